Source: an optimization exercise on an open RTL-to-GDS flow (aim: small area). Production flows keep margins and buffers that such runs may drop. In this exercise RTL edits were held to simulation tests only and were not proved equivalent to the original. Runs are listed by start time; runs that overlapped did not see each other's results, and the first one shown may already differ from the original design. Not every run is shown, and edits may drop behaviour that the tests do not exercise. No activity file was given, so power comes from the tool's default toggle rates.

--- constraint.sdc ---
create_clock -name core_clock -period 15.0 [get_ports {clk}]
set_input_delay 3.0000 -clock core_clock [delete_from_list [all_inputs] [get_ports {clk}]]
set_output_delay 3.0000 -clock core_clock [all_outputs]
set_load 0.01 [all_outputs]
--- config.mk ---
export PLATFORM = sky130hd
export DESIGN_NAME = klotski
export DESIGN_NICKNAME = klotski
export VERILOG_FILES = /design/flow/design.v
export SDC_FILE = /design/flow/constraint.sdc
export NUM_CORES = 4
export LEC_CHECK = 0
export ABC_AREA = 1
export CAP_MARGIN = 20
export CORE_MARGIN = 2
export CORE_UTILIZATION = 40
export SLEW_MARGIN = 20
--- design.v ---
`timescale 1ns / 1ps
module MUX2T1_5( input S,         
					input [4:0]D0,
					input [4:0]D1,
					output reg [4:0]Dout
    );
	 always @ * begin
		case(S)
			1'd0: Dout <= D0;
			1'd1: Dout <= D1;
			default: ;
		endcase
	end
endmodule
module init_rom(
    input  [2:0] mode,
    input  [4:0] a,
    output reg [4:0] d
);
    always @(*) begin
        d = 5'd0;
        case (mode)
        3'd0: case (a)
            5'd0: d = 5'd7;
            5'd1: d = 5'd1;
            5'd2: d = 5'd2;
            5'd3: d = 5'd9;
            5'd4: d = 5'd8;
            5'd5: d = 5'd3;
            5'd6: d = 5'd4;
            5'd7: d = 5'd10;
            5'd8: d = 5'd11;
            5'd9: d = 5'd5;
            5'd10: d = 5'd6;
            5'd11: d = 5'd13;
            5'd12: d = 5'd12;
            5'd13: d = 5'd15;
            5'd14: d = 5'd15;
            5'd15: d = 5'd14;
            5'd16: d = 5'd15;
            5'd17: d = 5'd0;
            5'd18: d = 5'd0;
            5'd19: d = 5'd15;
            default: d = 5'd0;
        endcase
        3'd1: case (a)
            5'd0: d = 5'd7;
            5'd1: d = 5'd1;
            5'd2: d = 5'd2;
            5'd3: d = 5'd9;
            5'd4: d = 5'd8;
            5'd5: d = 5'd3;
            5'd6: d = 5'd4;
            5'd7: d = 5'd10;
            5'd8: d = 5'd15;
            5'd9: d = 5'd5;
            5'd10: d = 5'd6;
            5'd11: d = 5'd15;
            5'd12: d = 5'd11;
            5'd13: d = 5'd15;
            5'd14: d = 5'd15;
            5'd15: d = 5'd13;
            5'd16: d = 5'd12;
            5'd17: d = 5'd0;
            5'd18: d = 5'd0;
            5'd19: d = 5'd14;
            default: d = 5'd0;
        endcase
        3'd2: case (a)
            5'd0: d = 5'd7;
            5'd1: d = 5'd1;
            5'd2: d = 5'd2;
            5'd3: d = 5'd9;
            5'd4: d = 5'd8;
            5'd5: d = 5'd3;
            5'd6: d = 5'd4;
            5'd7: d = 5'd10;
            5'd8: d = 5'd15;
            5'd9: d = 5'd15;
            5'd10: d = 5'd15;
            5'd11: d = 5'd15;
            5'd12: d = 5'd11;
            5'd13: d = 5'd5;
            5'd14: d = 5'd6;
            5'd15: d = 5'd13;
            5'd16: d = 5'd12;
            5'd17: d = 5'd0;
            5'd18: d = 5'd0;
            5'd19: d = 5'd14;
            default: d = 5'd0;
        endcase
        3'd3: case (a)
            5'd0: d = 5'd15;
            5'd1: d = 5'd1;
            5'd2: d = 5'd2;
            5'd3: d = 5'd15;
            5'd4: d = 5'd7;
            5'd5: d = 5'd3;
            5'd6: d = 5'd4;
            5'd7: d = 5'd9;
            5'd8: d = 5'd8;
            5'd9: d = 5'd5;
            5'd10: d = 5'd6;
            5'd11: d = 5'd10;
            5'd12: d = 5'd11;
            5'd13: d = 5'd15;
            5'd14: d = 5'd15;
            5'd15: d = 5'd13;
            5'd16: d = 5'd12;
            5'd17: d = 5'd0;
            5'd18: d = 5'd0;
            5'd19: d = 5'd14;
            default: d = 5'd0;
        endcase
        3'd4: case (a)
            5'd0: d = 5'd1;
            5'd1: d = 5'd2;
            5'd2: d = 5'd7;
            5'd3: d = 5'd9;
            5'd4: d = 5'd3;
            5'd5: d = 5'd4;
            5'd6: d = 5'd8;
            5'd7: d = 5'd10;
            5'd8: d = 5'd5;
            5'd9: d = 5'd6;
            5'd10: d = 5'd15;
            5'd11: d = 5'd15;
            5'd12: d = 5'd11;
            5'd13: d = 5'd13;
            5'd14: d = 5'd15;
            5'd15: d = 5'd15;
            5'd16: d = 5'd12;
            5'd17: d = 5'd14;
            5'd18: d = 5'd0;
            5'd19: d = 5'd0;
            default: d = 5'd0;
        endcase
        3'd5: case (a)
            5'd0: d = 5'd7;
            5'd1: d = 5'd1;
            5'd2: d = 5'd2;
            5'd3: d = 5'd9;
            5'd4: d = 5'd8;
            5'd5: d = 5'd3;
            5'd6: d = 5'd4;
            5'd7: d = 5'd10;
            5'd8: d = 5'd0;
            5'd9: d = 5'd11;
            5'd10: d = 5'd13;
            5'd11: d = 5'd0;
            5'd12: d = 5'd15;
            5'd13: d = 5'd12;
            5'd14: d = 5'd14;
            5'd15: d = 5'd15;
            5'd16: d = 5'd15;
            5'd17: d = 5'd5;
            5'd18: d = 5'd6;
            5'd19: d = 5'd15;
            default: d = 5'd0;
        endcase
        default: d = 5'd0;
        endcase
    end
endmodule
module board_ram(
    input            clk,
    input            clr,
    input            we,
    input      [4:0] a,
    input      [4:0] d,
    output     [4:0] spo
);
    reg [4:0] mem [0:31];
    integer i;
    always @(posedge clk) begin
        if (clr) begin
            for (i = 0; i < 32; i = i + 1) mem[i] <= 5'd0;
        end else if (we) begin
            mem[a] <= d;
        end
    end
    assign spo = mem[a];
endmodule
`timescale 1ns / 1ps
module control(	
						input clk,
						input [9:0]col,	 
						input [8:0]row,	 
						output reg [11:0]Dout,  
						output reg DisplayMux,	 
                  input test,			 
                  input [4:0]testnum,	 
						input [4:0]testnum2,	 
						output wire [15:0]DisplaySerial,	 
						output wire [31:0]testSerial1,	 
						output wire [4:0]testSerial2,		 
						input [4:0]RAMData,	 
						output wire [4:0]RAMaddr,  
						output reg [4:0]SyncAddr,  
						output reg RAMaddrEN,		 
						output reg [4:0]RAMwrite,  
						output reg RAMMux,			 
						output reg RAMMux2,			 
						input  [4:0]locout,	 
						output reg [4:0]RAMaddr2,  
						output reg [4:0]locin,  
						output reg RAMaddrEN2,  
						output reg RAMMux3,	 
						input rst,
						input [2:0]mode,
						input [11:0]Din,		 
						output wire [4:0]ROMmux,	 
						output reg [2:0]ROMmux2,	 
						output wire [12:0]ROMaddr,	 
						input [4:0]keyCode,		 
						input keyReady,			 
						output reg rdn			 
    );  
reg [2:0]x,y; 				 
wire [8:0]Addrx,Addry; 	 
reg [4:0]cnt;				 
reg Reseting;		 
reg [3:0]state;   
reg wasReady;				 
reg [2:0]direction;	 
reg move;			 
reg [4:0]step;				 
reg [4:0] locout_reg;	 
reg [11:0]counter;		 
reg judge;					 
reg status;					 
	assign testSerial1[31:29] = 3'b000;
	assign testSerial1[28:24] = step[4:0];
	assign testSerial1[23] = 1'b0;
	assign testSerial1[22:20] = direction[2:0];
	assign testSerial1[19:16] = state[3:0];
	assign testSerial1[15:13] = 3'b000;
	assign testSerial1[12:8] = locout_reg[4:0];
	assign testSerial1[7:5]= 3'b000;
	assign testSerial1[4:0] = RAMData[4:0];
	assign testSerial2[4] = RAMaddrEN;
	assign testSerial2[3] = RAMaddrEN2;
	assign testSerial2[2] = RAMMux;
	assign testSerial2[1] = RAMMux2;
	assign testSerial2[0] = DisplayMux;
   assign DisplaySerial[11:0] = counter[11:0];
   assign DisplaySerial[15:12] = state[3:0];
	always @ (posedge clk) begin
		if(!test) begin  
            if(rst) begin  
                cnt <= 5'd0;
                Reseting <= 1'b1;
                RAMMux <= 1'b1;			 
					 RAMMux2 <= 1'b0;     	 
					 RAMMux3 <= 1'b1;			 
                RAMaddrEN <= 1'b1;		 
					 RAMaddrEN2 <= 1'b1;		 
					 ROMmux2 <= mode;			 
                SyncAddr <= 5'd0;			 
					 locin <= 5'd0;				 
					 counter <= 12'd0;
                judge <= 1'd0;
                DisplayMux <= 1'd0;
                state <= 4'h6;
                direction <= 3'h0;
                move <= 1'd0;
                step <= 5'd0;
                wasReady <= 1'b0;
                rdn <= 1'b0;
                RAMaddr2 <= 5'd0;
                RAMwrite <= 5'd0;
            end
            else if(Reseting) begin	 
                cnt <= cnt + 1'd1;
                SyncAddr <= cnt;
                locin <= cnt;
                if(cnt == 5'd19) Reseting <= 1'd0;
            end
            else begin  
                    if(!judge)  begin
                        RAMMux <= 1'b0;
                        RAMMux2 <= 1'b0;
								RAMMux3 <= 1'b0;
								RAMaddrEN <= 1'b0;
								RAMaddrEN2 <= 1'b0;
                        if(RAMaddr == 5'd17)
									judge <= 1'd1; 
                    end
                    else begin
                        if(RAMData == 5'd3)
                            DisplayMux <= 1'd1;
                        else
                            DisplayMux <= 1'd0;
                        judge <= 1'd0;
                    end
					wasReady <= keyReady;
					rdn <= 0;
					if(move) begin	 
						if(step == 5'd0) begin
							RAMMux <= 1'b0;
							RAMMux2 <= 1'b0;
							RAMMux3 <= 1'b0;
							RAMaddrEN <= 1'b0;
							RAMaddrEN2 <= 1'b0;
							case(direction)
								3'd1: begin
										case(state)
											4'd0: RAMaddr2 <= 5'd1;
											4'd1: RAMaddr2 <= 5'd5;
											4'd2: RAMaddr2 <= 5'd7;
											4'd3: RAMaddr2 <= 5'd9;
											4'd4: RAMaddr2 <= 5'd11;
											4'd5: RAMaddr2 <= 5'd13;
											4'd6: RAMaddr2 <= 5'd15;
											4'd7: RAMaddr2 <= 5'd16;
											4'd8: RAMaddr2 <= 5'd17;
											4'd9: RAMaddr2 <= 5'd18;
											default : ;
										endcase
										end
								3'd2: begin
										case(state)
											4'd0: RAMaddr2 <= 5'd3;
											4'd1: RAMaddr2 <= 5'd5;
											4'd2: RAMaddr2 <= 5'd8;
											4'd3: RAMaddr2 <= 5'd10;
											4'd4: RAMaddr2 <= 5'd12;
											4'd5: RAMaddr2 <= 5'd14;
											4'd6: RAMaddr2 <= 5'd15;
											4'd7: RAMaddr2 <= 5'd16;
											4'd8: RAMaddr2 <= 5'd17;
											4'd9: RAMaddr2 <= 5'd18;
											default : ;
										endcase
										end
								3'd3: begin
										case(state)
											4'd0: RAMaddr2 <= 5'd1;
											4'd1:	RAMaddr2 <= 5'd5;
											4'd2: RAMaddr2 <= 5'd7;
											4'd3: RAMaddr2 <= 5'd9;
											4'd4: RAMaddr2 <= 5'd11;
											4'd5: RAMaddr2 <= 5'd13;
											4'd6: RAMaddr2 <= 5'd15;
											4'd7: RAMaddr2 <= 5'd16;
											4'd8: RAMaddr2 <= 5'd17;
											4'd9: RAMaddr2 <= 5'd18;
											default : ;
										endcase
										end
								3'd4: begin
										case(state)
											4'd0: RAMaddr2 <= 5'd2;
											4'd1:	RAMaddr2 <= 5'd6;
											4'd2: RAMaddr2 <= 5'd7;
											4'd3: RAMaddr2 <= 5'd9;
											4'd4: RAMaddr2 <= 5'd11;
											4'd5: RAMaddr2 <= 5'd13;
											4'd6: RAMaddr2 <= 5'd15;
											4'd7: RAMaddr2 <= 5'd16;
											4'd8: RAMaddr2 <= 5'd17;
											4'd9: RAMaddr2 <= 5'd18;
											default : ;
										endcase
										end
								default : ;
							endcase
							step <= step + 1;
						end  
						else if(step == 5'd1) begin
							RAMMux <= 1'b1;
							RAMMux2 <= 1'b0;
							RAMMux3 <= 1'b0;
							RAMaddrEN <= 1'b0;
							RAMaddrEN2 <= 1'b0;
							case(direction)
								3'd1: begin
											if(locout_reg/4 == 0 )
												move <= 1'd0;
											else begin
												SyncAddr <= locout_reg - 5'd4;
											end
										end
								3'd2: begin
											if(locout_reg/4 == 4 )
												move <= 1'd0;
											else begin
												SyncAddr <= locout_reg + 5'd4;
											end
										end
								3'd3: begin
											if(locout_reg%4 == 0 )
												move <= 1'd0;
											else begin
												SyncAddr <= locout_reg - 5'd1;
											end
										end
								3'd4: begin
											if(locout_reg%4 == 3 )
												move <= 1'd0;
											else begin
												SyncAddr <= locout_reg + 5'd1;
											end
										end
								default : ;
							endcase
							step <= step + 1;
						end  
						else if(step == 5'd2) begin
							RAMMux <= 1'b1;
							RAMMux2 <= 1'b0;
							RAMMux3 <= 1'b0;
							RAMaddrEN <= 1'b0;
							RAMaddrEN2 <= 1'b0;
							case(direction)
								3'd1: begin
											if(RAMData != 0 )
												move <= 1'd0;
											else begin
												case(state)
													4'd0: RAMaddr2 <= 5'd2;
													4'd1:	RAMaddr2 <= 5'd6;
													4'd2: ;
													4'd3: ;
													4'd4: ;
													4'd5: ;
													4'd6: ;
													4'd7: ;
													4'd8: ;
													4'd9: ;
													default : ;
												endcase
											end
										end
								3'd2: begin
											if(RAMData != 0 )
												move <= 1'd0;
											else begin
												case(state)
													4'd0: RAMaddr2 <= 5'd4;
													4'd1:	RAMaddr2 <= 5'd6;
													4'd2: ;
													4'd3: ;
													4'd4: ;
													4'd5: ;
													4'd6: ;
													4'd7: ;
													4'd8: ;
													4'd9: ;
													default : ;
												endcase
											end
										end
								3'd3: begin
											if(RAMData != 0 )
												move <= 1'd0;
											else begin
												case(state)
													4'd0: RAMaddr2 <= 5'd3;
													4'd1:	;
													4'd2: RAMaddr2 <= 5'd8;
													4'd3: RAMaddr2 <= 5'd10;
													4'd4: RAMaddr2 <= 5'd12;
													4'd5: RAMaddr2 <= 5'd14;
													4'd6: ;
													4'd7: ;
													4'd8: ;
													4'd9: ;
													default : ;
												endcase
											end
										end
								3'd4: begin
											if(RAMData != 0 )
												move <= 1'd0;
											else begin
												case(state)
													4'd0: RAMaddr2 <= 5'd4;
													4'd1:	;
													4'd2: RAMaddr2 <= 5'd8;
													4'd3: RAMaddr2 <= 5'd10;
													4'd4: RAMaddr2 <= 5'd12;
													4'd5: RAMaddr2 <= 5'd14;
													4'd6: ;
													4'd7: ;
													4'd8: ;
													4'd9: ;
													default : ;
												endcase
											end
										end
								default : ;
							endcase
							step <= step + 1;
						end  
						else if(step == 5'd3) begin
							RAMMux <= 1'b1;
							RAMMux2 <= 1'b0;
							RAMMux3 <= 1'b0;
							RAMaddrEN <= 1'b0;
							RAMaddrEN2 <= 1'b0;
							case(direction)
								3'd1: begin
											if(locout_reg/4 == 0 )
												move <= 1'd0;
											else begin
												SyncAddr <= locout_reg - 5'd4;
											end
										end
								3'd2: begin
											if(locout_reg/4 == 4 )
												move <= 1'd0;
											else begin
												SyncAddr <= locout_reg + 5'd4;
											end
										end
								3'd3: begin
											if(locout_reg%4 == 0 )
												move <= 1'd0;
											else begin
												SyncAddr <= locout_reg - 5'd1;
											end
										end
								3'd4: begin
											if(locout_reg%4 == 3 )
												move <= 1'd0;
											else begin
												SyncAddr <= locout_reg + 5'd1;
											end
										end
								default : ;
							endcase
							step <= step + 1;
						end  
						else if(step == 5'd4) begin
							RAMMux <= 1'b1;
							RAMMux2 <= 1'b1;
							RAMaddrEN <= 1'b1;
							RAMMux3 <= 1'b0;
							RAMaddrEN2 <= 1'b0;
							case(direction)
								3'd1: begin
											if(RAMData != 0 )
												move <= 1'd0;
											else begin
												case(state)
													4'd0: begin
																SyncAddr <= locout_reg;
																RAMwrite <= 5'd4;
																RAMaddr2 <= 5'd1;
															end
													4'd1: begin
																SyncAddr <= locout_reg;
																RAMwrite <= 5'd0;
																RAMaddr2 <= 5'd5;
															end
													4'd2: begin
																SyncAddr <= locout_reg;
																RAMwrite <= 5'd8;
																RAMaddr2 <= 5'd8;
															end
													4'd3: begin
																SyncAddr <= locout_reg;
																RAMwrite <= 5'd10;
																RAMaddr2 <= 5'd10;
															end
													4'd4: begin
																SyncAddr <= locout_reg;
																RAMwrite <= 5'd12;
																RAMaddr2 <= 5'd12;
															end
													4'd5: begin
																SyncAddr <= locout_reg;
																RAMwrite <= 5'd14;
																RAMaddr2 <= 5'd14;
															end
													4'd6: begin
																SyncAddr <= locout_reg;
																RAMwrite <= 5'd0;
																RAMaddr2 <= 5'd15;
															end
													4'd7: begin
																SyncAddr <= locout_reg;
																RAMwrite <= 5'd0;
																RAMaddr2 <= 5'd16;
															end
													4'd8: begin
																SyncAddr <= locout_reg;
																RAMwrite <= 5'd0;
																RAMaddr2 <= 5'd17;
															end
													4'd9: begin
																SyncAddr <= locout_reg;
																RAMwrite <= 5'd0;
																RAMaddr2 <= 5'd18;
															end
													default : ;
												endcase
											end
										end
								3'd2: begin
											if(RAMData != 0 )
												move <= 1'd0;
											else begin
												case(state)
													4'd0: begin
																SyncAddr <= locout_reg;
																RAMwrite <= 5'd2;
																RAMaddr2 <= 5'd3;
															end
													4'd1: begin
																SyncAddr <= locout_reg;
																RAMwrite <= 5'd0;
																RAMaddr2 <= 5'd5;
															end
													4'd2: begin
																SyncAddr <= locout_reg;
																RAMwrite <= 5'd7;
																RAMaddr2 <= 5'd7;
															end
													4'd3: begin
																SyncAddr <= locout_reg;
																RAMwrite <= 5'd9;
																RAMaddr2 <= 5'd9;
															end
													4'd4: begin
																SyncAddr <= locout_reg;
																RAMwrite <= 5'd11;
																RAMaddr2 <= 5'd11;
															end
													4'd5: begin
																SyncAddr <= locout_reg;
																RAMwrite <= 5'd13;
																RAMaddr2 <= 5'd13;
															end
													4'd6: begin
																SyncAddr <= locout_reg;
																RAMwrite <= 5'd0;
																RAMaddr2 <= 5'd15;
															end
													4'd7: begin
																SyncAddr <= locout_reg;
																RAMwrite <= 5'd0;
																RAMaddr2 <= 5'd16;
															end
													4'd8: begin
																SyncAddr <= locout_reg;
																RAMwrite <= 5'd0;
																RAMaddr2 <= 5'd17;
															end
													4'd9: begin
																SyncAddr <= locout_reg;
																RAMwrite <= 5'd0;
																RAMaddr2 <= 5'd18;
															end
													default : ;
												endcase
											end
										end
								3'd3: begin
											if(RAMData != 0 )
												move <= 1'd0;
											else begin
												case(state)
													4'd0: begin
																SyncAddr <= locout_reg;
																RAMwrite <= 5'd4;
																RAMaddr2 <= 5'd1;
															end
													4'd1: begin
																SyncAddr <= locout_reg;
																RAMwrite <= 5'd6;
																RAMaddr2 <= 5'd6;
															end
													4'd2: begin
																SyncAddr <= locout_reg;
																RAMwrite <= 5'd0;
																RAMaddr2 <= 5'd7;
															end
													4'd3: begin
																SyncAddr <= locout_reg;
																RAMwrite <= 5'd0;
																RAMaddr2 <= 5'd9;
															end
													4'd4: begin
																SyncAddr <= locout_reg;
																RAMwrite <= 5'd0;
																RAMaddr2 <= 5'd11;
															end
													4'd5: begin
																SyncAddr <= locout_reg;
																RAMwrite <= 5'd0;
																RAMaddr2 <= 5'd13;
															end
													4'd6: begin
																SyncAddr <= locout_reg;
																RAMwrite <= 5'd0;
																RAMaddr2 <= 5'd15;
															end
													4'd7: begin
																SyncAddr <= locout_reg;
																RAMwrite <= 5'd0;
																RAMaddr2 <= 5'd16;
															end
													4'd8: begin
																SyncAddr <= locout_reg;
																RAMwrite <= 5'd0;
																RAMaddr2 <= 5'd17;
															end
													4'd9: begin
																SyncAddr <= locout_reg;
																RAMwrite <= 5'd0;
																RAMaddr2 <= 5'd18;
															end
													default : ;
												endcase
											end
										end
								3'd4: begin
											if(RAMData != 0 )
												move <= 1'd0;
											else begin
												case(state)
													4'd0: begin
																SyncAddr <= locout_reg;
																RAMwrite <= 5'd3;
																RAMaddr2 <= 5'd2;
															end
													4'd1: begin
																SyncAddr <= locout_reg;
																RAMwrite <= 5'd5;
																RAMaddr2 <= 5'd5;
															end
													4'd2: begin
																SyncAddr <= locout_reg;
																RAMwrite <= 5'd0;
																RAMaddr2 <= 5'd7;
															end
													4'd3: begin
																SyncAddr <= locout_reg;
																RAMwrite <= 5'd0;
																RAMaddr2 <= 5'd9;
															end
													4'd4: begin
																SyncAddr <= locout_reg;
																RAMwrite <= 5'd0;
																RAMaddr2 <= 5'd11;
															end
													4'd5: begin
																SyncAddr <= locout_reg;
																RAMwrite <= 5'd0;
																RAMaddr2 <= 5'd13;
															end
													4'd6: begin
																SyncAddr <= locout_reg;
																RAMwrite <= 5'd0;
																RAMaddr2 <= 5'd15;
															end
													4'd7: begin
																SyncAddr <= locout_reg;
																RAMwrite <= 5'd0;
																RAMaddr2 <= 5'd16;
															end
													4'd8: begin
																SyncAddr <= locout_reg;
																RAMwrite <= 5'd0;
																RAMaddr2 <= 5'd17;
															end
													4'd9: begin
																SyncAddr <= locout_reg;
																RAMwrite <= 5'd0;
																RAMaddr2 <= 5'd18;
															end
													default : ;
												endcase
											end
										end
								default : ;
							endcase
							step <= step + 1;
						end  
						else if(step == 5'd5) begin	 
							RAMMux <= 1'b1;
							RAMMux2 <= 1'b1;
							RAMaddrEN <= 1'b1;
							RAMMux3 <= 1'b0;
							RAMaddrEN2 <= 1'b0;
							case(direction)
								3'd1: begin
											case(state)
												4'd0: begin
															SyncAddr <= locout_reg;
															RAMwrite <= 5'd3;
															RAMaddr2 <= 5'd4;
                                                            step <= step + 1;
														end
												4'd1: begin
															SyncAddr <= locout_reg;
															RAMwrite <= 5'd0;
															RAMaddr2 <= 5'd6;
                                                            step <= step + 1;
														end
												4'd2: begin
															SyncAddr <= locout_reg;
															RAMwrite <= 5'd0;
															RAMaddr2 <= 5'd7;
                                                            step <= step + 1;
														end
												4'd3: begin
															SyncAddr <= locout_reg;
															RAMwrite <= 5'd0;
															RAMaddr2 <= 5'd9;
                                                            step <= step + 1;
														end
												4'd4: begin
															SyncAddr <= locout_reg;
															RAMwrite <= 5'd0;
															RAMaddr2 <= 5'd11;
                                                            step <= step + 1;
														end
												4'd5: begin
															SyncAddr <= locout_reg;
															RAMwrite <= 5'd0;
															RAMaddr2 <= 5'd13;
                                                            step <= step + 1;
														end
												4'd6: begin
															SyncAddr <= locout_reg - 4;
															RAMwrite <= 5'd15;
															step <= 5'd10;
														end
												4'd7: begin
															SyncAddr <= locout_reg - 4;
															RAMwrite <= 5'd16;
															step <= 5'd10;
														end
												4'd8: begin
															SyncAddr <= locout_reg - 4;
															RAMwrite <= 5'd17;
															step <= 5'd10;
														end
												4'd9: begin
															SyncAddr <= locout_reg - 4;
															RAMwrite <= 5'd18;
															step <= 5'd10;
														end
												default : ;
											endcase
										end
								3'd2: begin
											case(state)
												4'd0: begin
															SyncAddr <= locout_reg;
															RAMwrite <= 5'd1;
															RAMaddr2 <= 5'd2;
                                                            step <= step + 1;
														end
												4'd1: begin
															SyncAddr <= locout_reg;
															RAMwrite <= 5'd0;
															RAMaddr2 <= 5'd6;
                                                            step <= step + 1;
														end
												4'd2: begin
															SyncAddr <= locout_reg;
															RAMwrite <= 5'd0;
															RAMaddr2 <= 5'd8;
                                                            step <= step + 1;
														end
												4'd3: begin
															SyncAddr <= locout_reg;
															RAMwrite <= 5'd0;
															RAMaddr2 <= 5'd10;
                                                            step <= step + 1;
														end
												4'd4: begin
															SyncAddr <= locout_reg;
															RAMwrite <= 5'd0;
															RAMaddr2 <= 5'd12;
                                                            step <= step + 1;
														end
												4'd5: begin
															SyncAddr <= locout_reg;
															RAMwrite <= 5'd0;
															RAMaddr2 <= 5'd14;
                                                            step <= step + 1;
														end
												4'd6: begin
															SyncAddr <= locout_reg + 4;
															RAMwrite <= 5'd15;
															step <= 5'd10;
														end
												4'd7: begin
															SyncAddr <= locout_reg + 4;
															RAMwrite <= 5'd16;
															step <= 5'd10;
														end
												4'd8: begin
															SyncAddr <= locout_reg + 4;
															RAMwrite <= 5'd17;
															step <= 5'd10;
														end
												4'd9: begin
															SyncAddr <= locout_reg + 4;
															RAMwrite <= 5'd18;
															step <= 5'd10;
														end
												default : ;
											endcase
										end
								3'd3: begin
											case(state)
												4'd0: begin
															SyncAddr <= locout_reg;
															RAMwrite <= 5'd2;
															RAMaddr2 <= 5'd4;
                                                            step <= step + 1;
														end
												4'd1: begin
															SyncAddr <= locout_reg;
															RAMwrite <= 5'd0;
															RAMaddr2 <= 5'd5;
                                                            step <= step + 1;
														end
												4'd2: begin
															SyncAddr <= locout_reg;
															RAMwrite <= 5'd0;
															RAMaddr2 <= 5'd8;
                                                            step <= step + 1;
														end
												4'd3: begin
															SyncAddr <= locout_reg;
															RAMwrite <= 5'd0;
															RAMaddr2 <= 5'd10;
                                                            step <= step + 1;
														end
												4'd4: begin
															SyncAddr <= locout_reg;
															RAMwrite <= 5'd0;
															RAMaddr2 <= 5'd12;
                                                            step <= step + 1;
														end
												4'd5: begin
															SyncAddr <= locout_reg;
															RAMwrite <= 5'd0;
															RAMaddr2 <= 5'd14;
                                                            step <= step + 1;
														end
												4'd6: begin
															SyncAddr <= locout_reg - 1;
															RAMwrite <= 5'd15;
															step <= 5'd10;
														end
												4'd7: begin
															SyncAddr <= locout_reg - 1;
															RAMwrite <= 5'd16;
															step <= 5'd10;
														end
												4'd8: begin
															SyncAddr <= locout_reg - 1;
															RAMwrite <= 5'd17;
															step <= 5'd10;
														end
												4'd9: begin
															SyncAddr <= locout_reg - 1;
															RAMwrite <= 5'd18;
															step <= 5'd10;
														end
												default : ;
											endcase
										end
								3'd4: begin
											case(state)
												4'd0: begin
															SyncAddr <= locout_reg;
															RAMwrite <= 5'd1;
															RAMaddr2 <= 5'd3;
                                                            step <= step + 1;
														end
												4'd1: begin
															SyncAddr <= locout_reg;
															RAMwrite <= 5'd0;
															RAMaddr2 <= 5'd6;
                                                            step <= step + 1;
														end
												4'd2: begin
															SyncAddr <= locout_reg;
															RAMwrite <= 5'd0;
															RAMaddr2 <= 5'd8;
                                                            step <= step + 1;
														end
												4'd3: begin
															SyncAddr <= locout_reg;
															RAMwrite <= 5'd0;
															RAMaddr2 <= 5'd10;
                                                            step <= step + 1;
														end
												4'd4: begin
															SyncAddr <= locout_reg;
															RAMwrite <= 5'd0;
															RAMaddr2 <= 5'd12;
                                                            step <= step + 1;
														end
												4'd5: begin
															SyncAddr <= locout_reg;
															RAMwrite <= 5'd0;
															RAMaddr2 <= 5'd14;
                                                            step <= step + 1;
														end
												4'd6: begin
															SyncAddr <= locout_reg + 1;
															RAMwrite <= 5'd15;
															step <= 5'd10;
														end
												4'd7: begin
															SyncAddr <= locout_reg + 1;
															RAMwrite <= 5'd16;
															step <= 5'd10;
														end
												4'd8: begin
															SyncAddr <= locout_reg + 1;
															RAMwrite <= 5'd17;
															step <= 5'd10;
														end
												4'd9: begin
															SyncAddr <= locout_reg + 1;
															RAMwrite <= 5'd18;
															step <= 5'd10;
														end
												default : ;
											endcase
										end
								default : ;
							endcase
						end  
						else if(step == 5'd6) begin  
							RAMMux <= 1'b1;
							RAMMux2 <= 1'b1;
							RAMaddrEN <= 1'b1;
							RAMMux3 <= 1'b0;
							RAMaddrEN2 <= 1'b0;
							case(direction)
								3'd1: begin
											case(state)
												4'd0: begin
															SyncAddr <= locout_reg;
															RAMwrite <= 5'd0;
															RAMaddr2 <= 5'd3;
                                                            step <= step + 1;
														end
												4'd1: begin
															SyncAddr <= locout_reg - 4;
															RAMwrite <= 5'd6;
															RAMaddr2 <= 5'd5;
                                                            step <= step + 1;
														end
												4'd2: begin
															SyncAddr <= locout_reg - 4;
															RAMwrite <= 5'd7;
															step <= 5'd10;
														end
												4'd3: begin
															SyncAddr <= locout_reg - 4;
															RAMwrite <= 5'd9;
															step <= 5'd10;
														end
												4'd4: begin
															SyncAddr <= locout_reg - 4;
															RAMwrite <= 5'd11;
															step <= 5'd10;
														end
												4'd5: begin
															SyncAddr <= locout_reg - 4;
															RAMwrite <= 5'd13;
															step <= 5'd10;
														end
												default: ;
											endcase
										end
								3'd2: begin
											case(state)
												4'd0: begin
															SyncAddr <= locout_reg;
															RAMwrite <= 5'd0;
															RAMaddr2 <= 5'd1;
                                                            step <= step + 1;
														end
												4'd1: begin
															SyncAddr <= locout_reg + 4;
															RAMwrite <= 5'd6;
															RAMaddr2 <= 5'd5;
                                                            step <= step + 1;
														end
												4'd2: begin
															SyncAddr <= locout_reg + 4;
															RAMwrite <= 5'd8;
															step <= 5'd10; 
														end
												4'd3: begin
															SyncAddr <= locout_reg + 4;
															RAMwrite <= 5'd10;
															step <= 5'd10; 
														end
												4'd4: begin
															SyncAddr <= locout_reg + 4;
															RAMwrite <= 5'd12;
															step <= 5'd10;
														end
												4'd5: begin
															SyncAddr <= locout_reg + 4;
															RAMwrite <= 5'd14;
															step <= 5'd10;
														end
												default: ;
											endcase
										end
								3'd3: begin
											case(state)
												4'd0: begin
															SyncAddr <= locout_reg;
															RAMwrite <= 5'd0;
															RAMaddr2 <= 5'd2;
                                                            step <= step + 1;
														end
												4'd1: begin
															SyncAddr <= locout_reg - 1;
															RAMwrite <= 5'd5;
															step <= 5'd10;
														end
												4'd2: begin
															SyncAddr <= locout_reg - 1;
															RAMwrite <= 5'd8;
															RAMaddr2 <= 5'd7; 
                                                            step <= step + 1;
														end
												4'd3: begin
															SyncAddr <= locout_reg - 1;
															RAMwrite <= 5'd10;
															RAMaddr2 <= 5'd9;
                                                            step <= step + 1;
														end
												4'd4: begin
															SyncAddr <= locout_reg - 1;
															RAMwrite <= 5'd12;
															RAMaddr2 <= 5'd11;
                                                            step <= step + 1;
														end
												4'd5: begin
															SyncAddr <= locout_reg - 1;
															RAMwrite <= 5'd14;
															RAMaddr2 <= 5'd13;
                                                            step <= step + 1;
														end
												default: ;
											endcase
										end
								3'd4: begin
											case(state)
												4'd0: begin
															SyncAddr <= locout_reg;
															RAMwrite <= 5'd0;
															RAMaddr2 <= 5'd1;
                                                            step <= step + 1;
														end
												4'd1: begin
															SyncAddr <= locout_reg + 1;
															RAMwrite <= 5'd6;
															step <= 5'd10;
														end
												4'd2: begin
															SyncAddr <= locout_reg + 1;
															RAMwrite <= 5'd8;
															RAMaddr2 <= 5'd7;
                                                            step <= step + 1;
														end
												4'd3: begin
															SyncAddr <= locout_reg + 1;
															RAMwrite <= 5'd10;
															RAMaddr2 <= 5'd9;
                                                            step <= step + 1;
														end
												4'd4: begin
															SyncAddr <= locout_reg + 1;
															RAMwrite <= 5'd12;
															RAMaddr2 <= 5'd11;
                                                            step <= step + 1;
														end
												4'd5: begin
															SyncAddr <= locout_reg + 1;
															RAMwrite <= 5'd14;
															RAMaddr2 <= 5'd13;
                                                            step <= step + 1;
														end
												default: ;
											endcase
										end
								default : ;
							endcase
						end  
						else if(step == 5'd7) begin  
							RAMMux <= 1'b1;
							RAMMux2 <= 1'b1;
							RAMaddrEN <= 1'b1;
							RAMMux3 <= 1'b0;
							RAMaddrEN2 <= 1'b0;
							case(direction)
								3'd1: begin
											case(state)
												4'd0: begin
															SyncAddr <= locout_reg;
															RAMwrite <= 5'd0;
															RAMaddr2 <= 5'd2;
                                                            step <= step + 1;
														end
												4'd1: begin
															SyncAddr <= locout_reg - 4;
															RAMwrite <= 5'd5;
															step <= 5'd10;
														end
												default: ;	
											endcase
										end
								3'd2: begin
											case(state)
												4'd0: begin
															SyncAddr <= locout_reg;
															RAMwrite <= 5'd0;
															RAMaddr2 <= 5'd4;
                                                            step <= step + 1;
														end
												4'd1: begin
															SyncAddr <= locout_reg + 4;
															RAMwrite <= 5'd5;
															step <= 5'd10;
														end
												default : ;
											endcase
										end
								3'd3: begin
											case(state)
												4'd0: begin
															SyncAddr <= locout_reg;
															RAMwrite <= 5'd0;
															RAMaddr2 <= 5'd3;
                                                            step <= step + 1;
														end
												4'd2: begin
															SyncAddr <= locout_reg - 1;
															RAMwrite <= 5'd7;
															step <= 5'd10;
														end
												4'd3: begin
															SyncAddr <= locout_reg - 1;
															RAMwrite <= 5'd9;
															step <= 5'd10;
														end
												4'd4: begin
															SyncAddr <= locout_reg - 1;
															RAMwrite <= 5'd11;
															step <= 5'd10;
														end
												4'd5: begin
															SyncAddr <= locout_reg - 1;
															RAMwrite <= 5'd13;
															step <= 5'd10;
														end
												default: ;
											endcase
										end
								3'd4: begin 
											case(state)
												4'd0: begin
															SyncAddr <= locout_reg;
															RAMwrite <= 5'd0;
															RAMaddr2 <= 5'd4;
                                                            step <= step + 1;
														end
												4'd2: begin
															SyncAddr <= locout_reg + 1;
															RAMwrite <= 5'd7;
															step <= 5'd10;
														end
												4'd3: begin
															SyncAddr <= locout_reg + 1;
															RAMwrite <= 5'd9;
															step <= 5'd10; 
														end
												4'd4: begin
															SyncAddr <= locout_reg + 1;
															RAMwrite <= 5'd11;
															step <= 5'd10;
														end
												4'd5: begin
															SyncAddr <= locout_reg + 1;
															RAMwrite <= 5'd13;
															step <= 5'd10;
														end
												default: ;
											endcase
										end
								default: ;
							endcase
						end 
						else if(step == 5'd8) begin  
							RAMMux <= 1'b1;
							RAMMux2 <= 1'b1;
							RAMaddrEN <= 1'b1;
							RAMMux3 <= 1'b0;
							RAMaddrEN2 <= 1'b0;
							case(direction)
								3'd1: begin
											SyncAddr <= locout_reg - 4;
											RAMwrite <= 5'd2;
											RAMaddr2 <= 5'd1;
										end
								3'd2: begin
											SyncAddr <= locout_reg + 4;
											RAMwrite <= 5'd4;
											RAMaddr2 <= 5'd3;
										end
								3'd3: begin
											SyncAddr <= locout_reg - 1;
											RAMwrite <= 5'd3;
											RAMaddr2 <= 5'd1;
										end
								3'd4: begin
											SyncAddr <= locout_reg + 1;
											RAMwrite <= 5'd4;
											RAMaddr2 <= 5'd2;
										end
								default : ;
							endcase
							step <= step + 1;
						end 
						else if(step == 5'd9) begin  
							RAMMux <= 1'b1;
							RAMMux2 <= 1'b1;
							RAMaddrEN <= 1'b1;
							RAMMux3 <= 1'b0;
							RAMaddrEN2 <= 1'b0;
							case(direction)
								3'd1: begin
											SyncAddr <= locout_reg - 4;
											RAMwrite <= 5'd1;
										end
								3'd2: begin
											SyncAddr <= locout_reg + 4;
											RAMwrite <= 5'd3;
										end
								3'd3: begin
											SyncAddr <= locout_reg - 1;
											RAMwrite <= 5'd1;
										end
								3'd4: begin
											SyncAddr <= locout_reg + 1;
											RAMwrite <= 5'd2;
										end
								default : ;
							endcase
							step <= step + 1;
						end 
						else if(step == 5'd10) begin
							RAMMux <= 1'b0;
							RAMMux2 <= 1'b0;
							RAMMux3 <= 1'b0;
							RAMaddrEN <= 1'b0;
							RAMaddrEN2 <= 1'b0;
							case(state)
								4'd0: RAMaddr2 <= 5'd1;
								4'd1: RAMaddr2 <= 5'd5;
								4'd2: RAMaddr2 <= 5'd7;
								4'd3: RAMaddr2 <= 5'd9;
								4'd4: RAMaddr2 <= 5'd11;
								4'd5: RAMaddr2 <= 5'd13;
								4'd6: RAMaddr2 <= 5'd15;
								4'd7: RAMaddr2 <= 5'd16;
								4'd8: RAMaddr2 <= 5'd17;
								4'd9: RAMaddr2 <= 5'd18;
								default: ;
							endcase
							step <= step + 1;
						end  
						else if(step == 5'd11) begin
							RAMMux <= 1'b0;
							RAMMux2 <= 1'b0;
							RAMMux3 <= 1'b0;
							RAMaddrEN <= 1'b0;
							RAMaddrEN2 <= 1'b1;
							case(direction)
								3'd1: locin <= locout_reg - 5'd4;
								3'd2: locin <= locout_reg + 5'd4;
								3'd3: locin <= locout_reg - 5'd1;
								3'd4: locin <= locout_reg + 5'd1;
								default : ;
							endcase
							step <= step + 1;
						end  
						else if(step == 5'd12) begin
							RAMMux <= 1'b0;
							RAMMux2 <= 1'b0;
							RAMMux3 <= 1'b0;
							RAMaddrEN <= 1'b0;
							RAMaddrEN2 <= 1'b0;
							case(state)
								4'd0:   begin
                                            RAMaddr2 <= 5'd2;
                                            step <= step + 1;
                                        end
								4'd1:   begin
                                            RAMaddr2 <= 5'd6;
                                            step <= step + 1;
                                        end
								4'd2:   begin
                                            RAMaddr2 <= 5'd8;
                                            step <= step + 1;
                                        end
								4'd3:   begin
                                            RAMaddr2 <= 5'd10;
                                            step <= step + 1;
                                        end
								4'd4:   begin
                                            RAMaddr2 <= 5'd12;
                                            step <= step + 1;
                                        end
								4'd5:   begin
                                            RAMaddr2 <= 5'd14;
                                            step <= step + 1;
                                        end
								4'd6: step <= 5'd17;
								4'd7: step <= 5'd17;
								4'd8: step <= 5'd17;
								4'd9: step <= 5'd17;
								default: ;
							endcase
						end  
						else if(step == 5'd13) begin
							RAMMux <= 1'b0;
							RAMMux2 <= 1'b0;
							RAMMux3 <= 1'b0;
							RAMaddrEN <= 1'b0;
							RAMaddrEN2 <= 1'b1;
							case(direction)
								3'd1: locin <= locout_reg - 5'd4;
								3'd2: locin <= locout_reg + 5'd4;
								3'd3: locin <= locout_reg - 5'd1;
								3'd4: locin <= locout_reg + 5'd1;
								default : ;
							endcase
							step <= step + 1;
						end  
						else if(step == 5'd14) begin
							RAMMux <= 1'b0;
							RAMMux2 <= 1'b0;
							RAMMux3 <= 1'b0;
							RAMaddrEN <= 1'b0;
							RAMaddrEN2 <= 1'b0;
							case(state)
								4'd0: begin RAMaddr2 <= 5'd3; step <= step + 1; end
								4'd1: step <= 5'd17;
								4'd2: step <= 5'd17;
								4'd3: step <= 5'd17;
								4'd4: step <= 5'd17;
								4'd5: step <= 5'd17;
								default: ;
							endcase
						end  
						else if(step == 5'd15) begin
							RAMMux <= 1'b0;
							RAMMux2 <= 1'b0;
							RAMMux3 <= 1'b0;
							RAMaddrEN <= 1'b0;
							RAMaddrEN2 <= 1'b1;
							case(direction)
								3'd1: locin <= locout_reg - 5'd4;
								3'd2: locin <= locout_reg + 5'd4;
								3'd3: locin <= locout_reg - 5'd1;
								3'd4: locin <= locout_reg + 5'd1;
								default : ;
							endcase
							step <= step + 1;
						end  
						else if(step == 5'd16) begin
							RAMMux <= 1'b0;
							RAMMux2 <= 1'b0;
							RAMMux3 <= 1'b0;
							RAMaddrEN <= 1'b0;
							RAMaddrEN2 <= 1'b0;
							RAMaddr2 <= 5'd4;
							step <= step + 1;
						end  
						else if(step == 5'd17) begin
							RAMMux <= 1'b0;
							RAMMux2 <= 1'b0;
							RAMMux3 <= 1'b0;
							RAMaddrEN <= 1'b0;
							if(state == 4'd0) begin
								RAMaddrEN2 <= 1'b1;
								case(direction)
									3'd1: locin <= locout_reg - 5'd4;
									3'd2: locin <= locout_reg + 5'd4;
									3'd3: locin <= locout_reg - 5'd1;
									3'd4: locin <= locout_reg + 5'd1;
									default : ;
								endcase;
							end
							move <= 1'd0;
							counter <= counter + 12'd1;
						end  
					end  
					else if(!wasReady && keyReady) begin 		 
						rdn <= 1;
						case(keyCode)
							5'hc: begin												 
									if(state == 4'd0)
										state <= 4'd9;
									else
										state <= state - 4'd1;
								end
							5'he: begin												 
									if(state == 4'd9)
										state <= 4'd0;
									else
										state <= state + 4'd1;
								end
							5'h5: begin 											 
									direction <= 3'h1;
									move <= 1'd1;
									step <= 5'd0;
								end
							5'hd: begin 											 
									direction <= 3'h2;
									move <= 1'd1;
									step <= 5'd0;
								end
							5'h8: begin												 
									direction <= 3'h3;
									move <= 1'd1;
									step <= 5'd0;
								end
							5'hA: begin 											 
									direction <= 3'h4;
									move <= 1'd1;
									step <= 5'd0;
								end
							default : ;
						endcase
					end  
                    else begin
                        RAMMux <= 1'b0;
								RAMMux2 <= 1'b0;
								RAMMux3 <= 1'b0;
								RAMaddrEN <= 1'b0;
								RAMaddrEN2 <= 1'b0;
                    end 
                end  
        end  
		else begin
         RAMaddrEN <= 1'b0;
			RAMaddrEN2 <= 1'b0;
         RAMMux <= 1'b1;
			RAMMux2 <= 1'b0;
			RAMMux3 <= 1'b0;
			SyncAddr <= testnum;
			RAMaddr2 <= testnum2;
		end  
	end  
	always @ (*) begin		 
		locout_reg[4:0] <= locout[4:0];
		status <= 1'd0;
		x <= 3'h0;
		y <= 3'h0;
		Dout <= 12'h000;
        case(state)
            4'd0: begin
                    if(RAMData == 5'd1 || RAMData == 5'd2 || RAMData == 5'd3 || RAMData == 5'd4)
                        status <= 1'd1;      
                    else
                        status <= 1'd0;
                  end
            4'd1: begin
                    if(RAMData == 5'd5 || RAMData == 5'd6)
                        status <= 1'd1;
                    else
                        status <= 1'd0;
                  end
            4'd2: begin
                    if(RAMData == 5'd7 || RAMData == 5'd8)
                        status <= 1'd1;
                    else
                        status <= 1'd0;
                  end
            4'd3: begin
                    if(RAMData == 5'd9 || RAMData == 5'd10)
                        status <= 1'd1;
                    else
                        status <= 1'd0;
                  end
            4'd4: begin
                    if(RAMData == 5'd11 || RAMData == 5'd12)
                        status <= 1'd1;
                    else
                        status <= 1'd0;
                  end
            4'd5: begin
                    if(RAMData == 5'd13 || RAMData == 5'd14)
                        status <= 1'd1;
                    else
                        status <= 1'd0;
                  end
            4'd6: begin
                    if(RAMData == 5'd15)
                        status <= 1'd1;
                    else
                        status <= 1'd0;
                  end
            4'd7: begin
                    if(RAMData == 5'd16)
                        status <= 1'd1;
                    else
                        status <= 1'd0;
                  end
            4'd8: begin
                    if(RAMData == 5'd17)
                        status <= 1'd1;
                    else
                        status <= 1'd0;
                  end
            4'd9: begin
                    if(RAMData == 5'd18)
                        status <= 1'd1;
                    else
                        status <= 1'd0;
                  end
            default: ;
        endcase
		if(!test) begin
			if(col < 496 && col >143 && row < 460 && row > 19) begin  
                if(col < 232) y <= 3'h0;
					else if(col < 320) y <= 3'h1;
						else if(col < 408) y <= 3'h2;
							else y <= 3'h3;
                if(row < 108) x <= 3'h0;
                    else if(row < 196) x <= 3'h1;
						else if(row < 284) x <= 3'h2;
							else if(row < 372) x <= 3'h3;
								else x <= 3'h4;		
				if(status) begin													 
                    Dout[3:0] <= 4'd15 - Din[3:0];						 
                    Dout[7:4] <= 4'd15 - Din[7:4];
                    Dout[11:8] <= 4'd15 - Din[11:8];
                end
                else																 
                    Dout <= Din;
			end
			else
				Dout <= 12'h000;
		end
	end
		assign Addrx = col - 8'd144 - y*88;									 
		assign Addry = row - 8'd20 - x*88;	
		assign RAMaddr = x*4 + y;
		assign ROMmux = RAMData;
		assign ROMaddr = Addrx + Addry*88;
endmodule
module klotski(
    input         clk,
    input         rst,
    input  [2:0]  mode,
    input  [4:0]  keyCode,
    input         keyReady,
    input  [9:0]  col,
    input  [8:0]  row,
    input  [11:0] Din,
    input         test,
    input  [4:0]  testnum,
    input  [4:0]  testnum2,
    output [11:0] Dout,
    output [4:0]  ROMmux,
    output [12:0] ROMaddr,
    output        DisplayMux,
    output        rdn,
    output [15:0] DisplaySerial,
    output [4:0]  cur_q,
    output [4:0]  loc_q
);
    wire [4:0] RAMData, RAMaddr, SyncAddr, RAMwrite, locout, RAMaddr2, locin;
    wire       RAMaddrEN, RAMMux, RAMMux2, RAMaddrEN2, RAMMux3;
    wire [2:0] ROMmux2;
    wire [31:0] testSerial1;
    wire [4:0]  testSerial2;
    wire [4:0] init_d, cur_a, cur_d, loc_a;
    control u_control(
        .clk(clk), .col(col), .row(row), .Dout(Dout), .DisplayMux(DisplayMux),
        .test(test), .testnum(testnum), .testnum2(testnum2),
        .DisplaySerial(DisplaySerial), .testSerial1(testSerial1), .testSerial2(testSerial2),
        .RAMData(RAMData), .RAMaddr(RAMaddr), .SyncAddr(SyncAddr), .RAMaddrEN(RAMaddrEN),
        .RAMwrite(RAMwrite), .RAMMux(RAMMux), .RAMMux2(RAMMux2),
        .locout(locout), .RAMaddr2(RAMaddr2), .locin(locin), .RAMaddrEN2(RAMaddrEN2),
        .RAMMux3(RAMMux3), .rst(rst), .mode(mode),
        .Din(Din), .ROMmux(ROMmux), .ROMmux2(ROMmux2), .ROMaddr(ROMaddr),
        .keyCode(keyCode), .keyReady(keyReady), .rdn(rdn)
    );
    init_rom u_init(.mode(ROMmux2), .a(SyncAddr), .d(init_d));
    MUX2T1_5 u_mux_cur_a(.S(RAMMux),  .D0(RAMaddr),  .D1(SyncAddr), .Dout(cur_a));
    MUX2T1_5 u_mux_cur_d(.S(RAMMux2), .D0(init_d),   .D1(RAMwrite), .Dout(cur_d));
    MUX2T1_5 u_mux_loc_a(.S(RAMMux3), .D0(RAMaddr2), .D1(cur_d),    .Dout(loc_a));
    board_ram u_current (.clk(clk), .clr(rst), .we(RAMaddrEN),  .a(cur_a), .d(cur_d), .spo(RAMData));
    board_ram u_location(.clk(clk), .clr(rst), .we(RAMaddrEN2), .a(loc_a), .d(locin), .spo(locout));
    assign cur_q = RAMData;
    assign loc_q = locout;
endmodule
--- run.sh ---
#!/bin/bash
# synth_recipe.tcl (not shown) runs the flow's synth.tcl, then flattens the netlist and writes it again
# the make line also repeats each setting of config.mk as NAME=value (left out here)
make -C /OpenROAD-flow-scripts/flow DESIGN_CONFIG=/design/flow/config.mk WORK_HOME=/design/flow/orfs CLKGATE_MAP_FILE= SYNTH_SCRIPT=/design/flow/synth_recipe.tcl finish
==> impl_metrics.ini, run 1 <==
[run_status]
status = no timing/DRC/antenna violations

[worst_setup_path]
crit_buf_inv = 7
crit_start = row[1]
crit_family = buffers and inverters
cp_max_fo = 48
slowest_stage = a21oi_1
rr_startpoint = u_control.RAMMux2
worst-path-stages = 31
max_stage_delay_ns = 0.71
endpoint_kind = primary output
start_kind = input port
ff2ff_path_depth = 36
worstPathRequired_ns = 12.00
cp.arrival_ns = 9.18
crit_top_cell = nand2_1
critPathKind = input port to primary output

[power]
p_clk_frac = 0.323
p_sw_frac = 0.341
power_uw = 3740
ir_drop_uv = 176
p_leak_uw = 0.0126
pwr-share-comb = 0.325
power_switching_uw = 1280
seqPwrFrac = 0.353
p_int_uw = 2460
power.density_nw_per_um2 = 126

[floorplan]
die_w_um = 262
ios = 111
core_area_um2 = 65700
rows = 94
die_h_um = 262
dieArea_um2 = 68600
start_util = 0.405

[synth]
synthTopCellsByCount = nand2_1, nor2_1, edfxtp_1
synth_area_leaders = edfxtp_1, nand2_1, nor2_1
yosys.area.top_type_share = 0.427
synthesis.nets = 3570
synth_seq_cells = 405
yosys_most_used_dff = edfxtp_1
yosysUniqueCellTypes = 65
synth_cells = 3436
async_flop_share = 0
synth_area_leader_cell = edfxtp_1
syn-cell-area_um2 = 26600
ys_seq_area_frac = 0.447
yosys_warnings = 4
synth_edf_count = 378
yosys.cell_count.top_type = nand2_1
avgSynthCellArea_um2 = 7.74

[drt]
vias_per_cell = 5.47
first_pass_iters = 6
wl_per_cell_um = 19.3
route.final.wire_length_um = 84100
num_vias = 23800
postRouteAntennaNets = 0
drc_errors = 0
drt-initial-drc-count = 2370

[timing]
min_period_over_period = 0.812
rsz0062_at_grt = no
worstMarginPinSlew_ns = 1.06
timing.final.hold_violations = 0
setup_viol = 0
maxSlewViolCount = 0
slew_headroom = 0.286
layout_min_cycle_time_ns = 12.18
tns_ns = 0
worst_slack_ns = 2.82
skew_ns = 0.0387
timing.fmax_ghz = 0.0821

[min_path]
hold_depth = 2
hold_path.class = flop to flop
hold_start = u_control.RAMaddrEN2

[grt]
met3_usage = 0.0384
grt_overflow = 0
grt-busiest-layer = met2
grt_pass1_vias = 22800
use_met1 = 0.325
met2_usage = 0.396
gr-usage-all-layers = 0.243
grt_pass1_wl_um = 130000
grt_max_degree = 93
grt_antenna_before_repair = 0

[clock_tree]
root_buffer = clkbuf_16
holdBufCountCts = 0
cts_tree = built
cts_setup_buffers = 0
clock-sinks = 405
cts.clk_slew.worst_paths_ns = 0.06
cts_resized = 0
cts_made_buffers = 45
htreeDepth = 2
clk_latency_ns = 0.61
clockBufferDepth = 3

[placement]
place_ws_ns = 2.89
port_buffers = 108
place_congestion = 1.03
dp_hpwl_um = 58300

[cells_and_area]
syn_to_final_growth_pct = 11.8
nNetsFinal = 3595
regArea_um2 = 11900
fin_util = 0.452
final.fill_count = 6558
antenna_cells = 0
multi_input_area_um2 = 12400
drive_gt1_frac = 0.0615

[run]
drv_cap = 0
==> power groups by stage <==
| stage | Combinational (uW) | Clock [uW] | Sequential, uW |
|---|---|---|---|
| 6_report | 1220 | 1210 | 1320 |
| 2_1_floorplan | 811 | 0 | 1330 |
| 4_1_cts | 1210 | 1220 | 1320 |
| 5_1_grt | 1340 | 1270 | 1320 |
| 3_5_place_dp | 1200 | 0 | 1340 |
| 3_3_place_gp | 1200 | 0 | 1340 |
==> final timing paths <==
path / end / slack, ns
min: u_control.RAMaddrEN2 / 0.62
max reg2reg: flop / 7.57
max: Dout[1] / 2.82
min reg2reg: u_control.RAMaddrEN2 / 0.62
==> placed cells by master (no fill, tap or decap), types with 40 or more instances in the layout <==
| master | count |
|---|---|
| clkbuf_16 | 46 |
| nor2_1 | 571 |
| nor3_1 | 40 |
| edfxtp_1 | 378 |
| inv_1 | 336 |
| buf_4 | 42 |
| ha_1 | 73 |
| nand2_1 | 863 |
| a21oi_1 | 118 |
| nand4_1 | 64 |
| o21ai_0 | 103 |
| nand3_1 | 309 |
| clkdlybuf4s50_1 | 107 |
| nand3b_1 | 62 |
==> worst min-delay path, cell delays in order, from the launching register on <==
cell	delay, ns
dfxtp_1	0.34
o21ai_0	0.18
a21oi_1	0.04
==> state kept, by name, summed over array words and instances (netlist names), 3 cells and up, named ones only <==
name	count
u_control.RAMaddr2	5
u_control.RAMwrite	5
u_control.ROMmux2	3
u_control.SyncAddr	5
u_control.cnt	5
u_control.counter	12
u_control.direction	3
u_control.locin	5
u_control.state	4
u_control.step	5
u_current.mem	160
u_location.mem	160
==> cell families after synthesis <==
kind of cell / count (synthesis) / share of synthesized area
adders and majority gates: 81 / 0.0404
xor gates and xnor gates: 39 / 0.0128
AOI/OAI and AO/OA: 378 / 0.0842
DFF: 405 / 0.447
buffers and inverters: 537 / 0.0893
and+or+nand+nor: 1996 / 0.326
==> stage by stage <==
step	std cells	hold slack, ns	area [um2]
6_report	4361	0.620	29700
4_1_cts	4361	0.611	29700
2_1_floorplan	3436	0.523	26600
3_3_place_gp	4278	0.577	28100
5_1_grt	4361	0.665	29700
3_5_place_dp	4278	0.601	28100
==> cell type report <==
type / count / area share
clock buffer: 49 / 0.0391
clock inverter: 34 / 0.0146
inverter: 365 / 0.0464
multi-input combinational: 2494 / 0.417
sequential: 405 / 0.400
tap: 864 / 0.0364
timing repair buffer: 150 / 0.0468
==> routing by layer <==
metal  part of all wire  routed length, um  up-vias
li1                   -                  -    11500
met1               0.42              35000    11000
met2               0.46              38900     1061
met3              0.080               6710      213
met4              0.041               3460        0
met5                  0                  0        -
==> inputs of run 2 (changes only) <==
==> design.v (replaced) <==
module MUX2T1_5(input S, input [4:0] D0, input [4:0] D1, output [4:0] Dout);
    assign Dout = S ? D1 : D0;
endmodule
module init_rom(
    input  [2:0] mode,
    input  [4:0] a,
    output reg [4:0] d
);
    always @(*) begin
        d = 5'd0;
        case (mode)
        3'd0: case (a)
            5'd0: d = 5'd7;
            5'd1: d = 5'd1;
            5'd2: d = 5'd2;
            5'd3: d = 5'd9;
            5'd4: d = 5'd8;
            5'd5: d = 5'd3;
            5'd6: d = 5'd4;
            5'd7: d = 5'd10;
            5'd8: d = 5'd11;
            5'd9: d = 5'd5;
            5'd10: d = 5'd6;
            5'd11: d = 5'd13;
            5'd12: d = 5'd12;
            5'd13: d = 5'd15;
            5'd14: d = 5'd15;
            5'd15: d = 5'd14;
            5'd16: d = 5'd15;
            5'd17: d = 5'd0;
            5'd18: d = 5'd0;
            5'd19: d = 5'd15;
            default: d = 5'd0;
        endcase
        3'd1: case (a)
            5'd0: d = 5'd7;
            5'd1: d = 5'd1;
            5'd2: d = 5'd2;
            5'd3: d = 5'd9;
            5'd4: d = 5'd8;
            5'd5: d = 5'd3;
            5'd6: d = 5'd4;
            5'd7: d = 5'd10;
            5'd8: d = 5'd15;
            5'd9: d = 5'd5;
            5'd10: d = 5'd6;
            5'd11: d = 5'd15;
            5'd12: d = 5'd11;
            5'd13: d = 5'd15;
            5'd14: d = 5'd15;
            5'd15: d = 5'd13;
            5'd16: d = 5'd12;
            5'd17: d = 5'd0;
            5'd18: d = 5'd0;
            5'd19: d = 5'd14;
            default: d = 5'd0;
        endcase
        3'd2: case (a)
            5'd0: d = 5'd7;
            5'd1: d = 5'd1;
            5'd2: d = 5'd2;
            5'd3: d = 5'd9;
            5'd4: d = 5'd8;
            5'd5: d = 5'd3;
            5'd6: d = 5'd4;
            5'd7: d = 5'd10;
            5'd8: d = 5'd15;
            5'd9: d = 5'd15;
            5'd10: d = 5'd15;
            5'd11: d = 5'd15;
            5'd12: d = 5'd11;
            5'd13: d = 5'd5;
            5'd14: d = 5'd6;
            5'd15: d = 5'd13;
            5'd16: d = 5'd12;
            5'd17: d = 5'd0;
            5'd18: d = 5'd0;
            5'd19: d = 5'd14;
            default: d = 5'd0;
        endcase
        3'd3: case (a)
            5'd0: d = 5'd15;
            5'd1: d = 5'd1;
            5'd2: d = 5'd2;
            5'd3: d = 5'd15;
            5'd4: d = 5'd7;
            5'd5: d = 5'd3;
            5'd6: d = 5'd4;
            5'd7: d = 5'd9;
            5'd8: d = 5'd8;
            5'd9: d = 5'd5;
            5'd10: d = 5'd6;
            5'd11: d = 5'd10;
            5'd12: d = 5'd11;
            5'd13: d = 5'd15;
            5'd14: d = 5'd15;
            5'd15: d = 5'd13;
            5'd16: d = 5'd12;
            5'd17: d = 5'd0;
            5'd18: d = 5'd0;
            5'd19: d = 5'd14;
            default: d = 5'd0;
        endcase
        3'd4: case (a)
            5'd0: d = 5'd1;
            5'd1: d = 5'd2;
            5'd2: d = 5'd7;
            5'd3: d = 5'd9;
            5'd4: d = 5'd3;
            5'd5: d = 5'd4;
            5'd6: d = 5'd8;
            5'd7: d = 5'd10;
            5'd8: d = 5'd5;
            5'd9: d = 5'd6;
            5'd10: d = 5'd15;
            5'd11: d = 5'd15;
            5'd12: d = 5'd11;
            5'd13: d = 5'd13;
            5'd14: d = 5'd15;
            5'd15: d = 5'd15;
            5'd16: d = 5'd12;
            5'd17: d = 5'd14;
            5'd18: d = 5'd0;
            5'd19: d = 5'd0;
            default: d = 5'd0;
        endcase
        3'd5: case (a)
            5'd0: d = 5'd7;
            5'd1: d = 5'd1;
            5'd2: d = 5'd2;
            5'd3: d = 5'd9;
            5'd4: d = 5'd8;
            5'd5: d = 5'd3;
            5'd6: d = 5'd4;
            5'd7: d = 5'd10;
            5'd8: d = 5'd0;
            5'd9: d = 5'd11;
            5'd10: d = 5'd13;
            5'd11: d = 5'd0;
            5'd12: d = 5'd15;
            5'd13: d = 5'd12;
            5'd14: d = 5'd14;
            5'd15: d = 5'd15;
            5'd16: d = 5'd15;
            5'd17: d = 5'd5;
            5'd18: d = 5'd6;
            5'd19: d = 5'd15;
            default: d = 5'd0;
        endcase
        default: d = 5'd0;
        endcase
    end
endmodule
module board_ram(
    input            clk,
    input            clr,
    input            we,
    input      [4:0] a,
    input      [4:0] d,
    output     [4:0] spo
);
    wire [31:0] sel = 32'd1 << a;
    wire [4:0]  wd  = d & {5{~clr}};
    reg  [4:0]  mem [0:31];
    reg  [4:0]  rd;
    integer i;
    always @(posedge clk)
        for (i = 0; i < 32; i = i + 1)
            if (clr | (we & sel[i])) mem[i] <= wd;
    always @(*) begin
        rd = 5'd0;
        for (i = 0; i < 32; i = i + 1)
            rd = rd | (mem[i] & {5{sel[i]}});
    end
    assign spo = rd;
endmodule
module control(
    input             clk,
    input             rst,
    input       [2:0] mode,
    input       [9:0] col,
    input       [8:0] row,
    input      [11:0] Din,
    input             test,
    input       [4:0] testnum,
    input       [4:0] testnum2,
    input       [4:0] keyCode,
    input             keyReady,
    input       [4:0] RAMData,    
    input       [4:0] locout,     
    output reg [11:0] Dout,
    output reg        DisplayMux,
    output     [15:0] DisplaySerial,
    output            rdn_o,
    output      [4:0] RAMaddr,    
    output reg  [4:0] SyncAddr,
    output reg  [4:0] RAMwrite,
    output reg  [4:0] RAMaddr2,
    output reg  [4:0] locin,
    output reg  [2:0] ROMmux2,
    output            RAMMux_o,   
    output            RAMMux2_o,  
    output            RAMMux3_o,  
    output            RAMaddrEN_o,
    output            RAMaddrEN2_o,
    output     [12:0] ROMaddr
);
    localparam [4:0] IDLE = 5'd31;
    reg  [4:0]  cnt;
    reg  [3:0]  state;
    reg  [1:0]  dir;        
    reg  [4:0]  step;       
    reg  [11:0] counter;
    reg         judge, wasReady, rdn;
    reg         RAMMux, RAMMux2, RAMaddrEN2;
    wire Reseting = (cnt != 5'd20);
    wire moving   = (step != IDLE);
    assign rdn_o        = rdn;
    assign RAMMux_o     = RAMMux;
    assign RAMMux2_o    = RAMMux2;
    assign RAMMux3_o    = RAMMux & RAMaddrEN2;
    assign RAMaddrEN_o  = RAMMux & (RAMMux2 | RAMaddrEN2);
    assign RAMaddrEN2_o = RAMaddrEN2;
    assign DisplaySerial = {state, counter};
    wire [4:0] L = locout;
    reg  [4:0] off;
    reg        blocked;
    always @(*) begin
        case (dir)
            2'd0: begin off = 5'd28; blocked = (L[4:2] == 3'd0); end
            2'd1: begin off = 5'd4;  blocked = (L[4:2] == 3'd4); end
            2'd2: begin off = 5'd31; blocked = (L[1:0] == 2'd0); end
            default: begin off = 5'd1; blocked = (L[1:0] == 2'd3); end
        endcase
    end
    wire [4:0] Lo    = L + off;
    wire       empty = (RAMData == 5'd0);
    function [4:0] first_cell(input [1:0] d, input [3:0] s);
        begin
            case (s)
                4'd0: first_cell = (d == 2'd1) ? 5'd3 : (d == 2'd3) ? 5'd2 : 5'd1;
                4'd1: first_cell = (d == 2'd3) ? 5'd6 : 5'd5;
                4'd2, 4'd3, 4'd4, 4'd5:
                      first_cell = {s[2:0], 1'b0} + ((d == 2'd1) ? 5'd4 : 5'd3);
                default: first_cell = {1'b0, s} + 5'd9;
            endcase
        end
    endfunction
    reg       a2_set;
    reg [4:0] a2_val;
    always @(*) begin
        a2_set = 1'b0; a2_val = 5'd0;
        case (dir)
            2'd0: case (state)
                4'd0: begin a2_set = 1'b1; a2_val = 5'd2; end
                4'd1: begin a2_set = 1'b1; a2_val = 5'd6; end
                default: ;
            endcase
            2'd1: case (state)
                4'd0: begin a2_set = 1'b1; a2_val = 5'd4; end
                4'd1: begin a2_set = 1'b1; a2_val = 5'd6; end
                default: ;
            endcase
            default: case (state)
                4'd0: begin a2_set = 1'b1; a2_val = dir[0] ? 5'd4 : 5'd3; end
                4'd2, 4'd3, 4'd4, 4'd5: begin a2_set = 1'b1; a2_val = {state[2:0], 1'b0} + 5'd4; end
                default: ;
            endcase
        endcase
    end
    reg       w_lo, w_aset, w_j10;
    reg [4:0] w_val, w_a;
    always @(*) begin
        w_lo = 1'b0; w_aset = 1'b0; w_j10 = 1'b0; w_val = 5'd0; w_a = 5'd0;
        case (step)
        5'd4: begin
            w_aset = 1'b1;
            case (state)
                4'd0: case (dir)
                        2'd0: begin w_val = 5'd4; w_a = 5'd1; end
                        2'd1: begin w_val = 5'd2; w_a = 5'd3; end
                        2'd2: begin w_val = 5'd4; w_a = 5'd1; end
                        default: begin w_val = 5'd3; w_a = 5'd2; end
                      endcase
                4'd1: case (dir)
                        2'd2: begin w_val = 5'd6; w_a = 5'd6; end
                        2'd3: begin w_val = 5'd5; w_a = 5'd5; end
                        default: begin w_val = 5'd0; w_a = 5'd5; end
                      endcase
                4'd2, 4'd3, 4'd4, 4'd5: begin
                        w_a = {state[2:0], 1'b0} + ((dir == 2'd0) ? 5'd4 : 5'd3);
                        w_val = dir[1] ? 5'd0 : w_a;
                      end
                default: begin w_val = 5'd0; w_a = {1'b0, state} + 5'd9; end
            endcase
        end
        5'd5: begin
            if (state >= 4'd6) begin
                w_lo = 1'b1; w_j10 = 1'b1; w_val = {1'b0, state} + 5'd9;
            end else begin
                w_aset = 1'b1;
                case (state)
                    4'd0: case (dir)
                            2'd0: begin w_val = 5'd3; w_a = 5'd4; end
                            2'd1: begin w_val = 5'd1; w_a = 5'd2; end
                            2'd2: begin w_val = 5'd2; w_a = 5'd4; end
                            default: begin w_val = 5'd1; w_a = 5'd3; end
                          endcase
                    4'd1: w_a = (dir == 2'd2) ? 5'd5 : 5'd6;
                    default: w_a = {state[2:0], 1'b0} + ((dir == 2'd0) ? 5'd3 : 5'd4);
                endcase
            end
        end
        5'd6: begin
            case (state)
                4'd0: begin w_aset = 1'b1; w_a = (dir == 2'd0) ? 5'd3 : (dir == 2'd2) ? 5'd2 : 5'd1; end
                4'd1: begin
                        w_lo = 1'b1;
                        if (dir[1]) begin w_j10 = 1'b1; w_val = dir[0] ? 5'd6 : 5'd5; end
                        else begin w_aset = 1'b1; w_val = 5'd6; w_a = 5'd5; end
                      end
                default: begin
                        w_lo = 1'b1;
                        w_val = {state[2:0], 1'b0} + ((dir == 2'd0) ? 5'd3 : 5'd4);
                        if (dir[1]) begin w_aset = 1'b1; w_a = {state[2:0], 1'b0} + 5'd3; end
                        else w_j10 = 1'b1;
                      end
            endcase
        end
        5'd7: begin
            case (state)
                4'd0: begin w_aset = 1'b1; w_a = (dir == 2'd0) ? 5'd2 : (dir == 2'd2) ? 5'd3 : 5'd4; end
                4'd1: begin w_lo = 1'b1; w_j10 = 1'b1; w_val = 5'd5; end
                default: begin w_lo = 1'b1; w_j10 = 1'b1; w_val = {state[2:0], 1'b0} + 5'd3; end
            endcase
        end
        5'd8: begin
            w_lo = 1'b1; w_aset = 1'b1;
            case (dir)
                2'd0: begin w_val = 5'd2; w_a = 5'd1; end
                2'd1: begin w_val = 5'd4; w_a = 5'd3; end
                2'd2: begin w_val = 5'd3; w_a = 5'd1; end
                default: begin w_val = 5'd4; w_a = 5'd2; end
            endcase
        end
        default: begin  
            w_lo = 1'b1;
            case (dir)
                2'd0: w_val = 5'd1;
                2'd1: w_val = 5'd3;
                2'd2: w_val = 5'd1;
                default: w_val = 5'd2;
            endcase
        end
        endcase
    end
    wire inboard = !test && col < 10'd496 && col > 10'd143 && row < 9'd460 && row > 9'd19;
    wire [1:0] y = !inboard ? 2'd0 : (col < 10'd232) ? 2'd0 : (col < 10'd320) ? 2'd1 : (col < 10'd408) ? 2'd2 : 2'd3;
    wire [2:0] x = !inboard ? 3'd0 : (row < 9'd108) ? 3'd0 : (row < 9'd196) ? 3'd1 : (row < 9'd284) ? 3'd2 : (row < 9'd372) ? 3'd3 : 3'd4;
    assign RAMaddr = {x, 2'b00} + {3'b000, y};
    wire [8:0] Addrx = col - 10'd144 - y * 10'd88;
    wire [8:0] Addry = row - 9'd20 - x * 9'd88;
    assign ROMaddr = {4'd0, Addrx} + {4'd0, Addry} * 13'd88;
    reg status;
    always @(*) begin
        case (state)
            4'd0: status = (RAMData == 5'd1 || RAMData == 5'd2 || RAMData == 5'd3 || RAMData == 5'd4);
            4'd1, 4'd2, 4'd3, 4'd4, 4'd5:
                  status = (RAMData == {state, 1'b0} + 5'd3) || (RAMData == {state, 1'b0} + 5'd4);
            4'd6, 4'd7, 4'd8, 4'd9:
                  status = (RAMData == {1'b0, state} + 5'd9);
            default: status = 1'b0;
        endcase
        Dout = inboard ? (Din ^ {12{status}}) : 12'd0;
    end
    always @(posedge clk) begin
        if (!test) begin
            if (rst) begin
                cnt <= 5'd0;
                RAMMux <= 1'b1; RAMMux2 <= 1'b0; RAMaddrEN2 <= 1'b1;
                ROMmux2 <= mode;
                SyncAddr <= 5'd0;
                locin <= 5'd0;
                counter <= 12'd0;
                judge <= 1'b0;
                DisplayMux <= 1'b0;
                state <= 4'd6;
                dir <= 2'd0;
                step <= IDLE;
                wasReady <= 1'b0;
                rdn <= 1'b0;
                RAMaddr2 <= 5'd0;
                RAMwrite <= 5'd0;
            end else if (Reseting) begin
                cnt <= cnt + 5'd1;
                SyncAddr <= cnt;
                locin <= cnt;
            end else begin
                if (!judge) begin
                    RAMMux <= 1'b0; RAMMux2 <= 1'b0; RAMaddrEN2 <= 1'b0;
                    if (RAMaddr == 5'd17) judge <= 1'b1;
                end else begin
                    DisplayMux <= (RAMData == 5'd3);
                    judge <= 1'b0;
                end
                wasReady <= keyReady;
                rdn <= 1'b0;
                if (moving) begin
                    RAMMux  <= (step >= 5'd1 && step <= 5'd9);
                    RAMMux2 <= (step >= 5'd4 && step <= 5'd9);
                    RAMaddrEN2 <= (step == 5'd11 || step == 5'd13 || step == 5'd15 ||
                                   (step == 5'd17 && state == 4'd0));
                    step <= step + 5'd1;
                    case (step)
                        5'd0: RAMaddr2 <= first_cell(dir, state);
                        5'd1, 5'd3: begin
                            if (blocked) step <= IDLE;
                            else SyncAddr <= Lo;
                        end
                        5'd2: begin
                            if (!empty) step <= IDLE;
                            else if (a2_set) RAMaddr2 <= a2_val;
                        end
                        5'd4, 5'd5, 5'd6, 5'd7, 5'd8, 5'd9: begin
                            if (step == 5'd4 && !empty) step <= IDLE;
                            else begin
                                SyncAddr <= w_lo ? Lo : L;
                                RAMwrite <= w_val;
                                if (w_aset) RAMaddr2 <= w_a;
                                if (w_j10) step <= 5'd10;
                            end
                        end
                        5'd10: RAMaddr2 <= first_cell(2'd0, state);
                        5'd11, 5'd13, 5'd15: locin <= Lo;
                        5'd12: begin
                            if (state >= 4'd6) step <= 5'd17;
                            else RAMaddr2 <= (state == 4'd0) ? 5'd2 : (state == 4'd1) ? 5'd6 : {state[2:0], 1'b0} + 5'd4;
                        end
                        5'd14: begin
                            if (state != 4'd0) step <= 5'd17;
                            else RAMaddr2 <= 5'd3;
                        end
                        5'd16: RAMaddr2 <= 5'd4;
                        default: begin  
                            if (state == 4'd0) locin <= Lo;
                            step <= IDLE;
                            counter <= counter + 12'd1;
                        end
                    endcase
                end else if (!wasReady && keyReady) begin
                    rdn <= 1'b1;
                    case (keyCode)
                        5'hc: state <= (state == 4'd0) ? 4'd9 : state - 4'd1;
                        5'he: state <= (state == 4'd9) ? 4'd0 : state + 4'd1;
                        5'h5: begin dir <= 2'd0; step <= 5'd0; end
                        5'hd: begin dir <= 2'd1; step <= 5'd0; end
                        5'h8: begin dir <= 2'd2; step <= 5'd0; end
                        5'ha: begin dir <= 2'd3; step <= 5'd0; end
                        default: ;
                    endcase
                end else begin
                    RAMMux <= 1'b0; RAMMux2 <= 1'b0; RAMaddrEN2 <= 1'b0;
                end
            end
        end else begin
            RAMMux <= 1'b1; RAMMux2 <= 1'b0; RAMaddrEN2 <= 1'b0;
            SyncAddr <= testnum;
            RAMaddr2 <= testnum2;
        end
    end
endmodule
module klotski(
    input         clk,
    input         rst,
    input  [2:0]  mode,
    input  [4:0]  keyCode,
    input         keyReady,
    input  [9:0]  col,
    input  [8:0]  row,
    input  [11:0] Din,
    input         test,
    input  [4:0]  testnum,
    input  [4:0]  testnum2,
    output [11:0] Dout,
    output [4:0]  ROMmux,
    output [12:0] ROMaddr,
    output        DisplayMux,
    output        rdn,
    output [15:0] DisplaySerial,
    output [4:0]  cur_q,
    output [4:0]  loc_q
);
    wire [4:0] RAMData, RAMaddr, SyncAddr, RAMwrite, locout, RAMaddr2, locin;
    wire       RAMaddrEN, RAMMux, RAMMux2, RAMaddrEN2, RAMMux3;
    wire [2:0] ROMmux2;
    wire [4:0] init_d, cur_a, cur_d, loc_a;
    control u_control(
        .clk(clk), .rst(rst), .mode(mode), .col(col), .row(row), .Din(Din),
        .test(test), .testnum(testnum), .testnum2(testnum2),
        .keyCode(keyCode), .keyReady(keyReady),
        .RAMData(RAMData), .locout(locout),
        .Dout(Dout), .DisplayMux(DisplayMux), .DisplaySerial(DisplaySerial), .rdn_o(rdn),
        .RAMaddr(RAMaddr), .SyncAddr(SyncAddr), .RAMwrite(RAMwrite), .RAMaddr2(RAMaddr2),
        .locin(locin), .ROMmux2(ROMmux2),
        .RAMMux_o(RAMMux), .RAMMux2_o(RAMMux2), .RAMMux3_o(RAMMux3),
        .RAMaddrEN_o(RAMaddrEN), .RAMaddrEN2_o(RAMaddrEN2),
        .ROMaddr(ROMaddr)
    );
    init_rom u_init(.mode(ROMmux2), .a(SyncAddr), .d(init_d));
    MUX2T1_5 u_mux_cur_a(.S(RAMMux),  .D0(RAMaddr),  .D1(SyncAddr), .Dout(cur_a));
    MUX2T1_5 u_mux_cur_d(.S(RAMMux2), .D0(init_d),   .D1(RAMwrite), .Dout(cur_d));
    MUX2T1_5 u_mux_loc_a(.S(RAMMux3), .D0(RAMaddr2), .D1(cur_d),    .Dout(loc_a));
    board_ram u_current (.clk(clk), .clr(rst), .we(RAMaddrEN),  .a(cur_a), .d(cur_d), .spo(RAMData));
    board_ram u_location(.clk(clk), .clr(rst), .we(RAMaddrEN2), .a(loc_a), .d(locin), .spo(locout));
    assign ROMmux = RAMData;
    assign cur_q  = RAMData;
    assign loc_q  = locout;
endmodule
==> run 2 against run 1 <==
Compared with the run above:
- largest cell class is now flip-flops and latches
- sequential cell count shrank 5
- highest routed layer unchanged
- critical endpoint is now ROMaddr[12]
- die area shrank 12%
- synthesized cell count shrank 24%
- cell count shrank 20%
- still clean on timing, DRC and antenna
- utilization grew 0.58 points
- sequential share of layout area grew 4.6 points
==> impl_metrics.ini, run 2 <==
[min_path]
hold_depth = 2
hold_path.class = flop to flop

[drt]
route.final.wire_length_um = 72200
num_vias = 19500
postRouteAntennaNets = 0
first_pass_iters = 8
drt-initial-drc-count = 1963
vias_per_cell = 5.62
drc_errors = 0
wl_per_cell_um = 20.8

[timing]
tns_ns = 0
timing.final.hold_violations = 0
min_period_over_period = 0.828
maxSlewViolCount = 0
slew_headroom = 0.284
rsz0062_at_grt = no
skew_ns = 0.0247
layout_min_cycle_time_ns = 12.42
hold_ws_ns = 0.625
worstMarginPinSlew_ns = 1.05
timing.fmax_ghz = 0.0805
setup_viol = 0

[worst_setup_path]
cp_max_fo = 16
cp.arrival_ns = 9.42
critPathKind = input port to primary output
ff2ff_path_depth = 32
endpoint_kind = primary output
worstPathRequired_ns = 12.00
start_kind = input port

[synth]
yosysUniqueCellTypes = 59
synth_cells = 2616
yosys_most_used_dff = edfxtp_1
async_flop_share = 0
avgSynthCellArea_um2 = 8.90
syn-cell-area_um2 = 23300
ys_seq_area_frac = 0.505
yosys_warnings = 4
synthesis.nets = 2772
yosys.area.top_type_share = 0.484
synth_seq_cells = 400
synthTopCellsByCount = nand2_1, edfxtp_1, nor2_1
synth_edf_count = 375
synth_area_leaders = edfxtp_1, nand2_1, nand4_1
synth_area_leader_cell = edfxtp_1
yosys.cell_count.top_type = nand2_1

[power]
ir_drop_uv = 181
power.density_nw_per_um2 = 130
p_leak_uw = 0.0111

[grt]
grt_antenna_before_repair = 0
gr-usage-all-layers = 0.237
grt_overflow = 0
grt_pass1_wl_um = 110000
grt_max_degree = 77
grt_pass1_vias = 18700

[cells_and_area]
antenna_cells = 0
multi_input_area_um2 = 9950
regArea_um2 = 11800
nNetsFinal = 2823
mostFrequentLayoutCell = nand2_1
drive_gt1_frac = 0.0725
final_cell_mix = nand2_1, edfxtp_1, nor2_1
reg.largest.list = u_current.mem: 160 flops, u_location.mem: 160 flops, u_control.counter: 12 flops
final.fill_count = 5553
syn_to_final_growth_pct = 13.3

[clock_tree]
htreeDepth = 2
cts_tree = built
cts_setup_buffers = 0
cts_resized = 0
clk_latency_ns = 0.60
root_buffer = clkbuf_16
cts.clk_slew.worst_paths_ns = 0.05
holdBufCountCts = 0
clock-sinks = 400
cts_made_buffers = 46
clockBufferDepth = 3

[floorplan]
rows = 88
dieArea_um2 = 60200
ios = 111
start_util = 0.404
core_area_um2 = 57600
die_h_um = 245
die_w_um = 245

[placement]
port_buffers = 108
place_congestion = 0.889
dp_hpwl_um = 49700

[run]
drv_cap = 0

[run_status]
status = no timing/DRC/antenna violations
## run 2: path summary, 6_finish.rpt
kind,endpoint,startpoint,slack [ns]
setup / recovery,ROMaddr[12],row[1],2.58
hold / removal,u_control.RAMMux2,u_control.RAMMux2,0.62
setup reg to reg,flop,u_control.RAMMux,8.76
hold reg to reg,u_control.RAMMux2,u_control.RAMMux2,0.62
## run 2: layout make-up
class / count / area share
Sequential cell: 400 / 0.446
Timing Repair Buffer: 134 / 0.0482
Clock buffer: 61 / 0.0481
Multi-Input combinational cell: 1818 / 0.377
Tap cell: 765 / 0.0363
Clock inverter: 23 / 0.00626
Inverter: 267 / 0.0381
## run 2: kinds of logic after synthesis
group / Yosys count / synth area share
buf+inv: 398 / 0.0714
compound gates: 317 / 0.0796
flops: 400 / 0.505
xor+xnor: 50 / 0.0188
simple gates: 1348 / 0.266
fa+ha+maj: 103 / 0.0592
## run 2: worst max-delay path, stage by stage
cell             delay [ns]
clkdlybuf4s50_1        0.65
ha_1                   0.20
nand4_1                0.12
nand3_1                0.11
nand2_1                0.09
nor2_4                 0.40
nand3_2                0.16
inv_1                  0.15
ha_1                   0.16
ha_1                   0.19
fa_1                   0.43
ha_1                   0.28
inv_1                  0.04
ha_1                   0.32
inv_1                  0.08
xor2_1                 0.22
inv_1                  0.14
ha_1                   0.31
fa_1                   0.51
ha_1                   0.36
a21oi_1                0.20
xnor2_1                0.17
nand2_1                0.09
xnor2_1                0.18
xor2_1                 0.25
clkdlybuf4s50_1        0.59
## run 2: per-stage QoR
| step | utilization | std cells | setup slack [ns] | power (uW) | instance area [um2] |
|---|---|---|---|---|---|
| 6_report | 0.458 | 3468 | 2.58 | 3430 | 26400 |
| 5_1_grt | 0.458 | 3468 | 2.22 | 3580 | 26400 |
| 4_1_cts | 0.458 | 3468 | 2.57 | 3450 | 26400 |
| 3_5_place_dp | 0.433 | 3384 | 2.58 | 2380 | 24900 |
| 3_3_place_gp | 0.433 | 3384 | 2.66 | 2370 | 24900 |
| 2_1_floorplan | - | 2616 | 4.38 | 1970 | 23300 |
## run 2: report_power, final
group / internal (uW) / switching, uW
sequential: 1330 / 34.0
clock: 616 / 462
combinational: 381 / 611
total: 2330 / 1110
## run 2: per-layer routing
metal / track usage / wire length, um / vias up
li1: - / - / 9219
met1: 0.319 / 31000 / 9360
met2: 0.393 / 34200 / 792
met3: 0.0334 / 5000 / 123
met4: 0.0746 / 2060 / 0
met5: 0 / 0 / -
==> inputs of run 3 (changes only) <==
--- a/config.mk
+++ b/config.mk
@@ -7,6 +7,6 @@
 export LEC_CHECK = 0
 export ABC_AREA = 1
-export CAP_MARGIN = 20
+export CAP_MARGIN = 0
 export CORE_MARGIN = 2
-export CORE_UTILIZATION = 40
-export SLEW_MARGIN = 20
+export CORE_UTILIZATION = 60
+export SLEW_MARGIN = 0
==> run 3 against run 2 <==
Compared with the run above:
- critical endpoint unchanged
- clock power barely moved
- critical path type unchanged
- power fell by 1.6%
- largest power group unchanged
- final area fell by 1.4%
- clock-buffer cell count fell by 14
- clock skew fell by 0.010 ns
- utilization rose by 22 points
- highest routed layer unchanged
==> impl_metrics.ini, run 3 <==
[run_status]
status = no timing/DRC/antenna violations

[floorplan]
start_util = 0.605
die_h_um = 201
ios = 111
rows = 72
core_area_um2 = 38500
dieArea_um2 = 40400
die_w_um = 201

[cells_and_area]
final_cell_mix = nand2_1, edfxtp_1, nor2_1
mostFrequentLayoutCell = nand2_1
antenna_cells = 0
fin_util = 0.676
syn_to_final_growth_pct = 11.7
nNetsFinal = 2821
drive_gt1_frac = 0.0712
reg.largest.list = u_current.mem: 160 flops, u_location.mem: 160 flops, u_control.counter: 12 flops

[worst_setup_path]
cp_max_fo = 16
crit_top_cell = ha_1
endpoint_kind = primary output
slowest_stage = clkdlybuf4s50_1
crit_family = adder cells
crit_buf_inv = 6
critPathKind = input port to primary output
max_stage_delay_ns = 0.68
start_kind = input port
worstPathRequired_ns = 12.00
cp.arrival_ns = 9.27

[synth]
synthTopCellsByCount = nand2_1, edfxtp_1, nor2_1
avgSynthCellArea_um2 = 8.90
async_flop_share = 0
synthesis.nets = 2772
ys_seq_area_frac = 0.505
synth_seq_cells = 400
yosys.cell_count.top_type = nand2_1
synth_area_leaders = edfxtp_1, nand2_1, nand4_1
yosys.area.top_type_share = 0.484
synth_edf_count = 375
yosys_warnings = 4
syn-cell-area_um2 = 23300
synth_cells = 2616
yosys_most_used_dff = edfxtp_1
yosysUniqueCellTypes = 59
synth_area_leader_cell = edfxtp_1

[clock_tree]
root_buffer = clkbuf_16
cts_setup_buffers = 0
cts_tree = built
cts_resized = 0
clk_latency_ns = 0.58
cts_made_buffers = 42
htreeDepth = 2
clock-sinks = 400
holdBufCountCts = 0
clockBufferDepth = 3
cts.clk_slew.worst_paths_ns = 0.06

[drt]
first_pass_iters = 6
drc_errors = 0
postRouteAntennaNets = 0
num_vias = 19600
wl_per_cell_um = 20.7
route.final.wire_length_um = 66400
vias_per_cell = 6.11
drt-initial-drc-count = 2058

[power]
power.density_nw_per_um2 = 130
ir_drop_uv = 137
p_leak_uw = 0.0111

[grt]
grt_pass1_wl_um = 105000
gr-usage-all-layers = 0.329
grt_max_degree = 76
grt_antenna_before_repair = 0
grt_overflow = 0
grt_pass1_vias = 19000

[timing]
skew_ns = 0.0142
min_period_over_period = 0.818
layout_min_cycle_time_ns = 12.27
rsz0062_at_grt = no
maxSlewViolCount = 0
tns_ns = 0
timing.final.hold_violations = 0
worstMarginPinSlew_ns = 1.17
timing.fmax_ghz = 0.0815
slew_headroom = 0.211
setup_viol = 0

[run]
drv_cap = 0

[placement]
dp_hpwl_um = 44700
place_congestion = 0.948
port_buffers = 108

[min_path]
hold_path.class = flop to flop
-- run 3: cell types whose count changed in the layout (fill, tap and decap cells not counted), sizes merged --
cell / previous run / this run
clkbuf: 61 / 47
bufinv: 1 / 6
inv: 270 / 266
clkinvlp: 0 / 3
buf: 27 / 29
clkinv: 19 / 20
-- run 3: logic make-up after synthesis --
logic type | share of synthesized area
AOI/OAI and AO/OA | 0.0796
xor gates and xnor gates | 0.0188
adders and majority gates | 0.0592
buffers and inverters | 0.0714
DFF | 0.505
and+or+nand+nor | 0.266
-- run 3: metal layers --
| metal | vias up | track usage | share of wire | wire (um) |
|---|---|---|---|---|
| li1 | 9209 | - | - | - |
| met2 | 1011 | 0.518 | 0.46 | 30600 |
| met5 | - | 0 | 0 | 0 |
| met3 | 137 | 0.0536 | 0.091 | 6040 |
| met4 | 0 | 0.113 | 0.031 | 2090 |
| met1 | 9271 | 0.466 | 0.42 | 27700 |
-- run 3: per-stage QoR --
stage | worst slack [ns] | hold slack (ns) | power, uW | area [um2] | instances
2_1_floorplan | 4.38 | 0.479 | 1970 | 23300 | 2616
3_3_place_gp | 2.86 | 0.562 | 2310 | 24600 | 3139
3_5_place_dp | 2.75 | 0.578 | 2340 | 24600 | 3139
4_1_cts | 2.72 | 0.595 | 3380 | 26000 | 3214
5_1_grt | 2.28 | 0.648 | 3530 | 26000 | 3214
6_report | 2.73 | 0.600 | 3380 | 26000 | 3214
-- run 3: power breakdown --
group	switching, uW	internal [uW]
clock network	438	618
logic	578	381
registers	32.6	1330
-- run 3: final cells by class --
type	instances	area, um2
clock inverter	28	312
clock buffer	47	1070
fill	3039	12400
multi-input combinational	1818	9940
timing repair buffer	136	1290
tap	518	648
inverter	267	1000
sequential	400	11800
-- run 3: worst reg2reg max path, delay by kind of cell, from the launching register on --
family                     cells  cell delay (ns)
and+or+nand+nor               25             3.80
buffers and inverters          3             0.17
AOI/OAI and AO/OA              3             0.44
adders and majority gates      3             1.18
DFF                            1             0.55
-- run 3: final timing paths --
path / cells past startpoint / start / endpoint / slack [ns]
worst max-delay path: 26 / row[1] / ROMaddr[12] / 2.73
worst max register to register: 34 / u_control.ROMmux2[2] / flop / 8.73
worst min-delay path: 2 / u_control.locin[0] / u_location.mem[17][0] / 0.60
worst min register to register: 2 / u_control.locin[0] / u_location.mem[17][0] / 0.60
==> inputs of run 4 (changes only) <==
--- a/config.mk
+++ b/config.mk
@@ -10,3 +10,5 @@
 export CORE_MARGIN = 2
 export CORE_UTILIZATION = 60
+export CTS_CLUSTER_DIAMETER = 60
+export CTS_CLUSTER_SIZE = 30
 export SLEW_MARGIN = 0
==> run 4 against run 3 <==
Compared with the run above:
- critical endpoint unchanged
- clock skew increased by 0.014 ns
- clock power shrank 23%
- synthesized area unchanged
- power fell by 7.0%
- largest cell class unchanged
- highest routed layer unchanged
- still clean on timing, DRC and antenna
==> impl_metrics.ini, run 4 <==
[worst_setup_path]
max_stage_delay_ns = 0.68
slowest_stage = clkdlybuf4s50_1
crit_buf_inv = 6
endpoint_kind = primary output
r2r_slack_ns = 8.75
cp_max_fo = 16
start_kind = input port
cp.arrival_ns = 9.27
worstPathRequired_ns = 12.00
critPathKind = input port to primary output
crit_top_cell = ha_1
crit_family = adder cells

[cells_and_area]
mostFrequentLayoutCell = nand2_1
nNetsFinal = 2807
instances_no_fill = 3191
drive_gt1_frac = 0.0681
final_cell_mix = nand2_1, edfxtp_1, nor2_1
reg.largest.list = u_current.mem: 160 flops, u_location.mem: 160 flops, u_control.counter: 12 flops
fin_area_um2 = 25600
syn_to_final_growth_pct = 9.96
antenna_cells = 0

[timing]
min_period_over_period = 0.818
hold_ws_ns = 0.582
skew_ns = 0.0283
slew_headroom = 0.244
timing.final.hold_violations = 0
tns_ns = 0
timing.fmax_ghz = 0.0815
rsz0062_at_grt = no
worstMarginPinSlew_ns = 1.12
setup_viol = 0
maxSlewViolCount = 0
layout_min_cycle_time_ns = 12.27

[power]
p_leak_uw = 0.0109
p_sw_frac = 0.334
seqPwrFrac = 0.433
ir_drop_uv = 137
p_int_uw = 2090
power.density_nw_per_um2 = 123
p_clk_frac = 0.262
power_switching_uw = 1050
pwr-share-comb = 0.305
power_uw = 3140

[placement]
place_area_um2 = 24600
dp_hpwl_um = 44700
dp_cells = 3139
place_congestion = 0.948
port_buffers = 108

[grt]
grt_pass1_vias = 18900
grt_overflow = 0
grt_pass1_wl_um = 104000
grt_max_degree = 76
grt_antenna_before_repair = 0
gr-usage-all-layers = 0.325

[synth]
avgSynthCellArea_um2 = 8.90
yosys_warnings = 4
synth_cells = 2616
synth_area_leaders = edfxtp_1, nand2_1, nand4_1
synthesis.nets = 2772
yosys.area.top_type_share = 0.484
synthTopCellsByCount = nand2_1, edfxtp_1, nor2_1
synth_area_leader_cell = edfxtp_1
yosys.cell_count.top_type = nand2_1
ys_seq_area_frac = 0.505
yosys_most_used_dff = edfxtp_1
async_flop_share = 0
synth_edf_count = 375
syn-cell-area_um2 = 23300
yosysUniqueCellTypes = 59
synth_seq_cells = 400

[run_status]
status = no timing/DRC/antenna violations

[drt]
drc_errors = 0
wl_per_cell_um = 20.7
first_pass_iters = 5
drt-initial-drc-count = 2295
num_vias = 19500
route.final.wire_length_um = 66000
postRouteAntennaNets = 0
vias_per_cell = 6.12

[clock_tree]
cts_setup_buffers = 0
htreeDepth = 1
cts_made_buffers = 28
holdBufCountCts = 0
clock-sinks = 400
clockBufferDepth = 3
root_buffer = clkbuf_16
cts_resized = 0
cts.clk_slew.worst_paths_ns = 0.09
clk_latency_ns = 0.62
cts_tree = built

[floorplan]
ios = 111
dieArea_um2 = 40400
start_util = 0.605
die_w_um = 201
core_area_um2 = 38500
rows = 72
die_h_um = 201

[run]
drv_cap = 0

[min_path]
hold_path.class = flop to flop
==> run 4: cell type report <==
cell class | count | area [um2]
Clock buffer | 28 | 701
Fill cell | 3093 | 12900
Timing Repair Buffer | 136 | 1290
Multi-Input combinational cell | 1818 | 9940
Tap cell | 518 | 648
Sequential cell | 400 | 11800
Clock inverter | 24 | 272
Inverter | 267 | 1000
==> run 4: kinds of logic after synthesis <==
kind of cell / count (synthesis) / share of synthesized area
compound gates: 317 / 0.0796
xor+xnor: 50 / 0.0188
fa+ha+maj: 103 / 0.0592
buf+inv: 398 / 0.0714
flops: 400 / 0.505
simple gates: 1348 / 0.266
==> run 4: worst paths after layout <==
path                                            from                    end  cells past startpoint
worst min register to register    u_control.locin[0]  u_location.mem[17][0]                      2
worst max register to register  u_control.ROMmux2[2]                   flop                     35
worst min-delay path              u_control.locin[0]  u_location.mem[17][0]                      2
worst max-delay path                          row[1]            ROMaddr[12]                     26
==> run 4: per-layer routing <==
layer / track usage / vias to the layer above / share of wire
met5: 0 / - / 0
met1: 0.462 / 9270 / 0.42
li1: - / 9172 / -
met4: 0.0963 / 0 / 0.027
met2: 0.523 / 957 / 0.47
met3: 0.0446 / 116 / 0.088
==> run 4: through the flow <==
| step | setup WS, ns | util |
|---|---|---|
| after floorplan | 4.38 | - |
| after global placement | 2.86 | 0.640 |
| after detailed placement | 2.75 | 0.640 |
| after CTS | 2.72 | 0.666 |
| after global routing | 2.28 | 0.666 |
| final | 2.73 | 0.666 |
==> run 4: power by group through the flow <==
stage	Combinational [uW]	Sequential (uW)	Clock, uW
2_1_floorplan	602	1370	0
3_3_place_gp	932	1380	0
3_5_place_dp	952	1380	0
4_1_cts	958	1360	825
5_1_grt	1060	1370	862
6_report	959	1360	821
==> run 4: worst register-to-register path, delay by kind of cell (launching register included) <==
kind | cells | cell delay (ns)
DFF | 1 | 0.56
AOI/OAI and AO/OA | 3 | 0.44
adders and majority gates | 3 | 1.17
buffers and inverters | 3 | 0.17
and+or+nand+nor | 26 | 3.87
==> inputs of run 5 (changes only) <==
==> flow/run.sh (new file) <==
#!/bin/bash
# Own layout flow: the standard synthesis, then the combinational logic
# re-mapped by ABC for area (flip-flops untouched), then the standard
# floorplan-to-finish flow on the re-mapped netlist.
set -euo pipefail
W=$(pwd)
RES=$W/orfs/results/${FLOW_PLATFORM}/klotski/base
LIB=$FLOW_HOME/platforms/${FLOW_PLATFORM}/lib/sky130_fd_sc_hd__tt_025C_1v80.lib

bash standard.sh synth > $W/synth.log 2>&1
cp $RES/1_2_yosys.v $W/standard_synth.v

REMAP_LIB=$LIB REMAP_IN=$W/standard_synth.v REMAP_TOP=$FLOW_TOP \
REMAP_SCRIPT=$W/flow/area.abc REMAP_STAT=$W/remap_stat.txt REMAP_OUT=$W/remapped.v \
    yosys -c $W/flow/remap.tcl > $W/remap.log 2>&1

cp $W/remapped.v $RES/1_2_yosys.v
rm -f $RES/1_synth.odb $RES/1_synth.sdc
bash standard.sh finish > $W/layout.log 2>&1
==> flow/area.abc (new file) <==
strash
dch -f
map -a
strash
dch -f
map -a
topo
==> flow/remap.tcl (new file) <==
# Re-map the combinational logic of the standard synthesis netlist for area.
# The flip-flops and tie cells keep their cell types and instance names.
yosys -import
set lib     $::env(REMAP_LIB)
set netlist $::env(REMAP_IN)
set top     $::env(REMAP_TOP)
set script  $::env(REMAP_SCRIPT)

# cells ABC must not use: the platform's don't-use cells (lpflow_*, probes)
set dont_use {}
set fh [open $lib r]
while {[gets $fh line] >= 0} {
    if {[regexp {^\s*cell\s*\(\s*"?(sky130_fd_sc_hd__(lpflow_|probe)[A-Za-z0-9_]*)"?\s*\)} $line -> name]} {
        lappend dont_use -dont_use $name
    }
}
close $fh

read_liberty -ignore_miss_func $lib
# sequential, tie and multi-output cells stay as they are
foreach c {sky130_fd_sc_hd__edfxtp_1 sky130_fd_sc_hd__dfxtp_1 sky130_fd_sc_hd__conb_1} {
    blackbox $c
}
read_verilog $netlist
hierarchy -top $top
flatten
hierarchy -top $top
opt_clean -purge
abc -liberty $lib -script $script {*}$dont_use
opt_clean -purge
read_liberty -lib -overwrite $lib
hilomap -singleton -hicell sky130_fd_sc_hd__conb_1 HI -locell sky130_fd_sc_hd__conb_1 LO
splitnets
opt_clean -purge
yosys rename -enumerate -pattern remap_%
insbuf -buf sky130_fd_sc_hd__buf_4 A X
check -assert
tee -o $::env(REMAP_STAT) stat -liberty $lib
write_verilog -noattr -nohex -nodec $::env(REMAP_OUT)
==> standard.sh (new file) <==
#!/bin/bash
# synth_recipe.tcl (not shown) runs the flow's synth.tcl, then flattens the netlist and writes it again
# the make line also repeats each setting of config.mk as NAME=value (left out here)
make -C /OpenROAD-flow-scripts/flow DESIGN_CONFIG=/design/flow/config.mk WORK_HOME=/design/flow/orfs CLKGATE_MAP_FILE= SYNTH_SCRIPT=/design/flow/synth_recipe.tcl "${@:-finish}"
--- a/config.mk
+++ b/config.mk
@@ -7,8 +7,6 @@
 export LEC_CHECK = 0
 export ABC_AREA = 1
-export CAP_MARGIN = 0
+export CAP_MARGIN = 20
 export CORE_MARGIN = 2
-export CORE_UTILIZATION = 60
-export CTS_CLUSTER_DIAMETER = 60
-export CTS_CLUSTER_SIZE = 30
-export SLEW_MARGIN = 0
+export CORE_UTILIZATION = 40
+export SLEW_MARGIN = 20
removed: run.sh
==> run 5 against run 4 <==
Compared with the run above:
- combinational power is 43% lower
- highest routed layer unchanged
- sequential cell count unchanged
- clock power grew 24%
- still clean
==> impl_metrics.ini, run 5 <==
[floorplan]
ios = 111
die_h_um = 224
die_w_um = 224
core_area_um2 = 47700
dieArea_um2 = 50100
start_util = 0.405
rows = 80

[grt]
met3_usage = 0.0375
grt-busiest-layer = met2
gr-usage-all-layers = 0.235
grt_max_degree = 70
grt_pass1_vias = 14700
grt_pass1_wl_um = 89600
use_met1 = 0.333
grt_antenna_before_repair = 0
met2_usage = 0.374
grt_overflow = 0

[timing]
rsz0062_at_grt = no
setup_viol = 0
maxSlewViolCount = 0
timing.final.hold_violations = 0
slew_headroom = 0.319
skew_ns = 0.0163
timing.fmax_ghz = 0.0747
layout_min_cycle_time_ns = 13.39
worst_slack_ns = 1.61
tns_ns = 0
min_period_over_period = 0.893
worstMarginPinSlew_ns = 1.02

[drt]
route.final.wire_length_um = 59200
drc_errors = 0
drt-initial-drc-count = 1677
postRouteAntennaNets = 0
first_pass_iters = 6
vias_per_cell = 5.70
wl_per_cell_um = 21.8
num_vias = 15500

[worst_setup_path]
r2r_slack_ns = 7.04
start_kind = input port
rr_startpoint = u_control.RAMMux
slowest_stage = clkdlybuf4s50_1
cp.arrival_ns = 10.39
critPathKind = input port to primary output
max_stage_delay_ns = 0.63
cp_max_fo = 24
crit_top_cell = nor2_1
endpoint_kind = primary output
ff2ff_path_depth = 24
worstPathRequired_ns = 12.00

[clock_tree]
clockBufferDepth = 3
cts_resized = 0
cts_setup_buffers = 0
root_buffer = clkbuf_16
clk_latency_ns = 0.57
cts_tree = built
cts.clk_slew.worst_paths_ns = 0.06
htreeDepth = 2
holdBufCountCts = 0
clock-sinks = 400
cts_made_buffers = 42

[power]
power.density_nw_per_um2 = 130
ir_drop_uv = 75.8
p_leak_uw = 0.00801

[synth]
avgSynthCellArea_um2 = 10.0
yosys_warnings = 4
synth_cells = 1932
synthesis.nets = 1985
syn-cell-area_um2 = 19300

[min_path]
hold_path.class = flop to flop
hold_depth = 2
hold_path_end = u_control.RAMMux
hold_start = u_control.RAMMux

[cells_and_area]
regArea_um2 = 11800
fin_util = 0.471
syn_to_final_growth_pct = 16.3
fin_area_um2 = 22500
multi_input_area_um2 = 6650
reg.largest.list = u_current.mem: 160 flops, u_location.mem: 160 flops, u_control.counter: 12 flops
final.fill_count = 4484
final_cell_mix = edfxtp_1, nand2_1, nor2_1
mostFrequentLayoutCell = edfxtp_1
nNetsFinal = 2127
drive_gt1_frac = 0.0698
antenna_cells = 0

[placement]
place_congestion = 0.952
dp_hpwl_um = 42400
place_area_um2 = 21100
place_ws_ns = 1.77
port_buffers = 104

[run]
drv_cap = 0

[run_status]
status = no timing/DRC/antenna violations
run 5: power breakdown:
group          internal (uW)  leakage [uW]  total (uW)  switching, uW
clock                    586      0.000656        1020            438
sequential              1330       0.00404        1360           34.4
combinational            195       0.00332         543            347
total                   2110       0.00801        2930            820
run 5: through the flow:
stage / power (uW) / hold slack [ns] / instances
floorplan: 1680 / 0.488 / 1932
global placement: 1920 / 0.516 / 2645
detailed placement: 1920 / 0.519 / 2645
CTS: 2950 / 0.532 / 2720
global route: 3040 / 0.564 / 2720
finish: 2930 / 0.534 / 2720
run 5: metal layers:
metal | vias to the layer above | share of wire
met5 | - | 0
met4 | 0 | 0.023
met3 | 104 | 0.075
met2 | 719 | 0.46
met1 | 7424 | 0.44
li1 | 7257 | -
run 5: cell type report:
type,count,area share
inverter,211,0.0352
tap,615,0.0342
clock buffer,51,0.0496
multi-input combinational,1297,0.296
timing repair buffer,122,0.0521
sequential,400,0.523
clock inverter,24,0.00996
run 5: worst max-delay path, delay by kind of cell:
kind,cells,cell delay [ns]
xor gates and xnor gates,1,0.18
and+or+nand+nor,11,2.10
buffers and inverters,6,2.21
AOI/OAI and AO/OA,9,2.90
run 5: how the worst max path moves through the flow:
stage	start	to	slack, ns
after floorplan	row[2]	Dout[0]	4.83
after global placement	row[2]	Dout[2]	1.98
after detailed placement	row[2]	Dout[7]	1.77
after CTS	row[2]	Dout[7]	1.77
after global routing	row[2]	Dout[6]	0.91
final	row[2]	Dout[3]	1.61
==> inputs of run 6 (changes only) <==
--- a/design.v
+++ b/design.v
@@ -160,18 +160,24 @@
     output     [4:0] spo
 );
-    wire [31:0] sel = 32'd1 << a;
-    wire [4:0]  wd  = d & {5{~clr}};
-    reg  [4:0]  mem [0:31];
-    reg  [4:0]  rd;
-    integer i;
+    wire [3:0] hi = 4'd1 << a[4:3];
+    wire [7:0] lo = 8'd1 << a[2:0];
+    wire [3:0] hiw = (hi & {4{we}}) | {4{clr}};
+    wire [7:0] low = lo | {8{clr}};
+    wire [4:0] wd  = d & {5{~clr}};
+    reg  [159:0] q;
+    integer i, j, k;
     always @(posedge clk)
         for (i = 0; i < 32; i = i + 1)
-            if (clr | (we & sel[i])) mem[i] <= wd;
+            if (hiw[i / 8] & low[i % 8]) q[i*5 +: 5] <= wd;
+    reg [4:0] g, r;
     always @(*) begin
-        rd = 5'd0;
-        for (i = 0; i < 32; i = i + 1)
-            rd = rd | (mem[i] & {5{sel[i]}});
+        r = 5'd0;
+        for (j = 0; j < 4; j = j + 1) begin
+            g = 5'd0;
+            for (k = 0; k < 8; k = k + 1) g = g | (q[(8*j+k)*5 +: 5] & {5{lo[k]}});
+            r = r | (g & {5{hi[j]}});
+        end
     end
-    assign spo = rd;
+    assign spo = r;
 endmodule
 module control(
@@ -358,8 +364,16 @@
     wire [1:0] y = !inboard ? 2'd0 : (col < 10'd232) ? 2'd0 : (col < 10'd320) ? 2'd1 : (col < 10'd408) ? 2'd2 : 2'd3;
     wire [2:0] x = !inboard ? 3'd0 : (row < 9'd108) ? 3'd0 : (row < 9'd196) ? 3'd1 : (row < 9'd284) ? 3'd2 : (row < 9'd372) ? 3'd3 : 3'd4;
-    assign RAMaddr = {x, 2'b00} + {3'b000, y};
-    wire [8:0] Addrx = col - 10'd144 - y * 10'd88;
-    wire [8:0] Addry = row - 9'd20 - x * 9'd88;
-    assign ROMaddr = {4'd0, Addrx} + {4'd0, Addry} * 13'd88;
+    assign RAMaddr = {x, y};
+    wire m = (col[8:0] < 9'd144);
+    wire k = (row < 9'd20);
+    reg [9:0] C;
+    always @(*) begin
+        case ({x, y})
+            5'd0:    C = {k, 2'b00, m, 6'd0} + 10'd786;
+            default: C = 10'd786 + {x, 3'b000} * 10'd7 - {8'd0, y} * 10'd11;
+        endcase
+    end
+    wire [9:0] rsum = {4'd0, col[8:3]} + {1'b0, row} + {row, 1'b0} + {row[6:0], 3'b000} + C;
+    assign ROMaddr = {rsum, col[2:0]};
     reg status;
     always @(*) begin
==> flow/area.abc (replaced) <==
strash
dch -f
amap
strash
dch -f
amap
topo
--- a/config.mk
+++ b/config.mk
@@ -7,6 +7,6 @@
 export LEC_CHECK = 0
 export ABC_AREA = 1
-export CAP_MARGIN = 20
+export CAP_MARGIN = 0
 export CORE_MARGIN = 2
-export CORE_UTILIZATION = 40
-export SLEW_MARGIN = 20
+export CORE_UTILIZATION = 60
+export SLEW_MARGIN = 0
==> run 6 against run 5 <==
Compared with the run above:
- clock power shrank 8%
- final area shrank 4.8%
- power shrank 4.2%
- synthesized area shrank 4.4%
- setup slack lost 0.92 ns
- non-clock buffer count grew 22
- largest cell class unchanged
- highest routed layer unchanged
==> impl_metrics.ini, run 6 <==
[run_status]
status = no timing/DRC/antenna violations

[power]
ir_drop_uv = 143
p_leak_uw = 0.00711
power.density_nw_per_um2 = 131
power_uw = 2800

[floorplan]
core_area_um2 = 30400
ios = 111
start_util = 0.607
dieArea_um2 = 32200
die_h_um = 179
rows = 64
die_w_um = 179

[cells_and_area]
reg.largest.list = u_current.q: 160 flops, u_location.q: 160 flops, u_control.counter: 12 flops
syn_to_final_growth_pct = 15.9
final_cell_mix = edfxtp_1, nor2_1, clkinv_1
drive_gt1_frac = 0.0593
nNetsFinal = 1878
antenna_cells = 0
mostFrequentLayoutCell = edfxtp_1

[clock_tree]
htreeDepth = 2
cts_setup_buffers = 0
cts_made_buffers = 40
clock-sinks = 400
clockBufferDepth = 3
cts.clk_slew.worst_paths_ns = 0.06
holdBufCountCts = 0
cts_tree = built
clk_latency_ns = 0.54
root_buffer = clkbuf_16

[grt]
grt_pass1_wl_um = 79700
gr-usage-all-layers = 0.315
grt_max_degree = 43
grt_pass1_vias = 14100
grt_antenna_before_repair = 0
grt_overflow = 0

[worst_setup_path]
cp.arrival_ns = 11.31
start_kind = input port
endpoint_kind = primary output
ff2ff_path_depth = 28
rr_startpoint = u_control.ROMmux2[1]
cp_max_fo = 24
worstPathRequired_ns = 12.00
critPathKind = input port to primary output
r2r_slack_ns = 7.47
crit_start = row[4]

[drt]
wl_per_cell_um = 23.1
vias_per_cell = 6.74
drt-initial-drc-count = 2125
first_pass_iters = 9
drc_errors = 0
num_vias = 15200
route.final.wire_length_um = 51900
postRouteAntennaNets = 0

[timing]
worstMarginPinSlew_ns = 1.28
rsz0062_at_grt = no
setup_viol = 0
maxSlewViolCount = 0
layout_min_cycle_time_ns = 14.31
slew_headroom = 0.146
tns_ns = 0
min_period_over_period = 0.954
timing.fmax_ghz = 0.0699
skew_ns = 0.0186
timing.final.hold_violations = 0

[synth]
syn-cell-area_um2 = 18500
yosys_warnings = 3
synthesis.nets = 1716
synth_cells = 1663
avgSynthCellArea_um2 = 11.1

[run]
drv_cap = 0

[min_path]
hold_path_end = u_control.cnt[0]
hold_start = u_control.cnt[0]
hold_path.class = flop to flop
hold_depth = 1

[placement]
dp_hpwl_um = 35300
port_buffers = 104
place_congestion = 0.993
[run 6: changes by cell type in the layout (fill, tap and decap cells not counted), sizes merged, moves of 19 or more]
cell	before	now
a21oi	98	77
a222oi	0	35
a22o	38	12
a31oi	11	30
buf	19	40
clkinv	223	147
nand2	345	103
nand3	47	21
nand4	27	8
nor2	328	365
o21ai	119	75
o22ai	12	50
xor2	31	0
[run 6: worst max path at each step]
stage / slack [ns] / cells past startpoint / end
floorplan: 3.35 / 20 / Dout[0]
global placement: 1.12 / 25 / Dout[7]
detailed placement: 0.67 / 25 / Dout[11]
CTS: 0.64 / 25 / Dout[11]
global route: 0.22 / 24 / Dout[11]
finish: 0.69 / 24 / Dout[11]
[run 6: per-layer routing]
| layer | track usage | routed length [um] | up-vias | share of wire |
|---|---|---|---|---|
| met2 | 0.502 | 24200 | 1027 | 0.47 |
| met5 | 0 | 0 | - | 0 |
| met3 | 0.0519 | 5420 | 128 | 0.10 |
| met4 | 0.103 | 1570 | 0 | 0.030 |
| met1 | 0.446 | 20800 | 7234 | 0.40 |
| li1 | - | - | 6766 | - |
[run 6: final cells by class]
cell class              instances  area (um2)
inverters                     130         488
clock inverters                22         173
clock buffers                  49        1070
flip-flops and latches        400       11800
repair buffers                144        1330
multi-input cells            1109        6080
fillers                      2208        9030
well taps                     396         495
[run 6: worst max-delay path, cell delays in order]
cell	delay (ns)
clkdlybuf4s50_1	0.63
clkinv_1	0.25
a21oi_1	0.26
nor3_1	0.11
or3_1	0.33
or4_1	0.69
nor3_1	0.68
clkinv_1	0.32
o22ai_1	0.33
or2_0	0.20
nor2_1	0.05
buf_4	0.22
and2_0	0.20
a2111oi_0	0.68
a21oi_1	0.26
nor4_1	0.49
buf_4	0.25
clkinv_1	0.17
o22ai_1	0.22
o41ai_1	0.11
a222oi_1	0.28
clkinv_1	0.53
a211oi_1	0.43
clkdlybuf4s50_1	0.59
[run 6: what timing repair did]
item                                    in CTS  in global routing
gates resized for setup                      0                  1
endpoints found under the hold margin        0                  0
endpoints found under the setup margin       0                  3
[run 6: where the power goes]
part	total, uW	switching (uW)	internal [uW]
Sequential	1360	30.2	1330
Clock	941	415	527
Combinational	501	325	176
[run 6: per-stage QoR]
| step | hold WS (ns) | util | instances | cell area [um2] | worst slack, ns |
|---|---|---|---|---|---|
| after global routing | 0.625 | 0.703 | 2250 | 21400 | 0.220 |
| after CTS | 0.609 | 0.703 | 2249 | 21400 | 0.636 |
| after global placement | 0.591 | 0.662 | 2178 | 20100 | 1.12 |
| after detailed placement | 0.600 | 0.662 | 2178 | 20100 | 0.666 |
| after floorplan | 0.548 | - | 1663 | 18500 | 3.35 |
| final | 0.603 | 0.703 | 2250 | 21400 | 0.694 |
==> inputs of run 7 (changes only) <==
--- a/design.v
+++ b/design.v
@@ -2,152 +2,265 @@
     assign Dout = S ? D1 : D0;
 endmodule
-module init_rom(
-    input  [2:0] mode,
-    input  [4:0] a,
-    output reg [4:0] d
-);
+module init_rom(input [2:0] mode, input [4:0] a, output reg [4:0] d);
     always @(*) begin
-        d = 5'd0;
-        case (mode)
-        3'd0: case (a)
-            5'd0: d = 5'd7;
-            5'd1: d = 5'd1;
-            5'd2: d = 5'd2;
-            5'd3: d = 5'd9;
-            5'd4: d = 5'd8;
-            5'd5: d = 5'd3;
-            5'd6: d = 5'd4;
-            5'd7: d = 5'd10;
-            5'd8: d = 5'd11;
-            5'd9: d = 5'd5;
-            5'd10: d = 5'd6;
-            5'd11: d = 5'd13;
-            5'd12: d = 5'd12;
-            5'd13: d = 5'd15;
-            5'd14: d = 5'd15;
-            5'd15: d = 5'd14;
-            5'd16: d = 5'd15;
-            5'd17: d = 5'd0;
-            5'd18: d = 5'd0;
-            5'd19: d = 5'd15;
-            default: d = 5'd0;
-        endcase
-        3'd1: case (a)
-            5'd0: d = 5'd7;
-            5'd1: d = 5'd1;
-            5'd2: d = 5'd2;
-            5'd3: d = 5'd9;
-            5'd4: d = 5'd8;
-            5'd5: d = 5'd3;
-            5'd6: d = 5'd4;
-            5'd7: d = 5'd10;
-            5'd8: d = 5'd15;
-            5'd9: d = 5'd5;
-            5'd10: d = 5'd6;
-            5'd11: d = 5'd15;
-            5'd12: d = 5'd11;
-            5'd13: d = 5'd15;
-            5'd14: d = 5'd15;
-            5'd15: d = 5'd13;
-            5'd16: d = 5'd12;
-            5'd17: d = 5'd0;
-            5'd18: d = 5'd0;
-            5'd19: d = 5'd14;
-            default: d = 5'd0;
-        endcase
-        3'd2: case (a)
-            5'd0: d = 5'd7;
-            5'd1: d = 5'd1;
-            5'd2: d = 5'd2;
-            5'd3: d = 5'd9;
-            5'd4: d = 5'd8;
-            5'd5: d = 5'd3;
-            5'd6: d = 5'd4;
-            5'd7: d = 5'd10;
-            5'd8: d = 5'd15;
-            5'd9: d = 5'd15;
-            5'd10: d = 5'd15;
-            5'd11: d = 5'd15;
-            5'd12: d = 5'd11;
-            5'd13: d = 5'd5;
-            5'd14: d = 5'd6;
-            5'd15: d = 5'd13;
-            5'd16: d = 5'd12;
-            5'd17: d = 5'd0;
-            5'd18: d = 5'd0;
-            5'd19: d = 5'd14;
-            default: d = 5'd0;
-        endcase
-        3'd3: case (a)
-            5'd0: d = 5'd15;
-            5'd1: d = 5'd1;
-            5'd2: d = 5'd2;
-            5'd3: d = 5'd15;
-            5'd4: d = 5'd7;
-            5'd5: d = 5'd3;
-            5'd6: d = 5'd4;
-            5'd7: d = 5'd9;
-            5'd8: d = 5'd8;
-            5'd9: d = 5'd5;
-            5'd10: d = 5'd6;
-            5'd11: d = 5'd10;
-            5'd12: d = 5'd11;
-            5'd13: d = 5'd15;
-            5'd14: d = 5'd15;
-            5'd15: d = 5'd13;
-            5'd16: d = 5'd12;
-            5'd17: d = 5'd0;
-            5'd18: d = 5'd0;
-            5'd19: d = 5'd14;
-            default: d = 5'd0;
-        endcase
-        3'd4: case (a)
-            5'd0: d = 5'd1;
-            5'd1: d = 5'd2;
-            5'd2: d = 5'd7;
-            5'd3: d = 5'd9;
-            5'd4: d = 5'd3;
-            5'd5: d = 5'd4;
-            5'd6: d = 5'd8;
-            5'd7: d = 5'd10;
-            5'd8: d = 5'd5;
-            5'd9: d = 5'd6;
-            5'd10: d = 5'd15;
-            5'd11: d = 5'd15;
-            5'd12: d = 5'd11;
-            5'd13: d = 5'd13;
-            5'd14: d = 5'd15;
-            5'd15: d = 5'd15;
-            5'd16: d = 5'd12;
-            5'd17: d = 5'd14;
-            5'd18: d = 5'd0;
-            5'd19: d = 5'd0;
+        case ({mode, a})
+            8'd0: d = 5'd7;
+            8'd1: d = 5'd1;
+            8'd2: d = 5'd2;
+            8'd3: d = 5'd9;
+            8'd4: d = 5'd8;
+            8'd5: d = 5'd3;
+            8'd6: d = 5'd4;
+            8'd7: d = 5'd10;
+            8'd8: d = 5'd11;
+            8'd9: d = 5'd5;
+            8'd10: d = 5'd6;
+            8'd11: d = 5'd13;
+            8'd12: d = 5'd12;
+            8'd13: d = 5'd15;
+            8'd14: d = 5'd15;
+            8'd15: d = 5'd14;
+            8'd16: d = 5'd15;
+            8'd17: d = 5'd0;
+            8'd18: d = 5'd0;
+            8'd19: d = 5'd15;
+            8'd20: d = 5'd8;
+            8'd21: d = 5'd3;
+            8'd22: d = 5'd4;
+            8'd23: d = 5'd10;
+            8'd24: d = 5'd11;
+            8'd25: d = 5'd5;
+            8'd26: d = 5'd6;
+            8'd27: d = 5'd13;
+            8'd28: d = 5'd12;
+            8'd29: d = 5'd15;
+            8'd30: d = 5'd15;
+            8'd31: d = 5'd14;
+            8'd32: d = 5'd7;
+            8'd33: d = 5'd1;
+            8'd34: d = 5'd2;
+            8'd35: d = 5'd9;
+            8'd36: d = 5'd8;
+            8'd37: d = 5'd3;
+            8'd38: d = 5'd4;
+            8'd39: d = 5'd10;
+            8'd40: d = 5'd15;
+            8'd41: d = 5'd5;
+            8'd42: d = 5'd6;
+            8'd43: d = 5'd15;
+            8'd44: d = 5'd11;
+            8'd45: d = 5'd15;
+            8'd46: d = 5'd15;
+            8'd47: d = 5'd13;
+            8'd48: d = 5'd12;
+            8'd49: d = 5'd0;
+            8'd50: d = 5'd0;
+            8'd51: d = 5'd14;
+            8'd52: d = 5'd8;
+            8'd53: d = 5'd3;
+            8'd54: d = 5'd4;
+            8'd55: d = 5'd10;
+            8'd56: d = 5'd15;
+            8'd57: d = 5'd5;
+            8'd58: d = 5'd6;
+            8'd59: d = 5'd15;
+            8'd60: d = 5'd11;
+            8'd61: d = 5'd15;
+            8'd62: d = 5'd15;
+            8'd63: d = 5'd13;
+            8'd64: d = 5'd7;
+            8'd65: d = 5'd1;
+            8'd66: d = 5'd2;
+            8'd67: d = 5'd9;
+            8'd68: d = 5'd8;
+            8'd69: d = 5'd3;
+            8'd70: d = 5'd4;
+            8'd71: d = 5'd10;
+            8'd72: d = 5'd15;
+            8'd73: d = 5'd15;
+            8'd74: d = 5'd15;
+            8'd75: d = 5'd15;
+            8'd76: d = 5'd11;
+            8'd77: d = 5'd5;
+            8'd78: d = 5'd6;
+            8'd79: d = 5'd13;
+            8'd80: d = 5'd12;
+            8'd81: d = 5'd0;
+            8'd82: d = 5'd0;
+            8'd83: d = 5'd14;
+            8'd84: d = 5'd8;
+            8'd85: d = 5'd3;
+            8'd86: d = 5'd4;
+            8'd87: d = 5'd10;
+            8'd88: d = 5'd15;
+            8'd89: d = 5'd15;
+            8'd90: d = 5'd15;
+            8'd91: d = 5'd15;
+            8'd92: d = 5'd11;
+            8'd93: d = 5'd5;
+            8'd94: d = 5'd6;
+            8'd95: d = 5'd13;
+            8'd96: d = 5'd15;
+            8'd97: d = 5'd1;
+            8'd98: d = 5'd2;
+            8'd99: d = 5'd15;
+            8'd100: d = 5'd7;
+            8'd101: d = 5'd3;
+            8'd102: d = 5'd4;
+            8'd103: d = 5'd9;
+            8'd104: d = 5'd8;
+            8'd105: d = 5'd5;
+            8'd106: d = 5'd6;
+            8'd107: d = 5'd10;
+            8'd108: d = 5'd11;
+            8'd109: d = 5'd15;
+            8'd110: d = 5'd15;
+            8'd111: d = 5'd13;
+            8'd112: d = 5'd12;
+            8'd113: d = 5'd0;
+            8'd114: d = 5'd0;
+            8'd115: d = 5'd14;
+            8'd116: d = 5'd7;
+            8'd117: d = 5'd3;
+            8'd118: d = 5'd4;
+            8'd119: d = 5'd9;
+            8'd120: d = 5'd8;
+            8'd121: d = 5'd5;
+            8'd122: d = 5'd6;
+            8'd123: d = 5'd10;
+            8'd124: d = 5'd11;
+            8'd125: d = 5'd15;
+            8'd126: d = 5'd15;
+            8'd127: d = 5'd13;
+            8'd128: d = 5'd1;
+            8'd129: d = 5'd2;
+            8'd130: d = 5'd7;
+            8'd131: d = 5'd9;
+            8'd132: d = 5'd3;
+            8'd133: d = 5'd4;
+            8'd134: d = 5'd8;
+            8'd135: d = 5'd10;
+            8'd136: d = 5'd5;
+            8'd137: d = 5'd6;
+            8'd138: d = 5'd15;
+            8'd139: d = 5'd15;
+            8'd140: d = 5'd11;
+            8'd141: d = 5'd13;
+            8'd142: d = 5'd15;
+            8'd143: d = 5'd15;
+            8'd144: d = 5'd12;
+            8'd145: d = 5'd14;
+            8'd146: d = 5'd0;
+            8'd147: d = 5'd0;
+            8'd148: d = 5'd3;
+            8'd149: d = 5'd4;
+            8'd150: d = 5'd8;
+            8'd151: d = 5'd10;
+            8'd152: d = 5'd5;
+            8'd153: d = 5'd6;
+            8'd154: d = 5'd15;
+            8'd155: d = 5'd15;
+            8'd156: d = 5'd11;
+            8'd157: d = 5'd13;
+            8'd158: d = 5'd15;
+            8'd159: d = 5'd15;
+            8'd160: d = 5'd7;
+            8'd161: d = 5'd1;
+            8'd162: d = 5'd2;
+            8'd163: d = 5'd9;
+            8'd164: d = 5'd8;
+            8'd165: d = 5'd3;
+            8'd166: d = 5'd4;
+            8'd167: d = 5'd10;
+            8'd168: d = 5'd0;
+            8'd169: d = 5'd11;
+            8'd170: d = 5'd13;
+            8'd171: d = 5'd0;
+            8'd172: d = 5'd15;
+            8'd173: d = 5'd12;
+            8'd174: d = 5'd14;
+            8'd175: d = 5'd15;
+            8'd176: d = 5'd15;
+            8'd177: d = 5'd5;
+            8'd178: d = 5'd6;
+            8'd179: d = 5'd15;
+            8'd180: d = 5'd8;
+            8'd181: d = 5'd3;
+            8'd182: d = 5'd4;
+            8'd183: d = 5'd10;
+            8'd184: d = 5'd0;
+            8'd185: d = 5'd11;
+            8'd186: d = 5'd13;
+            8'd187: d = 5'd0;
+            8'd188: d = 5'd15;
+            8'd189: d = 5'd12;
+            8'd190: d = 5'd14;
+            8'd191: d = 5'd15;
+            8'd192: d = 5'd0;
+            8'd193: d = 5'd0;
+            8'd194: d = 5'd0;
+            8'd195: d = 5'd0;
+            8'd196: d = 5'd0;
+            8'd197: d = 5'd0;
+            8'd198: d = 5'd0;
+            8'd199: d = 5'd0;
+            8'd200: d = 5'd0;
+            8'd201: d = 5'd0;
+            8'd202: d = 5'd0;
+            8'd203: d = 5'd0;
+            8'd204: d = 5'd0;
+            8'd205: d = 5'd0;
+            8'd206: d = 5'd0;
+            8'd207: d = 5'd0;
+            8'd208: d = 5'd0;
+            8'd209: d = 5'd0;
+            8'd210: d = 5'd0;
+            8'd211: d = 5'd0;
+            8'd212: d = 5'd0;
+            8'd213: d = 5'd0;
+            8'd214: d = 5'd0;
+            8'd215: d = 5'd0;
+            8'd216: d = 5'd0;
+            8'd217: d = 5'd0;
+            8'd218: d = 5'd0;
+            8'd219: d = 5'd0;
+            8'd220: d = 5'd0;
+            8'd221: d = 5'd0;
+            8'd222: d = 5'd0;
+            8'd223: d = 5'd0;
+            8'd224: d = 5'd0;
+            8'd225: d = 5'd0;
+            8'd226: d = 5'd0;
+            8'd227: d = 5'd0;
+            8'd228: d = 5'd0;
+            8'd229: d = 5'd0;
+            8'd230: d = 5'd0;
+            8'd231: d = 5'd0;
+            8'd232: d = 5'd0;
+            8'd233: d = 5'd0;
+            8'd234: d = 5'd0;
+            8'd235: d = 5'd0;
+            8'd236: d = 5'd0;
+            8'd237: d = 5'd0;
+            8'd238: d = 5'd0;
+            8'd239: d = 5'd0;
+            8'd240: d = 5'd0;
+            8'd241: d = 5'd0;
+            8'd242: d = 5'd0;
+            8'd243: d = 5'd0;
+            8'd244: d = 5'd0;
+            8'd245: d = 5'd0;
+            8'd246: d = 5'd0;
+            8'd247: d = 5'd0;
+            8'd248: d = 5'd0;
+            8'd249: d = 5'd0;
+            8'd250: d = 5'd0;
+            8'd251: d = 5'd0;
+            8'd252: d = 5'd0;
+            8'd253: d = 5'd0;
+            8'd254: d = 5'd0;
+            8'd255: d = 5'd0;
             default: d = 5'd0;
         endcase
-        3'd5: case (a)
-            5'd0: d = 5'd7;
-            5'd1: d = 5'd1;
-            5'd2: d = 5'd2;
-            5'd3: d = 5'd9;
-            5'd4: d = 5'd8;
-            5'd5: d = 5'd3;
-            5'd6: d = 5'd4;
-            5'd7: d = 5'd10;
-            5'd8: d = 5'd0;
-            5'd9: d = 5'd11;
-            5'd10: d = 5'd13;
-            5'd11: d = 5'd0;
-            5'd12: d = 5'd15;
-            5'd13: d = 5'd12;
-            5'd14: d = 5'd14;
-            5'd15: d = 5'd15;
-            5'd16: d = 5'd15;
-            5'd17: d = 5'd5;
-            5'd18: d = 5'd6;
-            5'd19: d = 5'd15;
-            default: d = 5'd0;
-        endcase
-        default: d = 5'd0;
-        endcase
     end
 endmodule
@@ -213,5 +326,6 @@
 );
     localparam [4:0] IDLE = 5'd31;
-    reg  [4:0]  cnt;
+    reg         Reseting;   
+    reg         first;      
     reg  [3:0]  state;
     reg  [1:0]  dir;        
@@ -220,5 +334,4 @@
     reg         judge, wasReady, rdn;
     reg         RAMMux, RAMMux2, RAMaddrEN2;
-    wire Reseting = (cnt != 5'd20);
     wire moving   = (step != IDLE);
     assign rdn_o        = rdn;
@@ -391,5 +504,6 @@
         if (!test) begin
             if (rst) begin
-                cnt <= 5'd0;
+                Reseting <= 1'b1;
+                first <= 1'b1;
                 RAMMux <= 1'b1; RAMMux2 <= 1'b0; RAMaddrEN2 <= 1'b1;
                 ROMmux2 <= mode;
@@ -407,7 +521,8 @@
                 RAMwrite <= 5'd0;
             end else if (Reseting) begin
-                cnt <= cnt + 5'd1;
-                SyncAddr <= cnt;
-                locin <= cnt;
+                first <= 1'b0;
+                SyncAddr <= locin + {4'd0, ~first};
+                locin <= locin + {4'd0, ~first};
+                if (!first && locin == 5'd18) Reseting <= 1'b0;
             end else begin
                 if (!judge) begin
==> flow/run.sh (replaced) <==
#!/bin/bash
# Own layout flow: the standard synthesis, then the combinational logic
# re-mapped by ABC for area (flip-flops keep their cells and names), then
# the standard floorplan-to-finish flow on the re-mapped netlist, with
# the port buffers made of the smallest buffer cell.
set -euo pipefail
W=$(pwd)
RES=$W/orfs/results/${FLOW_PLATFORM}/klotski/base
LIB=$FLOW_HOME/platforms/${FLOW_PLATFORM}/lib/sky130_fd_sc_hd__tt_025C_1v80.lib

bash standard.sh synth > $W/synth.log 2>&1
cp $RES/1_2_yosys.v $W/standard_synth.v

# two ABC scripts; keep the smaller result
for s in amap deep; do
    REMAP_LIB=$LIB REMAP_IN=$W/standard_synth.v REMAP_TOP=$FLOW_TOP \
    REMAP_SCRIPT=$W/flow/$s.abc REMAP_STAT=$W/remap_$s.txt REMAP_OUT=$W/remapped_$s.v \
        yosys -c $W/flow/remap.tcl > $W/remap_$s.log 2>&1 &
done
wait
area() { awk '/Chip area/ {print $NF}' $1; }
best=amap
if awk -v a=$(area $W/remap_deep.txt) -v b=$(area $W/remap_amap.txt) 'BEGIN{exit !(a < b)}'; then best=deep; fi
echo "remap: amap $(area $W/remap_amap.txt) deep $(area $W/remap_deep.txt) -> $best" > $W/remap_choice.txt
cp $W/remapped_$best.v $RES/1_2_yosys.v
rm -f $RES/1_synth.odb $RES/1_synth.sdc
BUFFER_PORTS_ARGS="-buffer_cell sky130_fd_sc_hd__buf_1" bash standard.sh finish > $W/layout.log 2>&1
==> flow/amap.abc (new file) <==
strash
dch -f
amap
strash
dch -f
amap
topo
==> flow/deep.abc (new file) <==
strash
&get -n
&deepsyn -T 150
&put
dch -f
amap
strash
dch -f
amap
topo
--- a/config.mk
+++ b/config.mk
@@ -10,3 +10,5 @@
 export CORE_MARGIN = 2
 export CORE_UTILIZATION = 60
+export CTS_CLUSTER_DIAMETER = 60
+export CTS_CLUSTER_SIZE = 30
 export SLEW_MARGIN = 0
removed: flow/area.abc
==> run 7 against run 6 <==
Compared with the run above:
- critical path depth grew 3
- clock power shrank 12%
- cell count shrank 7.7%
- maximum frequency grew 7.3%
- die area shrank 5.4%
- worst hold slack lost 0.023 ns
- register-to-register slack lost 0.72 ns
- sequential power shrank 4%
- global-route usage shrank 0.46 points
- first-iteration DRC count shrank 15%
- critical endpoint is now Dout[4]
- largest cell class unchanged
==> impl_metrics.ini, run 7 <==
[run_status]
status = no timing/DRC/antenna violations

[clock_tree]
cts_made_buffers = 27
root_buffer = clkbuf_16
clockBufferDepth = 3
holdBufCountCts = 0
htreeDepth = 1
cts_tree = built
cts.clk_slew.worst_paths_ns = 0.08
clock-sinks = 375
clk_latency_ns = 0.58
cts_resized = 0
cts_setup_buffers = 0

[cells_and_area]
reg.largest.list = u_current.q: 160 flops, u_location.q: 160 flops, u_control.counter: 12 flops
drive_gt1_frac = 0.0508
antenna_cells = 0
nNetsFinal = 1727
final_cell_mix = edfxtp_1, nor2_1, clkinv_1
mostFrequentLayoutCell = edfxtp_1
syn_to_final_growth_pct = 11.5

[synth]
synthesis.nets = 1590
avgSynthCellArea_um2 = 11.4
yosys_warnings = 3
syn-cell-area_um2 = 17500
synth_cells = 1537

[power]
power.density_nw_per_um2 = 134
p_leak_uw = 0.00631
ir_drop_uv = 189

[worst_setup_path]
cp_max_fo = 18
crit_start = row[4]
cp.arrival_ns = 10.34
critPathKind = input port to primary output
start_kind = input port
worstPathRequired_ns = 12.00
endpoint_kind = primary output
rr_startpoint = u_control.SyncAddr[0]

[drt]
route.final.wire_length_um = 47900
first_pass_iters = 8
drc_errors = 0
wl_per_cell_um = 23.0
drt-initial-drc-count = 1805
num_vias = 14000
vias_per_cell = 6.72
postRouteAntennaNets = 0

[timing]
slew_headroom = 0.118
worstMarginPinSlew_ns = 1.32
maxSlewViolCount = 0
timing.final.hold_violations = 0
setup_viol = 0
skew_ns = 0.0371
layout_min_cycle_time_ns = 13.34
min_period_over_period = 0.889
rsz0062_at_grt = no
worst_slack_ns = 1.66
tns_ns = 0
timing.fmax_ghz = 0.0750

[min_path]
hold_start = u_control.judge
hold_path.class = flop to flop

[floorplan]
rows = 62
dieArea_um2 = 30500
die_h_um = 175
ios = 111
die_w_um = 175
core_area_um2 = 28700
start_util = 0.608

[placement]
place_congestion = 1.01
port_buffers = 104
place_ws_ns = 1.99
dp_hpwl_um = 33000

[grt]
gr-usage-all-layers = 0.310
grt_max_degree = 56
grt_antenna_before_repair = 1
grt_pass1_vias = 13100
grt_pass1_wl_um = 73400
grt_overflow = 0

[run]
drv_cap = 0
-- run 7: final timing paths --
path / endpoint / slack (ns) / depth (start not counted)
max: Dout[4] / 1.66 / 27
min reg2reg: u_control.judge / 0.58 / 1
max reg2reg: u_control.SyncAddr[2] / 6.75 / 27
min: u_control.judge / 0.58 / 1
-- run 7: routing by layer --
layer	global-route usage	part of all wire
met5	0	0.00027
met4	0.111	0.032
met3	0.0464	0.11
met2	0.486	0.46
met1	0.448	0.40
-- run 7: area by class of cell --
cell class	count	area (um2)
clock inverter	21	390
tap	384	480
multi-input combinational	1010	5600
sequential	375	11200
inverter	128	480
timing repair buffer	132	602
fill	2138	9250
clock buffer	27	676
-- run 7: per-stage QoR --
stage | util | instance area, um2 | hold slack, ns | cells | total power (uW)
after global routing | 0.678 | 19500 | 0.600 | 2077 | 2710
final | 0.678 | 19500 | 0.580 | 2077 | 2620
after detailed placement | 0.641 | 18400 | 0.569 | 2029 | 1800
after global placement | 0.641 | 18400 | 0.593 | 2029 | 1790
after floorplan | - | 17500 | 0.499 | 1537 | 1620
after CTS | 0.678 | 19500 | 0.581 | 2077 | 2620
-- run 7: critical path, cell delays in order --
cell and delay (ns):
buf_1 0.20, clkinv_1 0.26, nor2_1 0.20, nor3_1 0.09, nor4_1 0.26, o221ai_1 0.15
buf_4 0.22, nor3_1 0.57, o22ai_1 0.29, clkinv_1 0.15, nor2_1 0.18, buf_4 0.26
a222oi_1 0.34, a31oi_1 0.21, nor4_1 0.84, clkinv_1 0.37, nor2_1 0.23, clkinv_1 0.12
a21oi_1 0.14, nor4_1 0.07, a31oi_1 0.18, nor3_1 0.08, a31oi_1 0.80, nor2b_1 0.71
nand2_1 0.13, o31ai_1 0.09, buf_1 0.18
-- run 7: report_power, final --
part	total, uW	switching [uW]	internal [uW]
logic	482	344	138
clock network	830	435	395
registers	1300	35.3	1270
total	2620	814	1800
==> inputs of run 8 (changes only) <==
--- a/flow/run.sh
+++ b/flow/run.sh
@@ -25,3 +25,5 @@
 cp $W/remapped_$best.v $RES/1_2_yosys.v
 rm -f $RES/1_synth.odb $RES/1_synth.sdc
+# clock tree: sink clustering as set in config.mk, without dummy balancing loads
+export CTS_ARGS='-sink_clustering_enable -repair_clock_nets -sink_clustering_size 30 -sink_clustering_max_diameter 60 -dont_use_dummy_load'
 BUFFER_PORTS_ARGS="-buffer_cell sky130_fd_sc_hd__buf_1" bash standard.sh finish > $W/layout.log 2>&1
==> run 8 against run 7 <==
Compared with the run above:
- still clean on timing, DRC and antenna
- sequential cell count unchanged
- combinational power about the same
- first-iteration DRC count up 1.2%
- power down 7.4%
- sequential power about the same
==> impl_metrics.ini, run 8 <==
[floorplan]
die_w_um = 175
die_h_um = 175
dieArea_um2 = 30500
core_area_um2 = 28700
rows = 62
start_util = 0.608
ios = 111

[clock_tree]
holdBufCountCts = 0
cts_made_buffers = 27
cts_resized = 0
htreeDepth = 1
cts_tree = built
cts.clk_slew.worst_paths_ns = 0.04
cts_setup_buffers = 0
clockBufferDepth = 3
clk_latency_ns = 0.57
root_buffer = clkbuf_16
clock-sinks = 375

[timing]
tns_ns = 0
timing.final.hold_violations = 0
skew_ns = 0.0619
slew_headroom = 0.137
min_period_over_period = 0.887
maxSlewViolCount = 0
layout_min_cycle_time_ns = 13.30
setup_viol = 0
rsz0062_at_grt = no
worstMarginPinSlew_ns = 1.29
timing.fmax_ghz = 0.0752
worst_slack_ns = 1.70

[min_path]
hold_depth = 1
hold_path.class = flop to flop
hold_start = u_control.judge
hold_path_end = u_control.judge

[drt]
wl_per_cell_um = 23.3
num_vias = 13800
drt-initial-drc-count = 1827
postRouteAntennaNets = 0
first_pass_iters = 8
drc_errors = 0
vias_per_cell = 6.72
route.final.wire_length_um = 47800

[worst_setup_path]
endpoint_kind = primary output
cp.arrival_ns = 10.30
worstPathRequired_ns = 12.00
max_stage_delay_ns = 0.82
r2r_slack_ns = 6.77
cp_max_fo = 18
ff2ff_path_depth = 27
crit_buf_inv = 8
slowest_stage = nor4_1
rr_startpoint = u_control.SyncAddr[0]
crit_family = simple AND/OR/NAND/NOR gates
worst_r2r_endpoint = u_control.SyncAddr[2]
critPathKind = input port to primary output
crit_top_cell = clkinv_1
start_kind = input port

[power]
p_leak_uw = 0.00614
power_uw = 2420
ir_drop_uv = 149
power.density_nw_per_um2 = 127

[cells_and_area]
nNetsFinal = 1727
regArea_um2 = 11200
reg.largest.list = u_current.q: 160 flops, u_location.q: 160 flops, u_control.counter: 12 flops
mostFrequentLayoutCell = edfxtp_1
syn_to_final_growth_pct = 9.22
multi_input_area_um2 = 5600
final.fill_count = 2216
antenna_cells = 0
final_cell_mix = edfxtp_1, nor2_1, clkinv_1
drive_gt1_frac = 0.0401

[synth]
synth_cells = 1537
avgSynthCellArea_um2 = 11.4
synthesis.nets = 1590
yosys_warnings = 3
syn-cell-area_um2 = 17500

[run]
drv_cap = 0

[grt]
grt_overflow = 0
grt_max_degree = 56
grt_pass1_wl_um = 73000
grt_pass1_vias = 13100
gr-usage-all-layers = 0.309
grt_antenna_before_repair = 1

[placement]
place_congestion = 1.01
place_ws_ns = 1.99
port_buffers = 104
dp_hpwl_um = 33000

[run_status]
status = no timing/DRC/antenna violations
-- run 8: stage by stage --
stage	utilization	instances	instance area [um2]	hold slack [ns]
after floorplan	-	1537	17500	0.499
after global placement	0.641	2029	18400	0.593
after detailed placement	0.641	2029	18400	0.569
after CTS	0.664	2056	19100	0.576
after global routing	0.664	2056	19100	0.594
final	0.664	2056	19100	0.575
-- run 8: final cells by class --
type,instances,share of cell area
Sequential cell,375,0.589
Multi-Input combinational cell,1010,0.293
Clock buffer,27,0.0354
Timing Repair Buffer,132,0.0316
Inverter,128,0.0252
Tap cell,384,0.0252
-- run 8: worst max path at each step --
stage                       from        to  cells after the start  slack (ns)
after CTS                 row[4]   Dout[7]                     27        1.99
after detailed placement  row[4]   Dout[7]                     27        1.99
after global routing      row[4]  Dout[11]                     31        1.06
after global placement    row[4]   Dout[3]                     27        2.46
final                     row[4]   Dout[4]                     27        1.70
after floorplan           row[4]   Dout[0]                     25        3.20
-- run 8: metal layers --
layer	track usage	vias up	routed length [um]
met5	0	-	13
li1	-	6247	-
met4	0.111	2	1540
met1	0.445	6563	19000
met3	0.0470	97	5450
met2	0.483	917	21800
-- run 8: power breakdown --
part | total (uW) | internal [uW] | switching [uW]
registers | 1310 | 1270 | 35.3
clock network | 634 | 316 | 318
logic | 482 | 138 | 345
==> inputs of run 9 (changes only) <==
--- a/flow/run.sh
+++ b/flow/run.sh
@@ -26,4 +26,4 @@
 rm -f $RES/1_synth.odb $RES/1_synth.sdc
 # clock tree: sink clustering as set in config.mk, without dummy balancing loads
-export CTS_ARGS='-sink_clustering_enable -repair_clock_nets -sink_clustering_size 30 -sink_clustering_max_diameter 60 -dont_use_dummy_load'
+export CTS_ARGS='-sink_clustering_enable -repair_clock_nets -sink_clustering_size 20 -sink_clustering_max_diameter 50 -dont_use_dummy_load -buf_list {sky130_fd_sc_hd__clkbuf_8 sky130_fd_sc_hd__clkbuf_16}'
 BUFFER_PORTS_ARGS="-buffer_cell sky130_fd_sc_hd__buf_1" bash standard.sh finish > $W/layout.log 2>&1
==> run 9 against run 8 <==
Compared with the run above:
- worst hold slack got worse by 0.00085 ns
- die area stayed put
- critical endpoint is now Dout[7]
- sequential cell count did not move
- via count is 0.48% higher
- utilization is 0.31 points higher
- still clean
==> impl_metrics.ini, run 9 <==
[drt]
drc_errors = 0
drt-initial-drc-count = 2079
route.final.wire_length_um = 47800
num_vias = 13900
vias_per_cell = 6.74
postRouteAntennaNets = 0
first_pass_iters = 7
wl_per_cell_um = 23.2

[clock_tree]
clk_latency_ns = 0.58
cts_tree = built
htreeDepth = 1
cts_resized = 0
cts_setup_buffers = 0
clock-sinks = 375
clockBufferDepth = 3
root_buffer = clkbuf_16
holdBufCountCts = 0
cts.clk_slew.worst_paths_ns = 0.04
cts_made_buffers = 30

[timing]
tns_ns = 0
timing.final.hold_violations = 0
rsz0062_at_grt = no
slew_headroom = 0.118
timing.fmax_ghz = 0.0755
layout_min_cycle_time_ns = 13.24
worstMarginPinSlew_ns = 1.32
skew_ns = 0.0461
min_period_over_period = 0.883
setup_viol = 0
worst_slack_ns = 1.76
maxSlewViolCount = 0

[synth]
yosys_warnings = 3
syn-cell-area_um2 = 17500
synthesis.nets = 1590
avgSynthCellArea_um2 = 11.4
synth_cells = 1537

[worst_setup_path]
crit_top_cell = clkinv_1
cp_max_fo = 18
cp.arrival_ns = 10.24
crit_start = row[4]
ff2ff_path_depth = 27
r2r_slack_ns = 6.69
worst_r2r_endpoint = u_control.SyncAddr[1]
endpoint_kind = primary output
slowest_stage = nor4_1
max_stage_delay_ns = 0.79
critPathKind = input port to primary output
crit_path_end = Dout[7]
start_kind = input port
rr_startpoint = u_control.SyncAddr[0]
worstPathRequired_ns = 12.00

[run]
drv_cap = 0

[power]
p_leak_uw = 0.00618
pwr-share-comb = 0.196
power_switching_uw = 705
ir_drop_uv = 129
p_clk_frac = 0.274
power.density_nw_per_um2 = 129
p_int_uw = 1760
p_sw_frac = 0.286
seqPwrFrac = 0.530

[floorplan]
ios = 111
die_w_um = 175
dieArea_um2 = 30500
rows = 62
die_h_um = 175
core_area_um2 = 28700
start_util = 0.608

[cells_and_area]
syn_to_final_growth_pct = 9.73
nNetsFinal = 1731
final_cell_mix = edfxtp_1, nor2_1, clkinv_1
regArea_um2 = 11200
drive_gt1_frac = 0.0424
multi_input_area_um2 = 5600
mostFrequentLayoutCell = edfxtp_1
final.fill_count = 2188
antenna_cells = 0
reg.largest.list = u_current.q: 160 flops, u_location.q: 160 flops, u_control.counter: 12 flops

[grt]
grt_max_degree = 56
grt_antenna_before_repair = 0
gr-usage-all-layers = 0.309
grt_pass1_wl_um = 73200
grt_pass1_vias = 13100
grt_overflow = 0

[placement]
place_congestion = 1.01
dp_hpwl_um = 33000
port_buffers = 104
place_ws_ns = 1.99

[run_status]
status = no timing/DRC/antenna violations

[min_path]
hold_path.class = flop to flop
run 9: worst min path at each step:
stage / startpoint / to / cells after the start
after detailed placement: u_control.judge / u_control.judge / 1
after floorplan: u_control.RAMaddrEN2 / u_control.RAMaddrEN2 / 2
after global placement: u_control.counter[11] / u_control.counter[11] / 1
after global routing: u_control.judge / u_control.judge / 1
final: u_control.judge / u_control.judge / 1
after CTS: u_control.judge / u_control.judge / 1
run 9: power groups by stage:
stage | clock network (uW) | logic, uW | registers (uW)
final | 674 | 483 | 1310
after global routing | 708 | 529 | 1310
after CTS | 677 | 473 | 1310
after detailed placement | 0 | 471 | 1330
after global placement | 0 | 463 | 1330
after floorplan | 0 | 310 | 1310
run 9: cell type report:
class,instances,share of cell area
Sequential cell,375,0.586
Multi-Input combinational cell,1010,0.292
Clock buffer,30,0.0392
Timing Repair Buffer,133,0.0322
Inverter,128,0.0251
Tap cell,384,0.0251
run 9: worst max-delay path: cells and delay by family:
kind	cells	cell delay, ns
and+or+nand+nor	11	3.28
AOI/OAI and AO/OA	8	2.19
buffers and inverters	8	1.74
run 9: per-stage QoR:
stage	area [um2]	cells	hold slack, ns	power [uW]	utilization
floorplan	17500	1537	0.499	1620	-
global placement	18400	2029	0.593	1790	0.641
detailed placement	18400	2029	0.569	1800	0.641
CTS	19100	2059	0.575	2460	0.667
global route	19200	2060	0.594	2550	0.667
finish	19200	2060	0.574	2460	0.667
run 9: routing by layer:
layer	GRT usage	vias to the layer above	wire length [um]
met2	0.481	895	21800
li1	-	6252	-
met5	0	-	0
met1	0.447	6639	19300
met4	0.118	0	1650
met3	0.0448	106	5040
==> inputs of run 10 (changes only) <==
--- a/flow/run.sh
+++ b/flow/run.sh
@@ -26,4 +26,4 @@
 rm -f $RES/1_synth.odb $RES/1_synth.sdc
 # clock tree: sink clustering as set in config.mk, without dummy balancing loads
-export CTS_ARGS='-sink_clustering_enable -repair_clock_nets -sink_clustering_size 20 -sink_clustering_max_diameter 50 -dont_use_dummy_load -buf_list {sky130_fd_sc_hd__clkbuf_8 sky130_fd_sc_hd__clkbuf_16}'
+export CTS_ARGS='-sink_clustering_enable -repair_clock_nets -sink_clustering_size 16 -sink_clustering_max_diameter 40 -dont_use_dummy_load -buf_list {sky130_fd_sc_hd__clkbuf_8}'
 BUFFER_PORTS_ARGS="-buffer_cell sky130_fd_sc_hd__buf_1" bash standard.sh finish > $W/layout.log 2>&1
==> run 10 against run 9 <==
Compared with the run above:
- non-clock buffer count shrank 1
- critical path depth is the same
- clock-buffer cell count is 9 higher
- clock power shrank 19%
- worst hold slack improved by 0.0011 ns
- sequential power hardly changed
- setup slack got worse by 0.068 ns
- power decreased by 5.3%
- maximum frequency is 0.51% lower
- clock skew is 0.026 ns higher
- sequential share of layout area grew 0.71 points
- synthesized cell count is the same
- critical path type unchanged
- critical endpoint unchanged
- largest cell class unchanged
- largest power group unchanged
==> impl_metrics.ini, run 10 <==
[floorplan]
dieArea_um2 = 30500
rows = 62
die_w_um = 175
ios = 111
die_h_um = 175
core_area_um2 = 28700
start_util = 0.608

[clock_tree]
cts_made_buffers = 39
holdBufCountCts = 0
clk_latency_ns = 0.57
clockBufferDepth = 3
root_buffer = clkbuf_8
cts.clk_slew.worst_paths_ns = 0.04
cts_tree = built
clock-sinks = 375
htreeDepth = 2
cts_resized = 0
cts_setup_buffers = 0

[cells_and_area]
drive_gt1_frac = 0.0469
final.fill_count = 2243
reg.largest.list = u_current.q: 160 flops, u_location.q: 160 flops, u_control.counter: 12 flops
fin_area_um2 = 18900
syn_to_final_growth_pct = 8.42
mostFrequentLayoutCell = edfxtp_1
nNetsFinal = 1739
final_cell_mix = edfxtp_1, nor2_1, clkinv_1
antenna_cells = 0

[power]
p_leak_uw = 0.00609
ir_drop_uv = 99.2
power.density_nw_per_um2 = 123

[drt]
drc_errors = 0
wl_per_cell_um = 23.0
vias_per_cell = 6.73
first_pass_iters = 6
drt-initial-drc-count = 2046
postRouteAntennaNets = 0
route.final.wire_length_um = 47600
num_vias = 13900

[grt]
grt_pass1_wl_um = 73000
grt_overflow = 0
gr-usage-all-layers = 0.309
grt_pass1_vias = 13100
grt_max_degree = 56
grt_antenna_before_repair = 1

[min_path]
hold_path.class = flop to flop
hold_path_end = u_control.judge
hold_depth = 1
hold_start = u_control.judge

[worst_setup_path]
worst_r2r_endpoint = u_control.SyncAddr[1]
critPathKind = input port to primary output
endpoint_kind = primary output
rr_startpoint = u_control.SyncAddr[0]
cp.arrival_ns = 10.31
worstPathRequired_ns = 12.00
ff2ff_path_depth = 27
cp_max_fo = 18
start_kind = input port
r2r_slack_ns = 6.76

[synth]
synth_cells = 1537
syn-cell-area_um2 = 17500
yosys_warnings = 3
avgSynthCellArea_um2 = 11.4
synthesis.nets = 1590

[run_status]
status = no timing/DRC/antenna violations

[timing]
min_period_over_period = 0.888
tns_ns = 0
timing.final.hold_violations = 0
timing.fmax_ghz = 0.0751
layout_min_cycle_time_ns = 13.31
setup_viol = 0
rsz0062_at_grt = no
slew_headroom = 0.108
maxSlewViolCount = 0
skew_ns = 0.0717
worstMarginPinSlew_ns = 1.33

[placement]
place_area_um2 = 18400
dp_hpwl_um = 33000
place_congestion = 1.01
port_buffers = 104

[run]
drv_cap = 0
run 10: how the worst max path moves through the flow:
stage	to	slack [ns]	depth (start not counted)	start
after global routing	Dout[11]	1.05	31	row[4]
final	Dout[7]	1.69	27	row[4]
after detailed placement	Dout[7]	1.99	27	row[4]
after floorplan	Dout[0]	3.20	25	row[4]
after global placement	Dout[3]	2.46	27	row[4]
after CTS	Dout[7]	1.98	27	row[4]
run 10: final cells by class:
| class | instances | area [um2] | area share |
|---|---|---|---|
| flip-flops and latches | 375 | 11200 | 0.593 |
| multi-input cells | 1010 | 5600 | 0.296 |
| repair buffers | 132 | 602 | 0.0318 |
| clock buffers | 39 | 537 | 0.0284 |
| inverters | 128 | 480 | 0.0254 |
| well taps | 384 | 480 | 0.0254 |
run 10: report_power, final:
part	internal, uW	total [uW]	switching [uW]
clock network	232	546	314
registers	1270	1300	34.6
logic	138	482	344
total	1640	2330	693
run 10: layer usage:
layer	vias up	global-route usage	routed length (um)
li1	6261	-	-
met1	6626	0.449	19500
met2	896	0.479	21400
met3	126	0.0440	4950
met4	2	0.119	1700
met5	-	0	13
run 10: worst max-delay path, stage by stage:
cell and delay [ns]:
buf_1 0.20, clkinv_1 0.25, nor2_1 0.21, nor3_1 0.10, nor4_1 0.27, o221ai_1 0.15, buf_4 0.22, nor3_1 0.56
o22ai_1 0.28, clkinv_1 0.15, nor2_1 0.19, buf_4 0.27, a222oi_1 0.35, a31oi_1 0.20, nor4_1 0.86, clkinv_1 0.36
nor2_1 0.23, clkinv_1 0.12, a21oi_1 0.14, nor4_1 0.07, a31oi_1 0.17, nor3_1 0.08, a31oi_1 0.79, nor2b_1 0.71
nand2_1 0.11, o31ai_1 0.09, buf_1 0.18
run 10: through the flow:
| step | hold WS [ns] | instances | power [uW] | utilization | worst slack, ns |
|---|---|---|---|---|---|
| after floorplan | 0.499 | 1537 | 1620 | - | 3.20 |
| after global placement | 0.593 | 2029 | 1790 | 0.641 | 2.46 |
| after detailed placement | 0.569 | 2029 | 1800 | 0.641 | 1.99 |
| after CTS | 0.575 | 2068 | 2330 | 0.659 | 1.98 |
| after global routing | 0.594 | 2068 | 2420 | 0.659 | 1.05 |
| final | 0.575 | 2068 | 2330 | 0.659 | 1.69 |
==> inputs of run 11 (changes only) <==
--- a/flow/run.sh
+++ b/flow/run.sh
@@ -26,4 +26,4 @@
 rm -f $RES/1_synth.odb $RES/1_synth.sdc
 # clock tree: sink clustering as set in config.mk, without dummy balancing loads
-export CTS_ARGS='-sink_clustering_enable -repair_clock_nets -sink_clustering_size 16 -sink_clustering_max_diameter 40 -dont_use_dummy_load -buf_list {sky130_fd_sc_hd__clkbuf_8}'
+export CTS_ARGS='-sink_clustering_enable -repair_clock_nets -sink_clustering_size 10 -sink_clustering_max_diameter 30 -dont_use_dummy_load -buf_list {sky130_fd_sc_hd__clkbuf_4 sky130_fd_sc_hd__clkbuf_8}'
 BUFFER_PORTS_ARGS="-buffer_cell sky130_fd_sc_hd__buf_1" bash standard.sh finish > $W/layout.log 2>&1
--- a/flow/remap.tcl
+++ b/flow/remap.tcl
@@ -26,4 +26,6 @@
 flatten
 hierarchy -top $top
+# the wires flattening made for the old cells' pins get private names
+yosys rename -hide w:_*_.*
 opt_clean -purge
 abc -liberty $lib -script $script {*}$dont_use
@@ -34,5 +36,5 @@
 opt_clean -purge
 yosys rename -enumerate -pattern remap_%
-insbuf -buf sky130_fd_sc_hd__buf_4 A X
+insbuf -buf sky130_fd_sc_hd__buf_1 A X
 check -assert
 tee -o $::env(REMAP_STAT) stat -liberty $lib
--- a/config.mk
+++ b/config.mk
@@ -10,5 +10,3 @@
 export CORE_MARGIN = 2
 export CORE_UTILIZATION = 60
-export CTS_CLUSTER_DIAMETER = 60
-export CTS_CLUSTER_SIZE = 30
 export SLEW_MARGIN = 0
==> run 11 against run 10 <==
Compared with the run above:
- register-to-register slack worse by 0.06 ns
- global-route usage rose by 0.95 points
- final area increased by 1.5%
- power grew 6.4%
==> impl_metrics.ini, run 11 <==
[cells_and_area]
final_cell_mix = edfxtp_1, nor2_1, clkinv_1
mostFrequentLayoutCell = edfxtp_1
drive_gt1_frac = 0.0587
instances_no_fill = 2089
fin_util = 0.673
multi_input_area_um2 = 5600
syn_to_final_growth_pct = 11.0
regArea_um2 = 11200
reg.largest.list = u_current.q: 160 flops, u_location.q: 160 flops, u_control.counter: 12 flops
antenna_cells = 0
final.fill_count = 2084
nNetsFinal = 1760

[grt]
grt_pass1_wl_um = 74600
grt_antenna_before_repair = 0
grt_pass1_vias = 13400
grt_max_degree = 64
gr-usage-all-layers = 0.319
grt_overflow = 0

[worst_setup_path]
cp.arrival_ns = 10.13
cp_max_fo = 21
worstPathRequired_ns = 12.00
start_kind = input port
endpoint_kind = primary output
ff2ff_path_depth = 27
critPathKind = input port to primary output

[floorplan]
die_w_um = 174
dieArea_um2 = 30200
start_util = 0.606
die_h_um = 174
ios = 111
rows = 62
core_area_um2 = 28500

[synth]
synthesis.nets = 1576
synth_cells = 1523
syn-cell-area_um2 = 17300
avgSynthCellArea_um2 = 11.4
yosys_warnings = 3

[run]
drv_cap = 0

[drt]
drt-initial-drc-count = 2384
wl_per_cell_um = 23.3
postRouteAntennaNets = 0
vias_per_cell = 6.79
num_vias = 14200
drc_errors = 0
route.final.wire_length_um = 48600
first_pass_iters = 7

[min_path]
hold_depth = 1
hold_path.class = flop to flop

[power]
ir_drop_uv = 123
p_leak_uw = 0.00624
power.density_nw_per_um2 = 129
power_uw = 2480

[clock_tree]
cts_setup_buffers = 0
cts_made_buffers = 60
clk_latency_ns = 0.64
clockBufferDepth = 3
holdBufCountCts = 0
root_buffer = clkbuf_8
cts_resized = 0
htreeDepth = 2
clock-sinks = 375
cts_tree = built
cts.clk_slew.worst_paths_ns = 0.04

[run_status]
status = no timing/DRC/antenna violations

[timing]
skew_ns = 0.117
worstMarginPinSlew_ns = 1.33
rsz0062_at_grt = no
hold_ws_ns = 0.607
timing.fmax_ghz = 0.0762
timing.final.hold_violations = 0
maxSlewViolCount = 0
setup_viol = 0
slew_headroom = 0.113
min_period_over_period = 0.875
layout_min_cycle_time_ns = 13.13
tns_ns = 0

[placement]
port_buffers = 104
dp_cells = 2029
dp_hpwl_um = 33300
place_congestion = 0.984
-- run 11: changes by cell type in the layout (fill, tap and decap cells not counted) --
cell,before,now
clkbuf_8,39,60
-- run 11: area by class of cell --
class / count / share of cell area
clock buffers: 60 / 0.0430
inverters: 128 / 0.0250
multi-input cells: 1010 / 0.291
flip-flops and latches: 375 / 0.584
well taps: 384 / 0.0250
repair buffers: 132 / 0.0313
-- run 11: report_power, final --
part           switching [uW]  internal, uW
Clock                     337           348
Combinational             347           139
Sequential               36.5          1270
Total                     721          1760
-- run 11: final timing paths --
| check | to | start | slack (ns) |
|---|---|---|---|
| hold / removal | u_control.counter[11] | u_control.counter[11] | 0.61 |
| setup / recovery | Dout[4] | row[4] | 1.87 |
| hold reg to reg | u_control.counter[11] | u_control.counter[11] | 0.61 |
| setup reg to reg | u_control.SyncAddr[2] | u_control.SyncAddr[0] | 6.70 |
-- run 11: critical path: stages --
cell	delay, ns
buf_1	0.20
clkinv_1	0.25
nor2_1	0.20
nor3_1	0.09
nor4_1	0.27
o221ai_1	0.24
nor3_1	0.66
o22ai_1	0.30
clkinv_1	0.15
nor2_1	0.06
buf_4	0.24
a222oi_1	0.41
a31oi_1	0.23
nor4_1	0.76
clkinv_1	0.33
nor2_1	0.25
clkinv_1	0.14
a21oi_1	0.16
nor4_1	0.07
a31oi_1	0.14
nor3_1	0.07
a31oi_1	0.77
nor2b_1	0.67
nand2_1	0.16
o31ai_1	0.11
buf_1	0.18
-- run 11: stage by stage --
stage	setup slack, ns	instance area [um2]
final	1.87	19200
after detailed placement	2.17	18400
after CTS	2.16	19200
after floorplan	3.20	17300
after global routing	1.04	19200
after global placement	2.59	18400
-- run 11: metal layers --
metal	GRT usage	vias to the layer above	routed length (um)
met4	0.128	0	1950
met3	0.0614	161	5350
met2	0.504	1012	22200
li1	-	6317	-
met5	0	-	0
met1	0.440	6704	19100
==> inputs of run 12 (changes only) <==
--- a/flow/run.sh
+++ b/flow/run.sh
@@ -26,4 +26,4 @@
 rm -f $RES/1_synth.odb $RES/1_synth.sdc
 # clock tree: sink clustering as set in config.mk, without dummy balancing loads
-export CTS_ARGS='-sink_clustering_enable -repair_clock_nets -sink_clustering_size 10 -sink_clustering_max_diameter 30 -dont_use_dummy_load -buf_list {sky130_fd_sc_hd__clkbuf_4 sky130_fd_sc_hd__clkbuf_8}'
+export CTS_ARGS='-sink_clustering_enable -repair_clock_nets -sink_clustering_size 16 -sink_clustering_max_diameter 40 -dont_use_dummy_load -buf_list {sky130_fd_sc_hd__clkbuf_8}'
 BUFFER_PORTS_ARGS="-buffer_cell sky130_fd_sc_hd__buf_1" bash standard.sh finish > $W/layout.log 2>&1
--- a/config.mk
+++ b/config.mk
@@ -9,4 +9,4 @@
 export CAP_MARGIN = 0
 export CORE_MARGIN = 2
-export CORE_UTILIZATION = 60
+export CORE_UTILIZATION = 70
 export SLEW_MARGIN = 0
==> run 12 against run 11 <==
Compared with the run above:
- still clean
- global-route usage is 7.8 points higher
- via count up 5.1%
- wire length rose by 6.5%
- utilization rose by 9.9 points
- synthesized area unchanged
- critical path depth fell by 2
- sequential power about the same
- clock-buffer cell count fell by 23
- setup slack worse by 0.25 ns
- clock power fell by 22%
- register-to-register slack lost 0.39 ns
- critical endpoint is now Dout[5]
==> impl_metrics.ini, run 12 <==
[drt]
postRouteAntennaNets = 0
first_pass_iters = 12
num_vias = 14900
route.final.wire_length_um = 51800
drc_errors = 0
wl_per_cell_um = 25.9
drt-initial-drc-count = 3032
vias_per_cell = 7.45

[power]
ir_drop_uv = 122
power.density_nw_per_um2 = 125
power_uw = 2340
p_leak_uw = 0.00605

[synth]
synth_cells = 1523
syn-cell-area_um2 = 17300
synthesis.nets = 1576
avgSynthCellArea_um2 = 11.4
yosys_warnings = 3

[clock_tree]
cts_setup_buffers = 0
cts.clk_slew.worst_paths_ns = 0.06
cts_resized = 0
holdBufCountCts = 0
clk_latency_ns = 0.59
cts_tree = built
clockBufferDepth = 3
clock-sinks = 375
cts_made_buffers = 37
root_buffer = clkbuf_8
htreeDepth = 2

[grt]
gr-usage-all-layers = 0.397
grt_pass1_wl_um = 79100
grt_antenna_before_repair = 0
grt_pass1_vias = 14000
grt_max_degree = 57
grt_overflow = 0

[run]
drv_cap = 0

[timing]
setup_viol = 0
tns_ns = 0
maxSlewViolCount = 0
min_period_over_period = 0.892
hold_ws_ns = 0.617
rsz0062_at_grt = no
layout_min_cycle_time_ns = 13.38
timing.final.hold_violations = 0
slew_headroom = 0.0840
timing.fmax_ghz = 0.0748
worstMarginPinSlew_ns = 1.36
skew_ns = 0.106

[worst_setup_path]
ff2ff_path_depth = 27
cp.arrival_ns = 10.38
cp_max_fo = 21
worstPathRequired_ns = 12.00
worst_r2r_endpoint = u_control.SyncAddr[2]
rr_startpoint = u_control.SyncAddr[0]
start_kind = input port
critPathKind = input port to primary output
endpoint_kind = primary output
r2r_slack_ns = 6.31

[floorplan]
rows = 57
core_area_um2 = 24300
start_util = 0.712
die_w_um = 161
ios = 111
dieArea_um2 = 26000
die_h_um = 161

[cells_and_area]
nNetsFinal = 1732
reg.largest.list = u_current.q: 160 flops, u_location.q: 160 flops, u_control.counter: 12 flops
mostFrequentLayoutCell = edfxtp_1
drive_gt1_frac = 0.0429
final_cell_mix = edfxtp_1, nor2_1, clkinv_1
antenna_cells = 0
final.fill_count = 1448
fin_util = 0.772
instances_no_fill = 2001
syn_to_final_growth_pct = 8.51

[min_path]
hold_path_end = u_control.RAMMux2
hold_depth = 2
hold_start = u_control.RAMMux2
hold_path.class = flop to flop

[placement]
dp_cells = 1964
dp_hpwl_um = 34400
port_buffers = 104
place_congestion = 1.00

[run_status]
status = no timing/DRC/antenna violations
-- run 12: where the power goes --
part           switching (uW)  total [uW]  internal [uW]  leakage (uW)
combinational             361         498            137       0.00212
clock                     313         533            220      0.000266
sequential               42.0        1310           1270       0.00366
total                     716        2340           1630       0.00605
-- run 12: critical path, cell delays in order --
cell,delay [ns]
buf_1,0.21
clkinv_1,0.24
nor2_1,0.20
nor3_1,0.09
nor4_1,0.29
o221ai_1,0.31
nor3_1,0.69
o22ai_1,0.29
clkinv_1,0.14
nor2_1,0.06
buf_4,0.24
a222oi_1,0.41
a31oi_1,0.23
nor4_1,1.16
clkinv_1,0.37
nor2_1,0.22
a21oi_1,0.06
a31oi_1,0.18
nor3_1,0.07
a31oi_1,0.78
nor2b_1,0.69
nand2_1,0.15
o31ai_1,0.10
buf_1,0.18
-- run 12: layer usage --
metal,up-vias,part of all wire,global-route usage
met5,-,0,0
met4,0,0.056,0.189
met3,292,0.15,0.0953
met2,1590,0.46,0.628
met1,6796,0.34,0.527
li1,6237,-,-
-- run 12: layout make-up --
type,instances,area (um2),area share
Sequential cell,375,11200,0.598
Clock buffer,37,509,0.0271
Tap cell,324,405,0.0216
Timing Repair Buffer,127,564,0.0300
Multi-Input combinational cell,1010,5600,0.298
Inverter,128,480,0.0256
-- run 12: worst max-delay path by stage --
| stage | startpoint | endpoint | slack [ns] | cells after the start |
|---|---|---|---|---|
| 6_report | row[4] | Dout[5] | 1.62 | 24 |
| 5_1_grt | row[4] | Dout[6] | 1.02 | 28 |
| 4_1_cts | row[4] | Dout[6] | 1.97 | 24 |
| 3_5_place_dp | row[4] | Dout[6] | 2.01 | 28 |
| 3_3_place_gp | row[4] | Dout[1] | 2.62 | 28 |
| 2_1_floorplan | row[4] | Dout[0] | 3.20 | 25 |
-- run 12: metrics by stage --
| stage | cell area, um2 | setup slack, ns |
|---|---|---|
| 5_1_grt | 18800 | 1.02 |
| 3_5_place_dp | 18300 | 2.01 |
| 3_3_place_gp | 18300 | 2.62 |
| 4_1_cts | 18800 | 1.97 |
| 2_1_floorplan | 17300 | 3.20 |
| 6_report | 18800 | 1.62 |
==> inputs of run 13 (changes only) <==
--- a/design.v
+++ b/design.v
@@ -355,123 +355,134 @@
     wire [4:0] Lo    = L + off;
     wire       empty = (RAMData == 5'd0);
-    function [4:0] first_cell(input [1:0] d, input [3:0] s);
+    localparam [1:0] BIG = 2'd0, HOR = 2'd1, VER = 2'd2, SMALL = 2'd3;
+    wire [1:0] cls = (state == 4'd0) ? BIG : (state == 4'd1) ? HOR :
+                     (state <= 4'd5) ? VER : SMALL;
+    function [4:0] piece_id(input [1:0] c, input [3:0] s, input [1:0] i);
         begin
-            case (s)
-                4'd0: first_cell = (d == 2'd1) ? 5'd3 : (d == 2'd3) ? 5'd2 : 5'd1;
-                4'd1: first_cell = (d == 2'd3) ? 5'd6 : 5'd5;
-                4'd2, 4'd3, 4'd4, 4'd5:
-                      first_cell = {s[2:0], 1'b0} + ((d == 2'd1) ? 5'd4 : 5'd3);
-                default: first_cell = {1'b0, s} + 5'd9;
+            case (c)
+                BIG:     piece_id = {3'd0, i} + 5'd1;
+                HOR:     piece_id = {4'd0, i[0]} + 5'd5;
+                VER:     piece_id = {s, 1'b0} + {4'd0, i[0]} + 5'd3;
+                default: piece_id = {1'b0, s} + 5'd9;
             endcase
         end
     endfunction
-    reg       a2_set;
-    reg [4:0] a2_val;
+    reg       a_set, w_zero, w_lo, w_j10;
+    reg [1:0] a_idx, w_idx;
     always @(*) begin
-        a2_set = 1'b0; a2_val = 5'd0;
-        case (dir)
-            2'd0: case (state)
-                4'd0: begin a2_set = 1'b1; a2_val = 5'd2; end
-                4'd1: begin a2_set = 1'b1; a2_val = 5'd6; end
-                default: ;
-            endcase
-            2'd1: case (state)
-                4'd0: begin a2_set = 1'b1; a2_val = 5'd4; end
-                4'd1: begin a2_set = 1'b1; a2_val = 5'd6; end
-                default: ;
+        a_set = 1'b0; a_idx = 2'd0; w_zero = 1'b1; w_idx = 2'd0; w_lo = 1'b0; w_j10 = 1'b0;
+        case (step)
+        5'd0: begin
+            a_set = 1'b1;
+            case (cls)
+                BIG:     a_idx = (dir == 2'd1) ? 2'd2 : (dir == 2'd3) ? 2'd1 : 2'd0;
+                HOR:     a_idx = (dir == 2'd3) ? 2'd1 : 2'd0;
+                VER:     a_idx = (dir == 2'd1) ? 2'd1 : 2'd0;
+                default: a_idx = 2'd0;
             endcase
-            default: case (state)
-                4'd0: begin a2_set = 1'b1; a2_val = dir[0] ? 5'd4 : 5'd3; end
-                4'd2, 4'd3, 4'd4, 4'd5: begin a2_set = 1'b1; a2_val = {state[2:0], 1'b0} + 5'd4; end
+        end
+        5'd2: begin
+            case (cls)
+                BIG:     begin a_set = 1'b1; a_idx = (dir == 2'd0) ? 2'd1 : (dir == 2'd2) ? 2'd2 : 2'd3; end
+                HOR:     begin a_set = !dir[1]; a_idx = 2'd1; end
+                VER:     begin a_set = dir[1]; a_idx = 2'd1; end
                 default: ;
             endcase
-        endcase
-    end
-    reg       w_lo, w_aset, w_j10;
-    reg [4:0] w_val, w_a;
-    always @(*) begin
-        w_lo = 1'b0; w_aset = 1'b0; w_j10 = 1'b0; w_val = 5'd0; w_a = 5'd0;
-        case (step)
+        end
         5'd4: begin
-            w_aset = 1'b1;
-            case (state)
-                4'd0: case (dir)
-                        2'd0: begin w_val = 5'd4; w_a = 5'd1; end
-                        2'd1: begin w_val = 5'd2; w_a = 5'd3; end
-                        2'd2: begin w_val = 5'd4; w_a = 5'd1; end
-                        default: begin w_val = 5'd3; w_a = 5'd2; end
-                      endcase
-                4'd1: case (dir)
-                        2'd2: begin w_val = 5'd6; w_a = 5'd6; end
-                        2'd3: begin w_val = 5'd5; w_a = 5'd5; end
-                        default: begin w_val = 5'd0; w_a = 5'd5; end
-                      endcase
-                4'd2, 4'd3, 4'd4, 4'd5: begin
-                        w_a = {state[2:0], 1'b0} + ((dir == 2'd0) ? 5'd4 : 5'd3);
-                        w_val = dir[1] ? 5'd0 : w_a;
-                      end
-                default: begin w_val = 5'd0; w_a = {1'b0, state} + 5'd9; end
+            a_set = 1'b1;
+            case (cls)
+                BIG: begin
+                    w_zero = 1'b0;
+                    case (dir)
+                        2'd0: begin w_idx = 2'd3; a_idx = 2'd0; end
+                        2'd1: begin w_idx = 2'd1; a_idx = 2'd2; end
+                        2'd2: begin w_idx = 2'd3; a_idx = 2'd0; end
+                        default: begin w_idx = 2'd2; a_idx = 2'd1; end
+                    endcase
+                end
+                HOR: begin
+                    w_zero = !dir[1];
+                    w_idx = {1'b0, ~dir[0]};
+                    a_idx = {1'b0, dir == 2'd2};
+                end
+                VER: begin
+                    w_zero = dir[1];
+                    w_idx = {1'b0, dir == 2'd0};
+                    a_idx = {1'b0, dir == 2'd0};
+                end
+                default: ;
             endcase
         end
         5'd5: begin
-            if (state >= 4'd6) begin
-                w_lo = 1'b1; w_j10 = 1'b1; w_val = {1'b0, state} + 5'd9;
+            if (cls == SMALL) begin
+                w_lo = 1'b1; w_j10 = 1'b1; w_zero = 1'b0;
             end else begin
-                w_aset = 1'b1;
-                case (state)
-                    4'd0: case (dir)
-                            2'd0: begin w_val = 5'd3; w_a = 5'd4; end
-                            2'd1: begin w_val = 5'd1; w_a = 5'd2; end
-                            2'd2: begin w_val = 5'd2; w_a = 5'd4; end
-                            default: begin w_val = 5'd1; w_a = 5'd3; end
-                          endcase
-                    4'd1: w_a = (dir == 2'd2) ? 5'd5 : 5'd6;
-                    default: w_a = {state[2:0], 1'b0} + ((dir == 2'd0) ? 5'd3 : 5'd4);
+                a_set = 1'b1;
+                case (cls)
+                    BIG: begin
+                        w_zero = 1'b0;
+                        case (dir)
+                            2'd0: begin w_idx = 2'd2; a_idx = 2'd3; end
+                            2'd1: begin w_idx = 2'd0; a_idx = 2'd1; end
+                            2'd2: begin w_idx = 2'd1; a_idx = 2'd3; end
+                            default: begin w_idx = 2'd0; a_idx = 2'd2; end
+                        endcase
+                    end
+                    HOR:     a_idx = {1'b0, dir != 2'd2};
+                    default: a_idx = {1'b0, dir != 2'd0};
                 endcase
             end
         end
         5'd6: begin
-            case (state)
-                4'd0: begin w_aset = 1'b1; w_a = (dir == 2'd0) ? 5'd3 : (dir == 2'd2) ? 5'd2 : 5'd1; end
-                4'd1: begin
-                        w_lo = 1'b1;
-                        if (dir[1]) begin w_j10 = 1'b1; w_val = dir[0] ? 5'd6 : 5'd5; end
-                        else begin w_aset = 1'b1; w_val = 5'd6; w_a = 5'd5; end
-                      end
+            case (cls)
+                BIG: begin
+                    a_set = 1'b1;
+                    a_idx = (dir == 2'd0) ? 2'd2 : (dir == 2'd2) ? 2'd1 : 2'd0;
+                end
+                HOR: begin
+                    w_lo = 1'b1; w_zero = 1'b0;
+                    w_idx = {1'b0, dir != 2'd2};
+                    if (dir[1]) w_j10 = 1'b1;
+                    else a_set = 1'b1;
+                end
                 default: begin
-                        w_lo = 1'b1;
-                        w_val = {state[2:0], 1'b0} + ((dir == 2'd0) ? 5'd3 : 5'd4);
-                        if (dir[1]) begin w_aset = 1'b1; w_a = {state[2:0], 1'b0} + 5'd3; end
-                        else w_j10 = 1'b1;
-                      end
+                    w_lo = 1'b1; w_zero = 1'b0;
+                    w_idx = {1'b0, dir != 2'd0};
+                    if (dir[1]) a_set = 1'b1;
+                    else w_j10 = 1'b1;
+                end
             endcase
         end
         5'd7: begin
-            case (state)
-                4'd0: begin w_aset = 1'b1; w_a = (dir == 2'd0) ? 5'd2 : (dir == 2'd2) ? 5'd3 : 5'd4; end
-                4'd1: begin w_lo = 1'b1; w_j10 = 1'b1; w_val = 5'd5; end
-                default: begin w_lo = 1'b1; w_j10 = 1'b1; w_val = {state[2:0], 1'b0} + 5'd3; end
-            endcase
+            if (cls == BIG) begin
+                a_set = 1'b1;
+                a_idx = (dir == 2'd0) ? 2'd1 : (dir == 2'd2) ? 2'd2 : 2'd3;
+            end else begin
+                w_lo = 1'b1; w_zero = 1'b0; w_j10 = 1'b1;
+            end
         end
         5'd8: begin
-            w_lo = 1'b1; w_aset = 1'b1;
-            case (dir)
-                2'd0: begin w_val = 5'd2; w_a = 5'd1; end
-                2'd1: begin w_val = 5'd4; w_a = 5'd3; end
-                2'd2: begin w_val = 5'd3; w_a = 5'd1; end
-                default: begin w_val = 5'd4; w_a = 5'd2; end
-            endcase
-        end
-        default: begin  
-            w_lo = 1'b1;
+            w_lo = 1'b1; w_zero = 1'b0; a_set = 1'b1;
             case (dir)
-                2'd0: w_val = 5'd1;
-                2'd1: w_val = 5'd3;
-                2'd2: w_val = 5'd1;
-                default: w_val = 5'd2;
+                2'd0: begin w_idx = 2'd1; a_idx = 2'd0; end
+                2'd1: begin w_idx = 2'd3; a_idx = 2'd2; end
+                2'd2: begin w_idx = 2'd2; a_idx = 2'd0; end
+                default: begin w_idx = 2'd3; a_idx = 2'd1; end
             endcase
         end
+        5'd9: begin
+            w_lo = 1'b1; w_zero = 1'b0;
+            w_idx = (dir == 2'd1) ? 2'd2 : (dir == 2'd3) ? 2'd1 : 2'd0;
+        end
+        5'd10: a_set = 1'b1;
+        5'd12: begin a_set = (cls != SMALL); a_idx = 2'd1; end
+        5'd14: begin a_set = (cls == BIG); a_idx = 2'd2; end
+        5'd16: begin a_set = 1'b1; a_idx = 2'd3; end
+        default: ;
         endcase
     end
+    wire [4:0] a_id = piece_id(cls, state, a_idx);
+    wire [4:0] w_id = w_zero ? 5'd0 : piece_id(cls, state, w_idx);
     wire inboard = !test && col < 10'd496 && col > 10'd143 && row < 9'd460 && row > 9'd19;
     wire [1:0] y = !inboard ? 2'd0 : (col < 10'd232) ? 2'd0 : (col < 10'd320) ? 2'd1 : (col < 10'd408) ? 2'd2 : 2'd3;
@@ -489,13 +500,12 @@
     wire [9:0] rsum = {4'd0, col[8:3]} + {1'b0, row} + {row, 1'b0} + {row[6:0], 3'b000} + C;
     assign ROMaddr = {rsum, col[2:0]};
+    wire [4:0] rel = RAMData - piece_id(cls, state, 2'd0);
     reg status;
     always @(*) begin
-        case (state)
-            4'd0: status = (RAMData == 5'd1 || RAMData == 5'd2 || RAMData == 5'd3 || RAMData == 5'd4);
-            4'd1, 4'd2, 4'd3, 4'd4, 4'd5:
-                  status = (RAMData == {state, 1'b0} + 5'd3) || (RAMData == {state, 1'b0} + 5'd4);
-            4'd6, 4'd7, 4'd8, 4'd9:
-                  status = (RAMData == {1'b0, state} + 5'd9);
-            default: status = 1'b0;
+        case (cls)
+            BIG:     status = (rel[4:2] == 3'd0);
+            HOR:     status = (rel[4:1] == 4'd0);
+            VER:     status = (rel[4:1] == 4'd0);
+            default: status = (rel == 5'd0);
         endcase
         Dout = inboard ? (Din ^ {12{status}}) : 12'd0;
@@ -542,5 +552,4 @@
                     step <= step + 5'd1;
                     case (step)
-                        5'd0: RAMaddr2 <= first_cell(dir, state);
                         5'd1, 5'd3: begin
                             if (blocked) step <= IDLE;
@@ -549,5 +558,5 @@
                         5'd2: begin
                             if (!empty) step <= IDLE;
-                            else if (a2_set) RAMaddr2 <= a2_val;
+                            else if (a_set) RAMaddr2 <= a_id;
                         end
                         5'd4, 5'd5, 5'd6, 5'd7, 5'd8, 5'd9: begin
@@ -555,25 +564,20 @@
                             else begin
                                 SyncAddr <= w_lo ? Lo : L;
-                                RAMwrite <= w_val;
-                                if (w_aset) RAMaddr2 <= w_a;
+                                RAMwrite <= w_id;
+                                if (a_set) RAMaddr2 <= a_id;
                                 if (w_j10) step <= 5'd10;
                             end
                         end
-                        5'd10: RAMaddr2 <= first_cell(2'd0, state);
                         5'd11, 5'd13, 5'd15: locin <= Lo;
-                        5'd12: begin
-                            if (state >= 4'd6) step <= 5'd17;
-                            else RAMaddr2 <= (state == 4'd0) ? 5'd2 : (state == 4'd1) ? 5'd6 : {state[2:0], 1'b0} + 5'd4;
-                        end
-                        5'd14: begin
-                            if (state != 4'd0) step <= 5'd17;
-                            else RAMaddr2 <= 5'd3;
+                        5'd12, 5'd14: begin
+                            if (a_set) RAMaddr2 <= a_id;
+                            else step <= 5'd17;
                         end
-                        5'd16: RAMaddr2 <= 5'd4;
-                        default: begin  
+                        5'd17: begin
                             if (state == 4'd0) locin <= Lo;
                             step <= IDLE;
                             counter <= counter + 12'd1;
                         end
+                        default: if (a_set) RAMaddr2 <= a_id;  
                     endcase
                 end else if (!wasReady && keyReady) begin
==> flow/amap.abc (replaced) <==
strash
dch -f
amap
strash
dch -f
amap
strash
dch -f
amap
strash
dch -f
amap
strash
dch -f
amap
strash
dch -f
amap
topo
==> flow/deep.abc (replaced) <==
strash
&get -n
&deepsyn -T 150
&put
dch -f
amap
strash
dch -f
amap
strash
dch -f
amap
strash
dch -f
amap
strash
dch -f
amap
topo
==> run 13 against run 12 <==
Compared with the run above:
- non-clock buffer count is 8 higher
- utilization decreased by 0.21 points
- combinational power fell by 7.2%
- power is 1.8% lower
- synthesized cell count fell by 3.0%
- die area fell by 1.8%
- final area shrank 1.1%
==> impl_metrics.ini, run 13 <==
[worst_setup_path]
cp_max_fo = 24
endpoint_kind = primary output
critPathKind = input port to primary output
rr_startpoint = u_control.SyncAddr[0]
start_kind = input port
r2r_slack_ns = 7.10
worst_r2r_endpoint = u_control.step[1]
cp.arrival_ns = 9.70
ff2ff_path_depth = 28
worstPathRequired_ns = 12.00

[placement]
place_congestion = 0.970
port_buffers = 104
dp_cells = 1927
dp_hpwl_um = 31300
place_ws_ns = 2.58

[grt]
grt_overflow = 0
grt_pass1_vias = 12800
grt_pass1_wl_um = 71800
grt_antenna_before_repair = 0
grt_max_degree = 59
gr-usage-all-layers = 0.363

[power]
p_sw_frac = 0.294
p_clk_frac = 0.235
p_leak_uw = 0.00604
seqPwrFrac = 0.564
pwr-share-comb = 0.201
ir_drop_uv = 125
p_int_uw = 1620
power_switching_uw = 677
power_uw = 2300
power.density_nw_per_um2 = 124

[timing]
rsz0062_at_grt = no
timing.final.hold_violations = 0
timing.fmax_ghz = 0.0787
tns_ns = 0
maxSlewViolCount = 0
min_period_over_period = 0.847
slew_headroom = 0.113
layout_min_cycle_time_ns = 12.70
worstMarginPinSlew_ns = 1.33
setup_viol = 0
skew_ns = 0.103
worst_slack_ns = 2.30

[cells_and_area]
final_cell_mix = edfxtp_1, nor2_1, clkinv_1
mostFrequentLayoutCell = edfxtp_1
reg.largest.list = u_current.q: 160 flops, u_location.q: 160 flops, u_control.counter: 12 flops
syn_to_final_growth_pct = 9.24
nNetsFinal = 1697
fin_util = 0.770
antenna_cells = 0
instances_no_fill = 1966
drive_gt1_frac = 0.0505

[drt]
drt-initial-drc-count = 2508
postRouteAntennaNets = 0
met3_length_um = 6720
wl_met1_um = 16900
wl_per_cell_um = 23.7
drc_errors = 0
dr.max_layer_used = met4
route.final.wire_length_um = 46700
num_vias = 13900
first_pass_iters = 12
wl_met2_um = 21200
vias_per_cell = 7.07

[synth]
synth_cells = 1478
syn-cell-area_um2 = 17000
avgSynthCellArea_um2 = 11.5
synthesis.nets = 1531
yosys_warnings = 3

[clock_tree]
cts_tree = built
clockBufferDepth = 3
root_buffer = clkbuf_8
clk_latency_ns = 0.59
clock-sinks = 375
htreeDepth = 2
cts_resized = 0
cts.clk_slew.worst_paths_ns = 0.07
holdBufCountCts = 0
cts_setup_buffers = 0
cts_made_buffers = 39

[run_status]
status = no timing/DRC/antenna violations

[floorplan]
start_util = 0.705
ios = 111
core_area_um2 = 24100
dieArea_um2 = 25500
die_w_um = 160
die_h_um = 160
rows = 57

[min_path]
hold_path_end = u_control.counter[0]
hold_start = u_control.counter[0]
hold_path.class = flop to flop
hold_depth = 1

[run]
drv_cap = 0
==> run 13: per-stage QoR <==
stage                     hold slack (ns)  cell area [um2]
final                               0.626            18600
after global routing                0.642            18600
after CTS                           0.630            18600
after detailed placement            0.618            18000
after global placement              0.593            18000
after floorplan                     0.504            17000
==> run 13: worst max-delay path by stage <==
stage	from	endpoint	slack (ns)
after floorplan	row[2]	Dout[0]	2.02
after global placement	row[2]	Dout[10]	2.96
after detailed placement	row[3]	Dout[2]	2.58
after CTS	row[2]	Dout[6]	2.60
after global routing	row[3]	Dout[2]	1.74
final	row[4]	Dout[2]	2.30
==> run 13: critical path: stages <==
cell	delay [ns]
buf_1	0.29
clkinv_1	0.23
nor2_1	0.21
or3_1	0.17
o311ai_2	0.10
buf_4	0.22
a21oi_1	0.30
o21ai_0	0.19
nor2_1	0.38
o22ai_1	0.25
clkinv_1	0.15
nor2_1	0.06
buf_4	0.22
a222oi_1	0.44
a31oi_1	0.15
nor4_1	0.94
clkinv_1	0.36
nor3_1	0.31
xnor2_1	0.15
o221ai_1	0.14
nor3_2	0.95
nor2_1	0.09
a211oi_1	0.22
buf_1	0.17
==> run 13: final cells by class <==
| cell class | count | area [um2] |
|---|---|---|
| multi-input combinational | 981 | 5350 |
| clock buffer | 39 | 537 |
| fill | 1491 | 5540 |
| inverter | 112 | 420 |
| tap | 324 | 405 |
| sequential | 375 | 11200 |
| timing repair buffer | 135 | 624 |
==> run 13: power by group through the flow <==
stage | clock network [uW] | registers (uW) | logic, uW
2_1_floorplan | 0 | 1300 | 284
3_3_place_gp | 0 | 1310 | 432
3_5_place_dp | 0 | 1320 | 444
4_1_cts | 541 | 1300 | 448
5_1_grt | 576 | 1300 | 500
6_report | 542 | 1300 | 462
==> run 13: metal layers <==
layer / track usage / vias up
met4: 0.131 / 0
met3: 0.0852 / 181
met1: 0.507 / 6385
met2: 0.568 / 1245
met5: 0 / -
li1: - / 6081
==> inputs of run 14 (changes only) <==
--- a/flow/run.sh
+++ b/flow/run.sh
@@ -26,4 +26,4 @@
 rm -f $RES/1_synth.odb $RES/1_synth.sdc
 # clock tree: sink clustering as set in config.mk, without dummy balancing loads
-export CTS_ARGS='-sink_clustering_enable -repair_clock_nets -sink_clustering_size 16 -sink_clustering_max_diameter 40 -dont_use_dummy_load -buf_list {sky130_fd_sc_hd__clkbuf_8}'
+export CTS_ARGS='-sink_clustering_enable -repair_clock_nets -sink_clustering_size 20 -sink_clustering_max_diameter 45 -dont_use_dummy_load -buf_list {sky130_fd_sc_hd__clkbuf_8}'
 BUFFER_PORTS_ARGS="-buffer_cell sky130_fd_sc_hd__buf_1" bash standard.sh finish > $W/layout.log 2>&1
==> run 14 against run 13 <==
Compared with the run above:
- critical path depth stayed put
- register-to-register slack better by 0.05 ns
- first-iteration DRC count is 5.1% lower
- final area is 0.37% lower
- combinational power hardly changed
- utilization is 0.29 points lower
- global-route usage hardly changed
- clock power is 5.9% lower
- cell count is 0.25% lower
- sequential power hardly changed
- worst hold slack hardly changed
- critical path type unchanged
- largest power group unchanged
==> impl_metrics.ini, run 14 <==
[cells_and_area]
final_cell_mix = edfxtp_1, nor2_1, clkinv_1
antenna_cells = 0
mostFrequentLayoutCell = edfxtp_1
syn_to_final_growth_pct = 8.83
regArea_um2 = 11200
nNetsFinal = 1692
drive_gt1_frac = 0.0476
final.fill_count = 1484
multi_input_area_um2 = 5350
reg.largest.list = u_current.q: 160 flops, u_location.q: 160 flops, u_control.counter: 12 flops

[grt]
gr-usage-all-layers = 0.363
grt_pass1_wl_um = 71600
grt_antenna_before_repair = 0
grt_pass1_vias = 12800
grt_overflow = 0
grt_max_degree = 59

[worst_setup_path]
slowest_stage = nor3_2
cp_max_fo = 24
endpoint_kind = primary output
critPathKind = input port to primary output
cp.arrival_ns = 9.70
start_kind = input port
crit_top_cell = nor2_1
worstPathCellList = buf_1, clkinv_1, nor2_1, or3_1, o311ai_2, buf_4, a21oi_1, o21ai_0, nor2_1, o22ai_1, clkinv_1, nor2_1, buf_4, a222oi_1, a31oi_1, nor4_1, clkinv_1, nor3_1, xnor2_1, o221ai_1, nor3_2, nor2_1, a211oi_1, buf_1
max_stage_delay_ns = 0.95
rr_startpoint = u_control.SyncAddr[0]
worst_r2r_endpoint = u_control.step[1]
ff2ff_path_depth = 28
crit_path_end = Dout[2]
crit_start = row[4]
r2r_slack_ns = 7.15
worstPathRequired_ns = 12.00

[clock_tree]
clock-sinks = 375
cts_resized = 0
htreeDepth = 2
cts_tree = built
holdBufCountCts = 0
clk_latency_ns = 0.59
root_buffer = clkbuf_8
cts_made_buffers = 34
clockBufferDepth = 3
cts.clk_slew.worst_paths_ns = 0.08
cts_setup_buffers = 0

[timing]
setup_viol = 0
timing.fmax_ghz = 0.0787
timing.final.hold_violations = 0
tns_ns = 0
skew_ns = 0.104
hold_ws_ns = 0.626
rsz0062_at_grt = no
min_period_over_period = 0.847
worstMarginPinSlew_ns = 1.36
slew_headroom = 0.0891
maxSlewViolCount = 0
layout_min_cycle_time_ns = 12.70

[power]
p_leak_uw = 0.00601
ir_drop_uv = 105
power.density_nw_per_um2 = 123

[run_status]
status = no timing/DRC/antenna violations

[placement]
dp_hpwl_um = 31300
place_congestion = 0.970
port_buffers = 104

[drt]
postRouteAntennaNets = 0
drt-initial-drc-count = 2379
drc_errors = 0
num_vias = 13700
first_pass_iters = 12
route.final.wire_length_um = 46400
wl_per_cell_um = 23.7
vias_per_cell = 7.00

[synth]
synth_cells = 1478
yosys_warnings = 3
avgSynthCellArea_um2 = 11.5
synthesis.nets = 1531
syn-cell-area_um2 = 17000

[floorplan]
core_area_um2 = 24100
dieArea_um2 = 25500
die_h_um = 160
rows = 57
ios = 111
start_util = 0.705
die_w_um = 160

[min_path]
hold_path.class = flop to flop

[run]
drv_cap = 0
==> run 14: worst min-delay path by stage <==
stage                          start                    end  depth (start not counted)
6_report        u_control.counter[0]   u_control.counter[0]                          1
5_1_grt         u_control.counter[0]   u_control.counter[0]                          1
4_1_cts         u_control.counter[0]   u_control.counter[0]                          1
3_5_place_dp    u_control.counter[0]   u_control.counter[0]                          1
3_3_place_gp   u_control.counter[11]  u_control.counter[11]                          1
2_1_floorplan   u_control.RAMaddrEN2   u_control.RAMaddrEN2                          2
==> run 14: critical path, delay by kind of cell <==
family                 cells  cell delay (ns)
buffers and inverters      7             1.61
AND/OR/NAND/NOR            8             3.04
AO/OA/AOI/OAI              8             1.88
XOR/XNOR                   1             0.15
==> run 14: area by class of cell <==
| type | instances | area share |
|---|---|---|
| Sequential cell | 375 | 0.607 |
| Multi-Input combinational cell | 981 | 0.289 |
| Inverter | 112 | 0.0227 |
| Timing Repair Buffer | 135 | 0.0337 |
| Clock buffer | 34 | 0.0253 |
| Tap cell | 324 | 0.0219 |
==> run 14: power by group <==
part	internal [uW]	total [uW]	switching, uW
Combinational	133	461	328
Sequential	1260	1300	37.4
Clock	203	510	307
==> run 14: routing by layer <==
| metal | share of wire | routed length (um) | global-route usage | vias up |
|---|---|---|---|---|
| met5 | 0 | 0 | 0 | - |
| met4 | 0.035 | 1610 | 0.129 | 0 |
| met3 | 0.14 | 6600 | 0.0891 | 171 |
| met2 | 0.45 | 21000 | 0.563 | 1193 |
| met1 | 0.37 | 17200 | 0.510 | 6293 |
| li1 | - | - | - | 6078 |
==> run 14: metrics by stage <==
stage / cells / power (uW) / utilization / setup slack, ns / area (um2)
6_report: 1961 / 2270 / 0.768 / 2.30 / 18500
5_1_grt: 1961 / 2340 / 0.768 / 1.67 / 18500
4_1_cts: 1961 / 2250 / 0.767 / 2.54 / 18500
3_5_place_dp: 1927 / 1760 / 0.748 / 2.58 / 18000
3_3_place_gp: 1927 / 1740 / 0.748 / 2.96 / 18000
2_1_floorplan: 1478 / 1580 / - / 2.02 / 17000
==> inputs of run 15 (changes only) <==
--- a/flow/run.sh
+++ b/flow/run.sh
@@ -12,15 +12,24 @@
 cp $RES/1_2_yosys.v $W/standard_synth.v
 
-# two ABC scripts; keep the smaller result
-for s in amap deep; do
+# ABC scripts: plain area mapping, and deep AIG synthesis (four random
+# seeds) followed by area mapping; keep the smallest result
+for s in amap deep0 deep1 deep2 deep3; do
+    if [[ $s == deep* ]]; then
+        sed "s/&deepsyn -T 150/\&deepsyn -T 150 -S ${s#deep}/" $W/flow/deep.abc > $W/$s.abc
+    else
+        cp $W/flow/$s.abc $W/$s.abc
+    fi
     REMAP_LIB=$LIB REMAP_IN=$W/standard_synth.v REMAP_TOP=$FLOW_TOP \
-    REMAP_SCRIPT=$W/flow/$s.abc REMAP_STAT=$W/remap_$s.txt REMAP_OUT=$W/remapped_$s.v \
+    REMAP_SCRIPT=$W/$s.abc REMAP_STAT=$W/remap_$s.txt REMAP_OUT=$W/remapped_$s.v \
         yosys -c $W/flow/remap.tcl > $W/remap_$s.log 2>&1 &
 done
 wait
-area() { awk '/Chip area/ {print $NF}' $1; }
+area() { awk '/Chip area/ {print $NF; f = 1} END {if (!f) print 1e99}' $1 2>/dev/null || echo 1e99; }
 best=amap
-if awk -v a=$(area $W/remap_deep.txt) -v b=$(area $W/remap_amap.txt) 'BEGIN{exit !(a < b)}'; then best=deep; fi
-echo "remap: amap $(area $W/remap_amap.txt) deep $(area $W/remap_deep.txt) -> $best" > $W/remap_choice.txt
+for s in deep0 deep1 deep2 deep3; do
+    if awk -v a=$(area $W/remap_$s.txt) -v b=$(area $W/remap_$best.txt) 'BEGIN{exit !(a < b)}'; then best=$s; fi
+done
+for s in amap deep0 deep1 deep2 deep3; do echo "remap $s: $(area $W/remap_$s.txt)"; done > $W/remap_choice.txt
+echo "chosen: $best" >> $W/remap_choice.txt
 cp $W/remapped_$best.v $RES/1_2_yosys.v
 rm -f $RES/1_synth.odb $RES/1_synth.sdc
==> run 15 against run 14 <==
Compared with the run above:
- combinational power is 2% lower
- sequential share of layout area is 0.61 points higher
- global-route usage is 0.92 points lower
- utilization is 0.83 points higher
- final area is 0.99% lower
- still clean
- non-clock buffer count is 10 lower
- largest power group unchanged
- cell count is 0.10% lower
- via count is 0.58% higher
- register-to-register slack hardly changed
- maximum frequency is 3.5% lower
- power is 2.1% lower
- sequential power hardly changed
==> impl_metrics.ini, run 15 <==
[timing]
skew_ns = 0.128
slew_headroom = 0.0901
maxSlewViolCount = 0
worstMarginPinSlew_ns = 1.36
timing.fmax_ghz = 0.0760
tns_ns = 0
rsz0062_at_grt = no
setup_viol = 0
min_period_over_period = 0.877
timing.final.hold_violations = 0
layout_min_cycle_time_ns = 13.16

[synth]
yosys_warnings = 3
avgSynthCellArea_um2 = 11.4
synth_cells = 1494
syn-cell-area_um2 = 17000
synthesis.nets = 1547

[floorplan]
dieArea_um2 = 25500
die_w_um = 160
core_area_um2 = 23600
start_util = 0.719
ios = 111
die_h_um = 160
rows = 56

[drt]
num_vias = 13800
wl_per_cell_um = 23.2
drt-initial-drc-count = 2838
vias_per_cell = 7.05
drc_errors = 0
postRouteAntennaNets = 0
route.final.wire_length_um = 45400
first_pass_iters = 10

[power]
power_uw = 2220
p_leak_uw = 0.00604
p_clk_frac = 0.212
p_int_uw = 1560
power.density_nw_per_um2 = 121
p_sw_frac = 0.296
ir_drop_uv = 160
pwr-share-comb = 0.203
seqPwrFrac = 0.585
power_switching_uw = 657

[grt]
grt_pass1_wl_um = 70600
grt_pass1_vias = 12800
grt_max_degree = 70
grt_antenna_before_repair = 1
gr-usage-all-layers = 0.354
grt_overflow = 0

[cells_and_area]
fin_util = 0.776
reg.largest.list = u_current.q: 160 flops, u_location.q: 160 flops, u_control.counter: 12 flops
syn_to_final_growth_pct = 7.96
nNetsFinal = 1694
final_cell_mix = edfxtp_1, nor2_1, clkinv_1
fin_area_um2 = 18300
drive_gt1_frac = 0.0378
final.fill_count = 1441
mostFrequentLayoutCell = edfxtp_1

[placement]
port_buffers = 104
place_area_um2 = 17900
place_congestion = 0.950
dp_hpwl_um = 30700

[worst_setup_path]
rr_startpoint = u_control.SyncAddr[1]
max_stage_delay_ns = 0.87
start_kind = input port
cp.arrival_ns = 10.16
cp_max_fo = 21
endpoint_kind = primary output
crit_top_cell = a21oi_1
worstPathRequired_ns = 12.00
r2r_slack_ns = 7.16
critPathKind = input port to primary output
ff2ff_path_depth = 33
slowest_stage = nor4_1
worst_r2r_endpoint = u_control.step[3]

[clock_tree]
cts_resized = 0
cts_setup_buffers = 0
cts_made_buffers = 30
cts.clk_slew.worst_paths_ns = 0.06
clock-sinks = 375
root_buffer = clkbuf_8
clockBufferDepth = 3
htreeDepth = 1
clk_latency_ns = 0.66
cts_tree = built
holdBufCountCts = 0

[min_path]
hold_depth = 1
hold_path.class = flop to flop
hold_path_end = u_control.counter[11]
hold_start = u_control.counter[11]

[run]
drv_cap = 0

[run_status]
status = no timing/DRC/antenna violations
## run 15: worst max path at each step
stage / from / endpoint / cells past startpoint
floorplan: row[3] / Dout[0] / 27
global placement: row[3] / Dout[8] / 29
finish: row[3] / Dout[7] / 29
detailed placement: row[3] / Dout[6] / 29
CTS: row[3] / Dout[6] / 29
global route: row[3] / Dout[4] / 29
## run 15: cell type report
type | count | area (um2) | share of cell area
diodes | 1 | 2.50 | 0.000137
repair buffers | 125 | 549 | 0.0300
clock buffers | 30 | 413 | 0.0225
flip-flops and latches | 375 | 11200 | 0.613
multi-input cells | 990 | 5280 | 0.288
well taps | 319 | 399 | 0.0218
inverters | 119 | 447 | 0.0244
## run 15: layer usage
layer / part of all wire / up-vias / global-route usage
met2: 0.45 / 1257 / 0.541
li1: - / 6053 / -
met4: 0.044 / 0 / 0.148
met3: 0.15 / 188 / 0.0688
met5: 0 / - / 0
met1: 0.36 / 6316 / 0.507
## run 15: power by group through the flow
| stage | Clock, uW | Combinational (uW) | Sequential [uW] |
|---|---|---|---|
| 2_1_floorplan | 0 | 281 | 1300 |
| 3_3_place_gp | 0 | 423 | 1310 |
| 3_5_place_dp | 0 | 433 | 1320 |
| 4_1_cts | 472 | 436 | 1300 |
| 5_1_grt | 500 | 487 | 1300 |
| 6_report | 472 | 451 | 1300 |
## run 15: metrics by stage
| stage | instances | worst slack, ns | hold WS [ns] |
|---|---|---|---|
| finish | 1959 | 1.84 | 0.614 |
| global route | 1958 | 0.947 | 0.634 |
| CTS | 1958 | 2.01 | 0.622 |
| detailed placement | 1928 | 2.04 | 0.610 |
| global placement | 1928 | 2.43 | 0.590 |
| floorplan | 1494 | 3.79 | 0.515 |
## run 15: worst max-delay path: cells and delay by family
family	cells	cell delay, ns
AOI/OAI and AO/OA	11	2.68
buffers and inverters	7	1.65
and+or+nand+nor	11	2.84
==> inputs of run 16 (changes only) <==
--- a/flow/run.sh
+++ b/flow/run.sh
@@ -16,5 +16,5 @@
 for s in amap deep0 deep1 deep2 deep3; do
     if [[ $s == deep* ]]; then
-        sed "s/&deepsyn -T 150/\&deepsyn -T 150 -S ${s#deep}/" $W/flow/deep.abc > $W/$s.abc
+        sed "s/&deepsyn -T 300/\&deepsyn -T 300 -S ${s#deep}/" $W/flow/deep.abc > $W/$s.abc
     else
         cp $W/flow/$s.abc $W/$s.abc
--- a/flow/deep.abc
+++ b/flow/deep.abc
@@ -1,5 +1,5 @@
 strash
 &get -n
-&deepsyn -T 150
+&deepsyn -T 300
 &put
 dch -f
==> run 16 against run 15 <==
Compared with the run above:
- still clean on timing, DRC and antenna
- wire length fell by 4.2%
- combinational power rose by 1%
- clock power rose by 1%
- final area fell by 0.15%
- sequential share of layout area rose by 0.092 points
- sequential power barely moved
- global-route usage fell by 1.5 points
- register-to-register slack got worse by 0.89 ns
- sequential cell count did not move
- setup slack improved by 0.059 ns
- cell count fell by 2.3%
- critical path type unchanged
- largest cell class unchanged
- highest routed layer unchanged
==> impl_metrics.ini, run 16 <==
[worst_setup_path]
critPathKind = input port to primary output
slowest_stage = nor4_1
max_stage_delay_ns = 0.77
cp.arrival_ns = 10.10
worstPathRequired_ns = 12.00
endpoint_kind = primary output
start_kind = input port
cp_max_fo = 12

[floorplan]
die_h_um = 159
die_w_um = 159
dieArea_um2 = 25400
start_util = 0.716
ios = 111
rows = 56
core_area_um2 = 23600

[drt]
drc_errors = 0
postRouteAntennaNets = 0
wl_per_cell_um = 22.7
drt-initial-drc-count = 2246
num_vias = 13300
vias_per_cell = 6.94
first_pass_iters = 9
route.final.wire_length_um = 43400

[power]
p_leak_uw = 0.00600
ir_drop_uv = 112
power.density_nw_per_um2 = 122

[cells_and_area]
final.fill_count = 1546
fin_area_um2 = 18300
antenna_cells = 0
nNetsFinal = 1649
drive_gt1_frac = 0.0414
reg.largest.list = u_current.q: 160 flops, u_location.q: 160 flops, u_control.counter: 12 flops
instances_no_fill = 1913
syn_to_final_growth_pct = 8.14
mostFrequentLayoutCell = edfxtp_1
final_cell_mix = edfxtp_1, nor2_1, clkinv_1

[grt]
grt_pass1_vias = 12300
gr-usage-all-layers = 0.339
grt_pass1_wl_um = 67200
grt_max_degree = 53
grt_antenna_before_repair = 0
grt_overflow = 0

[timing]
hold_ws_ns = 0.622
maxSlewViolCount = 0
tns_ns = 0
timing.final.hold_violations = 0
skew_ns = 0.0432
layout_min_cycle_time_ns = 13.10
worst_slack_ns = 1.90
timing.fmax_ghz = 0.0763
min_period_over_period = 0.873
rsz0062_at_grt = no
setup_viol = 0
slew_headroom = 0.0848
worstMarginPinSlew_ns = 1.37

[placement]
dp_cells = 1882
dp_hpwl_um = 30200
port_buffers = 104
place_area_um2 = 17900
place_congestion = 0.961
place_ws_ns = 2.31

[clock_tree]
root_buffer = clkbuf_8
clk_latency_ns = 0.62
cts.clk_slew.worst_paths_ns = 0.07
clockBufferDepth = 3
cts_made_buffers = 31
cts_resized = 0
clock-sinks = 375
htreeDepth = 1
cts_tree = built
holdBufCountCts = 0
cts_setup_buffers = 0

[run]
drv_cap = 0

[synth]
syn-cell-area_um2 = 16900
synthesis.nets = 1502
synth_cells = 1449
yosys_warnings = 3
avgSynthCellArea_um2 = 11.7

[min_path]
hold_path.class = flop to flop

[run_status]
status = no timing/DRC/antenna violations
-- run 16: metrics by stage --
stage | total power, uW | util
3_3_place_gp | 1740 | 0.757
4_1_cts | 2210 | 0.775
5_1_grt | 2310 | 0.775
6_report | 2220 | 0.775
3_5_place_dp | 1750 | 0.757
2_1_floorplan | 1590 | -
-- run 16: where the power goes --
part	total, uW	switching, uW	internal [uW]
Clock	477	294	183
Sequential	1290	32.9	1260
Combinational	457	327	130
Total	2220	654	1570
-- run 16: worst paths after layout --
kind | start | endpoint | slack (ns) | cells after the start
setup / recovery | row[3] | Dout[5] | 1.90 | 31
hold / removal | u_control.counter[11] | u_control.counter[11] | 0.62 | 1
setup reg to reg | u_control.SyncAddr[2] | u_control.step[4] | 6.27 | 38
hold reg to reg | u_control.counter[11] | u_control.counter[11] | 0.62 | 1
-- run 16: layout make-up --
cell class                 count  area [um2]  area share
inverter                     129         484      0.0265
clock buffer                  31         427      0.0233
multi-input combinational    935        5210       0.285
sequential                   375       11200       0.614
timing repair buffer         124         542      0.0296
tap                          319         399      0.0218
-- run 16: metal layers --
layer	GRT usage	part of all wire	wire length, um
met1	0.474	0.37	16300
met2	0.537	0.46	20100
met3	0.0711	0.13	5480
met4	0.121	0.036	1560
met5	0	0	0
-- run 16: critical path: cells and delay by family --
| family | cells | cell delay, ns |
|---|---|---|
| AO/OA/AOI/OAI | 10 | 2.31 |
| buffers and inverters | 9 | 1.85 |
| AND/OR/NAND/NOR | 12 | 2.93 |
==> inputs of run 17 (changes only) <==
--- a/flow/run.sh
+++ b/flow/run.sh
@@ -35,4 +35,4 @@
 rm -f $RES/1_synth.odb $RES/1_synth.sdc
 # clock tree: sink clustering as set in config.mk, without dummy balancing loads
-export CTS_ARGS='-sink_clustering_enable -repair_clock_nets -sink_clustering_size 20 -sink_clustering_max_diameter 45 -dont_use_dummy_load -buf_list {sky130_fd_sc_hd__clkbuf_8}'
+export CTS_ARGS='-sink_clustering_enable -repair_clock_nets -sink_clustering_size 20 -sink_clustering_max_diameter 45 -dont_use_dummy_load -buf_list {sky130_fd_sc_hd__clkbuf_4 sky130_fd_sc_hd__clkbuf_8}'
 BUFFER_PORTS_ARGS="-buffer_cell sky130_fd_sc_hd__buf_1" bash standard.sh finish > $W/layout.log 2>&1
==> run 17 against run 16 <==
Compared with the run above:
- still clean
- via count did not move
- sequential power barely moved
- maximum frequency did not move
- synthesized area did not move
- register-to-register slack barely moved
- non-clock buffer count did not move
- sequential share of layout area did not move
- clock skew did not move
- synthesized cell count did not move
- wire length did not move
- worst hold slack did not move
- critical path type unchanged
- largest power group unchanged
- highest routed layer unchanged
==> impl_metrics.ini, run 17 <==
[run_status]
status = no timing/DRC/antenna violations

[grt]
grt_antenna_before_repair = 0
grt_pass1_vias = 12300
grt_max_degree = 53
grt_pass1_wl_um = 67200
grt_overflow = 0
gr-usage-all-layers = 0.339

[drt]
first_pass_iters = 9
drt-initial-drc-count = 2246
postRouteAntennaNets = 0
drc_errors = 0
route.final.wire_length_um = 43400
vias_per_cell = 6.94
num_vias = 13300
wl_per_cell_um = 22.7

[timing]
layout_min_cycle_time_ns = 13.10
skew_ns = 0.0432
worstMarginPinSlew_ns = 1.37
setup_viol = 0
timing.fmax_ghz = 0.0763
tns_ns = 0
timing.final.hold_violations = 0
min_period_over_period = 0.873
slew_headroom = 0.0848
rsz0062_at_grt = no
hold_ws_ns = 0.622
maxSlewViolCount = 0

[cells_and_area]
multi_input_area_um2 = 5210
fin_area_um2 = 18300
nNetsFinal = 1649
drive_gt1_frac = 0.0414
final_cell_mix = edfxtp_1, nor2_1, clkinv_1
reg.largest.list = u_current.q: 160 flops, u_location.q: 160 flops, u_control.counter: 12 flops
syn_to_final_growth_pct = 8.14
regArea_um2 = 11200
final.fill_count = 1546
antenna_cells = 0
mostFrequentLayoutCell = edfxtp_1

[worst_setup_path]
max_stage_delay_ns = 0.77
slowest_stage = nor4_1
crit_family = simple AND/OR/NAND/NOR gates
critPathKind = input port to primary output
worstPathRequired_ns = 12.00
cp.arrival_ns = 10.10
start_kind = input port
endpoint_kind = primary output
crit_buf_inv = 9
cp_max_fo = 12

[clock_tree]
htreeDepth = 1
root_buffer = clkbuf_8
cts.clk_slew.worst_paths_ns = 0.07
cts_made_buffers = 31
clk_latency_ns = 0.62
holdBufCountCts = 0
clock-sinks = 375
cts_tree = built
cts_resized = 0
cts_setup_buffers = 0
clockBufferDepth = 3

[power]
p_leak_uw = 0.00600
power_uw = 2220
ir_drop_uv = 112
power.density_nw_per_um2 = 122

[placement]
place_area_um2 = 17900
place_congestion = 0.961
port_buffers = 104
dp_hpwl_um = 30200

[synth]
synth_cells = 1449
synthesis.nets = 1502
avgSynthCellArea_um2 = 11.7
yosys_warnings = 3
syn-cell-area_um2 = 16900

[min_path]
hold_path.class = flop to flop

[floorplan]
ios = 111
start_util = 0.716
rows = 56
core_area_um2 = 23600
die_w_um = 159
dieArea_um2 = 25400
die_h_um = 159

[run]
drv_cap = 0
[run 17: cell counts in the layout (fill, tap and decap cells not counted)]
No cell type changed its count.
[run 17: cell type report]
type                            instances  share of cell area
Clock buffer                           31              0.0233
Inverter                              129              0.0265
Multi-Input combinational cell        935               0.285
Sequential cell                       375               0.614
Tap cell                              319              0.0218
Timing Repair Buffer                  124              0.0296
[run 17: final timing paths]
check                           slack [ns]               endpoint             startpoint  cells after the start
worst max-delay path                  1.90                Dout[5]                 row[3]                     31
worst min-delay path                  0.62  u_control.counter[11]  u_control.counter[11]                      1
worst max register to register        6.27      u_control.step[4]  u_control.SyncAddr[2]                     38
worst min register to register        0.62  u_control.counter[11]  u_control.counter[11]                      1
[run 17: worst reg2reg max path: cells and delay by family, from the launching register on]
kind	cells	cell delay (ns)
AOI/OAI and AO/OA	17	3.80
buffers and inverters	6	1.48
DFF	1	0.64
and+or+nand+nor	15	2.53
[run 17: layer usage]
metal | global-route usage | vias to the layer above | part of all wire
li1 | - | 5962 | -
met1 | 0.474 | 6186 | 0.37
met2 | 0.537 | 1012 | 0.46
met3 | 0.0711 | 125 | 0.13
met4 | 0.121 | 0 | 0.036
met5 | 0 | - | 0
[run 17: where the power goes]
group          switching, uW  total (uW)  internal [uW]
Combinational            327         457            130
Sequential              32.9        1290           1260
Clock                    294         477            183
[run 17: stage by stage]
step / instances / setup slack [ns] / utilization
floorplan: 1449 / 4.05 / -
global placement: 1882 / 2.75 / 0.757
detailed placement: 1882 / 2.31 / 0.757
CTS: 1913 / 2.27 / 0.775
global route: 1913 / 1.35 / 0.775
finish: 1913 / 1.90 / 0.775
==> inputs of run 18 (changes only) <==
--- a/flow/run.sh
+++ b/flow/run.sh
@@ -35,4 +35,4 @@
 rm -f $RES/1_synth.odb $RES/1_synth.sdc
 # clock tree: sink clustering as set in config.mk, without dummy balancing loads
-export CTS_ARGS='-sink_clustering_enable -repair_clock_nets -sink_clustering_size 20 -sink_clustering_max_diameter 45 -dont_use_dummy_load -buf_list {sky130_fd_sc_hd__clkbuf_4 sky130_fd_sc_hd__clkbuf_8}'
+export CTS_ARGS='-sink_clustering_enable -repair_clock_nets -sink_clustering_size 24 -sink_clustering_max_diameter 50 -dont_use_dummy_load -buf_list {sky130_fd_sc_hd__clkbuf_8}'
 BUFFER_PORTS_ARGS="-buffer_cell sky130_fd_sc_hd__buf_1" bash standard.sh finish > $W/layout.log 2>&1
==> run 18 against run 17 <==
Compared with the run above:
- still clean on timing, DRC and antenna
- final area barely moved
- critical path depth unchanged
- setup slack got worse by 0.096 ns
- sequential share of layout area hardly changed
- synthesized cell count unchanged
- combinational power about the same
- wire length rose by 0.56%
- clock power fell by 0.8%
- cell count is essentially flat
- global-route usage increased by 0.12 points
- largest power group unchanged
==> impl_metrics.ini, run 18 <==
[drt]
drt-initial-drc-count = 2368
route.final.wire_length_um = 43700
drc_errors = 0
first_pass_iters = 8
wl_per_cell_um = 22.8
num_vias = 13400
postRouteAntennaNets = 0
vias_per_cell = 6.99

[clock_tree]
root_buffer = clkbuf_8
cts_resized = 0
clockBufferDepth = 3
cts_tree = built
cts_setup_buffers = 0
clock-sinks = 375
cts_made_buffers = 30
htreeDepth = 1
cts.clk_slew.worst_paths_ns = 0.08
clk_latency_ns = 0.61
holdBufCountCts = 0

[grt]
met3_usage = 0.0693
use_met1 = 0.478
met2_usage = 0.535
grt_max_degree = 53
grt_overflow = 0
gr-usage-all-layers = 0.340
grt_pass1_vias = 12300
grt_pass1_wl_um = 67400
grt-busiest-layer = met2
grt_antenna_before_repair = 0

[worst_setup_path]
cp.arrival_ns = 10.20
max_stage_delay_ns = 0.79
slowest_stage = nor4_1
critPathKind = input port to primary output
cp_max_fo = 12
worstPathRequired_ns = 12.00
endpoint_kind = primary output
start_kind = input port
r2r_slack_ns = 6.10

[power]
p_int_uw = 1560
p_clk_frac = 0.213
power_switching_uw = 656
p_leak_uw = 0.00599
ir_drop_uv = 109
power.density_nw_per_um2 = 122
pwr-share-comb = 0.206
seqPwrFrac = 0.581
p_sw_frac = 0.295

[cells_and_area]
fin_area_um2 = 18300
mostFrequentLayoutCell = edfxtp_1
final.fill_count = 1531
antenna_cells = 0
nNetsFinal = 1648
final_cell_mix = edfxtp_1, nor2_1, clkinv_1
syn_to_final_growth_pct = 8.06
fin_util = 0.774
drive_gt1_frac = 0.0408
reg.largest.list = u_current.q: 160 flops, u_location.q: 160 flops, u_control.counter: 12 flops

[placement]
place_congestion = 0.961
port_buffers = 104
dp_hpwl_um = 30200
place_area_um2 = 17900

[timing]
layout_min_cycle_time_ns = 13.20
setup_viol = 0
min_period_over_period = 0.880
skew_ns = 0.0538
worstMarginPinSlew_ns = 1.34
rsz0062_at_grt = no
timing.final.hold_violations = 0
maxSlewViolCount = 0
tns_ns = 0
timing.fmax_ghz = 0.0758
slew_headroom = 0.106
hold_ws_ns = 0.619

[synth]
synth_cells = 1449
synthesis.nets = 1502
yosys_warnings = 3
syn-cell-area_um2 = 16900
avgSynthCellArea_um2 = 11.7

[floorplan]
die_w_um = 159
rows = 56
die_h_um = 159
dieArea_um2 = 25400
start_util = 0.716
core_area_um2 = 23600
ios = 111

[run]
drv_cap = 0

[run_status]
status = no timing/DRC/antenna violations

[min_path]
hold_path.class = flop to flop
run 18: cell types whose count changed in the layout (fill, tap and decap cells not counted), sizes merged:
| cell | before | now |
|---|---|---|
| clkbuf | 32 | 31 |
run 18: worst paths after layout:
| kind | startpoint | endpoint | cells after the start |
|---|---|---|---|
| worst max-delay path | row[3] | Dout[5] | 31 |
| worst min-delay path | u_control.counter[11] | u_control.counter[11] | 1 |
| worst max register to register | u_control.SyncAddr[2] | u_control.step[4] | 38 |
| worst min register to register | u_control.counter[11] | u_control.counter[11] | 1 |
run 18: stage by stage:
stage / total power [uW] / std cells / setup WS, ns
5_1_grt: 2300 / 1912 / 1.35
3_3_place_gp: 1740 / 1882 / 2.75
6_report: 2220 / 1912 / 1.80
4_1_cts: 2210 / 1912 / 2.25
3_5_place_dp: 1750 / 1882 / 2.31
2_1_floorplan: 1590 / 1449 / 4.05
run 18: routing by layer:
layer,wire length [um],up-vias
met4,1710,0
met3,5270,142
met5,0,-
met1,16600,6288
met2,20100,979
li1,-,5958
run 18: power by group through the flow:
stage | Clock, uW | Sequential, uW | Combinational, uW
5_1_grt | 505 | 1300 | 497
3_3_place_gp | 0 | 1310 | 433
6_report | 473 | 1290 | 458
3_5_place_dp | 0 | 1310 | 443
4_1_cts | 475 | 1290 | 445
2_1_floorplan | 0 | 1300 | 287
run 18: critical path, delay by kind of cell:
| kind | cells | cell delay (ns) |
|---|---|---|
| buffers and inverters | 9 | 1.89 |
| AOI/OAI and AO/OA | 10 | 2.36 |
| and+or+nand+nor | 12 | 2.96 |
run 18: cell type report:
class,count,area (um2),area share
tap,319,399,0.0218
clock buffer,30,413,0.0226
timing repair buffer,124,542,0.0296
sequential,375,11200,0.614
multi-input combinational,935,5210,0.285
inverter,129,484,0.0265

## static timing again, ports no longer ideal
How much do the figures lean on ideal ports? The routed layouts below were timed once more, with nothing changed but the port constraints.
Step 1, drivers: a clkbuf_16 drives clk and a buf_2 each remaining input, both assumed.
Step 2 moves the port delays by t, midway between the first and last clock arrival at a register: inputs arrive t later, outputs are due t later. That takes back most of the time a late clock gives input paths.
Slacks: no drivers / after step 1 / after step 2; pairs: no drivers / after step 1.
run	t, ns	setup WS [ns]	worst register clock-pin slew, ns
run 1	0.651	2.822 / 2.795 / 2.795	0.07 / 0.07
run 2	0.639	2.584 / 2.540 / 2.540	0.06 / 0.06
run 3	0.634	2.731 / 2.694 / 2.694	0.06 / 0.06
run 4	0.657	2.731 / 2.694 / 2.694	0.10 / 0.10
run 5	0.619	1.612 / 1.585 / 1.585	0.07 / 0.07
run 6	0.585	0.694 / 0.672 / 0.672	0.07 / 0.07
run 7	0.615	1.664 / 1.632 / 1.632	0.10 / 0.10
run 8	0.595	1.697 / 1.666 / 1.666	0.10 / 0.10
run 9	0.613	1.756 / 1.724 / 1.724	0.08 / 0.08
run 10	0.582	1.687 / 1.656 / 1.656	0.09 / 0.09
run 11	0.631	1.874 / 1.851 / 1.851	0.07 / 0.07
run 12	0.583	1.625 / 1.601 / 1.601	0.10 / 0.10
run 13	0.577	2.300 / 2.274 / 2.274	0.10 / 0.10
run 14	0.578	2.299 / 2.273 / 2.273	0.11 / 0.11
run 15	0.644	1.838 / 1.816 / 1.816	0.11 / 0.11
run 16	0.638	1.898 / 1.864 / 1.864	0.12 / 0.12
run 17	0.638	1.898 / 1.864 / 1.864	0.12 / 0.12
run 18	0.639	1.802 / 1.768 / 1.768	0.12 / 0.12
After both steps every run listed still meets setup and hold. The setup slack of run 2, which loses most, moves by -0.044 ns with the drivers and by -0.044 ns with both steps.
